Source: an optimization exercise on an open RTL-to-GDS flow (aim: small area, a short achievable clock period and few clock cycles per item). Production flows keep margins and buffers that such runs may drop.
At most, simulation tests tie the RTL to the original design; equivalence was not proved.
The runs stand in the order in which they began. Some may have run side by side, so a run need not build on the results above it, and the first need not be the original design.
Not every run is shown, and edits may drop behaviour that the tests do not exercise.
The RTL of runs 3 to 6, 9, 10, 16, 19, 20 and 26 was laid out without a check of its function.
The clock input has no modelled driver; a real chip could not lean on it and would need a root buffer or a full tree.

--- design/flow/run.sh ---
#!/bin/bash
# synth_recipe.tcl (not shown) runs the flow's synth.tcl, then flattens the netlist and writes it again
# the make line also repeats each setting of config.mk as NAME=value (left out here)
make -C /OpenROAD-flow-scripts/flow DESIGN_CONFIG=/design/flow/config.mk WORK_HOME=/design/flow/orfs CLKGATE_MAP_FILE= SYNTH_SCRIPT=/design/flow/synth_recipe.tcl finish
--- design/flow/config.mk ---
export PLATFORM = sky130hd
export DESIGN_NAME = MS_DMAC_AHBL
export DESIGN_NICKNAME = MS_DMAC_AHBL
export VERILOG_FILES = /design/flow/design.v
export SDC_FILE = /design/flow/constraint.sdc
export NUM_CORES = 4
export LEC_CHECK = 0
export CAP_MARGIN = 20
export CORE_MARGIN = 2
export CORE_UTILIZATION = 40
export SLEW_MARGIN = 20
--- design/flow/constraint.sdc ---
create_clock -name core_clock -period 7.0 [get_ports {HCLK}]
set_input_delay 1.4000 -clock core_clock [delete_from_list [all_inputs] [get_ports {HCLK}]]
set_output_delay 1.4000 -clock core_clock [all_outputs]
set_load 0.01 [all_outputs]
--- design/flow/design.v ---
`timescale          1ns/1ps
`default_nettype    none
module MS_DMAC_AHBL (
    input   wire    HCLK,
    input   wire    HRESETn,
    output  wire    IRQ,
    input wire          HSEL,
    input wire [31:0]   HADDR,
    input wire [1:0]    HTRANS,
    input wire          HWRITE,
    input wire          HREADY,
    input wire [31:0]   HWDATA,
    input wire [2:0]    HSIZE,
    output wire         HREADYOUT,
    output wire [31:0]  HRDATA,
    output wire [31:0]  M_HADDR,
    output wire [1:0]   M_HTRANS,
    output wire [2:0] 	M_HSIZE,
    output wire         M_HWRITE,
    output wire [31:0]  M_HWDATA,
    input wire          M_HREADY,
    input wire [31:0]   M_HRDATA
);
    localparam  CTRL_REG_OFF    =   8'h00, 
                STATUS_REG_OFF  =   8'h04, 
                SADDR_REG_OFF   =   8'h08,
                DADDR_REG_OFF   =   8'h0C,
                SIZE_REG_OFF    =   8'h10,
                TRIG_REG_OFF    =   8'h14;
    wire [31:0] STATUS_REG;
    wire done;
    wire finish;
    assign      STATUS_REG  = {31'h0,done};
    assign      IRQ         = done;
    reg             last_HSEL; 
    reg [31:0]      last_HADDR; 
    reg             last_HWRITE; 
    reg [1:0]       last_HTRANS; 
    always@ (posedge HCLK or negedge HRESETn) begin
        if(!HRESETn) begin 
            last_HSEL       <= 0;   
            last_HADDR      <= 0;  
            last_HWRITE     <= 0; 
            last_HTRANS     <= 0; 
        end else if(HREADY) begin
            last_HSEL       <= HSEL;   
            last_HADDR      <= HADDR;  
            last_HWRITE     <= HWRITE; 
            last_HTRANS     <= HTRANS; 
        end
    end
    wire rd_enable = last_HSEL & (~last_HWRITE) & last_HTRANS[1]; 
    wire wr_enable = last_HSEL & (last_HWRITE) & last_HTRANS[1];
        reg [32-1:0] CTRL_REG; 
        wire CTRL_REG_sel = wr_enable & (last_HADDR[15:0] == CTRL_REG_OFF); 
        always @(posedge HCLK or negedge HRESETn) 
            if (~HRESETn) 
                CTRL_REG <= 'h0; 
            else if (CTRL_REG_sel) 
                CTRL_REG <= HWDATA[32-1:0];
        reg [32-1:0] SADDR_REG; 
        wire SADDR_REG_sel = wr_enable & (last_HADDR[15:0] == SADDR_REG_OFF); 
        always @(posedge HCLK or negedge HRESETn) 
            if (~HRESETn) 
                SADDR_REG <= 'h0; 
            else if (SADDR_REG_sel) 
                SADDR_REG <= HWDATA[32-1:0];
        reg [32-1:0] DADDR_REG; 
        wire DADDR_REG_sel = wr_enable & (last_HADDR[15:0] == DADDR_REG_OFF); 
        always @(posedge HCLK or negedge HRESETn) 
            if (~HRESETn) 
                DADDR_REG <= 'h0; 
            else if (DADDR_REG_sel) 
                DADDR_REG <= HWDATA[32-1:0];
        reg [16-1:0] SIZE_REG; 
        wire SIZE_REG_sel = wr_enable & (last_HADDR[15:0] == SIZE_REG_OFF); 
        always @(posedge HCLK or negedge HRESETn) 
            if (~HRESETn) 
                SIZE_REG <= 'h0; 
            else if (SIZE_REG_sel) 
                SIZE_REG <= HWDATA[16-1:0];
    reg             TRIG_REG;
    wire TRIG_REG_sel = wr_enable & (last_HADDR[7:0] == TRIG_REG_OFF);
    always @(posedge HCLK or negedge HRESETn)
    begin
        if (~HRESETn)
            TRIG_REG <= 1'h0;
        else if (TRIG_REG_sel)
            TRIG_REG <= HWDATA[0];
        else if(finish)
            TRIG_REG <= 1'h0;
    end  
    reg             DONE_REG;
    always @(posedge HCLK or negedge HRESETn)
    begin
        if (~HRESETn)
            DONE_REG <= 1'h0;
        else if (TRIG_REG_sel)
            DONE_REG <= 1'h0;
        else if(finish)
            DONE_REG <= 1'h1;
    end  
    wire [0-0:0] CTRL_REG_EN = CTRL_REG[0:0];
    wire [11-8:0] CTRL_REG_TRIGGER = CTRL_REG[11:8];
    wire [17-16:0] CTRL_REG_SRC_TYPE = CTRL_REG[17:16];
    wire [20-18:0] CTRL_REG_SRC_AI = CTRL_REG[20:18];
    wire [25-24:0] CTRL_REG_DEST_TYPE = CTRL_REG[25:24];
    wire [28-26:0] CTRL_REG_DEST_AI = CTRL_REG[28:26];
    assign HRDATA =
        (last_HADDR[15:0] == CTRL_REG_OFF) ? CTRL_REG :
        (last_HADDR[15:0] == STATUS_REG_OFF) ? STATUS_REG :
        (last_HADDR[15:0] == SADDR_REG_OFF) ? SADDR_REG :
        (last_HADDR[15:0] == DADDR_REG_OFF) ? DADDR_REG :
        (last_HADDR[15:0] == SIZE_REG_OFF) ? SIZE_REG :
        (last_HADDR[15:0] == TRIG_REG_OFF) ? TRIG_REG :
        32'hDEADBEEF; 
    localparam  IDLE_STATE  =   5'b00001,
                RA_STATE    =   5'b00010, 
                RD_STATE    =   5'b00100,
                WA_STATE    =   5'b01000,
                WD_STATE    =   5'b10000;
    reg [4:0] state, nstate;
    reg  [15:0] CNTR;
    wire [15:0] CNTR_NEXT = CNTR + 16'h1;
    wire        all_moved = (CNTR == SIZE_REG);
    wire        last_item = (CNTR_NEXT == SIZE_REG);
    always @(posedge HCLK or negedge HRESETn)
        if(!HRESETn) state <= IDLE_STATE;
        else state <= nstate;
    always @*
        case(state)
            IDLE_STATE: if(TRIG_REG & CTRL_REG_EN & ~all_moved) 
                            nstate = RA_STATE; 
                        else 
                            nstate = IDLE_STATE;
            RA_STATE:   if(M_HREADY) nstate = RD_STATE; else nstate = RA_STATE;
            RD_STATE:   if(M_HREADY) nstate = WA_STATE; else nstate = RD_STATE;
            WA_STATE:   if(M_HREADY) nstate = WD_STATE; else nstate = WA_STATE;
            WD_STATE:   if(M_HREADY) begin
                            if(last_item)
                                nstate = IDLE_STATE;
                            else  
                                nstate = RA_STATE; 
                        end else nstate = WD_STATE;
            default: nstate = state;
        endcase 
    wire [17:0] R_CNTR = (CTRL_REG_SRC_AI == 4) ? CNTR << 2 :
                          (CTRL_REG_SRC_AI == 2) ? CNTR << 1 : 
                          (CTRL_REG_SRC_AI == 1) ? CNTR      : CNTR;
    wire [17:0] W_CNTR  = (CTRL_REG_DEST_AI == 4) ? CNTR << 2 :
                          (CTRL_REG_DEST_AI == 2) ? CNTR << 1 : 
                          (CTRL_REG_DEST_AI == 1) ? CNTR      : CNTR;
    wire [31:0] R_ADDR = (CTRL_REG_SRC_AI != 0) ? (SADDR_REG + R_CNTR) : SADDR_REG;
    wire [31:0] W_ADDR = (CTRL_REG_DEST_AI != 0) ? (DADDR_REG + W_CNTR) : DADDR_REG;
    always @(posedge HCLK or negedge HRESETn)
        if(!HRESETn) CNTR <= 16'h0;
        else if (TRIG_REG_sel) CNTR <= 16'h0;
        else if((state==WD_STATE) & M_HREADY & TRIG_REG) CNTR <= CNTR_NEXT;
    assign finish = (state == IDLE_STATE) & TRIG_REG & CTRL_REG_EN & all_moved;
    assign done = DONE_REG;
    assign HREADYOUT = 1'b1;
    reg [31:0] rdata;
    always @(posedge HCLK)
        if((state == RD_STATE) & M_HREADY)
            rdata <= M_HRDATA;
    wire [31:0] aligned_rdata = (CTRL_REG_SRC_TYPE == 2 & CTRL_REG_DEST_TYPE == 1 & M_HADDR[1]) ? {rdata[15:0], rdata[15:0]} : rdata;  
    assign M_HADDR = (state == RA_STATE) ? R_ADDR : W_ADDR;
    assign M_HTRANS =  M_HREADY & ((state == RA_STATE) || (state == WA_STATE)) ? 2'h2 : 2'h0;
    assign M_HWDATA = (state == WD_STATE)  ? aligned_rdata : 32'hEEEEEEEE;
    assign M_HWRITE = (state == WA_STATE)  ? 1'b1 : 1'b0; 
    assign M_HSIZE = (state == RA_STATE) ? CTRL_REG_SRC_TYPE : CTRL_REG_DEST_TYPE;
endmodule
==> results_dict.tcl, run 1 <==
set metrics [dict create \
    antenna_found_initial 0 \
    crit_chain "nor3b_2 > buf_4 > mux2i_1 > or2_2 > fa_1 > nor2b_1 > o2111ai_1 > a21oi_1 > a21oi_1 > a21oi_1 > buf_4 > nand4_1 > xor2_1 > o21ai_0 > clkdlybuf4s50_1" \
    grt_pass1_wl_um 58900 \
    crit_type "reg2out" \
    ys_ff_latch 186 \
    die_h_um 180 \
    postCtsSetupRepairBufs 0 \
    drtAntennaViolNets 0 \
    synthDistinctLibCells 69 \
    wl_per_cell_um 20.2 \
    yosys.area.top_type "dfrtp_1" \
    drtIter0Drc 802 \
    layout.cells.non_filler 1859 \
    root_buffer "clkbuf_16" \
    crit_fanout 18 \
    synth-seq-area-share_pct 38.7 \
    worst-path-buf-inv 3 \
    arrival_ps 4910 \
    dpl.hpwl_um 27000 \
    grt_overflow_total 0 \
    hold_violations 0 \
    synth_top_flop_cell "dfrtp_1" \
    clock-sinks 186 \
    grt_start_max_net_pins 97 \
    setup_violations 0 \
    period_share_pct 90.2 \
    clk_pin_slew_ps 70 \
    initial_core_util_pct 40.6 \
    rsz0062_at_grt "no" \
    cp_top_family "compound AO/OA/AOI/OAI gates" \
    diodes 0 \
    cts-htree-levels 4 \
    first_pass_iters 5 \
    critPathRequiredTime_ps 5600 \
    synthesis.area_sq_um 12400 \
    ctsHoldBuffers 0 \
    cts_resized 0 \
    vias 10600 \
    rows 64 \
    end_kind "primary output" \
    vias_per_cell 5.70 \
    dieArea_sq_um 32500 \
    cap_violations 0 \
    gp_congestion 0.957 \
    synthArstFlopShare_pct 82.8 \
    synth-edff-count 32 \
    critPathLaunchType "flop" \
    clockBufferDepth 2 \
    status "no timing/DRC/antenna violations" \
    insertion_delay_ps 450 \
    finClkSkew_ps 14.4 \
    synthTopCellsByArea "dfrtp_1 (31%), mux2_2 (8.8%), edfxtp_1 (7.7%)" \
    clock.fmax_ghz 0.158 \
    slew_violations 0 \
    slowest_stage "clkdlybuf4s50_1" \
    synth_cells 1299 \
    grt_pass1_vias 10400 \
    layout-drive-gt1-share_pct 12.0 \
    maxSlewHeadroom_pct 30.4 \
    dp_cells 1826 \
    synth_top_area_share_pct 30.8 \
    core_area_sq_um 30600 \
    yosys_warnings 1 \
    die_x_um 180 \
    critPathMaxStageDelay_ps 590 \
    ios 211 \
    hold_class "reg2reg" \
    syn_area_per_cell_sq_um 9.57 \
    numCtsBuffers 17 \
    wl_um 37500 \
    critical_path.most_common_cell "a21oi_1" \
    finalSetupTns_ps 0 \
    fin_nets 1598 \
    tightestPinTransition_ps 1040 \
    cts_tree "built" \
    drcViolationCount 0 \
    port_buffers 187 \
    grt_usage_pct 22.8 \
    syn_to_final_growth_pct 23.0 \
    post-route-min-period_ps 6310 \
    fin_util_pct 50.0 \
]
state kept, by name, summed over array words and instances, names as in the netlist, 5 cells and up:
name and flops:
SIZE_REG 16, CNTR 16, rdata 32, state 5, last_HADDR 16, SADDR_REG 32, DADDR_REG 32, CTRL_REG 32
path summary, 6_finish.rpt:
path | start | to | slack (ps) | cells after the start
max reg2reg | last_HADDR[13] | SADDR_REG[19] | 3490 | 8
min in group asynchronous | HRESETn | SADDR_REG[17] | 1010 | 1
min reg2reg | CTRL_REG[5] | CTRL_REG[5] | 490 | 1
min | CTRL_REG[5] | CTRL_REG[5] | 490 | 1
max in group asynchronous | HRESETn | CTRL_REG[5] | 4650 | 2
max | CTRL_REG[20] | M_HADDR[20] | 690 | 15
worst reg2reg max path: stages, from the launching register on:
cell,delay [ps]
dfrtp_1,380
nor4_1,300
nand2_1,240
nor3b_4,330
nand4_1,630
buf_4,470
nor2_4,120
buf_4,490
mux2_2,420
Yosys cell counts (all sizes together), types with 4 or more instances:
cell type	instances
dfrtp	153
nand2	151
mux2	131
o21ai	85
nor2	83
a21oi	69
mux2i	62
clkbuf	47
xnor2	44
xor2	42
ha	39
buf	33
nand3	33
edfxtp	32
nor3	32
o221ai	24
nand2b	21
inv	19
a211oi	16
o31ai	15
and3	13
a31oi	12
nand4	12
a21o	11
nor3b	11
nor4	10
or3	9
and2	8
o21a	8
a222oi	7
nor2b	7
o211ai	6
a22oi	5
o22ai	4
or2	4
per-stage QoR:
stage / instance area [sq um] / setup slack, ps / hold WS [ps]
after floorplan: 12400 / 1760 / 457
after global placement: 14700 / 1320 / 471
after detailed placement: 14700 / 1280 / 479
after CTS: 15300 / 777 / 495
after global routing: 15300 / 458 / 513
final: 15300 / 688 / 491
cells in the final DEF (no fill, tap or decap), types with 12 or more instances in the layout:
master           Yosys  routed
xnor2_1             44      44
and3_1              13      13
buf_4                6      24
dfrtp_1            153     153
nor2_1              81      80
o31ai_1             15      15
a211oi_1            16      16
a21oi_1             69      69
nor3_1              30      28
o21ai_0             85      85
nand2b_1            21      21
ha_1                39      39
xor2_1              42      42
mux2_1              34      34
mux2_2              97      97
clkbuf_16            0      17
clkdlybuf4s50_1      0     186
edfxtp_1            32      32
nand3_1             33      33
o221ai_1            24      24
mux2i_1             62      62
a31oi_1             12      12
nand2_1            151     151
inv_1               19      19
metal layers:
metal / track usage [%] / share of wire, % / up-vias
met2: 35.6 / 45 / 347
li1: - / - / 5049
met4: 4.39 / 1.2 / 0
met5: 0 / 0 / -
met3: 5.88 / 7.4 / 31
met1: 32.2 / 46 / 5176
area by class of cell:
class                           instances  area (sq um)
Inverter                               19          71.3
Sequential cell                       186          4820
Fill cell                            2894         15300
Timing Repair Buffer                  211          2050
Tap cell                              396           495
Multi-Input combinational cell       1015          7260
Clock inverter                         15           156
Clock buffer                           17           425
cells by family (layout without fill, tap and decap cells):
logic type                 count (synthesis)  count (layout)  share of synthesized area (%)
muxes                                    193             193                           16.9
and+or+nand+nor                          405             405                           15.8
buffers and inverters                     99             262                           3.49
adders and majority gates                 41              41                           4.25
other                                      2               3                         0.0604
AOI/OAI and AO/OA                        287             287                           14.7
DFF                                      186             186                           38.7
xor gates and xnor gates                  86              86                           6.06
Power of run 1 is not shown: the default activity estimate is doubtful for this run.
==> run 2, diff against run 1 <==
==> design/flow/design.v (replaced) <==
`timescale          1ns/1ps
`default_nettype    none
module MS_DMAC_AHBL (
    input   wire    HCLK,
    input   wire    HRESETn,
    output  wire    IRQ,
    input wire          HSEL,
    input wire [31:0]   HADDR,
    input wire [1:0]    HTRANS,
    input wire          HWRITE,
    input wire          HREADY,
    input wire [31:0]   HWDATA,
    input wire [2:0]    HSIZE,
    output wire         HREADYOUT,
    output wire [31:0]  HRDATA,
    output wire [31:0]  M_HADDR,
    output wire [1:0]   M_HTRANS,
    output wire [2:0] 	M_HSIZE,
    output wire         M_HWRITE,
    output wire [31:0]  M_HWDATA,
    input wire          M_HREADY,
    input wire [31:0]   M_HRDATA
);
    reg         wr_en;
    reg         s_ctrl, s_stat, s_saddr, s_daddr, s_size, s_trig;
    always @(posedge HCLK or negedge HRESETn)
        if (~HRESETn) wr_en <= 1'b0;
        else wr_en <= HREADY & HSEL & HTRANS[1] & HWRITE & (HADDR[7:5] == 3'b000);
    always @(posedge HCLK) begin
        s_ctrl  <= (HADDR[4:2] == 3'd0);
        s_stat  <= (HADDR[4:2] == 3'd1);
        s_saddr <= (HADDR[4:2] == 3'd2);
        s_daddr <= (HADDR[4:2] == 3'd3);
        s_size  <= (HADDR[4:2] == 3'd4);
        s_trig  <= (HADDR[4:2] == 3'd5);
    end
    wire        trig_wr = wr_en & s_trig;
    reg [31:0]  CTRL_REG;
    reg [31:0]  SADDR_REG;
    reg [31:0]  DADDR_REG;
    reg [15:0]  SIZE_REG;
    always @(posedge HCLK or negedge HRESETn)
        if (~HRESETn) CTRL_REG <= 32'h0;
        else if (wr_en & s_ctrl) CTRL_REG <= HWDATA;
    always @(posedge HCLK or negedge HRESETn)
        if (~HRESETn) SADDR_REG <= 32'h0;
        else if (wr_en & s_saddr) SADDR_REG <= HWDATA;
    always @(posedge HCLK or negedge HRESETn)
        if (~HRESETn) DADDR_REG <= 32'h0;
        else if (wr_en & s_daddr) DADDR_REG <= HWDATA;
    always @(posedge HCLK or negedge HRESETn)
        if (~HRESETn) SIZE_REG <= 16'h0;
        else if (wr_en & s_size) SIZE_REG <= HWDATA[15:0];
    wire        EN        = CTRL_REG[0];
    wire [1:0]  SRC_TYPE  = CTRL_REG[17:16];
    wire [2:0]  SRC_AI    = CTRL_REG[20:18];
    wire [1:0]  DEST_TYPE = CTRL_REG[25:24];
    wire [2:0]  DEST_AI   = CTRL_REG[28:26];
    reg         busy;        
    reg         done;        
    reg         htrans_q;    
    reg         hwrite_q;    
    reg [15:0]  cntr;        
    reg [31:0]  haddr_q;
    reg [31:0]  rdata;
    wire        issue     = htrans_q & M_HREADY;
    wire        last      = (cntr == SIZE_REG);
    wire        start     = trig_wr & HWDATA[0] & EN & (SIZE_REG != 16'h0);
    wire        finish    = busy & EN & ~htrans_q & M_HREADY;
    wire [2:0]  ai        = hwrite_q ? SRC_AI : DEST_AI;
    wire [31:0] base      = hwrite_q ? SADDR_REG : DADDR_REG;
    wire [17:0] offset    = (ai == 3'd4) ? {cntr, 2'b00} :
                            (ai == 3'd2) ? {1'b0, cntr, 1'b0} :
                            (ai != 3'd0) ? {2'b00, cntr} : 18'h0;
    wire [31:0] next_addr = base + {14'h0, offset};
    always @(posedge HCLK or negedge HRESETn)
        if (~HRESETn) begin
            htrans_q <= 1'b0;
            hwrite_q <= 1'b1;
        end else if (start) begin
            htrans_q <= 1'b1;
            hwrite_q <= 1'b0;
        end else if (issue) begin
            if (~hwrite_q) begin
                hwrite_q <= 1'b1;
            end else if (last) begin
                htrans_q <= 1'b0;
            end else begin
                hwrite_q <= 1'b0;
            end
        end
    always @(posedge HCLK or negedge HRESETn)
        if (~HRESETn) cntr <= 16'h0;
        else if (issue & ~hwrite_q) cntr <= cntr + 16'h1;
        else if (issue & last) cntr <= 16'h0;
    always @(posedge HCLK)
        if (~htrans_q | M_HREADY) haddr_q <= next_addr;
    wire        half_from_word = (SRC_TYPE == 2'd2) & (DEST_TYPE == 2'd1);
    always @(posedge HCLK)
        if (htrans_q & hwrite_q) begin
            rdata[15:0]  <= M_HRDATA[15:0];
            rdata[31:16] <= half_from_word ? M_HRDATA[15:0] : M_HRDATA[31:16];
        end
    always @(posedge HCLK or negedge HRESETn)
        if (~HRESETn) busy <= 1'b0;
        else if (trig_wr) busy <= HWDATA[0];
        else if (finish) busy <= 1'b0;
    always @(posedge HCLK or negedge HRESETn)
        if (~HRESETn) done <= 1'b0;
        else if (trig_wr) done <= 1'b0;
        else if (finish) done <= 1'b1;
    assign IRQ       = done;
    assign HREADYOUT = 1'b1;
    assign HRDATA = ({32{s_ctrl}}  & CTRL_REG)
                  | ({32{s_saddr}} & SADDR_REG)
                  | ({32{s_daddr}} & DADDR_REG)
                  | ({32{s_size}}  & {16'h0, SIZE_REG})
                  | {31'h0, (s_stat & done) | (s_trig & busy)};
    assign M_HADDR  = haddr_q;
    assign M_HTRANS = {htrans_q, 1'b0};
    assign M_HWRITE = hwrite_q;
    assign M_HSIZE  = {1'b0, hwrite_q ? DEST_TYPE : SRC_TYPE};
    assign M_HWDATA = rdata;
endmodule
==> results_dict.tcl, run 2 <==
set metrics [dict create \
    status "no timing/DRC/antenna violations" \
    cap_violations 0 \
    finClkSkew_ps 12.0 \
    die_x_um 167 \
    synth_top_flop_cell "dfrtp_1" \
    min-delay-start "CTRL_REG[10]" \
    grt_pass1_vias 7582 \
    syn_area_per_cell_sq_um 11.7 \
    diodes 0 \
    hold_class "reg2reg" \
    arrival_ps 5090 \
    clockBufferDepth 3 \
    finalSetupTns_ps 0 \
    postCtsSetupRepairBufs 0 \
    synth_top_area_share_pct 31.2 \
    whs_path_depth 1 \
    grt_pass1_wl_um 42200 \
    synthArstFlopShare_pct 65.5 \
    yosys_warnings 1 \
    grt_usage_pct 18.7 \
    root_buffer "clkbuf_16" \
    layout_commonest_cell "clkdlybuf4s50_1" \
    core_area_sq_um 26000 \
    insertion_delay_ps 510 \
    synthTopCellsByArea "dfrtp_1 (31%), edfxtp_1 (18%), mux2_2 (16%)" \
    ctsHoldBuffers 0 \
    wl_per_cell_um 19.0 \
    maxSlewHeadroom_pct 36.2 \
    die_h_um 167 \
    grt_start_max_net_pins 71 \
    wl_um 26600 \
    ios 211 \
    drtIter0Drc 569 \
    synth-edff-count 64 \
    end_kind "flop" \
    crit_fanout 40 \
    critPathLaunchType "flop" \
    period_share_pct 69.3 \
    port_buffers 177 \
    grt_overflow_total 0 \
    syn_to_final_growth_pct 26.2 \
    clock-sinks 203 \
    gp_congestion 0.843 \
    synth_cells 901 \
    r2r_end "haddr_q[24]" \
    cts-htree-levels 1 \
    initial_core_util_pct 40.7 \
    cts_tree "built" \
    cts_resized 0 \
    dieArea_sq_um 27700 \
    dpl.hpwl_um 18800 \
    crit_type "reg2reg" \
    clk_pin_slew_ps 60 \
    vias 7688 \
    synthTopCellsByCount "mux2_2 (150), dfrtp_1 (132), nand2_1 (74)" \
    r2r_cells 12 \
    r2r_start "hwrite_q" \
    drtAntennaViolNets 0 \
    placed_cell_area_sq_um 12600 \
    hold_end "CTRL_REG[10]" \
    synthDistinctLibCells 74 \
    setup_violations 0 \
    antenna_found_initial 0 \
    reg2reg_slack_ps 2150 \
    synthesis.area_sq_um 10600 \
    critPathRequiredTime_ps 7240 \
    layout-drive-gt1-share_pct 20.3 \
    rows 59 \
    numCtsBuffers 23 \
    post-route-min-period_ps 4850 \
    slew_violations 0 \
    clock.fmax_ghz 0.206 \
    synth_most_common_cell "mux2_2" \
    design_area_sq_um 13300 \
    tightestPinTransition_ps 954 \
    ys_ff_latch 203 \
    rsz0062_at_grt "no" \
    drcViolationCount 0 \
    hold_violations 0 \
    synth-seq-area-share_pct 50.8 \
    final_cell_mix "clkdlybuf4s50_1 (176), mux2_2 (150), dfrtp_1 (132), nand2_1 (71), edfxtp_1 (64)" \
    fin_nets 1179 \
    yosys.area.top_type "dfrtp_1" \
    first_pass_iters 10 \
    vias_per_cell 5.48 \
]
==> run 2: critical path: stages, from the launching register on <==
cell and delay (ps):
dfstp_2 1000, buf_4 530, o32a_1 550, nor2_2 250, a22oi_1 200, a21oi_1 100, fa_1 480, a21o_1 210
a221o_1 400, o2111ai_2 320, nand3_1 250, nand4b_1 190, o211ai_2 100
==> run 2: through the flow <==
stage               instances  hold WS [ps]  utilization [%]  worst slack, ps
finish                   1403           505             51.3             2150
global route             1403           523             51.3             1800
CTS                      1403           508             51.3             2120
detailed placement       1362           494             48.4             2150
global placement         1362           487             48.4             2180
floorplan                 902           474                -             3300
==> run 2: routing by layer <==
layer,routed length [um],up-vias,global-route usage (%),share of wire (%)
met5,0,-,0,0
met4,495,0,4.50,1.9
li1,-,3652,-,-
met1,12700,3739,27.2,48
met2,11700,262,29.2,44
met3,1770,35,3.28,6.6
==> run 2: how the worst max path moves through the flow <==
| stage | from | to | slack, ps | cells past startpoint |
|---|---|---|---|---|
| 6_report | hwrite_q | haddr_q[24] | 2150 | 12 |
| 3_5_place_dp | hwrite_q | haddr_q[24] | 2150 | 12 |
| 3_3_place_gp | hwrite_q | haddr_q[24] | 2180 | 12 |
| 2_1_floorplan | hwrite_q | haddr_q[16] | 3300 | 12 |
| 5_1_grt | hwrite_q | haddr_q[24] | 1800 | 12 |
| 4_1_cts | hwrite_q | haddr_q[24] | 2120 | 12 |
==> run 2: cell type report <==
class | instances | area (sq um)
multi-input cells | 618 | 4890
fillers | 2326 | 12600
flip-flops and latches | 203 | 5380
repair buffers | 183 | 1810
inverters | 23 | 86.3
clock inverters | 11 | 104
clock buffers | 30 | 653
well taps | 335 | 419
==> run 2: cell families after synthesis <==
| logic type | Yosys count | synth area share (%) |
|---|---|---|
| flip-flops | 203 | 50.8 |
| AND/OR/NAND/NOR | 196 | 9.66 |
| AO/OA/AOI/OAI | 188 | 12.6 |
| multiplexers | 164 | 17.3 |
| buffers and inverters | 81 | 3.23 |
| XOR/XNOR | 47 | 3.89 |
| adder cells (fa/ha/maj) | 20 | 2.44 |
| other | 2 | 0.0710 |
Testbench counts for the RTL of run 2, summed over its fixed seeds: cycles 18,508, items 5,221.
Power of run 2 is not shown: the default activity estimate is doubtful for this run.
==> run 3, diff against run 2 <==
--- a/design/flow/design.v
+++ b/design/flow/design.v
@@ -60,19 +60,15 @@
     reg         done;        
     reg         htrans_q;    
     reg         hwrite_q;    
+    reg [1:0]   hsize_q;
     reg [15:0]  cntr;        
-    reg [31:0]  haddr_q;
+    reg [31:0]  haddr_q;     
+    reg [31:0]  nxaddr_q;    
     reg [31:0]  rdata;
     wire        issue     = htrans_q & M_HREADY;
     wire        last      = (cntr == SIZE_REG);
     wire        start     = trig_wr & HWDATA[0] & EN & (SIZE_REG != 16'h0);
     wire        finish    = busy & EN & ~htrans_q & M_HREADY;
-    wire [2:0]  ai        = hwrite_q ? SRC_AI : DEST_AI;
-    wire [31:0] base      = hwrite_q ? SADDR_REG : DADDR_REG;
-    wire [17:0] offset    = (ai == 3'd4) ? {cntr, 2'b00} :
-                            (ai == 3'd2) ? {1'b0, cntr, 1'b0} :
-                            (ai != 3'd0) ? {2'b00, cntr} : 18'h0;
-    wire [31:0] next_addr = base + {14'h0, offset};
     always @(posedge HCLK or negedge HRESETn)
         if (~HRESETn) begin
             htrans_q <= 1'b0;
@@ -89,12 +85,26 @@
                 hwrite_q <= 1'b0;
             end
         end
+    always @(posedge HCLK)
+        if (~htrans_q | M_HREADY)
+            hsize_q <= (htrans_q & ~hwrite_q) ? DEST_TYPE : SRC_TYPE;
     always @(posedge HCLK or negedge HRESETn)
         if (~HRESETn) cntr <= 16'h0;
         else if (issue & ~hwrite_q) cntr <= cntr + 16'h1;
         else if (issue & last) cntr <= 16'h0;
+    wire [2:0]  ai      = hwrite_q ? DEST_AI : SRC_AI;
+    wire [2:0]  step    = (ai == 3'd4) ? 3'd4 :
+                          (ai == 3'd2) ? 3'd2 :
+                          (ai != 3'd0) ? 3'd1 : 3'd0;
+    wire [31:0] stepped = haddr_q + {29'h0, step};
     always @(posedge HCLK)
-        if (~htrans_q | M_HREADY) haddr_q <= next_addr;
+        if (~htrans_q) begin
+            haddr_q  <= SADDR_REG;
+            nxaddr_q <= DADDR_REG;
+        end else if (M_HREADY) begin
+            haddr_q  <= nxaddr_q;
+            nxaddr_q <= stepped;
+        end
     wire        half_from_word = (SRC_TYPE == 2'd2) & (DEST_TYPE == 2'd1);
     always @(posedge HCLK)
         if (htrans_q & hwrite_q) begin
@@ -119,6 +129,6 @@
     assign M_HADDR  = haddr_q;
     assign M_HTRANS = {htrans_q, 1'b0};
     assign M_HWRITE = hwrite_q;
-    assign M_HSIZE  = {1'b0, hwrite_q ? DEST_TYPE : SRC_TYPE};
+    assign M_HSIZE  = {1'b0, hsize_q};
     assign M_HWDATA = rdata;
 endmodule
--- a/design/flow/config.mk
+++ b/design/flow/config.mk
@@ -5,7 +5,9 @@
 export SDC_FILE = /design/flow/constraint.sdc
 export NUM_CORES = 4
 export LEC_CHECK = 0
+export ABC_CLOCK_PERIOD_IN_PS = 2500
 export CAP_MARGIN = 20
 export CORE_MARGIN = 2
 export CORE_UTILIZATION = 40
+export SETUP_SLACK_MARGIN = 4.4
 export SLEW_MARGIN = 20
==> results_dict.tcl, run 3 <==
set metrics [dict create \
    status "no timing/DRC/antenna violations" \
    drcViolationCount 0 \
    synthArstFlopShare_pct 56.1 \
    die_x_um 170 \
    grt_pass1_wl_um 48900 \
    grt_overflow_total 0 \
    synthXorXnorAreaFrac_pct 3.28 \
    drtIter0Drc 609 \
    rows 60 \
    arrival_ps 1720 \
    root_buffer "clkbuf_16" \
    ctsHoldBuffers 0 \
    synthAdderAreaFrac_pct 0.525 \
    synth_top_family_by_area "multiplexers" \
    cts_tree "built" \
    synthDistinctLibCells 63 \
    dieArea_sq_um 28700 \
    synth_compound_area_share_pct 9.53 \
    slowest_stage "dfxtp_4" \
    synthesis.area_sq_um 11000 \
    ys_ff_latch 237 \
    cap_violations 0 \
    synthMuxAreaShare_pct 17.8 \
    rsz0062_at_grt "yes" \
    finalSetupTns_ps 0 \
    wl_per_cell_um 22.4 \
    clock.fmax_ghz 0.321 \
    layout.cells.non_filler 1454 \
    cts-htree-levels 1 \
    drtAntennaViolNets 0 \
    crit_type "reg2out" \
    maxSlewHeadroom_pct 41.2 \
    layout_commonest_cell "mux2_2" \
    numCtsBuffers 27 \
    end_kind "primary output" \
    yosys.area.top_type "dfrtp_1" \
    antenna_found_initial 0 \
    clock-sinks 237 \
    clk_pin_slew_ps 60 \
    reg2reg_slack_ps 4050 \
    critPathMaxStageDelay_ps 390 \
    layout-drive-gt1-share_pct 42.3 \
    ios 211 \
    hold_violations 0 \
    critPathLaunchType "flop" \
    vias 8057 \
    synth-edff-count 98 \
    yosys_warnings 1 \
    first_pass_iters 6 \
    holdWs_ps 507 \
    dp_cells 1310 \
    port_buffers 177 \
    diodes 0 \
    clockBufferDepth 3 \
    insertion_delay_ps 560 \
    synth_cells 837 \
    fin_nets 1203 \
    slew_violations 0 \
    syn_area_per_cell_sq_um 13.1 \
    synthTopCellsByCount "mux2_2 (168), dfrtp_1 (132), edfxtp_1 (98)" \
    synthTopCellsByArea "dfrtp_1 (30%), edfxtp_1 (27%), mux2_2 (17%)" \
    core_area_sq_um 27000 \
    tightestPinTransition_ps 880 \
    vias_per_cell 5.54 \
    dpl.hpwl_um 18500 \
    synth_top_flop_cell "dfrtp_1" \
    synth_top_area_share_pct 30.1 \
    period_share_pct 44.5 \
    die_h_um 170 \
    grt_pass1_vias 8156 \
    final_cell_mix "mux2_2 (168), dfrtp_1 (131), edfxtp_1 (98), clkdlybuf4s50_1 (74), buf_4 (66)" \
    setup_ws_ps 3880 \
    initial_core_util_pct 40.7 \
    syn_to_final_growth_pct 38.8 \
    post-place-ws_ps 3240 \
    setup_violations 0 \
    grt_usage_pct 22.3 \
    synthSimpleGateAreaFrac_pct 7.51 \
    finClkSkew_ps 25.1 \
    hold_class "reg2reg" \
    grt_start_max_net_pins 74 \
    synth-seq-area-share_pct 58.3 \
    wl_um 32600 \
    critPathRequiredTime_ps 5600 \
    crit_fanout 7 \
    crit_chain "buf_12 > a222oi_1 > inv_1 > buf_2" \
    gp_congestion 0.791 \
    post-route-min-period_ps 3120 \
    synth_most_common_cell "mux2_2" \
]
-- run 3: changes by cell type in the layout (fill, tap and decap cells not counted), sizes merged, moves of 9 or more --
| cell | previous run | this run |
|---|---|---|
| clkdlybuf4s50 | 176 | 74 |
| nand2 | 74 | 41 |
| nand3 | 26 | 9 |
| o21ai | 40 | 6 |
| clkbuf | 30 | 54 |
| xnor2 | 34 | 25 |
| ha | 19 | 3 |
| o2bb2ai | 0 | 12 |
| mux2 | 150 | 168 |
| edfxtp | 64 | 98 |
| buf | 7 | 159 |
| clkdlybuf4s15 | 0 | 33 |
| a21o | 14 | 4 |
-- run 3: logic make-up (layout without fill, tap and decap cells) --
family          Yosys count  after routing
simple gates            155            157
other cells               2              3
flops                   237            237
mux                     174            174
fa+ha+maj                 4              4
compound gates          143            143
buf+inv                  81            354
xor+xnor                 41             41
-- run 3: timing repair --
action                                  CTS  global route
pin swaps                                59            65
endpoints found under the setup margin  214            99
buffers inserted                         77             8
gates resized for setup                 388            89
cloned                                    7             2
-- run 3: through the flow --
stage / utilization (%) / cell area (sq um)
2_1_floorplan: - / 11000
3_3_place_gp: 48.5 / 13100
3_5_place_dp: 48.5 / 13100
4_1_cts: 54.9 / 14800
5_1_grt: 56.4 / 15200
6_report: 56.4 / 15200
-- run 3: routing by layer --
| layer | routed length (um) | global-route usage [%] |
|---|---|---|
| met4 | 1040 | 7.40 |
| met3 | 1620 | 3.47 |
| met5 | 0 | 0 |
| met2 | 15500 | 36.9 |
| met1 | 14400 | 30.3 |
-- run 3: area by class of cell --
type | count | area [sq um]
Fill cell | 2221 | 11700
Tap cell | 341 | 427
Inverter | 25 | 93.8
Sequential cell | 237 | 6410
Clock inverter | 8 | 105
Multi-Input combinational cell | 522 | 4870
Timing Repair Buffer | 279 | 2530
Clock buffer | 42 | 772
-- run 3: worst paths after layout --
| path | start | end | depth (start not counted) |
|---|---|---|---|
| worst max-delay path | s_ctrl | HRDATA[18] | 4 |
| worst min-delay path | CTRL_REG[22] | CTRL_REG[22] | 1 |
| worst max register to register | hwrite_q | nxaddr_q[20] | 12 |
| worst min register to register | CTRL_REG[22] | CTRL_REG[22] | 1 |
| max in group asynchronous | HRESETn | DADDR_REG[20] | 2 |
| min in group asynchronous | HRESETn | DADDR_REG[24] | 1 |
-- run 3: critical path, delay by kind of cell, from the launching register on --
kind / cells / cell delay [ps]
buf+inv: 3 / 450
flops: 1 / 390
compound gates: 1 / 340
Power of run 3 is not shown: the default activity estimate is doubtful for this run.
==> run 4, diff against run 3 <==
==> design/flow/config.mk (replaced) <==
export PLATFORM = sky130hd
export DESIGN_NAME = MS_DMAC_AHBL
export DESIGN_NICKNAME = MS_DMAC_AHBL
export VERILOG_FILES = /design/flow/design.v
export SDC_FILE = /design/flow/constraint.sdc
export NUM_CORES = 4
export LEC_CHECK = 0
export CAP_MARGIN = 20
export CORE_MARGIN = 2
export CORE_UTILIZATION = 40
export SLEW_MARGIN = 20
==> results_dict.tcl, run 4 <==
set metrics [dict create \
    end_kind "primary output" \
    root_buffer "clkbuf_16" \
    finalSetupTns_ps 0 \
    synth_most_common_cell "mux2_2" \
    clock-sinks 237 \
    die_x_um 170 \
    worst-path-buf-inv 3 \
    hold_violations 0 \
    whs_path_depth 1 \
    syn_area_per_cell_sq_um 13.1 \
    ios 211 \
    slowest_stage "dfxtp_1" \
    dieArea_sq_um 28700 \
    grt_start_max_net_pins 70 \
    synthArstFlopShare_pct 56.1 \
    vias 7536 \
    hold_end "done" \
    core_area_sq_um 27000 \
    hold_class "reg2reg" \
    gp_congestion 0.761 \
    crit_fanout 21 \
    rows 60 \
    synthAdderAreaFrac_pct 0.525 \
    r2r_cells 9 \
    drtAntennaViolNets 0 \
    antenna_found_initial 0 \
    crit_type "reg2out" \
    min-delay-start "s_trig" \
    synth_top_flop_cell "dfrtp_1" \
    cts_tree "built" \
    grt_usage_pct 19.7 \
    synthDistinctLibCells 63 \
    reg2reg_slack_ps 3080 \
    drcViolationCount 0 \
    insertion_delay_ps 540 \
    synth_compound_area_share_pct 9.53 \
    synthXorXnorAreaFrac_pct 3.28 \
    drtIter0Drc 502 \
    period_share_pct 58.2 \
    ys_ff_latch 237 \
    grt_overflow_total 0 \
    synth-edff-count 98 \
    synthMuxAreaShare_pct 17.8 \
    fin_nets 1110 \
    wl_um 28400 \
    numCtsBuffers 27 \
    layout-drive-gt1-share_pct 23.7 \
    post-route-min-period_ps 4080 \
    synthTopCellsByCount "mux2_2 (168), dfrtp_1 (132), edfxtp_1 (98)" \
    cts-htree-levels 1 \
    critPathRequiredTime_ps 5600 \
    slew_violations 0 \
    maxSlewHeadroom_pct 32.5 \
    dpl.hpwl_um 18500 \
    critPathMaxStageDelay_ps 770 \
    clk_pin_slew_ps 60 \
    clock.fmax_ghz 0.245 \
    cp_top_family "buffers and inverters" \
    crit_cells 4 \
    arrival_ps 2680 \
    port_buffers 177 \
    layout_commonest_cell "clkdlybuf4s50_1" \
    syn_to_final_growth_pct 26.8 \
    grt_pass1_vias 7538 \
    grt_pass1_wl_um 44100 \
    yosys_warnings 1 \
    status "no timing/DRC/antenna violations" \
    synth_top_family_by_area "multiplexers" \
    clockBufferDepth 3 \
    synth-seq-area-share_pct 58.3 \
    synthTopCellsByArea "dfrtp_1 (30%), edfxtp_1 (27%), mux2_2 (17%)" \
    tightestPinTransition_ps 1010 \
    final_cell_mix "clkdlybuf4s50_1 (176), mux2_2 (168), dfrtp_1 (131), edfxtp_1 (98), nand2_1 (41)" \
    postCtsSetupRepairBufs 0 \
    synthesis.area_sq_um 11000 \
    die_h_um 170 \
    r2r_start "hwrite_q" \
    rsz0062_at_grt "no" \
    cts_resized 0 \
    finClkSkew_ps 13.6 \
    yosys.area.top_type "dfrtp_1" \
    first_pass_iters 5 \
    vias_per_cell 5.54 \
    cap_violations 0 \
    synthSimpleGateAreaFrac_pct 7.51 \
    synth_cells 837 \
    r2r_end "nxaddr_q[31]" \
    crit_chain "buf_4 > a222oi_1 > inv_1 > clkdlybuf4s50_1" \
    setup_violations 0 \
    wl_per_cell_um 20.9 \
    initial_core_util_pct 40.7 \
    synth_top_area_share_pct 30.1 \
    ctsHoldBuffers 0 \
    critPathLaunchType "flop" \
    diodes 0 \
]
## run 4: cell counts after synthesis
No cell type changed its count.
## run 4: layer usage
metal	up-vias	share of wire, %	GRT usage (%)
li1	3490	-	-
met1	3810	45	27.7
met2	198	48	32.6
met3	38	4.7	2.47
met4	0	1.8	5.05
met5	-	0	0
## run 4: worst reg2reg max path, delay by kind of cell, from the launching register on
kind	cells	cell delay, ps
AO/OA/AOI/OAI	4	1420
flip-flops	1	900
adder cells (fa/ha/maj)	1	220
AND/OR/NAND/NOR	4	1140
## run 4: cell families after synthesis
logic type	count (synthesis)
muxes	174
DFF	237
xor gates and xnor gates	41
other	2
adders and majority gates	4
AOI/OAI and AO/OA	143
and+or+nand+nor	155
buffers and inverters	81
## run 4: how the worst max path moves through the flow
stage,start,to
global placement,hwrite_q,nxaddr_q[31]
CTS,s_ctrl,HRDATA[20]
floorplan,M_HREADY,haddr_q[0]
finish,s_ctrl,HRDATA[20]
detailed placement,hwrite_q,nxaddr_q[31]
global route,s_ctrl,HRDATA[20]
## run 4: per-stage QoR
| stage | area (sq um) | hold WS (ps) | cells | util [%] | setup slack (ps) |
|---|---|---|---|---|---|
| 3_5_place_dp | 13000 | 493 | 1311 | 48.4 | 3090 |
| 6_report | 13900 | 500 | 1361 | 51.6 | 2920 |
| 5_1_grt | 13900 | 513 | 1361 | 51.6 | 2860 |
| 4_1_cts | 13900 | 505 | 1361 | 51.6 | 2900 |
| 2_1_floorplan | 11000 | 445 | 838 | - | 3540 |
| 3_3_place_gp | 13000 | 480 | 1311 | 48.4 | 3120 |
## run 4: final cells by class
type	count	area (sq um)
Sequential cell	237	6400
Multi-Input combinational cell	520	4280
Fill cell	2342	13100
Clock buffer	36	749
Tap cell	341	427
Timing Repair Buffer	188	1860
Inverter	25	93.8
Clock inverter	14	97.6
Power of run 4 is not shown: the default activity estimate is doubtful for this run.
==> run 5, diff against run 4 <==
==> design/flow/design.v (replaced) <==
`timescale          1ns/1ps
`default_nettype    none
module MS_DMAC_AHBL (
    input   wire    HCLK,
    input   wire    HRESETn,
    output  wire    IRQ,
    input wire          HSEL,
    input wire [31:0]   HADDR,
    input wire [1:0]    HTRANS,
    input wire          HWRITE,
    input wire          HREADY,
    input wire [31:0]   HWDATA,
    input wire [2:0]    HSIZE,
    output wire         HREADYOUT,
    output wire [31:0]  HRDATA,
    output wire [31:0]  M_HADDR,
    output wire [1:0]   M_HTRANS,
    output wire [2:0] 	M_HSIZE,
    output wire         M_HWRITE,
    output wire [31:0]  M_HWDATA,
    input wire          M_HREADY,
    input wire [31:0]   M_HRDATA
);
    reg         wr_en;
    reg         s_ctrl, s_saddr, s_daddr, s_size, s_trig;
    always @(posedge HCLK or negedge HRESETn)
        if (~HRESETn) wr_en <= 1'b0;
        else wr_en <= HREADY & HSEL & HTRANS[1] & HWRITE & (HADDR[7:5] == 3'b000);
    always @(posedge HCLK) begin
        s_ctrl  <= (HADDR[4:2] == 3'd0);
        s_saddr <= (HADDR[4:2] == 3'd2);
        s_daddr <= (HADDR[4:2] == 3'd3);
        s_size  <= (HADDR[4:2] == 3'd4);
        s_trig  <= (HADDR[4:2] == 3'd5);
    end
    wire        trig_wr = wr_en & s_trig;
    reg [31:0]  CTRL_REG;
    reg [31:0]  SADDR_REG;
    reg [31:0]  DADDR_REG;
    reg [15:0]  SIZE_REG;
    wire [31:0] ctrl_nx  = (wr_en & s_ctrl)  ? HWDATA : CTRL_REG;
    wire [31:0] saddr_nx = (wr_en & s_saddr) ? HWDATA : SADDR_REG;
    wire [31:0] daddr_nx = (wr_en & s_daddr) ? HWDATA : DADDR_REG;
    wire [15:0] size_nx  = (wr_en & s_size)  ? HWDATA[15:0] : SIZE_REG;
    always @(posedge HCLK or negedge HRESETn)
        if (~HRESETn) begin
            CTRL_REG  <= 32'h0;
            SADDR_REG <= 32'h0;
            DADDR_REG <= 32'h0;
            SIZE_REG  <= 16'h0;
        end else begin
            CTRL_REG  <= ctrl_nx;
            SADDR_REG <= saddr_nx;
            DADDR_REG <= daddr_nx;
            SIZE_REG  <= size_nx;
        end
    wire        EN        = CTRL_REG[0];
    wire [1:0]  SRC_TYPE  = CTRL_REG[17:16];
    wire [2:0]  SRC_AI    = CTRL_REG[20:18];
    wire [1:0]  DEST_TYPE = CTRL_REG[25:24];
    wire [2:0]  DEST_AI   = CTRL_REG[28:26];
    reg         busy;        
    reg         done;        
    reg         htrans_q;    
    reg         hwrite_q;    
    reg [1:0]   hsize_q;
    reg         htrans_o;    
    reg         hwrite_o;
    reg [2:0]   step_q;      
    reg [15:0]  cntr;        
    reg [31:0]  haddr_q;     
    reg [31:0]  nxaddr_q;    
    reg [31:0]  rdata;
    wire        issue     = htrans_q & M_HREADY;
    wire        last      = (cntr == SIZE_REG);
    wire        start     = trig_wr & HWDATA[0] & EN & (SIZE_REG != 16'h0);
    wire        finish    = busy & EN & ~htrans_q & M_HREADY;
    reg         htrans_nx, hwrite_nx;
    always @* begin
        htrans_nx = htrans_q;
        hwrite_nx = hwrite_q;
        if (start) begin
            htrans_nx = 1'b1;
            hwrite_nx = 1'b0;
        end else if (issue) begin
            if (~hwrite_q) begin
                hwrite_nx = 1'b1;
            end else if (last) begin
                htrans_nx = 1'b0;
            end else begin
                hwrite_nx = 1'b0;
            end
        end
    end
    always @(posedge HCLK or negedge HRESETn)
        if (~HRESETn) begin
            htrans_q <= 1'b0;
            hwrite_q <= 1'b1;
            htrans_o <= 1'b0;
            hwrite_o <= 1'b1;
        end else begin
            htrans_q <= htrans_nx;
            hwrite_q <= hwrite_nx;
            htrans_o <= htrans_nx;
            hwrite_o <= hwrite_nx;
        end
    function [2:0] ai_step(input [2:0] ai);
        ai_step = (ai == 3'd4) ? 3'b100 :
                  (ai == 3'd2) ? 3'b010 :
                  (ai != 3'd0) ? 3'b001 : 3'b000;
    endfunction
    always @(posedge HCLK)
        if (~htrans_q | M_HREADY) begin
            hsize_q <= (htrans_q & ~hwrite_q) ? DEST_TYPE : SRC_TYPE;
            step_q  <= (htrans_q & ~hwrite_q) ? ai_step(DEST_AI) : ai_step(SRC_AI);
        end
    always @(posedge HCLK or negedge HRESETn)
        if (~HRESETn) cntr <= 16'h0;
        else if (issue & ~hwrite_q) cntr <= cntr + 16'h1;
        else if (issue & last) cntr <= 16'h0;
    wire [31:0] stepped = haddr_q + {29'h0, step_q};
    always @(posedge HCLK)
        if (~htrans_q) begin
            haddr_q  <= SADDR_REG;
            nxaddr_q <= DADDR_REG;
        end else if (M_HREADY) begin
            haddr_q  <= nxaddr_q;
            nxaddr_q <= stepped;
        end
    wire        half_from_word = (SRC_TYPE == 2'd2) & (DEST_TYPE == 2'd1);
    always @(posedge HCLK)
        if (htrans_q & hwrite_q) begin
            rdata[15:0]  <= M_HRDATA[15:0];
            rdata[31:16] <= half_from_word ? M_HRDATA[15:0] : M_HRDATA[31:16];
        end
    wire        busy_nx = trig_wr ? HWDATA[0] : (busy & ~finish);
    wire        done_nx = ~trig_wr & (done | finish);
    always @(posedge HCLK or negedge HRESETn)
        if (~HRESETn) begin
            busy <= 1'b0;
            done <= 1'b0;
        end else begin
            busy <= busy_nx;
            done <= done_nx;
        end
    reg [31:0]  hrdata_q;
    always @(posedge HCLK)
        case (HADDR[4:2])
            3'd0:    hrdata_q <= ctrl_nx;
            3'd1:    hrdata_q <= {31'h0, done_nx};
            3'd2:    hrdata_q <= saddr_nx;
            3'd3:    hrdata_q <= daddr_nx;
            3'd4:    hrdata_q <= {16'h0, size_nx};
            default: hrdata_q <= {31'h0, busy_nx};
        endcase
    assign IRQ       = done;
    assign HREADYOUT = 1'b1;
    assign HRDATA   = hrdata_q;
    assign M_HADDR  = haddr_q;
    assign M_HTRANS = {htrans_o, 1'b0};
    assign M_HWRITE = hwrite_o;
    assign M_HSIZE  = {1'b0, hsize_q};
    assign M_HWDATA = rdata;
endmodule
--- a/design/flow/config.mk
+++ b/design/flow/config.mk
@@ -5,7 +5,9 @@
 export SDC_FILE = /design/flow/constraint.sdc
 export NUM_CORES = 4
 export LEC_CHECK = 0
+export ABC_CLOCK_PERIOD_IN_PS = 2000
 export CAP_MARGIN = 20
 export CORE_MARGIN = 2
 export CORE_UTILIZATION = 40
+export SETUP_SLACK_MARGIN = 4.7
 export SLEW_MARGIN = 20
==> results_dict.tcl, run 5 <==
set metrics [dict create \
    grt_overflow_total 0 \
    hold_class "reg2reg" \
    drtIter0Drc 483 \
    ctsHoldBuffers 0 \
    grt_pass1_vias 8213 \
    syn_to_final_growth_pct 34.5 \
    synth_most_common_cell "mux2_2" \
    synth_top_flop_cell "dfrtp_1" \
    root_buffer "clkbuf_16" \
    yosys_warnings 1 \
    synth_top_area_share_pct 27.7 \
    cp_top_family "flip-flops" \
    synthAdderAreaFrac_pct 0.589 \
    layout_commonest_cell "mux2_2" \
    insertion_delay_ps 550 \
    worst-path-buf-inv 1 \
    vias_per_cell 5.23 \
    hold_violations 0 \
    post-place-ws_ps 3000 \
    slew_violations 0 \
    wl_um 33400 \
    post-route-min-period_ps 2690 \
    ys_ff_latch 271 \
    synthSimpleGateAreaFrac_pct 10.6 \
    core_area_sq_um 29500 \
    antenna_found_initial 1 \
    critPathLaunchType "flop" \
    drcViolationCount 0 \
    grt_pass1_wl_um 49600 \
    synthTopCellsByCount "mux2_2 (149), dfrtp_1 (132), edfxtp_1 (101)" \
    numCtsBuffers 29 \
    finClkSkew_ps 17.5 \
    synth_top_family_by_area "multiplexers" \
    cap_violations 0 \
    cts_tree "built" \
    setup_violations 0 \
    fin_nets 1310 \
    synthDistinctLibCells 54 \
    period_share_pct 38.4 \
    vias 8433 \
    grt_start_max_net_pins 84 \
    initial_core_util_pct 40.4 \
    first_pass_iters 4 \
    yosys.area.top_type "dfrtp_1" \
    rsz0062_at_grt "yes" \
    wl_per_cell_um 20.7 \
    status "no timing/DRC/antenna violations" \
    dieArea_sq_um 31200 \
    clock.fmax_ghz 0.372 \
    drtAntennaViolNets 0 \
    synthArstFlopShare_pct 49.1 \
    clockBufferDepth 3 \
    clk_pin_slew_ps 60 \
    synthXorXnorAreaFrac_pct 3.38 \
    synth_compound_area_share_pct 5.64 \
    crit_fanout 2 \
    synthTopCellsByArea "dfrtp_1 (28%), edfxtp_1 (25%), mux2_2 (14%)" \
    die_h_um 177 \
    ios 211 \
    synth_cells 940 \
    synthesis.area_sq_um 11900 \
    setup_ws_ps 4310 \
    synth-edff-count 101 \
    cts-htree-levels 1 \
    gp_congestion 0.775 \
    syn_area_per_cell_sq_um 12.7 \
    tightestPinTransition_ps 820 \
    end_kind "primary output" \
    synthMuxAreaShare_pct 17.3 \
    rows 63 \
    finalSetupTns_ps 0 \
    critPathMaxStageDelay_ps 640 \
    crit_type "reg2out" \
    clock-sinks 271 \
    maxSlewHeadroom_pct 45.3 \
    synth-seq-area-share_pct 59.7 \
    critPathRequiredTime_ps 5600 \
    dpl.hpwl_um 20000 \
    final_cell_mix "mux2_2 (149), dfrtp_1 (130), edfxtp_1 (101), nand2_1 (85), buf_4 (71)" \
    slowest_stage "dfstp_4" \
    crit_chain "buf_6" \
    port_buffers 177 \
    arrival_ps 1290 \
    layout-drive-gt1-share_pct 39.9 \
    grt_usage_pct 20.9 \
    die_x_um 177 \
]
-- run 5: changes by cell type in the layout (fill, tap and decap cells not counted), sizes merged, moves of 9 or more --
cell           change
dfxtp             +31
buf              +184
a22oi             -32
o2111ai           +15
nand2             +49
and2              +17
mux2              -19
a222oi            -16
mux2i             +32
clkdlybuf4s50    -106
o21ai             +15
clkbuf             +9
-- run 5: path summary, 6_finish.rpt --
path | from | endpoint | slack (ps) | cells past startpoint
max | hwrite_o | M_HWRITE | 4310 | 1
min | CTRL_REG[13] | CTRL_REG[13] | 490 | 1
max reg2reg | haddr_q[2] | nxaddr_q[18] | 4620 | 8
min reg2reg | CTRL_REG[13] | CTRL_REG[13] | 490 | 1
max in group asynchronous | HRESETn | CTRL_REG[15] | 5160 | 2
min in group asynchronous | HRESETn | SADDR_REG[29] | 900 | 1
-- run 5: through the flow --
step           cells  cell area (sq um)  utilization, %  hold WS [ps]
6_report        1611              16000            54.3           495
5_1_grt         1611              16000            54.3           512
4_1_cts         1583              15500            52.4           482
3_5_place_dp    1468              14100            47.7           475
3_3_place_gp    1468              14100            47.7           472
2_1_floorplan    941              12000               -           440
-- run 5: repair_timing --
item / 4_1_cts / 5_1_grt
cloned: 5 / 1
endpoints found under the setup margin: 237 / 192
pin swaps: 15 / 27
setup buffers: 57 / 26
resized for setup: 499 / 88
-- run 5: logic make-up (layout without fill, tap and decap cells) --
| kind of cell | after synthesis | in the layout |
|---|---|---|
| AND/OR/NAND/NOR | 243 | 246 |
| AO/OA/AOI/OAI | 105 | 105 |
| XOR/XNOR | 46 | 46 |
| buffers and inverters | 81 | 357 |
| flip-flops | 271 | 271 |
| multiplexers | 187 | 187 |
| adder cells (fa/ha/maj) | 5 | 5 |
| other | 2 | 4 |
-- run 5: layout make-up --
| type | instances | area (sq um) |
|---|---|---|
| Fill cell | 2508 | 13500 |
| Sequential cell | 271 | 7130 |
| Antenna cell | 1 | 2.50 |
| Inverter | 31 | 135 |
| Timing Repair Buffer | 272 | 2340 |
| Clock inverter | 9 | 71.3 |
| Timing Repair inverter | 1 | 5.00 |
| Clock buffer | 44 | 882 |
| Multi-Input combinational cell | 592 | 4950 |
| Tap cell | 390 | 488 |
-- run 5: metal layers --
metal  up-vias  wire length (um)  global-route usage (%)
met3        42              2260                    3.98
met1      4205             15400                    30.1
met2       264             15100                    32.6
li1       3922                 -                       -
met4         0               601                    5.27
met5         -                 0                       0
Power of run 5 is not shown: the default activity estimate is doubtful for this run.
==> run 6, diff against run 5 <==
==> design/flow/config.mk (replaced) <==
export PLATFORM = sky130hd
export DESIGN_NAME = MS_DMAC_AHBL
export DESIGN_NICKNAME = MS_DMAC_AHBL
export VERILOG_FILES = /design/flow/design.v
export SDC_FILE = /design/flow/constraint.sdc
export NUM_CORES = 4
export LEC_CHECK = 0
export ABC_CLOCK_PERIOD_IN_PS = 2500
export CAP_MARGIN = 20
export CORE_MARGIN = 2
export CORE_UTILIZATION = 40
export SETUP_SLACK_MARGIN = 4.4
export SLEW_MARGIN = 20
==> results_dict.tcl, run 6 <==
set metrics [dict create \
    wl_per_cell_um 20.3 \
    vias 8211 \
    wl_um 32000 \
    clk_pin_slew_ps 60 \
    dpl.hpwl_um 19900 \
    crit_type "reg2out" \
    synth_top_flop_cell "dfrtp_1" \
    vias_per_cell 5.22 \
    dieArea_sq_um 31200 \
    synthArstFlopShare_pct 49.1 \
    grt_overflow_total 0 \
    grt_start_max_net_pins 88 \
    status "no timing/DRC/antenna violations" \
    grt_pass1_vias 8281 \
    finalSetupTns_ps 0 \
    die_h_um 177 \
    final_cell_mix "mux2_2 (149), dfrtp_1 (131), edfxtp_1 (101), nand2_1 (86), clkdlybuf4s50_1 (71)" \
    cp_top_family "flip-flops" \
    rsz0062_at_grt "yes" \
    critPathLaunchType "flop" \
    cap_violations 0 \
    crit_chain "buf_6" \
    cts-htree-levels 1 \
    clockBufferDepth 3 \
    tightestPinTransition_ps 1050 \
    end_kind "primary output" \
    critPathMaxStageDelay_ps 640 \
    syn_to_final_growth_pct 29.8 \
    synth-seq-area-share_pct 59.7 \
    root_buffer "clkbuf_16" \
    period_share_pct 38.3 \
    insertion_delay_ps 540 \
    synth_top_area_share_pct 27.7 \
    ios 211 \
    synth-edff-count 101 \
    hold_class "reg2reg" \
    layout_commonest_cell "mux2_2" \
    finClkSkew_ps 15.3 \
    grt_pass1_wl_um 49300 \
    synthesis.area_sq_um 11900 \
    slowest_stage "dfstp_4" \
    syn_area_per_cell_sq_um 12.7 \
    core_area_sq_um 29500 \
    worst-path-buf-inv 1 \
    synthDistinctLibCells 54 \
    maxSlewHeadroom_pct 29.5 \
    rows 63 \
    numCtsBuffers 29 \
    yosys.area.top_type "dfrtp_1" \
    gp_congestion 0.783 \
    grt_usage_pct 20.5 \
    initial_core_util_pct 40.4 \
    cts_tree "built" \
    post-route-min-period_ps 2680 \
    clock.fmax_ghz 0.373 \
    hold_violations 0 \
    slew_violations 0 \
    drtIter0Drc 475 \
    synthTopCellsByArea "dfrtp_1 (28%), edfxtp_1 (25%), mux2_2 (14%)" \
    arrival_ps 1280 \
    synthTopCellsByCount "mux2_2 (149), dfrtp_1 (132), edfxtp_1 (101)" \
    layout-drive-gt1-share_pct 28.0 \
    drcViolationCount 0 \
    yosys_warnings 1 \
    holdWs_ps 491 \
    synth_cells 940 \
    clock-sinks 271 \
    crit_fanout 2 \
    critPathRequiredTime_ps 5600 \
    drtAntennaViolNets 0 \
    die_x_um 177 \
    setup_violations 0 \
    synth_most_common_cell "mux2_2" \
    ys_ff_latch 271 \
    port_buffers 177 \
    fin_nets 1274 \
    first_pass_iters 5 \
    antenna_found_initial 0 \
    diodes 0 \
]
run 6: repair_timing:
item                       in CTS  in global routing
hold endpoints to repair        0                  0
cloned                          2                  3
setup endpoints to repair     220                128
hold buffers                    0                  0
resized for setup             234                 52
setup buffers                  42                  4
pin swaps                       0                  2
run 6: kinds of logic after synthesis:
family          after synthesis  share of synthesized area [%]
compound gates              105                           5.64
xor+xnor                     46                           3.38
fa+ha+maj                     5                          0.589
buf+inv                      81                           2.79
flops                       271                           59.7
mux                         187                           17.3
other cells                   2                         0.0631
simple gates                243                           10.6
run 6: layout make-up:
class,instances,area [sq um]
Inverter,31,131
Fill cell,2572,14000
Clock buffer,50,926
Tap cell,390,488
Clock inverter,3,15.0
Timing Repair inverter,1,5.00
Timing Repair Buffer,237,2170
Multi-Input combinational cell,591,4610
Sequential cell,271,7110
run 6: metal layers:
layer  wire length [um]  global-route usage [%]  vias up
li1                   -                       -     3852
met1              14700                    29.7     4039
met2              14600                    32.5      291
met3               2310                    3.64       29
met4                431                    4.03        0
met5                  0                       0        -
run 6: metrics by stage:
| step | instance area (sq um) | util [%] | std cells | setup WS (ps) |
|---|---|---|---|---|
| floorplan | 11900 | - | 941 | 4420 |
| global placement | 14100 | 47.7 | 1470 | 3390 |
| detailed placement | 14100 | 47.7 | 1470 | 3370 |
| CTS | 15300 | 51.9 | 1567 | 4280 |
| global route | 15500 | 52.4 | 1574 | 4290 |
| finish | 15500 | 52.4 | 1574 | 4320 |
run 6: final timing paths:
check,start,endpoint,slack (ps),cells after the start
setup / recovery,hwrite_o,M_HWRITE,4320,1
hold / removal,CTRL_REG[30],CTRL_REG[30],490,1
setup reg to reg,haddr_q[11],nxaddr_q[25],4440,7
hold reg to reg,CTRL_REG[30],CTRL_REG[30],490,1
max in group asynchronous,HRESETn,SADDR_REG[25],4880,2
min in group asynchronous,HRESETn,SADDR_REG[11],920,1
Power of run 6 is not shown: the default activity estimate is doubtful for this run.
==> run 7, diff against run 6 <==
--- a/design/flow/design.v
+++ b/design/flow/design.v
@@ -97,12 +97,12 @@
             htrans_q <= 1'b0;
             hwrite_q <= 1'b1;
             htrans_o <= 1'b0;
-            hwrite_o <= 1'b1;
+            hwrite_o <= 1'b0;
         end else begin
             htrans_q <= htrans_nx;
             hwrite_q <= hwrite_nx;
             htrans_o <= htrans_nx;
-            hwrite_o <= hwrite_nx;
+            hwrite_o <= hwrite_nx & htrans_nx;
         end
     function [2:0] ai_step(input [2:0] ai);
         ai_step = (ai == 3'd4) ? 3'b100 :
==> results_dict.tcl, run 7 <==
set metrics [dict create \
    synth_top_flop_cell "dfrtp_1" \
    dieArea_sq_um 31300 \
    insertion_delay_ps 550 \
    critPathLaunchType "flop" \
    layout-drive-gt1-share_pct 28.7 \
    synth_cells 931 \
    final_cell_mix "mux2_2 (150), dfrtp_1 (132), edfxtp_1 (101), clkdlybuf4s50_1 (74), nand2_1 (59)" \
    vias 8118 \
    drtIter0Drc 487 \
    syn_to_final_growth_pct 29.3 \
    synth-edff-count 101 \
    cts-htree-levels 1 \
    r2r_start "wr_en" \
    whs_path_depth 1 \
    first_pass_iters 7 \
    critPathRequiredTime_ps 5600 \
    syn_area_per_cell_sq_um 12.9 \
    grt_start_max_net_pins 95 \
    grt_pass1_vias 8218 \
    setup_violations 0 \
    yosys_warnings 1 \
    ios 211 \
    hold_end "CTRL_REG[9]" \
    core_area_sq_um 29600 \
    critPathMaxStageDelay_ps 510 \
    r2r_cells 6 \
    synthDistinctLibCells 61 \
    dpl.hpwl_um 19900 \
    r2r_end "hrdata_q[18]" \
    min-delay-start "CTRL_REG[9]" \
    clock-sinks 272 \
    wl_per_cell_um 20.1 \
    cp_top_family "flip-flops" \
    synthTopCellsByCount "mux2_2 (150), dfrtp_1 (133), edfxtp_1 (101)" \
    initial_core_util_pct 40.5 \
    vias_per_cell 5.20 \
    finalSetupTns_ps 0 \
    period_share_pct 38.0 \
    maxSlewHeadroom_pct 30.3 \
    clk_pin_slew_ps 60 \
    cts_tree "built" \
    die_h_um 177 \
    synth_top_area_share_pct 27.8 \
    synthTopCellsByArea "dfrtp_1 (28%), edfxtp_1 (25%), mux2_2 (14%)" \
    hold_violations 0 \
    drtAntennaViolNets 0 \
    worst-path-buf-inv 1 \
    gp_congestion 0.808 \
    clockBufferDepth 3 \
    hold_class "reg2reg" \
    tightestPinTransition_ps 1040 \
    reg2reg_slack_ps 4470 \
    drcViolationCount 0 \
    rows 63 \
    grt_pass1_wl_um 47900 \
    synth_most_common_cell "mux2_2" \
    end_kind "primary output" \
    synthArstFlopShare_pct 49.3 \
    grt_usage_pct 19.8 \
    port_buffers 177 \
    slew_violations 0 \
    cap_violations 0 \
    rsz0062_at_grt "yes" \
    diodes 0 \
    post-route-min-period_ps 2660 \
    grt_overflow_total 0 \
    wl_um 31400 \
    crit_chain "buf_2" \
    die_x_um 177 \
    synth-seq-area-share_pct 59.5 \
    crit_fanout 3 \
    numCtsBuffers 30 \
    slowest_stage "edfxtp_1" \
    clock.fmax_ghz 0.376 \
    layout_commonest_cell "mux2_2" \
    root_buffer "clkbuf_16" \
    arrival_ps 1260 \
    antenna_found_initial 0 \
    yosys.area.top_type "dfrtp_1" \
    crit_type "reg2out" \
    fin_nets 1259 \
    synthesis.area_sq_um 12000 \
    finClkSkew_ps 8.95 \
    status "no timing/DRC/antenna violations" \
    crit_cells 1 \
    ys_ff_latch 272 \
]
[run 7: routing by layer]
layer / global-route usage [%] / part of all wire [%] / vias to the layer above
li1: - / - / 3813
met5: 0 / 0 / -
met2: 31.4 / 46 / 229
met4: 3.55 / 1.1 / 0
met1: 29.5 / 48 / 4052
met3: 2.64 / 5.4 / 24
[run 7: kinds of logic after synthesis]
family,after synthesis,share of synthesized area (%)
buffers and inverters,74,2.64
XOR/XNOR,48,3.57
AND/OR/NAND/NOR,228,10.4
other,2,0.0627
AO/OA/AOI/OAI,119,6.33
adder cells (fa/ha/maj),5,0.585
flip-flops,272,59.5
multiplexers,183,16.9
[run 7: worst max-delay path by stage]
stage	start	to	slack, ps
6_report	haddr_q[29]	M_HADDR[29]	4340
5_1_grt	haddr_q[29]	M_HADDR[29]	4320
4_1_cts	haddr_q[29]	M_HADDR[29]	4340
3_5_place_dp	HADDR[3]	hrdata_q[13]	3180
3_3_place_gp	HADDR[3]	hrdata_q[13]	3190
2_1_floorplan	HADDR[3]	hrdata_q[10]	4440
[run 7: through the flow]
step	instance area, sq um	instances	hold WS, ps	worst slack, ps	util [%]
2_1_floorplan	12000	932	456	4440	-
3_3_place_gp	14100	1459	476	3190	47.7
3_5_place_dp	14100	1459	483	3180	47.7
4_1_cts	15500	1555	497	4340	52.4
5_1_grt	15500	1561	508	4320	52.4
6_report	15500	1561	496	4340	52.4
[run 7: cell type report]
cell class | count | area [sq um]
clock buffer | 49 | 1020
inverter | 25 | 101
fill | 2637 | 14100
multi-input combinational | 588 | 4620
sequential | 272 | 7130
timing repair buffer | 230 | 2010
tap | 390 | 488
clock inverter | 7 | 114
[run 7: repair_timing]
action / 4_1_cts / 5_1_grt
gates cloned: 1 / 1
setup endpoints to repair: 252 / 142
hold endpoints to repair: 0 / 0
gates resized for setup: 235 / 38
hold buffers: 0 / 0
buffers inserted: 39 / 5
pin swaps: 1 / 0
Testbench counts for the RTL of run 7, summed over its fixed seeds: cycles 18,508, items 5,221.
Power of run 7 is not shown: the default activity estimate is doubtful for this run.
==> run 8, diff against run 7 <==
--- a/design/flow/config.mk
+++ b/design/flow/config.mk
@@ -9,5 +9,7 @@
 export CAP_MARGIN = 20
 export CORE_MARGIN = 2
 export CORE_UTILIZATION = 40
+export CTS_CLUSTER_DIAMETER = 100
+export CTS_CLUSTER_SIZE = 30
 export SETUP_SLACK_MARGIN = 4.4
 export SLEW_MARGIN = 20
==> results_dict.tcl, run 8 <==
set metrics [dict create \
    synth-edff-count 101 \
    yosys_warnings 1 \
    crit_fanout 3 \
    fin_nets 1245 \
    syn_to_final_growth_pct 23.3 \
    gp_congestion 0.808 \
    dpl.hpwl_um 19900 \
    diodes 0 \
    critPathRequiredTime_ps 5600 \
    slowest_stage "edfxtp_1" \
    grt_overflow_total 0 \
    arrival_ps 1210 \
    wl_um 31000 \
    maxSlewHeadroom_pct 30.2 \
    core_area_sq_um 29600 \
    post-route-min-period_ps 2610 \
    hold_class "reg2reg" \
    dieArea_sq_um 31300 \
    die_x_um 177 \
    fillCellCount 2727 \
    status "no timing/DRC/antenna violations" \
    antenna_found_initial 0 \
    rsz0062_at_grt "yes" \
    startpoint "haddr_q[29]" \
    r2r_start "haddr_q[0]" \
    ys_ff_latch 272 \
    numCtsBuffers 13 \
    insertion_delay_ps 500 \
    yosys.area.top_type "dfrtp_1" \
    synth_most_common_cell "mux2_2" \
    min-delay-start "CTRL_REG[21]" \
    worst-path-buf-inv 1 \
    final_cell_mix "mux2_2 (150), dfrtp_1 (132), edfxtp_1 (101), clkdlybuf4s50_1 (74), dlygate4sd2_1 (61)" \
    first_pass_iters 4 \
    clock-sinks 272 \
    cap_violations 0 \
    clockBufferDepth 3 \
    setup_violations 0 \
    clk_pin_slew_ps 110 \
    grt_pass1_wl_um 46700 \
    synthDistinctLibCells 61 \
    root_buffer "clkbuf_16" \
    crit_chain "buf_2" \
    cts-htree-levels 1 \
    tightestPinTransition_ps 1040 \
    wl_per_cell_um 20.3 \
    synth-seq-area-share_pct 59.5 \
    synthTopCellsByArea "dfrtp_1 (28%), edfxtp_1 (25%), mux2_2 (14%)" \
    slew_violations 0 \
    grt_start_max_net_pins 95 \
    rows 63 \
    finClkSkew_ps 18.5 \
    critPathMaxStageDelay_ps 520 \
    drtIter0Drc 536 \
    synth_cells 931 \
    layout-drive-gt1-share_pct 25.6 \
    syn_area_per_cell_sq_um 12.9 \
    drcViolationCount 0 \
    holdWs_ps 506 \
    initial_core_util_pct 40.5 \
    synthArstFlopShare_pct 49.3 \
    crit_type "reg2out" \
    grt_pass1_vias 7916 \
    drtAntennaViolNets 0 \
    critPathLaunchType "flop" \
    period_share_pct 37.3 \
    layout_commonest_cell "mux2_2" \
    grt_usage_pct 19.4 \
    vias_per_cell 5.26 \
    synthTopCellsByCount "mux2_2 (150), dfrtp_1 (133), edfxtp_1 (101)" \
    die_h_um 177 \
    vias 8044 \
    synth_top_flop_cell "dfrtp_1" \
    finalSetupTns_ps 0 \
    synthesis.area_sq_um 12000 \
    cp_top_family "flip-flops" \
    synth_top_area_share_pct 27.8 \
    port_buffers 177 \
    ctsHoldBuffers 0 \
    cts_tree "built" \
    ios 211 \
    end_kind "primary output" \
    clock.fmax_ghz 0.383 \
    hold_violations 0 \
]
run 8: per-layer routing:
metal / wire length [um] / vias up / GRT usage (%)
met1: 15000 / 4051 / 29.4
met2: 14100 / 213 / 30.6
li1: - / 3764 / -
met4: 213 / 0 / 2.65
met3: 1640 / 16 / 2.17
met5: 0 / - / 0
run 8: path summary, 6_finish.rpt:
kind / to / slack [ps] / cells past startpoint
setup / recovery: M_HADDR[29] / 4390 / 1
hold / removal: CTRL_REG[21] / 510 / 1
setup reg to reg: nxaddr_q[14] / 4540 / 8
hold reg to reg: CTRL_REG[21] / 510 / 1
max in group asynchronous: SADDR_REG[10] / 4900 / 2
min in group asynchronous: DADDR_REG[11] / 970 / 1
run 8: cell families after synthesis:
family | count (synthesis) | share of synthesized area, %
AOI/OAI and AO/OA | 119 | 6.33
xor gates and xnor gates | 48 | 3.57
adders and majority gates | 5 | 0.585
buffers and inverters | 74 | 2.64
DFF | 272 | 59.5
muxes | 183 | 16.9
other | 2 | 0.0627
and+or+nand+nor | 228 | 10.4
run 8: cell type report:
| cell class | count | area (sq um) | share of cell area, % |
|---|---|---|---|
| inverter | 25 | 101 | 0.686 |
| clock buffer | 18 | 344 | 2.33 |
| tap | 390 | 488 | 3.30 |
| sequential | 272 | 7130 | 48.3 |
| clock inverter | 3 | 31.3 | 0.212 |
| multi-input combinational | 588 | 4630 | 31.3 |
| timing repair buffer | 233 | 2040 | 13.8 |
run 8: repair_timing:
item / in CTS / in global routing
resized for setup: 171 / 44
pin swaps: 1 / 1
buffers inserted: 40 / 7
gates cloned: 0 / 2
setup endpoints to repair: 254 / 153
run 8: metrics by stage:
| step | worst slack [ps] | cell area (sq um) | utilization [%] | std cells |
|---|---|---|---|---|
| 5_1_grt | 4340 | 14800 | 50.0 | 1529 |
| 6_report | 4390 | 14800 | 50.0 | 1529 |
| 4_1_cts | 4390 | 14700 | 49.9 | 1520 |
| 3_3_place_gp | 3190 | 14100 | 47.7 | 1459 |
| 2_1_floorplan | 4440 | 12000 | - | 932 |
| 3_5_place_dp | 3180 | 14100 | 47.7 | 1459 |
Power of run 8 is not shown: the default activity estimate is doubtful for this run.
==> run 9, diff against run 8 <==
--- a/design/flow/design.v
+++ b/design/flow/design.v
@@ -66,10 +66,8 @@
     reg [1:0]   hsize_q;
     reg         htrans_o;    
     reg         hwrite_o;
-    reg [2:0]   step_q;      
     reg [15:0]  cntr;        
     reg [31:0]  haddr_q;     
-    reg [31:0]  nxaddr_q;    
     reg [31:0]  rdata;
     wire        issue     = htrans_q & M_HREADY;
     wire        last      = (cntr == SIZE_REG);
@@ -104,29 +102,33 @@
             htrans_o <= htrans_nx;
             hwrite_o <= hwrite_nx & htrans_nx;
         end
-    function [2:0] ai_step(input [2:0] ai);
-        ai_step = (ai == 3'd4) ? 3'b100 :
-                  (ai == 3'd2) ? 3'b010 :
-                  (ai != 3'd0) ? 3'b001 : 3'b000;
+    function [2:0] ai_shift(input [2:0] ai);
+        ai_shift = (ai == 3'd4) ? 3'b100 :
+                   (ai == 3'd2) ? 3'b010 :
+                   (ai != 3'd0) ? 3'b001 : 3'b000;
     endfunction
-    always @(posedge HCLK)
-        if (~htrans_q | M_HREADY) begin
+    wire        nx_is_wr = htrans_nx & ~hwrite_nx;
+    reg         sel_wr_q;
+    reg [2:0]   shift_q;
+    always @(posedge HCLK or negedge HRESETn)
+        if (~HRESETn) sel_wr_q <= 1'b0;
+        else sel_wr_q <= nx_is_wr;
+    always @(posedge HCLK) begin
+        shift_q <= nx_is_wr ? ai_shift(DEST_AI) : ai_shift(SRC_AI);
+        if (~htrans_q | M_HREADY)
             hsize_q <= (htrans_q & ~hwrite_q) ? DEST_TYPE : SRC_TYPE;
-            step_q  <= (htrans_q & ~hwrite_q) ? ai_step(DEST_AI) : ai_step(SRC_AI);
-        end
+    end
     always @(posedge HCLK or negedge HRESETn)
         if (~HRESETn) cntr <= 16'h0;
         else if (issue & ~hwrite_q) cntr <= cntr + 16'h1;
         else if (issue & last) cntr <= 16'h0;
-    wire [31:0] stepped = haddr_q + {29'h0, step_q};
+    wire [31:0] base      = sel_wr_q ? DADDR_REG : SADDR_REG;
+    wire [17:0] offset    = ({18{shift_q[2]}} & {cntr, 2'b00})
+                          | ({18{shift_q[1]}} & {1'b0, cntr, 1'b0})
+                          | ({18{shift_q[0]}} & {2'b00, cntr});
+    wire [31:0] next_addr = base + {14'h0, offset};
     always @(posedge HCLK)
-        if (~htrans_q) begin
-            haddr_q  <= SADDR_REG;
-            nxaddr_q <= DADDR_REG;
-        end else if (M_HREADY) begin
-            haddr_q  <= nxaddr_q;
-            nxaddr_q <= stepped;
-        end
+        if (~htrans_q | M_HREADY) haddr_q <= next_addr;
     wire        half_from_word = (SRC_TYPE == 2'd2) & (DEST_TYPE == 2'd1);
     always @(posedge HCLK)
         if (htrans_q & hwrite_q) begin
==> results_dict.tcl, run 9 <==
set metrics [dict create \
    setup_violations 0 \
    drcViolationCount 0 \
    vias_per_cell 5.32 \
    ys_ff_latch 241 \
    insertion_delay_ps 490 \
    die_x_um 173 \
    min-delay-start "CTRL_REG[30]" \
    end_kind "flop" \
    syn_to_final_growth_pct 27.7 \
    hold_violations 0 \
    critPathRequiredTime_ps 7250 \
    startpoint "sel_wr_q" \
    yosys.area.top_type "dfrtp_1" \
    crit_chain "buf_12 > mux2_4 > ha_4 > inv_2 > fa_2 > nor2b_4 > o31a_1 > o31a_4 > a31oi_4 > o21bai_1 > a21oi_2 > xnor2_1" \
    rsz0062_at_grt "yes" \
    ios 211 \
    synth-seq-area-share_pct 54.1 \
    hold_class "reg2reg" \
    rows 61 \
    finalSetupTns_ps 0 \
    cap_violations 0 \
    clk_pin_slew_ps 120 \
    post-route-min-period_ps 3030 \
    status "no timing/DRC/antenna violations" \
    wl_um 28800 \
    slew_violations 0 \
    fillCellCount 2479 \
    clock.fmax_ghz 0.331 \
    synth_most_common_cell "mux2_2" \
    drtAntennaViolNets 0 \
    wl_per_cell_um 19.1 \
    grt_pass1_wl_um 45500 \
    grt_usage_pct 18.9 \
    first_pass_iters 5 \
    initial_core_util_pct 40.7 \
    period_share_pct 43.2 \
    syn_area_per_cell_sq_um 12.1 \
    layout-drive-gt1-share_pct 27.7 \
    diodes 0 \
    layout_commonest_cell "mux2_2" \
    maxSlewHeadroom_pct 34.7 \
    ctsHoldBuffers 0 \
    synth_cells 944 \
    crit_fanout 7 \
    final_cell_mix "mux2_2 (153), dfrtp_1 (130), clkdlybuf4s50_1 (71), edfxtp_1 (66), nand2_1 (65)" \
    cts_tree "built" \
    clockBufferDepth 3 \
    root_buffer "clkbuf_16" \
    cts-htree-levels 1 \
    synthesis.area_sq_um 11400 \
    numCtsBuffers 12 \
    grt_start_max_net_pins 67 \
    use_met2_pct 30.0 \
    finClkSkew_ps 17.4 \
    slowest_stage "dfrtp_4" \
    crit_type "reg2reg" \
    vias 8027 \
    dpl.hpwl_um 20100 \
    synth_top_flop_cell "dfrtp_1" \
    dieArea_sq_um 29800 \
    synth-edff-count 66 \
    gp_congestion 0.814 \
    core_area_sq_um 27900 \
    grt_util_met1_pct 27.9 \
    synthTopCellsByArea "dfrtp_1 (29%), edfxtp_1 (17%), mux2_2 (16%)" \
    r2r_start "sel_wr_q" \
    cp_top_family "compound AO/OA/AOI/OAI gates" \
    synth_top_area_share_pct 29.5 \
    worst-path-buf-inv 2 \
    grt-busiest-layer "met2" \
    synthTopCellsByCount "mux2_2 (164), dfrtp_1 (134), nand2_1 (71)" \
    grt_overflow_total 0 \
    arrival_ps 3280 \
    tightestPinTransition_ps 976 \
    port_buffers 177 \
    clock-sinks 241 \
    die_h_um 173 \
    synthArstFlopShare_pct 56.0 \
    yosys_warnings 1 \
    antenna_found_initial 0 \
    synthDistinctLibCells 68 \
    critPathLaunchType "flop" \
    critPathMaxStageDelay_ps 530 \
    grt_pass1_vias 7987 \
    fin_nets 1252 \
    drtIter0Drc 463 \
    grt_util_met3_pct 2.95 \
]
[run 9: changes by cell type after synthesis, moves of 12 or more]
cell,before,now
mux2_2,150,164
ha_1,4,19
a222oi_1,0,14
nor3_1,12,0
a22oi_1,15,32
edfxtp_1,101,66
nand3_1,22,36
mux2i_1,33,13
o211ai_1,15,0
[run 9: worst paths after layout]
check,endpoint,slack (ps),depth (start not counted)
worst max-delay path,haddr_q[16],3970,12
worst min-delay path,CTRL_REG[30],510,1
worst max register to register,haddr_q[16],3970,12
worst min register to register,CTRL_REG[30],510,1
max in group asynchronous,sel_wr_q,5040,2
min in group asynchronous,DADDR_REG[9],770,1
[run 9: metrics by stage]
| step | utilization [%] | cell area [sq um] | setup slack [ps] | cells | hold slack [ps] |
|---|---|---|---|---|---|
| after floorplan | - | 11600 | 4020 | 945 | 471 |
| after global placement | 48.7 | 13600 | 2880 | 1454 | 477 |
| after detailed placement | 48.7 | 13600 | 2890 | 1454 | 483 |
| after CTS | 51.5 | 14400 | 4000 | 1506 | 509 |
| after global routing | 52.0 | 14500 | 3920 | 1509 | 521 |
| final | 52.0 | 14500 | 3970 | 1509 | 506 |
[run 9: layout make-up]
cell class                      instances  area [sq um]  share of cell area [%]
Timing Repair Buffer                  217          2050                    14.1
Multi-Input combinational cell        617          5290                    36.4
Clock buffer                           16           337                    2.32
Tap cell                              378           473                    3.25
Sequential cell                       241          6170                    42.5
Inverter                               36           149                    1.02
Clock inverter                          4          63.8                   0.439
[run 9: logic make-up after synthesis]
kind of cell / Yosys count / share of synthesized area (%)
xor+xnor: 43 / 3.31
other cells: 2 / 0.0660
flops: 241 / 54.1
compound gates: 173 / 11.1
fa+ha+maj: 20 / 2.26
simple gates: 201 / 8.48
mux: 177 / 17.4
buf+inv: 87 / 3.24
[run 9: per-layer routing]
| layer | share of wire (%) | vias to the layer above |
|---|---|---|
| met4 | 1.0 | 0 |
| met2 | 45 | 226 |
| met3 | 5.6 | 24 |
| met5 | 0 | - |
| met1 | 48 | 3966 |
| li1 | - | 3811 |
[run 9: what timing repair did]
item | 4_1_cts | 5_1_grt
gates cloned | 1 | 0
buffers inserted | 31 | 2
pin swaps | 27 | 15
setup endpoints to repair | 200 | 78
resized for setup | 183 | 57
Power of run 9 is not shown: the default activity estimate is doubtful for this run.
==> run 10, diff against run 9 <==
--- a/design/flow/config.mk
+++ b/design/flow/config.mk
@@ -9,7 +9,7 @@
 export CAP_MARGIN = 20
 export CORE_MARGIN = 2
 export CORE_UTILIZATION = 40
-export CTS_CLUSTER_DIAMETER = 100
-export CTS_CLUSTER_SIZE = 30
+export CTS_CLUSTER_DIAMETER = 80
+export CTS_CLUSTER_SIZE = 20
 export SETUP_SLACK_MARGIN = 4.4
 export SLEW_MARGIN = 20
==> results_dict.tcl, run 10 <==
set metrics [dict create \
    vias 8037 \
    insertion_delay_ps 510 \
    grt_overflow_total 0 \
    clk_pin_slew_ps 90 \
    synthArstFlopShare_pct 56.0 \
    maxSlewHeadroom_pct 34.4 \
    crit_type "reg2reg" \
    clockBufferDepth 3 \
    synthAdderAreaFrac_pct 2.26 \
    hold_class "reg2reg" \
    layout-drive-gt1-share_pct 26.7 \
    slew_violations 0 \
    synth-edff-count 66 \
    synth_top_flop_cell "dfrtp_1" \
    synthTopCellsByArea "dfrtp_1 (29%), edfxtp_1 (17%), mux2_2 (16%)" \
    status "no timing/DRC/antenna violations" \
    syn_area_per_cell_sq_um 12.1 \
    cts_tree "built" \
    tightestPinTransition_ps 980 \
    cts-htree-levels 1 \
    holdWs_ps 499 \
    drtIter0Drc 475 \
    end_kind "flop" \
    synthSimpleGateAreaFrac_pct 8.48 \
    port_buffers 177 \
    synth_most_common_cell "mux2_2" \
    drcViolationCount 0 \
    synthDistinctLibCells 68 \
    yosys.area.top_type "dfrtp_1" \
    first_pass_iters 5 \
    root_buffer "clkbuf_16" \
    setup_violations 0 \
    initial_core_util_pct 40.7 \
    synth_compound_area_share_pct 11.1 \
    dieArea_sq_um 29800 \
    final_cell_mix "mux2_2 (157), dfrtp_1 (128), clkdlybuf4s50_1 (71), dlygate4sd2_1 (70), nand2_1 (67)" \
    diodes 0 \
    grt_usage_pct 18.8 \
    core_area_sq_um 27900 \
    antenna_found_initial 0 \
    gp_congestion 0.814 \
    numCtsBuffers 16 \
    synth-seq-area-share_pct 54.1 \
    grt_pass1_wl_um 45100 \
    finClkSkew_ps 33.7 \
    synth_top_area_share_pct 29.5 \
    rsz0062_at_grt "yes" \
    wl_um 28600 \
    finalSetupTns_ps 0 \
    hold_violations 0 \
    synthMuxAreaShare_pct 17.4 \
    synthXorXnorAreaFrac_pct 3.31 \
    critPathLaunchType "flop" \
    drtAntennaViolNets 0 \
    ios 211 \
    yosys_warnings 1 \
    clock-sinks 241 \
    fin_nets 1246 \
    grt_pass1_vias 7915 \
    period_share_pct 42.6 \
    cap_violations 0 \
    ys_ff_latch 241 \
    vias_per_cell 5.33 \
    layout_commonest_cell "mux2_2" \
    synth_top_family_by_area "multiplexers" \
    syn_to_final_growth_pct 26.5 \
    synthesis.area_sq_um 11400 \
    die_x_um 173 \
    critPathRequiredTime_ps 7230 \
    arrival_ps 3210 \
    rows 61 \
    synth_cells 944 \
    crit_fanout 11 \
    clock.fmax_ghz 0.335 \
    dpl.hpwl_um 20100 \
    synthTopCellsByCount "mux2_2 (164), dfrtp_1 (134), nand2_1 (71)" \
    fillCellCount 2485 \
    die_h_um 173 \
    grt_start_max_net_pins 67 \
    wl_per_cell_um 19.0 \
    post-route-min-period_ps 2980 \
]
run 10: cell counts after synthesis:
Identical to the previous run, type by type.
run 10: cells by family (layout without fill, tap and decap cells):
| logic type | count (synthesis) | after routing |
|---|---|---|
| and+or+nand+nor | 201 | 201 |
| muxes | 177 | 177 |
| xor gates and xnor gates | 43 | 43 |
| adders and majority gates | 20 | 20 |
| other | 2 | 3 |
| buffers and inverters | 87 | 271 |
| AOI/OAI and AO/OA | 173 | 173 |
| DFF | 241 | 241 |
run 10: repair_timing:
item / 4_1_cts / 5_1_grt
cloned: 0 / 0
setup endpoints to repair: 200 / 72
hold buffers: 0 / 0
buffers inserted: 20 / 4
resized for setup: 168 / 51
pin swaps: 17 / 5
endpoints found under the hold margin: 0 / 0
run 10: worst max-delay path, cell delays in order, from the launching register on:
cell	delay, ps
dfrtp_4	500
buf_12	160
mux2_4	340
ha_4	180
inv_2	50
fa_2	200
nor2b_2	50
o31a_1	270
o31a_4	310
a31oi_4	290
o21ai_4	110
nor3b_2	200
a311oi_2	60
run 10: cell type report:
type | count | area, sq um | area share, %
well taps | 378 | 473 | 3.29
repair buffers | 207 | 1920 | 13.3
multi-input cells | 617 | 5200 | 36.1
inverters | 36 | 149 | 1.03
clock inverters | 3 | 22.5 | 0.156
clock buffers | 25 | 455 | 3.16
flip-flops and latches | 241 | 6170 | 42.9
run 10: routing by layer:
| layer | vias up | global-route usage (%) | wire [um] |
|---|---|---|---|
| met3 | 24 | 3.28 | 1660 |
| li1 | 3816 | - | - |
| met2 | 231 | 29.5 | 12700 |
| met4 | 0 | 3.35 | 378 |
| met5 | - | 0 | 0 |
| met1 | 3966 | 27.7 | 13800 |
run 10: worst paths after layout:
kind,start,to,slack [ps],cells after the start
max,sel_wr_q,haddr_q[20],4020,12
min,CTRL_REG[30],CTRL_REG[30],500,1
max reg2reg,sel_wr_q,haddr_q[20],4020,12
min reg2reg,CTRL_REG[30],CTRL_REG[30],500,1
max in group asynchronous,HRESETn,sel_wr_q,5050,2
min in group asynchronous,HRESETn,CTRL_REG[6],760,1
run 10: per-stage QoR:
step | utilization (%) | worst slack [ps] | instance area [sq um] | instances
after floorplan | - | 4020 | 11600 | 945
after global placement | 48.7 | 2880 | 13600 | 1454
after detailed placement | 48.7 | 2890 | 13600 | 1454
after CTS | 51.1 | 4040 | 14300 | 1502
after global routing | 51.5 | 3950 | 14400 | 1507
final | 51.5 | 4020 | 14400 | 1507
Power of run 10 is not shown: the default activity estimate is doubtful for this run.
==> run 11, diff against run 10 <==
==> design/flow/design.v: back to that of run 7 <==
==> results_dict.tcl, run 11 <==
set metrics [dict create \
    synthTopCellsByCount "mux2_2 (150), dfrtp_1 (133), edfxtp_1 (101)" \
    drcViolationCount 0 \
    crit_type "reg2out" \
    port_buffers 177 \
    vias_per_cell 5.24 \
    slowest_stage "edfxtp_1" \
    status "no timing/DRC/antenna violations" \
    synth_top_flop_cell "dfrtp_1" \
    cap_violations 0 \
    drtIter0Drc 501 \
    wl_per_cell_um 20.0 \
    ios 211 \
    yosys.area.top_type "dfrtp_1" \
    critPathMaxStageDelay_ps 520 \
    cts_tree "built" \
    grt_overflow_total 0 \
    synthTopCellsByArea "dfrtp_1 (28%), edfxtp_1 (25%), mux2_2 (14%)" \
    end_kind "primary output" \
    synth-edff-count 101 \
    synthDistinctLibCells 61 \
    whs_path_depth 1 \
    core_area_sq_um 29600 \
    period_share_pct 37.2 \
    die_h_um 177 \
    clock-sinks 272 \
    diodes 0 \
    final_cell_mix "mux2_2 (150), dfrtp_1 (132), edfxtp_1 (101), clkdlybuf4s50_1 (74), dlygate4sd2_1 (63)" \
    layout_commonest_cell "mux2_2" \
    ctsHoldBuffers 0 \
    clk_pin_slew_ps 80 \
    initial_core_util_pct 40.5 \
    slew_violations 0 \
    gp_congestion 0.808 \
    cts-htree-levels 1 \
    syn_area_per_cell_sq_um 12.9 \
    finClkSkew_ps 17.8 \
    dpl.hpwl_um 19900 \
    antenna_found_initial 0 \
    setup_violations 0 \
    insertion_delay_ps 500 \
    synthesis.area_sq_um 12000 \
    critPathRequiredTime_ps 5600 \
    synthArstFlopShare_pct 49.3 \
    ys_ff_latch 272 \
    crit_cells 1 \
    critPathLaunchType "flop" \
    post-route-min-period_ps 2610 \
    holdWs_ps 502 \
    synth-seq-area-share_pct 59.5 \
    clock.fmax_ghz 0.384 \
    first_pass_iters 5 \
    die_x_um 177 \
    grt_pass1_wl_um 46700 \
    synth_cells 931 \
    drtAntennaViolNets 0 \
    synth_top_area_share_pct 27.8 \
    ff_latch_area_sq_um 7130 \
    fillCellCount 2718 \
    rsz0062_at_grt "yes" \
    arrival_ps 1210 \
    wl_um 30500 \
    crit_fanout 3 \
    synth_most_common_cell "mux2_2" \
    finalSetupTns_ps 0 \
    vias 8019 \
    dieArea_sq_um 31300 \
    layout-drive-gt1-share_pct 24.6 \
    maxSlewHeadroom_pct 30.5 \
    fin_nets 1242 \
    worst-path-buf-inv 1 \
    hold_class "reg2reg" \
    numCtsBuffers 17 \
    rows 63 \
    tightestPinTransition_ps 1040 \
    hold_violations 0 \
    yosys_warnings 1 \
    grt_pass1_vias 7982 \
    grt_usage_pct 19.4 \
    grt_start_max_net_pins 95 \
    syn_to_final_growth_pct 23.9 \
    crit_chain "buf_2" \
    r2r_cells 6 \
    cp_top_family "flip-flops" \
    root_buffer "clkbuf_16" \
    clockBufferDepth 3 \
    multi_input_area_sq_um 4610 \
]
==> run 11: changes by cell type in the layout (fill, tap and decap cells not counted), sizes merged, moves of 9 or more <==
cell / previous run / this run
a222oi: 14 / 0
a22oi: 32 / 15
buf: 37 / 65
edfxtp: 66 / 101
ha: 19 / 4
inv: 33 / 24
mux2: 164 / 150
mux2i: 13 / 33
nand3: 36 / 22
nor2b: 8 / 18
nor3: 0 / 13
o211ai: 1 / 15
o21ai: 39 / 28
==> run 11: path summary, 6_finish.rpt <==
check / from / endpoint / slack, ps
worst min-delay path: CTRL_REG[21] / CTRL_REG[21] / 500
worst min register to register: CTRL_REG[21] / CTRL_REG[21] / 500
worst max register to register: wr_en / hrdata_q[18] / 4490
worst max-delay path: haddr_q[29] / M_HADDR[29] / 4390
max in group asynchronous: HRESETn / CTRL_REG[17] / 4890
min in group asynchronous: HRESETn / DADDR_REG[11] / 990
==> run 11: kinds of logic (layout without fill, tap and decap cells) <==
family                   after synthesis  count (layout)  share of synthesized area [%]
flip-flops                           272             272                           59.5
other                                  2               3                         0.0627
multiplexers                         183             183                           16.9
AND/OR/NAND/NOR                      228             229                           10.4
AO/OA/AOI/OAI                        119             119                           6.33
buffers and inverters                 74             281                           2.64
adder cells (fa/ha/maj)                5               5                          0.585
XOR/XNOR                              48              48                           3.57
==> run 11: metal layers <==
metal / up-vias / global-route usage (%) / part of all wire [%] / wire length, um
met5: - / 0 / 0 / 0
met4: 0 / 3.17 / 1.0 / 308
met3: 21 / 2.26 / 5.4 / 1640
met2: 221 / 30.8 / 46 / 14100
met1: 4015 / 29.0 / 47 / 14500
li1: 3762 / - / - / -
==> run 11: what timing repair did <==
action / CTS / global route
resized for setup: 173 / 27
setup endpoints to repair: 253 / 141
buffers inserted: 39 / 2
cloned: 0 / 1
pin swaps: 1 / 0
==> run 11: final cells by class <==
class | instances | area share, %
clock buffers | 27 | 3.25
well taps | 390 | 3.29
multi-input cells | 587 | 31.1
repair buffers | 227 | 13.6
flip-flops and latches | 272 | 48.0
clock inverters | 2 | 0.0590
inverters | 25 | 0.683
==> run 11: stage by stage <==
stage          utilization [%]  instances  instance area, sq um  setup WS [ps]
2_1_floorplan                -        932                 12000           4440
3_3_place_gp              47.7       1459                 14100           3190
3_5_place_dp              47.7       1459                 14100           3180
4_1_cts                   50.2       1527                 14800           4380
5_1_grt                   50.2       1530                 14800           4340
6_report                  50.2       1530                 14800           4390
Testbench counts for the RTL of run 11, summed over its fixed seeds: cycles 18,508, items 5,221.
Power of run 11 is not shown: the default activity estimate is doubtful for this run.
==> run 12, diff against run 11 <==
==> design/flow/flow/run.sh (new file) <==
#!/bin/bash
# The standard layout, with the port buffers built from the smallest buffer
# (buf_1) instead of the resizer's default pick; the resizer may still upsize
# them where timing needs it. make's output goes to flow_make.log here.
set -euo pipefail
export BUFFER_PORTS_ARGS="-buffer_cell sky130_fd_sc_hd__buf_1"
bash standard.sh > flow_make.log 2>&1
==> design/flow/standard.sh (new file) <==
#!/bin/bash
# synth_recipe.tcl (not shown) runs the flow's synth.tcl, then flattens the netlist and writes it again
# the make line also repeats each setting of config.mk as NAME=value (left out here)
make -C /OpenROAD-flow-scripts/flow DESIGN_CONFIG=/design/flow/config.mk WORK_HOME=/design/flow/orfs CLKGATE_MAP_FILE= SYNTH_SCRIPT=/design/flow/synth_recipe.tcl "${@:-finish}"
removed: design/flow/run.sh
==> results_dict.tcl, run 12 <==
set metrics [dict create \
    cts-htree-levels 1 \
    clock.fmax_ghz 0.388 \
    dpl.hpwl_um 19800 \
    synthTopCellsByCount "mux2_2 (150), dfrtp_1 (133), edfxtp_1 (101)" \
    grt_overflow_total 0 \
    syn_area_per_cell_sq_um 12.9 \
    ios 211 \
    ys_ff_latch 272 \
    layout-drive-gt1-share_pct 22.1 \
    syn_to_final_growth_pct 15.3 \
    fillCellCount 2754 \
    grt_usage_pct 19.0 \
    r2r_start "haddr_q[2]" \
    grt_pass1_wl_um 45800 \
    worst-path-buf-inv 1 \
    fin_nets 1230 \
    clk_pin_slew_ps 90 \
    clock-sinks 272 \
    initial_core_util_pct 40.5 \
    dieArea_sq_um 31300 \
    tightestPinTransition_ps 1050 \
    crit_chain "buf_1" \
    finClkSkew_ps 13.2 \
    port_buffers 177 \
    drtAntennaViolNets 0 \
    synth_top_flop_cell "dfrtp_1" \
    cap_violations 0 \
    r2r_cells 6 \
    core_area_sq_um 29600 \
    synthDistinctLibCells 61 \
    ctsHoldBuffers 0 \
    numCtsBuffers 17 \
    whs_path_depth 1 \
    first_pass_iters 5 \
    grt_start_max_net_pins 75 \
    critPathLaunchType "flop" \
    status "no timing/DRC/antenna violations" \
    synth_top_area_share_pct 27.8 \
    critPathRequiredTime_ps 5600 \
    drcViolationCount 0 \
    drtIter0Drc 407 \
    critPathMaxStageDelay_ps 490 \
    synthesis.area_sq_um 12000 \
    vias_per_cell 5.19 \
    cts_tree "built" \
    post-route-min-period_ps 2580 \
    clockBufferDepth 3 \
    die_x_um 177 \
    synth_cells 931 \
    final_cell_mix "buf_1 (168), mux2_2 (150), dfrtp_1 (132), edfxtp_1 (101), nand2_1 (61)" \
    end_kind "primary output" \
    crit_type "reg2out" \
    yosys_warnings 1 \
    hold_class "reg2reg" \
    synth-edff-count 101 \
    crit_cells 1 \
    grt_pass1_vias 7858 \
    synth_most_common_cell "mux2_2" \
    crit_fanout 3 \
    hold_violations 0 \
    gp_congestion 0.837 \
    finalSetupTns_ps 0 \
    synth-seq-area-share_pct 59.5 \
    maxSlewHeadroom_pct 29.5 \
    slew_violations 0 \
    insertion_delay_ps 510 \
    vias 7882 \
    min-delay-start "CTRL_REG[22]" \
    wl_um 29800 \
    synthTopCellsByArea "dfrtp_1 (28%), edfxtp_1 (25%), mux2_2 (14%)" \
    synthArstFlopShare_pct 49.3 \
    rows 63 \
    yosys.area.top_type "dfrtp_1" \
    root_buffer "clkbuf_16" \
    slowest_stage "edfxtp_1" \
    antenna_found_initial 1 \
    cp_top_family "flip-flops" \
    layout_commonest_cell "buf_1" \
    die_h_um 177 \
    rsz0062_at_grt "yes" \
    wl_per_cell_um 19.6 \
    arrival_ps 1180 \
    setup_violations 0 \
    period_share_pct 36.8 \
    startpoint "haddr_q[22]" \
]
run 12: cell counts after synthesis:
Identical to the previous run, type by type.
run 12: logic make-up after synthesis:
family / count (synthesis) / share of synthesized area (%)
xor+xnor: 48 / 3.57
buf+inv: 74 / 2.64
flops: 272 / 59.5
fa+ha+maj: 5 / 0.585
mux: 183 / 16.9
compound gates: 119 / 6.33
simple gates: 228 / 10.4
other cells: 2 / 0.0627
run 12: final timing paths:
path | endpoint | slack, ps
max in group asynchronous | SADDR_REG[25] | 4980
max reg2reg | nxaddr_q[27] | 4640
max | M_HADDR[22] | 4420
min | CTRL_REG[22] | 500
min reg2reg | CTRL_REG[22] | 500
min in group asynchronous | SADDR_REG[9] | 830
run 12: cell type report:
class / instances / area [sq um] / area share (%)
clock buffers: 28 / 477 / 3.45
clock inverters: 1 / 8.76 / 0.0634
multi-input cells: 587 / 4590 / 33.3
inverters: 25 / 101 / 0.734
flip-flops and latches: 272 / 7130 / 51.7
diodes: 1 / 2.50 / 0.0181
well taps: 390 / 488 / 3.53
repair buffers: 215 / 1000 / 7.26
run 12: metrics by stage:
stage | util, % | instance area, sq um | worst slack [ps] | hold slack [ps] | std cells
global route | 46.7 | 13800 | 4390 | 512 | 1518
global placement | 44.0 | 13000 | 3610 | 476 | 1460
finish | 46.7 | 13800 | 4420 | 503 | 1519
detailed placement | 44.0 | 13000 | 3530 | 484 | 1460
CTS | 46.1 | 13600 | 4350 | 504 | 1502
floorplan | - | 12000 | 4440 | 456 | 932
run 12: per-layer routing:
metal | vias up | global-route usage, % | wire (um)
li1 | 3731 | - | -
met1 | 3932 | 27.5 | 14400
met2 | 190 | 29.9 | 13300
met4 | 0 | 4.24 | 511
met5 | - | 0 | 0
met3 | 29 | 3.20 | 1600
run 12: repair_timing:
action	4_1_cts	5_1_grt
gates resized for setup	9	12
cloned	1	0
pin swaps	1	1
endpoints found under the setup margin	134	43
buffers inserted	12	16
Power of run 12 is not shown: the default activity estimate is doubtful for this run.
==> run 13, diff against run 12 <==
--- a/design/flow/config.mk
+++ b/design/flow/config.mk
@@ -8,8 +8,9 @@
 export ABC_CLOCK_PERIOD_IN_PS = 2500
 export CAP_MARGIN = 20
 export CORE_MARGIN = 2
-export CORE_UTILIZATION = 40
+export CORE_UTILIZATION = 65
 export CTS_CLUSTER_DIAMETER = 80
 export CTS_CLUSTER_SIZE = 20
+export PLACE_DENSITY = 0.75
 export SETUP_SLACK_MARGIN = 4.4
 export SLEW_MARGIN = 20
==> results_dict.tcl, run 13 <==
set metrics [dict create \
    clockBufferDepth 3 \
    slowest_stage "edfxtp_1" \
    critPathRequiredTime_ps 5600 \
    synthTopCellsByArea "dfrtp_1 (28%), edfxtp_1 (25%), mux2_2 (14%)" \
    synthArstFlopShare_pct 49.3 \
    yosys.area.top_type "dfrtp_1" \
    yosys_warnings 1 \
    core_area_sq_um 18000 \
    ios 211 \
    clk_pin_slew_ps 80 \
    setup_violations 0 \
    crit_cells 1 \
    insertion_delay_ps 490 \
    drcViolationCount 0 \
    grt_pass1_wl_um 43700 \
    synth_most_common_cell "mux2_2" \
    grt_start_max_net_pins 80 \
    cap_violations 0 \
    synth_top_area_share_pct 27.8 \
    synthesis.area_sq_um 12000 \
    cts_tree "built" \
    period_share_pct 37.0 \
    post-route-min-period_ps 2590 \
    crit_chain "buf_1" \
    finClkSkew_ps 16.2 \
    synth-edff-count 101 \
    rows 49 \
    hold_class "reg2reg" \
    worst-path-buf-inv 1 \
    clock.fmax_ghz 0.386 \
    numCtsBuffers 17 \
    synth-seq-area-share_pct 59.5 \
    drtAntennaViolNets 0 \
    syn_area_per_cell_sq_um 12.9 \
    wl_per_cell_um 20.7 \
    cts-htree-levels 1 \
    crit_type "reg2out" \
    maxSlewHeadroom_pct 32.3 \
    vias_per_cell 5.99 \
    wl_um 27700 \
    root_buffer "clkbuf_16" \
    layout-drive-gt1-share_pct 20.1 \
    grt_pass1_vias 8029 \
    first_pass_iters 5 \
    r2r_cells 6 \
    dpl.hpwl_um 18800 \
    arrival_ps 1190 \
    dieArea_sq_um 19500 \
    crit_fanout 3 \
    die_h_um 140 \
    cp_top_family "flip-flops" \
    synth_top_flop_cell "dfrtp_1" \
    drtIter0Drc 623 \
    antenna_found_initial 0 \
    finalSetupTns_ps 0 \
    diodes 0 \
    layout_commonest_cell "buf_1" \
    synthDistinctLibCells 61 \
    syn_to_final_growth_pct 12.3 \
    grt_overflow_total 0 \
    fillCellCount 1273 \
    fin_nets 1214 \
    synth_cells 931 \
    ys_ff_latch 272 \
    tightestPinTransition_ps 1020 \
    hold_violations 0 \
    critPathMaxStageDelay_ps 520 \
    initial_core_util_pct 66.4 \
    vias 8023 \
    gp_congestion 0.833 \
    rsz0062_at_grt "yes" \
    synthTopCellsByCount "mux2_2 (150), dfrtp_1 (133), edfxtp_1 (101)" \
    end_kind "primary output" \
    grt_usage_pct 28.4 \
    clock-sinks 272 \
    status "no timing/DRC/antenna violations" \
    die_x_um 140 \
    whs_path_depth 2 \
    slew_violations 0 \
    critPathLaunchType "flop" \
    port_buffers 177 \
    final_cell_mix "buf_1 (175), mux2_2 (150), dfrtp_1 (132), edfxtp_1 (101), nand2_1 (63)" \
]
run 13: worst paths after layout:
check	from	slack [ps]	end
setup / recovery	haddr_q[22]	4410	M_HADDR[22]
hold / removal	s_trig	490	busy
setup reg to reg	wr_en	4530	hrdata_q[27]
hold reg to reg	s_trig	490	busy
max in group asynchronous	HRESETn	4830	htrans_o
min in group asynchronous	HRESETn	1010	SADDR_REG[9]
run 13: per-layer routing:
layer | up-vias | track usage, % | wire length (um)
met5 | - | 0 | 0
met4 | 0 | 4.68 | 399
met3 | 22 | 4.03 | 1800
met2 | 276 | 46.5 | 13300
met1 | 4016 | 41.7 | 12200
li1 | 3709 | - | -
run 13: cell families after synthesis:
family | Yosys count | synth area share, %
mux | 183 | 16.9
flops | 272 | 59.5
compound gates | 119 | 6.33
buf+inv | 74 | 2.64
other cells | 2 | 0.0627
fa+ha+maj | 5 | 0.585
xor+xnor | 48 | 3.57
simple gates | 228 | 10.4
run 13: worst register-to-register path, cell delays in order, from the launching register on:
cell and delay, ps:
dfrtp_1 480, nand2_1 610, buf_4 430, mux2_2 390, mux2i_1 120, o21ai_0 140, nor2b_1 180
run 13: through the flow:
step / worst slack, ps / hold WS, ps / util [%] / cells / instance area [sq um]
3_3_place_gp: 3690 / 476 / 71.1 / 1300 / 12800
4_1_cts: 4400 / 500 / 74.2 / 1332 / 13400
3_5_place_dp: 3600 / 482 / 71.1 / 1300 / 12800
6_report: 4410 / 493 / 74.6 / 1340 / 13500
5_1_grt: 4370 / 520 / 74.6 / 1340 / 13500
2_1_floorplan: 4440 / 456 / - / 932 / 12000
run 13: repair_timing:
action / CTS / global route
hold buffers: 0 / 0
pin swaps: 1 / 0
resized for setup: 3 / 4
setup buffers: 4 / 8
setup endpoints to repair: 57 / 24
run 13: area by class of cell:
cell class | instances | area, sq um | share of cell area [%]
Timing Repair Buffer | 200 | 855 | 6.35
Inverter | 25 | 97.6 | 0.726
Clock buffer | 27 | 484 | 3.60
Clock inverter | 1 | 30.0 | 0.223
Sequential cell | 272 | 7130 | 53.0
Multi-Input combinational cell | 586 | 4570 | 34.0
Tap cell | 229 | 287 | 2.13
Power of run 13 is not shown: the default activity estimate is doubtful for this run.
==> run 14, diff against run 13 <==
==> design/flow/config.mk (replaced) <==
export PLATFORM = sky130hd
export DESIGN_NAME = MS_DMAC_AHBL
export DESIGN_NICKNAME = MS_DMAC_AHBL
export VERILOG_FILES = /design/flow/design.v
export SDC_FILE = /design/flow/constraint.sdc
export NUM_CORES = 4
export LEC_CHECK = 0
export ABC_CLOCK_PERIOD_IN_PS = 5000
export CAP_MARGIN = 20
export CORE_MARGIN = 2
export CORE_UTILIZATION = 40
export CTS_CLUSTER_DIAMETER = 80
export CTS_CLUSTER_SIZE = 20
export SETUP_SLACK_MARGIN = 4.4
export SLEW_MARGIN = 20
==> results_dict.tcl, run 14 <==
set metrics [dict create \
    post-route-min-period_ps 2580 \
    ctsHoldBuffers 0 \
    yosys_warnings 1 \
    wl_um 29800 \
    dieArea_sq_um 31300 \
    drtIter0Drc 407 \
    vias 7882 \
    synth_top_area_share_pct 27.8 \
    finClkSkew_ps 13.2 \
    slowest_stage "edfxtp_1" \
    tightestPinTransition_ps 1050 \
    synth_top_flop_cell "dfrtp_1" \
    synth-seq-area-share_pct 59.5 \
    setup_violations 0 \
    clock-sinks 272 \
    final_cell_mix "buf_1 (168), mux2_2 (150), dfrtp_1 (132), edfxtp_1 (101), nand2_1 (61)" \
    clock.fmax_ghz 0.388 \
    slew_violations 0 \
    crit_fanout 3 \
    crit_type "reg2out" \
    layout_commonest_cell "buf_1" \
    synth-edff-count 101 \
    rows 63 \
    initial_core_util_pct 40.5 \
    port_buffers 177 \
    arrival_ps 1180 \
    placed_cell_area_sq_um 13000 \
    syn_area_per_cell_sq_um 12.9 \
    first_pass_iters 5 \
    critPathMaxStageDelay_ps 490 \
    yosys.area.top_type "dfrtp_1" \
    maxSlewHeadroom_pct 29.5 \
    synthesis.area_sq_um 12000 \
    vias_per_cell 5.19 \
    grt_pass1_vias 7858 \
    synthArstFlopShare_pct 49.3 \
    fin_nets 1230 \
    die_h_um 177 \
    antenna_found_initial 1 \
    period_share_pct 36.8 \
    cts_tree "built" \
    status "no timing/DRC/antenna violations" \
    hold_class "reg2reg" \
    cp_top_family "flip-flops" \
    cap_violations 0 \
    critPathLaunchType "flop" \
    crit_chain "buf_1" \
    numCtsBuffers 17 \
    drtAntennaViolNets 0 \
    rsz0062_at_grt "yes" \
    core_area_sq_um 29600 \
    die_x_um 177 \
    clockBufferDepth 3 \
    dpl.hpwl_um 19800 \
    grt_start_max_net_pins 75 \
    root_buffer "clkbuf_16" \
    design_area_sq_um 13800 \
    critPathRequiredTime_ps 5600 \
    grt_usage_pct 19.0 \
    synthDistinctLibCells 61 \
    grt_pass1_wl_um 45800 \
    layout-drive-gt1-share_pct 22.1 \
    synth_most_common_cell "mux2_2" \
    finalSetupTns_ps 0 \
    hold_violations 0 \
    gp_congestion 0.837 \
    syn_to_final_growth_pct 15.3 \
    wl_per_cell_um 19.6 \
    ys_ff_latch 272 \
    fin_util_pct 46.7 \
    worst-path-buf-inv 1 \
    synthTopCellsByCount "mux2_2 (150), dfrtp_1 (133), edfxtp_1 (101)" \
    ios 211 \
    grt_overflow_total 0 \
    synth_cells 931 \
    end_kind "primary output" \
    drcViolationCount 0 \
    cts-htree-levels 1 \
    clk_pin_slew_ps 90 \
    holdWs_ps 503 \
    synthTopCellsByArea "dfrtp_1 (28%), edfxtp_1 (25%), mux2_2 (14%)" \
    insertion_delay_ps 510 \
]
-- run 14: cell count changes in the layout (fill, tap and decap cells not counted), sizes merged --
| cell | previous run | this run |
|---|---|---|
| clkinv | 0 | 1 |
| clkinvlp | 1 | 2 |
| buf | 198 | 210 |
| diode | 0 | 1 |
| inv | 24 | 23 |
| nor2 | 46 | 47 |
| clkbuf | 29 | 33 |
| bufinv | 1 | 0 |
-- run 14: area by class of cell --
class | count | area, sq um
flip-flops and latches | 272 | 7130
inverters | 25 | 101
diodes | 1 | 2.50
repair buffers | 215 | 1000
multi-input cells | 587 | 4590
fillers | 2754 | 15800
clock inverters | 1 | 8.76
clock buffers | 28 | 477
well taps | 390 | 488
-- run 14: routing by layer --
layer / share of wire, % / global-route usage, % / vias to the layer above
met4: 1.7 / 4.24 / 0
met5: 0 / 0 / -
met3: 5.4 / 3.20 / 29
met1: 48 / 27.5 / 3932
li1: - / - / 3731
met2: 45 / 29.9 / 190
-- run 14: what timing repair did --
action,4_1_cts,5_1_grt
pin swaps,1,1
setup endpoints to repair,134,43
buffers inserted,12,16
cloned,1,0
resized for setup,9,12
-- run 14: logic make-up after synthesis --
group / Yosys count / share of synthesized area, %
buffers and inverters: 74 / 2.64
flip-flops: 272 / 59.5
multiplexers: 183 / 16.9
other: 2 / 0.0627
XOR/XNOR: 48 / 3.57
AND/OR/NAND/NOR: 228 / 10.4
AO/OA/AOI/OAI: 119 / 6.33
adder cells (fa/ha/maj): 5 / 0.585
-- run 14: metrics by stage --
stage	setup WS, ps	std cells
after floorplan	4440	932
after global placement	3610	1460
after detailed placement	3530	1460
after CTS	4350	1502
after global routing	4390	1518
final	4420	1519
-- run 14: path summary, 6_finish.rpt --
path	cells past startpoint	startpoint	slack, ps	to
min	1	CTRL_REG[22]	500	CTRL_REG[22]
min in group asynchronous	1	HRESETn	830	SADDR_REG[9]
max	1	haddr_q[22]	4420	M_HADDR[22]
max reg2reg	6	haddr_q[2]	4640	nxaddr_q[27]
max in group asynchronous	2	HRESETn	4980	SADDR_REG[25]
min reg2reg	1	CTRL_REG[22]	500	CTRL_REG[22]
Power of run 14 is not shown: the default activity estimate is doubtful for this run.
==> run 15, diff against run 14 <==
--- a/design/flow/config.mk
+++ b/design/flow/config.mk
@@ -5,7 +5,7 @@
 export SDC_FILE = /design/flow/constraint.sdc
 export NUM_CORES = 4
 export LEC_CHECK = 0
-export ABC_CLOCK_PERIOD_IN_PS = 5000
+export ABC_AREA = 1
 export CAP_MARGIN = 20
 export CORE_MARGIN = 2
 export CORE_UTILIZATION = 40
==> results_dict.tcl, run 15 <==
set metrics [dict create \
    hold_class "reg2reg" \
    die_h_um 177 \
    crit_fanout 5 \
    synthTopCellsByArea "dfrtp_1 (28%), edfxtp_1 (25%), nand2_1 (16%)" \
    fillCellCount 2966 \
    clock-sinks 272 \
    slowest_stage "edfxtp_1" \
    synth_most_common_cell "nand2_1" \
    syn_area_per_cell_sq_um 9.04 \
    dieArea_sq_um 31200 \
    rsz0062_at_grt "yes" \
    ios 211 \
    grt_util_met3_pct 2.34 \
    cts_tree "built" \
    grt_start_max_net_pins 77 \
    antenna_found_initial 0 \
    crit_type "reg2out" \
    clk_pin_slew_ps 90 \
    yosys.area.top_type "dfrtp_1" \
    vias 9423 \
    diodes 0 \
    clock.fmax_ghz 0.382 \
    numCtsBuffers 18 \
    synth-edff-count 101 \
    die_x_um 177 \
    first_pass_iters 5 \
    port_buffers 177 \
    drcViolationCount 0 \
    critPathLaunchType "flop" \
    wl_per_cell_um 16.8 \
    grt_overflow_total 0 \
    post-route-min-period_ps 2620 \
    setup_violations 0 \
    synth_top_flop_cell "dfrtp_1" \
    initial_core_util_pct 40.5 \
    clockBufferDepth 3 \
    critPathMaxStageDelay_ps 520 \
    synthDistinctLibCells 45 \
    vias_per_cell 4.98 \
    period_share_pct 37.4 \
    core_area_sq_um 29500 \
    wl_um 31900 \
    synthesis.area_sq_um 11900 \
    synth_cells 1320 \
    grt_pass1_vias 9122 \
    syn_to_final_growth_pct 14.5 \
    finClkSkew_ps 17.6 \
    hold_violations 0 \
    arrival_ps 1220 \
    cp_top_family "flip-flops" \
    synthTopCellsByCount "nand2_1 (508), o21ai_0 (142), dfrtp_1 (133)" \
    synth_top_area_share_pct 27.9 \
    insertion_delay_ps 500 \
    use_met2_pct 33.3 \
    min-delay-start "CTRL_REG[29]" \
    dpl.hpwl_um 21600 \
    gp_congestion 0.876 \
    grt-busiest-layer "met2" \
    ys_ff_latch 272 \
    layout_commonest_cell "nand2_1" \
    worst-path-buf-inv 1 \
    synthArstFlopShare_pct 49.3 \
    yosys_warnings 1 \
    final_cell_mix "nand2_1 (505), buf_1 (173), o21ai_0 (142), dfrtp_1 (132), edfxtp_1 (101)" \
    tightestPinTransition_ps 1030 \
    end_kind "primary output" \
    synth-seq-area-share_pct 59.8 \
    layout-drive-gt1-share_pct 7.91 \
    drtIter0Drc 726 \
    rows 63 \
    drtAntennaViolNets 0 \
    status "no timing/DRC/antenna violations" \
    startpoint "haddr_q[13]" \
    cap_violations 0 \
    root_buffer "clkbuf_16" \
    finalSetupTns_ps 0 \
    maxSlewHeadroom_pct 31.4 \
    grt_pass1_wl_um 49900 \
    grt_util_met1_pct 29.1 \
    r2r_start "htrans_o" \
    grt_usage_pct 20.4 \
    fin_nets 1604 \
    cts-htree-levels 1 \
    critPathRequiredTime_ps 5600 \
    crit_chain "buf_6" \
    slew_violations 0 \
]
## run 15: worst paths after layout
path,end,slack [ps],cells after the start
max reg2reg,step_q[1],4640,7
min,CTRL_REG[29],500,2
max,M_HADDR[13],4380,1
min in group asynchronous,SIZE_REG[6],1030,1
max in group asynchronous,SIZE_REG[1],4700,2
min reg2reg,CTRL_REG[29],500,2
## run 15: layer usage
metal	vias up	part of all wire, %
li1	4641	-
met1	4526	45
met2	226	48
met3	30	5.1
met4	0	1.7
met5	-	0
## run 15: kinds of logic (layout without fill, tap and decap cells)
family	Yosys count	in the layout	share of synthesized area, %
and+or+nand+nor	671	671	23.3
other	2	3	0.0630
DFF	272	272	59.8
adders and majority gates	5	5	0.587
AOI/OAI and AO/OA	174	174	7.89
buffers and inverters	160	343	5.43
muxes	16	16	1.51
xor gates and xnor gates	20	20	1.47
## run 15: repair_timing
action | CTS | global route
hold buffers | 0 | 0
pin swaps | 0 | 0
resized for setup | 3 | 3
setup endpoints to repair | 81 | 14
buffers inserted | 4 | 13
## run 15: stage by stage
step / cell area, sq um / hold WS [ps] / utilization [%] / cells / setup slack, ps
global route: 13700 / 524 / 46.4 / 1894 / 4340
floorplan: 11900 / 461 / - / 1321 / 4590
CTS: 13600 / 504 / 46.0 / 1881 / 4370
detailed placement: 12900 / 483 / 43.9 / 1845 / 3730
finish: 13700 / 501 / 46.4 / 1894 / 4380
global placement: 12900 / 477 / 43.9 / 1845 / 3760
## run 15: layout make-up
type	instances	area [sq um]	area share, %
clock buffer	28	513	3.75
clock inverter	4	62.6	0.458
inverter	107	402	2.94
multi-input combinational	889	4180	30.6
sequential	272	7130	52.2
tap	390	488	3.57
timing repair buffer	204	888	6.50
## run 15: worst min-delay path: cells and delay by family (launching register included)
kind / cells / cell delay [ps]
AO/OA/AOI/OAI: 1 / 80
flip-flops: 1 / 330
AND/OR/NAND/NOR: 1 / 40
Power of run 15 is not shown: the default activity estimate is doubtful for this run.
==> run 16, diff against run 15 <==
--- a/design/flow/design.v
+++ b/design/flow/design.v
@@ -116,8 +116,8 @@
         end
     always @(posedge HCLK or negedge HRESETn)
         if (~HRESETn) cntr <= 16'h0;
-        else if (issue & ~hwrite_q) cntr <= cntr + 16'h1;
-        else if (issue & last) cntr <= 16'h0;
+        else if (~htrans_q) cntr <= 16'h0;
+        else if (M_HREADY & ~hwrite_q) cntr <= cntr + 16'h1;
     wire [31:0] stepped = haddr_q + {29'h0, step_q};
     always @(posedge HCLK)
         if (~htrans_q) begin
==> design/flow/flow/run.sh (replaced) <==
#!/bin/bash
# The standard layout with two changes:
# - the port buffers are built from the smallest buffer (buf_1) instead of
#   the resizer's default pick; the resizer may still upsize them;
# - after CTS, the clock tree's root buffer is removed, so the clock port
#   drives the first level of the tree (2 clock buffers) directly; every
#   register still gets its clock through two levels of buffers.
# make's output goes to flow_make.log here.
set -euo pipefail
export BUFFER_PORTS_ARGS="-buffer_cell sky130_fd_sc_hd__buf_1"
export POST_CTS_TCL="$PWD/flow/post_cts.tcl"
bash standard.sh > flow_make.log 2>&1
==> design/flow/flow/post_cts.tcl (new file) <==
set block [ord::get_db_block]
foreach root [$block getInsts] {
  if {![string match "clkbuf_0_*" [$root getName]]} { continue }
  set in_net [[$root findITerm A] getNet]
  set out_net [[$root findITerm X] getNet]
  if {$in_net eq "NULL" || $out_net eq "NULL"} { continue }
  if {[llength [$in_net getBTerms]] != 1} { continue }
  set loads {}
  foreach it [$out_net getITerms] {
    if {[$it getInst] ne $root} { lappend loads $it }
  }
  if {[llength $loads] > 4 || [llength [$out_net getBTerms]] != 0} { continue }
  puts "post_cts: removing [$root getName], [llength $loads] loads move to [$in_net getName]"
  foreach it $loads {
    $it disconnect
    $it connect $in_net
  }
  [$root findITerm A] disconnect
  [$root findITerm X] disconnect
  odb::dbInst_destroy $root
  odb::dbNet_destroy $out_net
}
estimate_parasitics -placement
report_clock_latency
--- a/design/flow/config.mk
+++ b/design/flow/config.mk
@@ -5,11 +5,11 @@
 export SDC_FILE = /design/flow/constraint.sdc
 export NUM_CORES = 4
 export LEC_CHECK = 0
-export ABC_AREA = 1
+export ABC_CLOCK_PERIOD_IN_PS = 2500
 export CAP_MARGIN = 20
 export CORE_MARGIN = 2
 export CORE_UTILIZATION = 40
 export CTS_CLUSTER_DIAMETER = 80
 export CTS_CLUSTER_SIZE = 20
-export SETUP_SLACK_MARGIN = 4.4
+export SETUP_SLACK_MARGIN = 4.7
 export SLEW_MARGIN = 20
==> results_dict.tcl, run 16 <==
set metrics [dict create \
    period_share_pct 35.4 \
    hold_violations 0 \
    post-route-min-period_ps 2480 \
    drtAntennaViolNets 0 \
    gp_congestion 0.825 \
    rsz0062_at_grt "yes" \
    critical_path.most_common_cell "buf_6" \
    wl_per_cell_um 20.8 \
    port_buffers 177 \
    die_x_um 177 \
    clock.fmax_ghz 0.403 \
    wl_met1_um 14300 \
    critPathLaunchType "flop" \
    wl_um 33000 \
    finalSetupTns_ps 0 \
    slowest_stage "or4_4" \
    critPathMaxStageDelay_ps 590 \
    synth-seq-area-share_pct 59.7 \
    met3WireLength_um 1760 \
    status "no timing/DRC/antenna violations" \
    die_h_um 177 \
    clk_pin_slew_ps 90 \
    insertion_delay_ps 380 \
    ys_ff_latch 272 \
    layout-drive-gt1-share_pct 34.2 \
    dieArea_sq_um 31200 \
    grt_overflow_total 0 \
    grt_pass1_wl_um 49200 \
    layout_commonest_cell "mux2_2" \
    maxSlewHeadroom_pct 56.9 \
    crit_fanout 6 \
    fin_nets 1296 \
    cp_top_family "simple AND/OR/NAND/NOR gates" \
    tightestPinTransition_ps 645 \
    vias_per_cell 5.47 \
    crit_type "reg2reg" \
    synthArstFlopShare_pct 49.3 \
    cap_violations 0 \
    diodes 0 \
    yosys_warnings 1 \
    slew_violations 0 \
    synth_top_area_share_pct 27.9 \
    synth-edff-count 101 \
    syn_to_final_growth_pct 24.0 \
    dpl.hpwl_um 20800 \
    syn_area_per_cell_sq_um 12.6 \
    grt_usage_pct 20.4 \
    hold_class "reg2reg" \
    vias 8682 \
    synthTopCellsByArea "dfrtp_1 (28%), edfxtp_1 (25%), mux2_2 (13%)" \
    synth_top_flop_cell "dfrtp_1" \
    synthTopCellsByCount "dfrtp_1 (133), mux2_2 (133), edfxtp_1 (101)" \
    final_cell_mix "mux2_2 (133), dfrtp_1 (132), edfxtp_1 (101), buf_1 (78), buf_4 (73)" \
    grt_start_max_net_pins 70 \
    rows 63 \
    worst-path-buf-inv 2 \
    yosys.area.top_type "dfrtp_1" \
    end_kind "flop" \
    ios 211 \
    drtIter0Drc 618 \
    grt_pass1_vias 8409 \
    finClkSkew_ps 17.2 \
    cts_tree "built" \
    initial_core_util_pct 40.5 \
    arrival_ps 2700 \
    topRoutingLayerUsed "met4" \
    fin_util_pct 50.2 \
    first_pass_iters 5 \
    wl_met2_um 16200 \
    synth_cells 950 \
    core_area_sq_um 29500 \
    critPathRequiredTime_ps 7220 \
    setup_violations 0 \
    crit_chain "buf_6 > ha_4 > a21oi_4 > or4_4 > buf_6 > or4_1 > a31oi_1" \
    drcViolationCount 0 \
    clock-sinks 272 \
    synthDistinctLibCells 57 \
    antenna_found_initial 0 \
    synthesis.area_sq_um 11900 \
]
-- run 16: cell types whose count changed after synthesis, sizes merged, moves of 36 or more --
| cell | before | now |
|---|---|---|
| a21oi | 7 | 43 |
| inv | 107 | 29 |
| mux2 | 16 | 133 |
| nand2 | 514 | 57 |
| nand3 | 47 | 10 |
| o21ai | 153 | 11 |
-- run 16: logic make-up (layout without fill, tap and decap cells) --
logic type | count (synthesis) | after routing | synth area share [%]
AOI/OAI and AO/OA | 190 | 191 | 11.0
xor gates and xnor gates | 33 | 33 | 2.42
adders and majority gates | 5 | 5 | 0.587
buffers and inverters | 84 | 327 | 2.78
DFF | 272 | 272 | 59.7
muxes | 149 | 149 | 13.9
other | 2 | 3 | 0.0629
and+or+nand+nor | 215 | 216 | 9.57
-- run 16: through the flow --
step | hold WS [ps] | std cells | worst slack, ps | cell area (sq um)
after floorplan | 451 | 951 | 4370 | 12100
after global placement | 461 | 1475 | 3200 | 13100
after detailed placement | 467 | 1475 | 3190 | 13100
after global routing | 509 | 1586 | 4490 | 14800
final | 484 | 1586 | 4520 | 14800
-- run 16: per-layer routing --
| metal | GRT usage (%) | vias up |
|---|---|---|
| met5 | 0 | - |
| met4 | 4.82 | 0 |
| met3 | 2.68 | 44 |
| met2 | 34.2 | 234 |
| met1 | 28.2 | 4362 |
| li1 | - | 4042 |
-- run 16: final timing paths --
check	from	to	slack (ps)	cells past startpoint
worst max register to register	haddr_q[2]	nxaddr_q[28]	4520	7
worst min-delay path	CTRL_REG[22]	CTRL_REG[22]	480	1
worst min register to register	CTRL_REG[22]	CTRL_REG[22]	480	1
min in group asynchronous	HRESETn	SADDR_REG[28]	990	1
worst max-delay path	haddr_q[2]	nxaddr_q[28]	4520	7
max in group asynchronous	HRESETn	htrans_o	4960	2
-- run 16: final cells by class --
cell class                 instances  area [sq um]
clock buffer                      27           494
clock inverter                     4          31.3
fill                            2678         14700
inverter                          31           165
multi-input combinational        597          4750
sequential                       272          7150
tap                              390           488
timing repair buffer             264          1720
timing repair inverter             1          5.00
Power of run 16 is not shown: the default activity estimate is doubtful for this run.
==> run 17, diff against run 16 <==
--- a/design/flow/design.v
+++ b/design/flow/design.v
@@ -116,8 +116,8 @@
         end
     always @(posedge HCLK or negedge HRESETn)
         if (~HRESETn) cntr <= 16'h0;
-        else if (~htrans_q) cntr <= 16'h0;
-        else if (M_HREADY & ~hwrite_q) cntr <= cntr + 16'h1;
+        else if (issue & ~hwrite_q) cntr <= cntr + 16'h1;
+        else if (issue & last) cntr <= 16'h0;
     wire [31:0] stepped = haddr_q + {29'h0, step_q};
     always @(posedge HCLK)
         if (~htrans_q) begin
==> results_dict.tcl, run 17 <==
set metrics [dict create \
    dieArea_sq_um 31300 \
    drtAntennaViolNets 0 \
    synth_cells 931 \
    dpl.hpwl_um 19800 \
    grt_pass1_vias 7873 \
    insertion_delay_ps 370 \
    hold_class "reg2reg" \
    slowest_stage "dfrtp_4" \
    worst-path-buf-inv 1 \
    reg2reg_slack_ps 4660 \
    post-route-min-period_ps 2430 \
    synthTopCellsByArea "dfrtp_1 (28%), edfxtp_1 (25%), mux2_2 (14%)" \
    initial_core_util_pct 40.5 \
    clock-sinks 272 \
    finClkSkew_ps 18.2 \
    arrival_ps 1030 \
    yosys_warnings 1 \
    post-place-ws_ps 3670 \
    syn_to_final_growth_pct 22.4 \
    rows 63 \
    antenna_found_initial 1 \
    grt_usage_pct 19.0 \
    gp_congestion 0.805 \
    synthesis.area_sq_um 12000 \
    ys_ff_latch 272 \
    end_kind "primary output" \
    critPathLaunchType "flop" \
    critPathRequiredTime_ps 5600 \
    grt_pass1_wl_um 46200 \
    synth-edff-count 101 \
    tightestPinTransition_ps 961 \
    layout_commonest_cell "mux2_2" \
    grt_start_max_net_pins 76 \
    yosys.area.top_type "dfrtp_1" \
    final_cell_mix "mux2_2 (150), dfrtp_1 (132), edfxtp_1 (101), buf_1 (89), buf_4 (63)" \
    vias 8129 \
    maxSlewHeadroom_pct 35.8 \
    crit_cells 1 \
    syn_area_per_cell_sq_um 12.9 \
    synth_top_flop_cell "dfrtp_1" \
    synthDistinctLibCells 61 \
    finalSetupTns_ps 0 \
    r2r_cells 8 \
    drtIter0Drc 582 \
    fin_nets 1270 \
    setup_violations 0 \
    drcViolationCount 0 \
    clk_pin_slew_ps 90 \
    slew_violations 0 \
    r2r_end "nxaddr_q[21]" \
    ios 211 \
    synthArstFlopShare_pct 49.3 \
    r2r_start "haddr_q[2]" \
    crit_fanout 4 \
    port_buffers 177 \
    cts_tree "built" \
    setup_ws_ps 4570 \
    synth_top_area_share_pct 27.8 \
    cp_top_family "flip-flops" \
    vias_per_cell 5.21 \
    wl_um 30900 \
    die_x_um 177 \
    hold_violations 0 \
    period_share_pct 34.7 \
    core_area_sq_um 29600 \
    grt_overflow_total 0 \
    clock.fmax_ghz 0.412 \
    cap_violations 0 \
    crit_type "reg2out" \
    startpoint "htrans_o" \
    synthTopCellsByCount "mux2_2 (150), dfrtp_1 (133), edfxtp_1 (101)" \
    wl_per_cell_um 19.8 \
    crit_chain "buf_6" \
    first_pass_iters 5 \
    synth-seq-area-share_pct 59.5 \
    status "no timing/DRC/antenna violations" \
    die_h_um 177 \
    crit_end "M_HTRANS[1]" \
    critPathMaxStageDelay_ps 520 \
    layout-drive-gt1-share_pct 34.8 \
    rsz0062_at_grt "yes" \
    synth_most_common_cell "mux2_2" \
]
==> run 17: worst min path at each step <==
| stage | from | to | slack (ps) | depth (start not counted) |
|---|---|---|---|---|
| floorplan | s_trig | busy | 460 | 2 |
| global placement | CTRL_REG[30] | CTRL_REG[30] | 480 | 1 |
| global route | CTRL_REG[1] | CTRL_REG[1] | 510 | 1 |
| detailed placement | CTRL_REG[1] | CTRL_REG[1] | 480 | 1 |
| finish | CTRL_REG[23] | CTRL_REG[23] | 500 | 1 |
==> run 17: layer usage <==
layer | vias to the layer above | share of wire [%] | global-route usage, %
met5 | - | 0 | 0
met3 | 31 | 5.0 | 2.38
met4 | 0 | 1.6 | 3.62
met1 | 4101 | 48 | 28.6
met2 | 181 | 45 | 29.6
li1 | 3816 | - | -
==> run 17: cell type report <==
cell class              instances  area [sq um]
well taps                     390           488
clock inverters                 1          7.51
inverters                      25           103
fillers                      2672         14900
repair buffers                255          1610
clock buffers                  27           452
diodes                          1          2.50
repair inverters                1          6.26
flip-flops and latches        272          7140
multi-input cells             587          4860
==> run 17: kinds of logic (layout without fill, tap and decap cells) <==
kind of cell / count (synthesis) / count (layout) / synth area share [%]
DFF: 272 / 272 / 59.5
and+or+nand+nor: 228 / 229 / 10.4
muxes: 183 / 183 / 16.9
AOI/OAI and AO/OA: 119 / 119 / 6.33
buffers and inverters: 74 / 309 / 2.64
xor gates and xnor gates: 48 / 48 / 3.57
adders and majority gates: 5 / 5 / 0.585
other: 2 / 4 / 0.0627
==> run 17: through the flow <==
step	instance area (sq um)	util, %	std cells	hold WS (ps)
global route	14700	49.6	1559	512
floorplan	12100	-	932	456
detailed placement	13100	44.3	1461	482
finish	14700	49.6	1559	502
global placement	13100	44.3	1461	477
Testbench counts for the RTL of run 17, summed over its fixed seeds: cycles 18,508, items 5,221.
Power of run 17 is not shown: the default activity estimate is doubtful for this run.
==> run 18, diff against run 17 <==
--- a/design/flow/config.mk
+++ b/design/flow/config.mk
@@ -11,5 +11,5 @@
 export CORE_UTILIZATION = 40
 export CTS_CLUSTER_DIAMETER = 80
 export CTS_CLUSTER_SIZE = 20
-export SETUP_SLACK_MARGIN = 4.7
+export SETUP_SLACK_MARGIN = 4.4
 export SLEW_MARGIN = 20
==> results_dict.tcl, run 18 <==
set metrics [dict create \
    final_cell_mix "buf_1 (171), mux2_2 (150), dfrtp_1 (132), edfxtp_1 (101), nand2_1 (60)" \
    syn_area_per_cell_sq_um 12.9 \
    period_share_pct 35.4 \
    ios 211 \
    post-route-min-period_ps 2480 \
    vias 7798 \
    grt_pass1_vias 7851 \
    synthesis.area_sq_um 12000 \
    layout-drive-gt1-share_pct 21.1 \
    grt_usage_pct 18.9 \
    setup_violations 0 \
    arrival_ps 2760 \
    fin_nets 1217 \
    synth_top_flop_cell "dfrtp_1" \
    crit_chain "buf_1 > buf_4 > nor2b_1 > nor2b_4 > buf_12 > a22oi_1 > o211ai_1" \
    syn_to_final_growth_pct 14.4 \
    vias_per_cell 5.18 \
    wl_met2_um 13300 \
    port_buffers 177 \
    die_x_um 177 \
    crit_fanout 24 \
    synth-edff-count 101 \
    finalSetupTns_ps 0 \
    synth_top_area_share_pct 27.8 \
    yosys.area.top_type "dfrtp_1" \
    cts_tree "built" \
    synthTopCellsByArea "dfrtp_1 (28%), edfxtp_1 (25%), mux2_2 (14%)" \
    core_area_sq_um 29600 \
    topRoutingLayerUsed "met4" \
    drcViolationCount 0 \
    drtAntennaViolNets 0 \
    critPathMaxStageDelay_ps 350 \
    critPathRequiredTime_ps 7280 \
    finClkSkew_ps 13.3 \
    initial_core_util_pct 40.5 \
    die_h_um 177 \
    wl_per_cell_um 19.7 \
    fillCellCount 2762 \
    synthArstFlopShare_pct 49.3 \
    rsz0062_at_grt "no" \
    hold_class "reg2reg" \
    crit_type "in2reg" \
    synth-seq-area-share_pct 59.5 \
    synthDistinctLibCells 61 \
    wl_met1_um 14300 \
    dpl.hpwl_um 19800 \
    cap_violations 0 \
    critPathLaunchType "primary input" \
    status "no timing/DRC/antenna violations" \
    dieArea_sq_um 31300 \
    wl_um 29700 \
    grt_start_max_net_pins 75 \
    clk_pin_slew_ps 90 \
    yosys_warnings 1 \
    grt_overflow_total 0 \
    hold_violations 0 \
    synth_most_common_cell "mux2_2" \
    slew_violations 0 \
    synth_cells 931 \
    tightestPinTransition_ps 1050 \
    rows 63 \
    ys_ff_latch 272 \
    slowest_stage "buf_4" \
    end_kind "flop" \
    grt_pass1_wl_um 45800 \
    antenna_found_initial 1 \
    insertion_delay_ps 370 \
    met3WireLength_um 1540 \
    first_pass_iters 4 \
    synthTopCellsByCount "mux2_2 (150), dfrtp_1 (133), edfxtp_1 (101)" \
    layout_commonest_cell "buf_1" \
    maxSlewHeadroom_pct 29.7 \
    gp_congestion 0.837 \
    clock-sinks 272 \
    clock.fmax_ghz 0.404 \
    drtIter0Drc 424 \
]
-- run 18: cell counts after synthesis --
Identical to the previous run, type by type.
-- run 18: per-layer routing --
metal / global-route usage, % / vias to the layer above
li1: - / 3707
met1: 27.5 / 3902
met2: 29.9 / 161
met3: 3.14 / 28
met4: 3.72 / 0
met5: 0 / -
-- run 18: final timing paths --
path                         startpoint             to  slack (ps)  cells after the start
min                        CTRL_REG[22]   CTRL_REG[22]         500                      1
min in group asynchronous       HRESETn   DADDR_REG[9]         970                      1
max reg2reg                  haddr_q[2]   nxaddr_q[27]        4610                      6
min reg2reg                CTRL_REG[22]   CTRL_REG[22]         500                      1
max in group asynchronous       HRESETn  SADDR_REG[25]        4850                      2
max                            HADDR[3]    hrdata_q[9]        4520                      7
-- run 18: cell type report --
cell class,count,area [sq um],share of cell area (%)
Antenna cell,1,2.50,0.0183
Tap cell,390,488,3.56
Clock inverter,1,8.76,0.0640
Sequential cell,272,7130,52.1
Multi-Input combinational cell,587,4600,33.6
Timing Repair Buffer,203,915,6.68
Clock buffer,27,452,3.30
Inverter,25,101,0.740
-- run 18: kinds of logic after synthesis --
| family | synth area share (%) |
|---|---|
| xor gates and xnor gates | 3.57 |
| and+or+nand+nor | 10.4 |
| muxes | 16.9 |
| buffers and inverters | 2.64 |
| DFF | 59.5 |
| other | 0.0627 |
| adders and majority gates | 0.585 |
| AOI/OAI and AO/OA | 6.33 |
-- run 18: through the flow --
step	hold WS [ps]	instances	setup slack [ps]	util, %	area, sq um
2_1_floorplan	456	932	4440	-	12000
3_3_place_gp	476	1460	3610	44.0	13000
3_5_place_dp	484	1460	3530	44.0	13000
5_1_grt	512	1505	4430	46.3	13700
6_report	503	1506	4520	46.3	13700
-- run 18: worst max-delay path, delay by kind of cell --
family	cells	cell delay [ps]
AO/OA/AOI/OAI	2	200
AND/OR/NAND/NOR	2	550
buffers and inverters	3	600
Power of run 18 is not shown: the default activity estimate is doubtful for this run.
==> run 19, diff against run 18 <==
--- a/design/flow/design.v
+++ b/design/flow/design.v
@@ -116,8 +116,8 @@
         end
     always @(posedge HCLK or negedge HRESETn)
         if (~HRESETn) cntr <= 16'h0;
-        else if (issue & ~hwrite_q) cntr <= cntr + 16'h1;
-        else if (issue & last) cntr <= 16'h0;
+        else if (~htrans_q) cntr <= 16'h0;
+        else if (M_HREADY & ~hwrite_q) cntr <= cntr + 16'h1;
     wire [31:0] stepped = haddr_q + {29'h0, step_q};
     always @(posedge HCLK)
         if (~htrans_q) begin
--- a/design/flow/config.mk
+++ b/design/flow/config.mk
@@ -11,5 +11,5 @@
 export CORE_UTILIZATION = 40
 export CTS_CLUSTER_DIAMETER = 80
 export CTS_CLUSTER_SIZE = 20
-export SETUP_SLACK_MARGIN = 4.4
+export SETUP_SLACK_MARGIN = 4.5
 export SLEW_MARGIN = 20
==> results_dict.tcl, run 19 <==
set metrics [dict create \
    rsz0062_at_grt "no" \
    critPathMaxStageDelay_ps 370 \
    setup_violations 0 \
    crit_fanout 19 \
    post-route-min-period_ps 2450 \
    wl_um 32100 \
    grt_usage_pct 20.0 \
    synth_top_flop_cell "dfrtp_1" \
    tightestPinTransition_ps 973 \
    critPathRequiredTime_ps 7250 \
    port_buffers 177 \
    diodes 0 \
    layout_commonest_cell "buf_1" \
    grt_pass1_vias 8447 \
    die_x_um 177 \
    clk_pin_slew_ps 90 \
    status "no timing/DRC/antenna violations" \
    dieArea_sq_um 31200 \
    worst-path-buf-inv 4 \
    synthesis.area_sq_um 11900 \
    cts_tree "built" \
    gp_congestion 0.830 \
    drtIter0Drc 708 \
    synth_top_area_share_pct 27.9 \
    crit_type "in2reg" \
    wl_per_cell_um 20.6 \
    insertion_delay_ps 370 \
    grt_start_max_net_pins 89 \
    antenna_found_initial 0 \
    synth-edff-count 101 \
    drcViolationCount 0 \
    initial_core_util_pct 40.5 \
    wl_met2_um 16000 \
    synth_cells 950 \
    rows 63 \
    synthTopCellsByArea "dfrtp_1 (28%), edfxtp_1 (25%), mux2_2 (13%)" \
    topRoutingLayerUsed "met4" \
    core_area_sq_um 29500 \
    finalSetupTns_ps 0 \
    crit_chain "clkbuf_4 > buf_12 > inv_6 > nor2_1 > buf_4 > and2_1 > o41a_1" \
    synthDistinctLibCells 57 \
    finClkSkew_ps 23.1 \
    synthTopCellsByCount "dfrtp_1 (133), mux2_2 (133), edfxtp_1 (101)" \
    fin_nets 1272 \
    dpl.hpwl_um 21100 \
    cp_top_family "buffers and inverters" \
    hold_class "reg2reg" \
    drtAntennaViolNets 0 \
    arrival_ps 2700 \
    vias 8567 \
    layout-drive-gt1-share_pct 22.2 \
    cap_violations 0 \
    first_pass_iters 5 \
    final_cell_mix "buf_1 (168), mux2_2 (133), dfrtp_1 (132), edfxtp_1 (101), buf_4 (59)" \
    ys_ff_latch 272 \
    grt_overflow_total 0 \
    syn_area_per_cell_sq_um 12.6 \
    syn_to_final_growth_pct 18.3 \
    die_h_um 177 \
    vias_per_cell 5.49 \
    grt_pass1_wl_um 48800 \
    critPathLaunchType "primary input" \
    synthArstFlopShare_pct 49.3 \
    maxSlewHeadroom_pct 35.1 \
    slew_violations 0 \
    clock.fmax_ghz 0.408 \
    met3WireLength_um 1510 \
    ios 211 \
    synth-seq-area-share_pct 59.7 \
    wl_met1_um 13900 \
    period_share_pct 35.0 \
    yosys_warnings 1 \
    clock-sinks 272 \
    reg2reg_slack_ps 4560 \
    hold_violations 0 \
    yosys.area.top_type "dfrtp_1" \
    slowest_stage "o41a_1" \
    end_kind "flop" \
]
==> run 19: changes by cell type after synthesis, sizes merged, moves of 14 or more <==
cell / change
o21ai: -17
a21o: +14
a31oi: +16
mux2i: -17
o211ai: +17
a211o: +16
mux2: -17
or4: +19
nor2b: -15
==> run 19: layout make-up <==
cell class / count / area, sq um
tap: 390 / 488
clock inverter: 1 / 8.76
timing repair buffer: 241 / 1260
sequential: 272 / 7130
clock buffer: 27 / 442
inverter: 31 / 139
fill: 2762 / 15400
multi-input combinational: 598 / 4660
==> run 19: through the flow <==
| stage | instances | cell area [sq um] | util [%] | setup slack, ps | hold WS, ps |
|---|---|---|---|---|---|
| after global placement | 1477 | 13000 | 44.2 | 3650 | 460 |
| after global routing | 1560 | 14100 | 47.9 | 4480 | 518 |
| after floorplan | 951 | 12000 | - | 4370 | 451 |
| final | 1560 | 14100 | 47.9 | 4550 | 491 |
| after detailed placement | 1477 | 13000 | 44.2 | 3660 | 471 |
==> run 19: kinds of logic after synthesis <==
group                    Yosys count  share of synthesized area, %
multiplexers                     149                          13.9
flip-flops                       272                          59.7
buffers and inverters             84                          2.78
AND/OR/NAND/NOR                  215                          9.57
adder cells (fa/ha/maj)            5                         0.587
XOR/XNOR                          33                          2.42
other                              2                        0.0629
AO/OA/AOI/OAI                    190                          11.0
==> run 19: worst paths after layout <==
path	from	to	cells after the start
hold / removal	CTRL_REG[23]	CTRL_REG[23]	1
setup reg to reg	haddr_q[9]	nxaddr_q[31]	5
setup / recovery	HADDR[3]	hrdata_q[0]	7
min in group asynchronous	HRESETn	CTRL_REG[11]	1
hold reg to reg	CTRL_REG[23]	CTRL_REG[23]	1
max in group asynchronous	HRESETn	CTRL_REG[5]	2
==> run 19: per-layer routing <==
| metal | GRT usage (%) | vias to the layer above |
|---|---|---|
| met5 | 0 | - |
| met4 | 4.68 | 0 |
| met3 | 1.93 | 33 |
| met2 | 34.1 | 236 |
| met1 | 27.6 | 4308 |
| li1 | - | 3990 |
==> run 19: worst register-to-register path, delay by kind of cell, from the launching register on <==
family / cells / cell delay [ps]
AO/OA/AOI/OAI: 2 / 780
AND/OR/NAND/NOR: 2 / 950
flip-flops: 1 / 400
buffers and inverters: 1 / 160
Power of run 19 is not shown: the default activity estimate is doubtful for this run.
==> run 20, diff against run 19 <==
--- a/design/flow/config.mk
+++ b/design/flow/config.mk
@@ -11,5 +11,5 @@
 export CORE_UTILIZATION = 40
 export CTS_CLUSTER_DIAMETER = 80
 export CTS_CLUSTER_SIZE = 20
-export SETUP_SLACK_MARGIN = 4.5
+export SETUP_SLACK_MARGIN = 4.4
 export SLEW_MARGIN = 20
==> results_dict.tcl, run 20 <==
set metrics [dict create \
    post-route-min-period_ps 2600 \
    vias_per_cell 5.54 \
    yosys.area.top_type "dfrtp_1" \
    crit_end "M_HADDR[1]" \
    reg2reg_slack_ps 4470 \
    startpoint "haddr_q[1]" \
    synthTopCellsByCount "dfrtp_1 (133), mux2_2 (133), edfxtp_1 (101)" \
    r2r_cells 5 \
    arrival_ps 1200 \
    period_share_pct 37.2 \
    diodes 0 \
    layout-drive-gt1-share_pct 19.7 \
    clk_pin_slew_ps 100 \
    rows 63 \
    hold_violations 0 \
    holdWs_ps 489 \
    synth_top_area_share_pct 27.9 \
    dieArea_sq_um 31200 \
    gp_congestion 0.842 \
    syn_to_final_growth_pct 15.8 \
    dpl.hpwl_um 21200 \
    synth-seq-area-share_pct 59.7 \
    slowest_stage "edfxtp_1" \
    layout_commonest_cell "buf_1" \
    synthTopCellsByArea "dfrtp_1 (28%), edfxtp_1 (25%), mux2_2 (13%)" \
    ys_ff_latch 272 \
    rsz0062_at_grt "yes" \
    cp_top_family "flip-flops" \
    finClkSkew_ps 32.9 \
    wl_um 32300 \
    core_area_sq_um 29500 \
    synthesis.area_sq_um 11900 \
    tightestPinTransition_ps 1040 \
    fillCellCount 2766 \
    r2r_start "haddr_q[1]" \
    ios 211 \
    synth_cells 950 \
    finalSetupTns_ps 0 \
    critPathMaxStageDelay_ps 510 \
    synth_top_flop_cell "dfrtp_1" \
    wl_per_cell_um 21.0 \
    vias 8505 \
    cts_tree "built" \
    cap_violations 0 \
    synth-edff-count 101 \
    synthDistinctLibCells 57 \
    end_kind "primary output" \
    status "no timing/DRC/antenna violations" \
    drtIter0Drc 651 \
    crit_cells 2 \
    antenna_found_initial 0 \
    die_h_um 177 \
    r2r_end "nxaddr_q[31]" \
    port_buffers 177 \
    critPathLaunchType "flop" \
    insertion_delay_ps 390 \
    crit_type "reg2out" \
    synthArstFlopShare_pct 49.3 \
    grt_overflow_total 0 \
    initial_core_util_pct 40.5 \
    slew_violations 0 \
    multi_input_area_sq_um 4570 \
    clock.fmax_ghz 0.385 \
    ff_latch_area_sq_um 7130 \
    drtAntennaViolNets 0 \
    drcViolationCount 0 \
    yosys_warnings 1 \
    setup_violations 0 \
    fin_nets 1246 \
    grt_pass1_vias 8195 \
    grt_usage_pct 20.3 \
    grt_pass1_wl_um 48900 \
    die_x_um 177 \
    hold_class "reg2reg" \
    first_pass_iters 5 \
    crit_fanout 3 \
    final_cell_mix "buf_1 (174), mux2_2 (133), dfrtp_1 (132), edfxtp_1 (101), nand2_1 (55)" \
    clock-sinks 272 \
    crit_chain "buf_4 > buf_6" \
    maxSlewHeadroom_pct 30.7 \
    critPathRequiredTime_ps 5600 \
    syn_area_per_cell_sq_um 12.6 \
    grt_start_max_net_pins 70 \
    worst-path-buf-inv 2 \
]
[run 20: cell counts after synthesis]
Identical to the previous run, type by type.
[run 20: worst min path at each step]
| stage | start | end | slack (ps) | cells after the start |
|---|---|---|---|---|
| 6_report | CTRL_REG[23] | CTRL_REG[23] | 490 | 1 |
| 5_1_grt | CTRL_REG[29] | CTRL_REG[29] | 500 | 1 |
| 2_1_floorplan | CTRL_REG[21] | CTRL_REG[21] | 450 | 1 |
| 3_3_place_gp | CTRL_REG[23] | CTRL_REG[23] | 460 | 1 |
| 3_5_place_dp | CTRL_REG[23] | CTRL_REG[23] | 470 | 1 |
[run 20: cell families after synthesis]
logic type	Yosys count	synth area share, %
muxes	149	13.9
xor gates and xnor gates	33	2.42
DFF	272	59.7
adders and majority gates	5	0.587
AOI/OAI and AO/OA	190	11.0
buffers and inverters	84	2.78
other	2	0.0629
and+or+nand+nor	215	9.57
[run 20: layout make-up]
type	instances	area share, %
clock buffers	26	3.32
clock inverters	3	0.127
inverters	31	0.987
multi-input cells	596	33.1
flip-flops and latches	272	51.6
well taps	390	3.53
repair buffers	217	7.36
[run 20: through the flow]
step	std cells	util [%]	instance area, sq um	setup slack, ps
global placement	1478	44.2	13000	3130
detailed placement	1478	44.2	13000	3120
finish	1535	46.9	13800	4400
floorplan	951	-	12000	4360
global route	1535	46.9	13800	4350
[run 20: routing by layer]
layer  wire length [um]  global-route usage, %
met4                523                   3.96
met5                  0                      0
met3               1750                   2.34
met2              15900                   33.8
met1              14100                   28.8
Power of run 20 is not shown: the default activity estimate is doubtful for this run.
==> run 21, diff against run 20 <==
--- a/design/flow/design.v
+++ b/design/flow/design.v
@@ -69,7 +69,6 @@
     reg [2:0]   step_q;      
     reg [15:0]  cntr;        
     reg [31:0]  haddr_q;     
-    reg [31:0]  nxaddr_q;    
     reg [31:0]  rdata;
     wire        issue     = htrans_q & M_HREADY;
     wire        last      = (cntr == SIZE_REG);
@@ -118,14 +117,25 @@
         if (~HRESETn) cntr <= 16'h0;
         else if (~htrans_q) cntr <= 16'h0;
         else if (M_HREADY & ~hwrite_q) cntr <= cntr + 16'h1;
-    wire [31:0] stepped = haddr_q + {29'h0, step_q};
+    reg         hc_q;
+    reg [17:0]  nx_lo;
+    reg         nx_c;
+    wire [18:0] stepped = {1'b0, haddr_q[17:0]} + {16'h0, step_q};
+    wire [13:0] nx_base = hwrite_q ? SADDR_REG[31:18] : DADDR_REG[31:18];
+    wire [13:0] nx_hi   = nx_base + {13'h0, nx_c & htrans_q};
+    always @(posedge HCLK)
+        if (~htrans_q | M_HREADY) haddr_q[31:18] <= nx_hi;
     always @(posedge HCLK)
         if (~htrans_q) begin
-            haddr_q  <= SADDR_REG;
-            nxaddr_q <= DADDR_REG;
+            haddr_q[17:0] <= SADDR_REG[17:0];
+            hc_q          <= 1'b0;
+            nx_lo         <= DADDR_REG[17:0];
+            nx_c          <= 1'b0;
         end else if (M_HREADY) begin
-            haddr_q  <= nxaddr_q;
-            nxaddr_q <= stepped;
+            haddr_q[17:0] <= nx_lo;
+            hc_q          <= nx_c;
+            nx_lo         <= stepped[17:0];
+            nx_c          <= hc_q | stepped[18];
         end
     wire        half_from_word = (SRC_TYPE == 2'd2) & (DEST_TYPE == 2'd1);
     always @(posedge HCLK)
==> results_dict.tcl, run 21 <==
set metrics [dict create \
    grt_overflow_total 0 \
    synthTopCellsByCount "mux2_2 (148), dfrtp_1 (133), edfxtp_1 (87)" \
    arrival_ps 2730 \
    post-route-min-period_ps 2490 \
    clk_pin_slew_ps 90 \
    rsz0062_at_grt "no" \
    synthesis.area_sq_um 11200 \
    grt_pass1_vias 7008 \
    synth_most_common_cell "mux2_2" \
    synth_cells 866 \
    maxSlewHeadroom_pct 29.5 \
    initial_core_util_pct 40.5 \
    layout-drive-gt1-share_pct 20.9 \
    drtIter0Drc 513 \
    first_pass_iters 4 \
    diodes 0 \
    crit_end "hrdata_q[0]" \
    status "no timing/DRC/antenna violations" \
    finalSetupTns_ps 0 \
    cts_tree "built" \
    reg2reg_slack_ps 4510 \
    r2r_start "wr_en" \
    grt_start_max_net_pins 73 \
    r2r_cells 5 \
    dieArea_sq_um 29400 \
    core_area_sq_um 27700 \
    vias_per_cell 5.07 \
    grt_pass1_wl_um 41600 \
    wl_per_cell_um 19.1 \
    layout_commonest_cell "buf_1" \
    insertion_delay_ps 370 \
    setup_violations 0 \
    port_buffers 177 \
    tightestPinTransition_ps 1050 \
    cap_violations 0 \
    fin_nets 1159 \
    die_x_um 171 \
    syn_to_final_growth_pct 16.0 \
    wl_um 27400 \
    yosys_warnings 1 \
    startpoint "wr_en" \
    slew_violations 0 \
    clock.fmax_ghz 0.402 \
    ios 211 \
    gp_congestion 0.833 \
    finClkSkew_ps 15.1 \
    drtAntennaViolNets 0 \
    final_cell_mix "buf_1 (172), mux2_2 (148), dfrtp_1 (132), edfxtp_1 (87), nand2_1 (66)" \
    drcViolationCount 0 \
    period_share_pct 35.5 \
    ys_ff_latch 260 \
    syn_area_per_cell_sq_um 13.0 \
    grt_usage_pct 18.5 \
    synthDistinctLibCells 54 \
    yosys.area.top_type "dfrtp_1" \
    end_kind "flop" \
    synthTopCellsByArea "dfrtp_1 (30%), edfxtp_1 (23%), mux2_2 (15%)" \
    crit_fanout 17 \
    dpl.hpwl_um 18100 \
    synth-edff-count 87 \
    synth_top_flop_cell "dfrtp_1" \
    critPathLaunchType "flop" \
    crit_type "reg2reg" \
    holdWs_ps 484 \
    antenna_found_initial 0 \
    clock-sinks 260 \
    rows 61 \
    critPathRequiredTime_ps 7240 \
    synth_top_area_share_pct 29.7 \
    r2r_end "hrdata_q[0]" \
    synth-seq-area-share_pct 60.2 \
    die_h_um 171 \
    synthArstFlopShare_pct 51.5 \
    hold_class "reg2reg" \
    hold_violations 0 \
    vias 7267 \
]
## run 21: changes by cell type after synthesis, sizes merged, moves of 14 or more
cell    change
inv        -18
and3       -14
xor2       +21
o211ai     -20
a31oi      -15
edfxtp     -14
mux2       +23
clkbuf     -17
a211o      -16
a21o       -15
nand3      +28
or4        -19
o31ai      -17
## run 21: worst min path at each step
stage	from	to	slack, ps	cells past startpoint
after floorplan	s_trig	done	440	1
after global placement	CTRL_REG[30]	CTRL_REG[30]	470	1
after detailed placement	s_trig	done	470	1
after global routing	CTRL_REG[9]	CTRL_REG[9]	510	1
final	s_trig	done	480	1
## run 21: area by class of cell
| type | instances | area, sq um |
|---|---|---|
| Multi-Input combinational cell | 551 | 4260 |
| Timing Repair inverter | 1 | 7.51 |
| Sequential cell | 260 | 6750 |
| Tap cell | 378 | 473 |
| Timing Repair Buffer | 204 | 985 |
| Inverter | 11 | 56.3 |
| Clock inverter | 4 | 51.3 |
| Clock buffer | 23 | 427 |
| Fill cell | 2568 | 14700 |
## run 21: layer usage
metal | global-route usage [%] | wire, um
met2 | 29.8 | 12700
met5 | 0 | 0
met4 | 3.21 | 347
met3 | 3.13 | 1470
met1 | 26.5 | 12900
## run 21: cell families (layout without fill, tap and decap cells)
logic type                 count (synthesis)  after routing  synth area share, %
other                                      2              3               0.0670
DFF                                      260            260                 60.2
muxes                                    173            173                 17.2
AOI/OAI and AO/OA                         93             93                 5.38
and+or+nand+nor                          218            218                 9.58
xor gates and xnor gates                  57             57                 4.45
adders and majority gates                  7              7                0.848
buffers and inverters                     56            243                 2.31
## run 21: worst max-delay path, cell delays in order (launching register included)
cell and delay [ps]:
dfrtp_1 480, nand2_1 710, buf_4 420, mux2_2 380, a22oi_1 240, a22oi_1 130
## run 21: metrics by stage
step,cells,setup slack [ps],util [%],instance area (sq um)
floorplan,867,4400,-,11200
global placement,1385,3630,44.2,12200
detailed placement,1385,3610,44.2,12200
global route,1432,4400,47.0,13000
finish,1432,4510,47.0,13000
Testbench counts for the RTL of run 21, summed over its fixed seeds: cycles 18,508, items 5,221.
Power of run 21 is not shown: the default activity estimate is doubtful for this run.
==> run 22, diff against run 21 <==
--- a/design/flow/config.mk
+++ b/design/flow/config.mk
@@ -11,5 +11,5 @@
 export CORE_UTILIZATION = 40
 export CTS_CLUSTER_DIAMETER = 80
 export CTS_CLUSTER_SIZE = 20
-export SETUP_SLACK_MARGIN = 4.4
+export SETUP_SLACK_MARGIN = 4.3
 export SLEW_MARGIN = 20
==> results_dict.tcl, run 22 <==
set metrics [dict create \
    crit_type "in2reg" \
    initial_core_util_pct 40.5 \
    post-route-min-period_ps 2560 \
    fillCellCount 2570 \
    final_cell_mix "buf_1 (173), mux2_2 (148), dfrtp_1 (132), edfxtp_1 (87), nand2_1 (66)" \
    grt_pass1_wl_um 41900 \
    clk_pin_slew_ps 90 \
    grt_pass1_vias 7152 \
    grt_overflow_total 0 \
    gp_congestion 0.823 \
    arrival_ps 2790 \
    vias 7334 \
    clock.fmax_ghz 0.391 \
    synth-seq-area-share_pct 60.2 \
    finClkSkew_ps 20.0 \
    port_buffers 177 \
    first_pass_iters 5 \
    ff_latch_area_sq_um 6750 \
    critPathLaunchType "primary input" \
    wl_per_cell_um 19.1 \
    period_share_pct 36.5 \
    drcViolationCount 0 \
    multi_input_area_sq_um 4250 \
    synthDistinctLibCells 54 \
    hold_violations 0 \
    rsz0062_at_grt "no" \
    wl_um 27400 \
    yosys.area.top_type "dfrtp_1" \
    grt_usage_pct 18.6 \
    yosys_warnings 1 \
    synthTopCellsByArea "dfrtp_1 (30%), edfxtp_1 (23%), mux2_2 (15%)" \
    synthArstFlopShare_pct 51.5 \
    status "no timing/DRC/antenna violations" \
    finalSetupTns_ps 0 \
    tightestPinTransition_ps 1030 \
    cts_tree "built" \
    synth_cells 866 \
    setup_ws_ps 4440 \
    slew_violations 0 \
    cap_violations 0 \
    crit_chain "buf_2 > nor2b_4 > o2111ai_2 > nor4_1 > xnor2_1 > nor2_1" \
    critPathMaxStageDelay_ps 340 \
    synthesis.area_sq_um 11200 \
    synth_most_common_cell "mux2_2" \
    syn_area_per_cell_sq_um 13.0 \
    drtIter0Drc 442 \
    ios 211 \
    end_kind "flop" \
    synth-edff-count 87 \
    layout_commonest_cell "buf_1" \
    setup_violations 0 \
    insertion_delay_ps 380 \
    rows 61 \
    maxSlewHeadroom_pct 30.8 \
    synthTopCellsByCount "mux2_2 (148), dfrtp_1 (133), edfxtp_1 (87)" \
    crit_fanout 10 \
    antenna_found_initial 2 \
    post-place-ws_ps 3380 \
    grt_start_max_net_pins 73 \
    synth_top_flop_cell "dfrtp_1" \
    syn_to_final_growth_pct 15.4 \
    clock-sinks 260 \
    synth_top_area_share_pct 29.7 \
    fin_nets 1155 \
    die_x_um 171 \
    layout-drive-gt1-share_pct 20.4 \
    slowest_stage "nor4_1" \
    dpl.hpwl_um 18300 \
    ys_ff_latch 260 \
    vias_per_cell 5.12 \
    critPathRequiredTime_ps 7240 \
    drtAntennaViolNets 0 \
    die_h_um 171 \
    hold_class "reg2reg" \
    dieArea_sq_um 29400 \
    core_area_sq_um 27700 \
]
==> run 22: cell counts after synthesis <==
Identical to the previous run, type by type.
==> run 22: cells by family after synthesis <==
family	Yosys count	synth area share (%)
mux	173	17.2
compound gates	93	5.38
xor+xnor	57	4.45
other cells	2	0.0670
fa+ha+maj	7	0.848
simple gates	218	9.58
flops	260	60.2
buf+inv	56	2.31
==> run 22: stage by stage <==
stage	hold WS, ps	util (%)	std cells	cell area (sq um)
finish	494	46.7	1432	12900
floorplan	438	-	867	11200
global route	516	46.7	1432	12900
global placement	475	44.2	1386	12200
detailed placement	478	44.2	1386	12200
==> run 22: worst paths after layout <==
path / from / to / slack (ps) / cells past startpoint
worst max register to register: wr_en / hrdata_q[0] / 4470 / 5
worst max-delay path: M_HREADY / cntr[15] / 4440 / 6
worst min register to register: CTRL_REG[30] / CTRL_REG[30] / 490 / 1
max in group asynchronous: HRESETn / htrans_o / 4830 / 2
min in group asynchronous: HRESETn / SIZE_REG[11] / 890 / 1
worst min-delay path: CTRL_REG[30] / CTRL_REG[30] / 490 / 1
==> run 22: layout make-up <==
type	count	share of cell area [%]
antenna	2	0.0387
clock buffer	24	3.33
clock inverter	5	0.280
inverter	11	0.406
multi-input combinational	551	32.9
sequential	260	52.2
tap	378	3.66
timing repair buffer	200	7.19
timing repair inverter	1	0.0387
==> run 22: critical path, delay by kind of cell <==
kind | cells | cell delay (ps)
AND/OR/NAND/NOR | 3 | 680
AO/OA/AOI/OAI | 1 | 300
buffers and inverters | 1 | 230
XOR/XNOR | 1 | 170
==> run 22: per-layer routing <==
| layer | vias to the layer above | track usage, % | wire [um] |
|---|---|---|---|
| met5 | - | 0 | 0 |
| met4 | 0 | 4.09 | 453 |
| met3 | 26 | 2.74 | 1320 |
| met2 | 194 | 30.0 | 12600 |
| met1 | 3653 | 26.7 | 13000 |
| li1 | 3461 | - | - |
Power of run 22 is not shown: the default activity estimate is doubtful for this run.
==> run 23, diff against run 22 <==
--- a/design/flow/config.mk
+++ b/design/flow/config.mk
@@ -8,8 +8,8 @@
 export ABC_CLOCK_PERIOD_IN_PS = 2500
 export CAP_MARGIN = 20
 export CORE_MARGIN = 2
-export CORE_UTILIZATION = 40
+export CORE_UTILIZATION = 55
 export CTS_CLUSTER_DIAMETER = 80
 export CTS_CLUSTER_SIZE = 20
-export SETUP_SLACK_MARGIN = 4.3
+export SETUP_SLACK_MARGIN = 4.4
 export SLEW_MARGIN = 20
==> results_dict.tcl, run 23 <==
set metrics [dict create \
    synth_most_common_cell "mux2_2" \
    initial_core_util_pct 55.8 \
    drtAntennaViolNets 0 \
    clock.fmax_ghz 0.390 \
    critPathMaxStageDelay_ps 430 \
    syn_to_final_growth_pct 14.0 \
    cts_tree "built" \
    synthesis.area_sq_um 11200 \
    final_cell_mix "buf_1 (174), mux2_2 (148), dfrtp_1 (132), edfxtp_1 (87), nand2_1 (67)" \
    die_x_um 147 \
    synthTopCellsByArea "dfrtp_1 (30%), edfxtp_1 (23%), mux2_2 (15%)" \
    crit_cells 2 \
    fillCellCount 1586 \
    vias_per_cell 5.72 \
    finClkSkew_ps 15.3 \
    critPathLaunchType "flop" \
    fin_nets 1151 \
    grt_pass1_wl_um 42900 \
    finalSetupTns_ps 0 \
    wl_per_cell_um 20.9 \
    startpoint "htrans_o" \
    crit_chain "buf_12 > buf_1" \
    slew_violations 0 \
    hold_class "reg2reg" \
    synth_cells 866 \
    syn_area_per_cell_sq_um 13.0 \
    worst-path-buf-inv 2 \
    wl_um 27500 \
    r2r_cells 6 \
    vias 7536 \
    core_area_sq_um 20100 \
    hold_violations 0 \
    synth_top_flop_cell "dfrtp_1" \
    grt_overflow_total 0 \
    synthArstFlopShare_pct 51.5 \
    drcViolationCount 0 \
    min-delay-start "CTRL_REG[12]" \
    synth-seq-area-share_pct 60.2 \
    status "no timing/DRC/antenna violations" \
    first_pass_iters 5 \
    r2r_start "wr_en" \
    synth-edff-count 87 \
    drtIter0Drc 406 \
    maxSlewHeadroom_pct 29.3 \
    ff_latch_area_sq_um 6750 \
    synthDistinctLibCells 54 \
    clk_pin_slew_ps 90 \
    yosys_warnings 1 \
    period_share_pct 36.6 \
    cap_violations 0 \
    arrival_ps 1160 \
    tightestPinTransition_ps 1060 \
    layout_commonest_cell "buf_1" \
    whs_path_depth 1 \
    crit_fanout 15 \
    synth_top_area_share_pct 29.7 \
    synthTopCellsByCount "mux2_2 (148), dfrtp_1 (133), edfxtp_1 (87)" \
    crit_type "reg2out" \
    multi_input_area_sq_um 4270 \
    setup_violations 0 \
    gp_congestion 0.815 \
    clock-sinks 260 \
    insertion_delay_ps 360 \
    port_buffers 177 \
    cp_top_family "flip-flops" \
    ys_ff_latch 260 \
    yosys.area.top_type "dfrtp_1" \
    antenna_found_initial 1 \
    grt_usage_pct 25.2 \
    critPathRequiredTime_ps 5600 \
    dieArea_sq_um 21600 \
    end_kind "primary output" \
    dpl.hpwl_um 17700 \
    die_h_um 147 \
    slowest_stage "dfrtp_2" \
    grt_pass1_vias 7624 \
    ios 211 \
    rows 52 \
    layout-drive-gt1-share_pct 20.0 \
    rsz0062_at_grt "no" \
    post-route-min-period_ps 2560 \
    grt_start_max_net_pins 69 \
]
run 23: cell types whose count changed in the layout (fill, tap and decap cells not counted), sizes merged:
cell	delta
inv	-2
clkinv	-3
diode	-1
buf	-3
clkbuf	+3
run 23: layer usage:
layer / wire length, um / track usage, % / vias up
met5: 0 / 0 / -
met4: 496 / 5.29 / 0
met3: 1430 / 3.29 / 36
met2: 13200 / 41.4 / 224
met1: 12400 / 36.6 / 3818
li1: - / - / 3458
run 23: area by class of cell:
cell class,instances,area share (%)
repair buffers,197,7.27
repair inverters,1,0.0587
diodes,1,0.0196
clock buffers,27,3.45
multi-input cells,551,33.4
inverters,11,0.411
flip-flops and latches,260,52.8
well taps,270,2.64
run 23: cells by family after synthesis:
group / synth area share (%)
xor gates and xnor gates: 4.45
and+or+nand+nor: 9.58
DFF: 60.2
AOI/OAI and AO/OA: 5.38
muxes: 17.2
other: 0.0670
adders and majority gates: 0.848
buffers and inverters: 2.31
run 23: final timing paths:
check                          endpoint  slack (ps)
setup / recovery            M_HTRANS[1]        4440
hold / removal             CTRL_REG[12]         500
setup reg to reg           hrdata_q[16]        4510
hold reg to reg            CTRL_REG[12]         500
max in group asynchronous      htrans_o        4680
min in group asynchronous      cntr[10]        1130
run 23: per-stage QoR:
step | setup WS (ps) | util [%] | cells | cell area (sq um) | hold WS, ps
final | 4440 | 63.6 | 1318 | 12800 | 499
after global routing | 4410 | 63.6 | 1318 | 12800 | 515
after detailed placement | 3670 | 60.2 | 1278 | 12100 | 469
after global placement | 3710 | 60.2 | 1278 | 12100 | 476
after floorplan | 4400 | - | 867 | 11200 | 438
Power of run 23 is not shown: the default activity estimate is doubtful for this run.
==> run 24, diff against run 23 <==
--- a/design/flow/design.v
+++ b/design/flow/design.v
@@ -113,9 +113,8 @@
             hsize_q <= (htrans_q & ~hwrite_q) ? DEST_TYPE : SRC_TYPE;
             step_q  <= (htrans_q & ~hwrite_q) ? ai_step(DEST_AI) : ai_step(SRC_AI);
         end
-    always @(posedge HCLK or negedge HRESETn)
-        if (~HRESETn) cntr <= 16'h0;
-        else if (~htrans_q) cntr <= 16'h0;
+    always @(posedge HCLK)
+        if (~htrans_q) cntr <= 16'h0;
         else if (M_HREADY & ~hwrite_q) cntr <= cntr + 16'h1;
     reg         hc_q;
     reg [17:0]  nx_lo;
==> design/flow/flow/run.sh (replaced) <==
#!/bin/bash
# The standard layout with three changes:
# - the port buffers are built from the smallest buffer (buf_1) instead of
#   the resizer's default pick; the resizer may still upsize them;
# - after CTS, the clock tree's root buffer is removed, so the clock port
#   drives the first level of the tree (2 clock buffers) directly; every
#   register still gets its clock through two levels of buffers;
# - CTS inserts no dummy loads to balance the tree.
# make's output goes to flow_make.log here.
set -euo pipefail
export BUFFER_PORTS_ARGS="-buffer_cell sky130_fd_sc_hd__buf_1"
export POST_CTS_TCL="$PWD/flow/post_cts.tcl"
export CTS_ARGS="-sink_clustering_enable -repair_clock_nets -sink_clustering_size 20 -sink_clustering_max_diameter 80 -dont_use_dummy_load"
bash standard.sh > flow_make.log 2>&1
--- a/design/flow/config.mk
+++ b/design/flow/config.mk
@@ -8,7 +8,7 @@
 export ABC_CLOCK_PERIOD_IN_PS = 2500
 export CAP_MARGIN = 20
 export CORE_MARGIN = 2
-export CORE_UTILIZATION = 55
+export CORE_UTILIZATION = 40
 export CTS_CLUSTER_DIAMETER = 80
 export CTS_CLUSTER_SIZE = 20
 export SETUP_SLACK_MARGIN = 4.4
==> results_dict.tcl, run 24 <==
set metrics [dict create \
    initial_core_util_pct 40.4 \
    first_pass_iters 5 \
    finalSetupTns_ps 0 \
    critPathMaxStageDelay_ps 420 \
    synthTopCellsByArea "dfrtp_1 (26%), edfxtp_1 (23%), mux2_2 (16%)" \
    period_share_pct 35.2 \
    ios 211 \
    synthSimpleGateAreaFrac_pct 10.6 \
    clock-sinks 260 \
    rsz0062_at_grt "no" \
    layout_commonest_cell "buf_1" \
    grt_pass1_vias 7087 \
    synthesis.area_sq_um 11200 \
    gp_congestion 0.797 \
    whs_path_depth 1 \
    clk_pin_slew_ps 80 \
    tightestPinTransition_ps 996 \
    use_met2_pct 28.3 \
    drtIter0Drc 409 \
    layout-drive-gt1-share_pct 19.7 \
    dieArea_sq_um 29300 \
    grt_pass1_wl_um 40300 \
    port_buffers 177 \
    slew_violations 0 \
    dpl.hpwl_um 17700 \
    slowest_stage "inv_1" \
    vias_per_cell 5.10 \
    grt-busiest-layer "met2" \
    synth_most_common_cell "mux2_2" \
    end_kind "flop" \
    synth-edff-count 87 \
    ys_ff_latch 260 \
    yosys.area.top_type "dfrtp_1" \
    setup_violations 0 \
    clock.fmax_ghz 0.406 \
    maxSlewHeadroom_pct 33.4 \
    crit_type "in2reg" \
    r2r_end "haddr_q[26]" \
    synth_top_family_by_area "multiplexers" \
    core_area_sq_um 27600 \
    syn_area_per_cell_sq_um 12.7 \
    drcViolationCount 0 \
    hold_class "reg2reg" \
    r2r_cells 8 \
    grt_util_met1_pct 25.3 \
    crit_chain "buf_1 > buf_4 > nor2_1 > nand2_1 > inv_1 > nand2_1 > nand3_1" \
    rows 61 \
    yosys_warnings 1 \
    die_h_um 171 \
    critPathLaunchType "primary input" \
    grt_usage_pct 17.7 \
    synthXorXnorAreaFrac_pct 4.55 \
    drtAntennaViolNets 0 \
    die_x_um 171 \
    synth_top_flop_cell "dfrtp_1" \
    synthAdderAreaFrac_pct 0.852 \
    startpoint "HADDR[3]" \
    synthDistinctLibCells 49 \
    critPathRequiredTime_ps 7280 \
    final_cell_mix "buf_1 (173), mux2_2 (156), dfrtp_1 (116), edfxtp_1 (87), nand2_1 (68)" \
    post-route-min-period_ps 2470 \
    synthTopCellsByCount "mux2_2 (156), dfrtp_1 (117), edfxtp_1 (87)" \
    reg2reg_slack_ps 4540 \
    synth_cells 876 \
    grt_util_met3_pct 3.10 \
    synthArstFlopShare_pct 45.4 \
    fillCellCount 2611 \
    hold_violations 0 \
    wl_um 26200 \
    vias 7222 \
    synth_top_area_share_pct 26.2 \
    synth-seq-area-share_pct 59.7 \
    wl_per_cell_um 18.5 \
    cap_violations 0 \
    critical_path.most_common_cell "nand2_1" \
    insertion_delay_ps 380 \
    antenna_found_initial 1 \
    synthMuxAreaShare_pct 17.3 \
    r2r_start "hwrite_q" \
    grt_overflow_total 0 \
    min-delay-start "CTRL_REG[21]" \
    status "no timing/DRC/antenna violations" \
    synth_compound_area_share_pct 4.72 \
    grt_start_max_net_pins 67 \
    finClkSkew_ps 72.6 \
    syn_to_final_growth_pct 13.8 \
    arrival_ps 2750 \
    crit_fanout 18 \
    fin_nets 1153 \
    hold_end "CTRL_REG[21]" \
]
[run 24: cell count changes in the layout (fill, tap and decap cells not counted), moves of 6 or more]
cell / previous run / this run
nand4_1: 8 / 16
clkbuf_1: 11 / 0
buf_4: 14 / 8
nor2_1: 38 / 45
mux2_1: 7 / 0
dfxtp_1: 39 / 55
mux2_2: 148 / 156
dfrtp_1: 132 / 116
[run 24: how the worst max path moves through the flow]
stage,endpoint,slack [ps],depth (start not counted)
floorplan,cntr[5],4420,8
global placement,hrdata_q[2],3260,6
detailed placement,hrdata_q[2],3250,6
global route,hrdata_q[31],4430,6
finish,hrdata_q[14],4530,7
[run 24: stage by stage]
stage               instance area (sq um)  hold WS [ps]  setup slack [ps]  instances  util, %
floorplan                           11200           438              4420        877        -
global route                        12700           515              4430       1416     46.0
global placement                    12200           474              3260       1392     44.1
detailed placement                  12200           480              3250       1392     44.1
finish                              12700           499              4530       1416     46.0
[run 24: critical path, delay by kind of cell]
kind | cells | cell delay [ps]
buffers and inverters | 3 | 710
AND/OR/NAND/NOR | 4 | 630
[run 24: kinds of logic (layout without fill, tap and decap cells)]
logic type,Yosys count,count (layout)
muxes,173,173
buffers and inverters,56,216
other,2,4
AOI/OAI and AO/OA,84,84
xor gates and xnor gates,58,58
and+or+nand+nor,236,236
adders and majority gates,7,7
DFF,260,260
[run 24: final cells by class]
class	count	area, sq um	share of cell area, %
Inverter	9	47.5	0.374
Timing Repair Buffer	191	826	6.50
Multi-Input combinational cell	561	4290	33.7
Tap cell	378	473	3.72
Antenna cell	1	2.50	0.0197
Clock buffer	16	400	3.15
Sequential cell	260	6670	52.5
[run 24: per-layer routing]
metal / routed length (um) / part of all wire (%) / vias to the layer above
li1: - / - / 3469
met3: 1420 / 5.4 / 27
met1: 12400 / 47 / 3546
met2: 11900 / 46 / 180
met5: 0 / 0 / -
met4: 426 / 1.6 / 0
Testbench counts for the RTL of run 24, summed over its fixed seeds: cycles 18,508, items 5,221.
Power of run 24 is not shown: the default activity estimate is doubtful for this run.
==> run 25, diff against run 24 <==
--- a/design/flow/config.mk
+++ b/design/flow/config.mk
@@ -11,5 +11,5 @@
 export CORE_UTILIZATION = 40
 export CTS_CLUSTER_DIAMETER = 80
 export CTS_CLUSTER_SIZE = 20
-export SETUP_SLACK_MARGIN = 4.4
+export SETUP_SLACK_MARGIN = 4.55
 export SLEW_MARGIN = 20
==> results_dict.tcl, run 25 <==
set metrics [dict create \
    layout.cells.non_filler 1447 \
    arrival_ps 1030 \
    insertion_delay_ps 370 \
    antenna_found_initial 1 \
    yosys.area.top_type "dfrtp_1" \
    drtIter0Drc 435 \
    min-delay-start "CTRL_REG[29]" \
    design_area_sq_um 13100 \
    initial_core_util_pct 40.4 \
    setup_ws_ps 4570 \
    synth-seq-area-share_pct 59.7 \
    grt_overflow_total 0 \
    end_kind "primary output" \
    gp_congestion 0.786 \
    critPathLaunchType "flop" \
    r2r_cells 9 \
    synth_top_flop_cell "dfrtp_1" \
    clock-sinks 260 \
    grt_pass1_wl_um 42000 \
    synthSimpleGateAreaFrac_pct 10.6 \
    synthXorXnorAreaFrac_pct 4.55 \
    wl_um 28000 \
    drtAntennaViolNets 0 \
    die_h_um 171 \
    slew_violations 0 \
    setup_violations 0 \
    crit_type "reg2out" \
    clk_pin_slew_ps 80 \
    hold_violations 0 \
    clock.fmax_ghz 0.411 \
    grt_usage_pct 18.6 \
    status "no timing/DRC/antenna violations" \
    yosys_warnings 1 \
    final_cell_mix "buf_1 (168), mux2_2 (156), dfrtp_1 (116), edfxtp_1 (87), nand2_1 (66)" \
    wl_per_cell_um 19.4 \
    synthesis.area_sq_um 11200 \
    syn_to_final_growth_pct 17.3 \
    finalSetupTns_ps 0 \
    reg2reg_slack_ps 4620 \
    synth-edff-count 87 \
    placed_cell_area_sq_um 12200 \
    fin_nets 1184 \
    first_pass_iters 5 \
    synth_cells 876 \
    cap_violations 0 \
    drcViolationCount 0 \
    die_x_um 171 \
    dieArea_sq_um 29300 \
    ios 211 \
    post-place-ws_ps 3730 \
    vias_per_cell 5.14 \
    synthArstFlopShare_pct 45.4 \
    dp_cells 1394 \
    ys_ff_latch 260 \
    synth_top_area_share_pct 26.2 \
    crit_fanout 2 \
    r2r_end "haddr_q[26]" \
    synthAdderAreaFrac_pct 0.852 \
    layout_commonest_cell "buf_1" \
    rsz0062_at_grt "yes" \
    synthDistinctLibCells 49 \
    vias 7444 \
    port_buffers 177 \
    synth_most_common_cell "mux2_2" \
    synthMuxAreaShare_pct 17.3 \
    synthTopCellsByArea "dfrtp_1 (26%), edfxtp_1 (23%), mux2_2 (16%)" \
    core_area_sq_um 27600 \
    post-route-min-period_ps 2430 \
    synth_top_family_by_area "multiplexers" \
    syn_area_per_cell_sq_um 12.7 \
    layout-drive-gt1-share_pct 23.6 \
    synthTopCellsByCount "mux2_2 (156), dfrtp_1 (117), edfxtp_1 (87)" \
    hold_class "reg2reg" \
    whs_path_depth 1 \
    r2r_start "hwrite_q" \
    finClkSkew_ps 38.9 \
    grt_pass1_vias 7267 \
    tightestPinTransition_ps 1010 \
    fillCellCount 2557 \
    synth_compound_area_share_pct 4.72 \
    rows 61 \
    critPathRequiredTime_ps 5600 \
    grt_start_max_net_pins 66 \
    dpl.hpwl_um 17600 \
    period_share_pct 34.7 \
    maxSlewHeadroom_pct 32.6 \
    hold_end "CTRL_REG[29]" \
]
run 25: cell types whose count changed in the layout (fill, tap and decap cells not counted), sizes merged:
| cell | before | now |
|---|---|---|
| buf | 187 | 216 |
| clkbuf | 20 | 16 |
| bufbuf | 0 | 3 |
| nand2b | 12 | 13 |
| clkinvlp | 2 | 6 |
| clkinv | 2 | 1 |
| inv | 5 | 4 |
run 25: critical path: stages, from the launching register on:
cell and delay [ps]:
dfrtp_2 430, buf_12 130, buf_6 110
run 25: cell families (layout without fill, tap and decap cells):
| kind of cell | after synthesis | in the layout |
|---|---|---|
| flops | 260 | 260 |
| mux | 173 | 173 |
| simple gates | 236 | 237 |
| other cells | 2 | 4 |
| xor+xnor | 58 | 58 |
| compound gates | 84 | 84 |
| buf+inv | 56 | 246 |
| fa+ha+maj | 7 | 7 |
run 25: worst max path at each step:
stage / startpoint / end / slack [ps] / cells past startpoint
floorplan: M_HREADY / cntr[5] / 4460 / 8
global placement: HADDR[2] / hrdata_q[11] / 3740 / 6
detailed placement: HADDR[2] / hrdata_q[3] / 3730 / 6
global route: HADDR[3] / hrdata_q[0] / 4530 / 7
finish: htrans_q / M_HTRANS[1] / 4570 / 2
run 25: area by class of cell:
class                           count  area [sq um]  area share [%]
Sequential cell                   260          6670            50.9
Timing Repair Buffer              219          1150            8.81
Tap cell                          378           473            3.61
Multi-Input combinational cell    562          4330            33.0
Antenna cell                        1          2.50          0.0191
Timing Repair inverter              2          10.0          0.0764
Inverter                            9          62.6           0.478
Clock buffer                       16           400            3.06
run 25: metrics by stage:
stage / hold WS [ps] / util (%)
3_5_place_dp: 481 / 44.2
3_3_place_gp: 477 / 44.2
5_1_grt: 505 / 47.4
2_1_floorplan: 438 / -
6_report: 499 / 47.4
run 25: routing by layer:
metal	wire length [um]	global-route usage (%)	vias up
met5	0	0	-
met4	351	3.35	0
met3	1540	2.87	22
met2	13100	30.6	211
li1	-	-	3515
met1	13100	26.4	3696
Power of run 25 is not shown: the default activity estimate is doubtful for this run.
==> run 26, diff against run 25 <==
--- a/design/flow/design.v
+++ b/design/flow/design.v
@@ -62,7 +62,8 @@
     reg         busy;        
     reg         done;        
     reg         htrans_q;    
-    reg         hwrite_q;    
+    reg         hread_q;     
+    wire        hwrite_q = ~hread_q;
     reg [1:0]   hsize_q;
     reg         htrans_o;    
     reg         hwrite_o;
@@ -74,34 +75,34 @@
     wire        last      = (cntr == SIZE_REG);
     wire        start     = trig_wr & HWDATA[0] & EN & (SIZE_REG != 16'h0);
     wire        finish    = busy & EN & ~htrans_q & M_HREADY;
-    reg         htrans_nx, hwrite_nx;
+    reg         htrans_nx, hread_nx;
     always @* begin
         htrans_nx = htrans_q;
-        hwrite_nx = hwrite_q;
+        hread_nx  = hread_q;
         if (start) begin
             htrans_nx = 1'b1;
-            hwrite_nx = 1'b0;
+            hread_nx  = 1'b1;
         end else if (issue) begin
-            if (~hwrite_q) begin
-                hwrite_nx = 1'b1;
+            if (hread_q) begin
+                hread_nx  = 1'b0;
             end else if (last) begin
                 htrans_nx = 1'b0;
             end else begin
-                hwrite_nx = 1'b0;
+                hread_nx  = 1'b1;
             end
         end
     end
     always @(posedge HCLK or negedge HRESETn)
         if (~HRESETn) begin
             htrans_q <= 1'b0;
-            hwrite_q <= 1'b1;
+            hread_q  <= 1'b0;
             htrans_o <= 1'b0;
             hwrite_o <= 1'b0;
         end else begin
             htrans_q <= htrans_nx;
-            hwrite_q <= hwrite_nx;
+            hread_q  <= hread_nx;
             htrans_o <= htrans_nx;
-            hwrite_o <= hwrite_nx & htrans_nx;
+            hwrite_o <= ~hread_nx & htrans_nx;
         end
     function [2:0] ai_step(input [2:0] ai);
         ai_step = (ai == 3'd4) ? 3'b100 :
@@ -113,9 +114,9 @@
             hsize_q <= (htrans_q & ~hwrite_q) ? DEST_TYPE : SRC_TYPE;
             step_q  <= (htrans_q & ~hwrite_q) ? ai_step(DEST_AI) : ai_step(SRC_AI);
         end
+    wire [15:0] cntr_inc = cntr + 16'h1;
     always @(posedge HCLK)
-        if (~htrans_q) cntr <= 16'h0;
-        else if (M_HREADY & ~hwrite_q) cntr <= cntr + 16'h1;
+        cntr <= ~htrans_q ? 16'h0 : (M_HREADY & hread_q) ? cntr_inc : cntr;
     reg         hc_q;
     reg [17:0]  nx_lo;
     reg         nx_c;
@@ -153,15 +154,11 @@
             done <= done_nx;
         end
     reg [31:0]  hrdata_q;
+    wire [31:0] rd_lo4 = HADDR[3] ? (HADDR[2] ? daddr_nx : saddr_nx)
+                                  : (HADDR[2] ? {31'h0, done_nx} : ctrl_nx);
+    wire [31:0] rd_hi4 = HADDR[2] ? {31'h0, busy_nx} : {16'h0, size_nx};
     always @(posedge HCLK)
-        case (HADDR[4:2])
-            3'd0:    hrdata_q <= ctrl_nx;
-            3'd1:    hrdata_q <= {31'h0, done_nx};
-            3'd2:    hrdata_q <= saddr_nx;
-            3'd3:    hrdata_q <= daddr_nx;
-            3'd4:    hrdata_q <= {16'h0, size_nx};
-            default: hrdata_q <= {31'h0, busy_nx};
-        endcase
+        hrdata_q <= HADDR[4] ? rd_hi4 : rd_lo4;
     assign IRQ       = done;
     assign HREADYOUT = 1'b1;
     assign HRDATA   = hrdata_q;
--- a/design/flow/config.mk
+++ b/design/flow/config.mk
@@ -11,5 +11,5 @@
 export CORE_UTILIZATION = 40
 export CTS_CLUSTER_DIAMETER = 80
 export CTS_CLUSTER_SIZE = 20
-export SETUP_SLACK_MARGIN = 4.55
+export SETUP_SLACK_MARGIN = 4.4
 export SLEW_MARGIN = 20
==> results_dict.tcl, run 26 <==
set metrics [dict create \
    status "no timing/DRC/antenna violations" \
    insertion_delay_ps 380 \
    vias_per_cell 5.14 \
    post-route-min-period_ps 2510 \
    synthTopCellsByArea "dfrtp_1 (26%), edfxtp_1 (23%), mux2_2 (15%)" \
    worst-path-buf-inv 2 \
    synthesis.area_sq_um 11200 \
    cap_violations 0 \
    drcViolationCount 0 \
    die_x_um 171 \
    antenna_found_initial 1 \
    synthTopCellsByCount "mux2_2 (149), dfrtp_1 (118), edfxtp_1 (87)" \
    synth-seq-area-share_pct 59.5 \
    grt_pass1_vias 7312 \
    yosys_warnings 1 \
    wl_per_cell_um 19.1 \
    finalSetupTns_ps 0 \
    initial_core_util_pct 40.4 \
    setup_ws_ps 4490 \
    synth_most_common_cell "mux2_2" \
    critPathLaunchType "flop" \
    layout-drive-gt1-share_pct 19.8 \
    clock-sinks 260 \
    synth_cells 877 \
    first_pass_iters 4 \
    clk_pin_slew_ps 80 \
    syn_to_final_growth_pct 14.7 \
    ios 211 \
    crit_chain "buf_12 > buf_1" \
    setup_violations 0 \
    synth_top_flop_cell "dfrtp_1" \
    critPathMaxStageDelay_ps 400 \
    drtAntennaViolNets 0 \
    fin_nets 1158 \
    maxSlewHeadroom_pct 44.6 \
    hold_class "reg2reg" \
    wl_um 27100 \
    cp_top_family "flip-flops" \
    wl_met1_um 12600 \
    clock.fmax_ghz 0.398 \
    grt_overflow_total 0 \
    period_share_pct 35.9 \
    fin_util_pct 46.4 \
    vias 7296 \
    crit_cells 2 \
    grt_usage_pct 18.2 \
    whs_path_depth 1 \
    synth-edff-count 87 \
    crit_fanout 15 \
    slowest_stage "dfrtp_2" \
    synth_top_area_share_pct 26.4 \
    crit_type "reg2out" \
    tightestPinTransition_ps 830 \
    topRoutingLayerUsed "met4" \
    critPathRequiredTime_ps 5600 \
    slew_violations 0 \
    met3WireLength_um 1230 \
    diodes 0 \
    port_buffers 177 \
    ys_ff_latch 260 \
    die_h_um 171 \
    core_area_sq_um 27700 \
    syn_area_per_cell_sq_um 12.8 \
    post-place-ws_ps 3780 \
    wl_met2_um 12900 \
    rows 61 \
    final_cell_mix "buf_1 (173), mux2_2 (148), dfrtp_1 (117), edfxtp_1 (87), nand2_1 (83)" \
    hold_violations 0 \
    grt_start_max_net_pins 80 \
    dieArea_sq_um 29400 \
    dpl.hpwl_um 17700 \
    drtIter0Drc 410 \
    yosys.area.top_type "dfrtp_1" \
    grt_pass1_wl_um 41500 \
    finClkSkew_ps 45.7 \
    gp_congestion 0.780 \
    synthArstFlopShare_pct 45.4 \
    layout_commonest_cell "buf_1" \
    rsz0062_at_grt "no" \
    design_area_sq_um 12900 \
    arrival_ps 1110 \
    r2r_cells 6 \
    end_kind "primary output" \
    placed_cell_area_sq_um 12300 \
    synthDistinctLibCells 52 \
]
-- run 26: changes by cell type after synthesis, moves of 8 or more --
cell,delta
a22oi_1,-15
nor2b_1,+18
o211ai_1,-9
and2_1,-8
xor2_1,-16
nand2_1,+14
mux2i_1,+11
a21oi_1,-10
o21ai_0,+12
a32oi_1,+13
nand2b_1,-8
xnor2_1,+18
-- run 26: worst reg2reg max path: cells and delay by family, from the launching register on --
family,cells,cell delay [ps]
adders and majority gates,1,370
DFF,1,400
AOI/OAI and AO/OA,2,290
and+or+nand+nor,2,830
xor gates and xnor gates,1,280
-- run 26: kinds of logic after synthesis --
group	Yosys count	share of synthesized area, %
muxes	180	17.8
AOI/OAI and AO/OA	75	4.31
DFF	260	59.5
xor gates and xnor gates	60	4.69
other	2	0.0670
adders and majority gates	7	0.849
buffers and inverters	56	2.32
and+or+nand+nor	237	10.5
-- run 26: area by class of cell --
| cell class | instances | area, sq um |
|---|---|---|
| Clock buffer | 16 | 400 |
| Fill cell | 2588 | 14900 |
| Inverter | 6 | 37.5 |
| Multi-Input combinational cell | 562 | 4360 |
| Sequential cell | 260 | 6670 |
| Tap cell | 378 | 473 |
| Timing Repair Buffer | 197 | 906 |
| Timing Repair inverter | 1 | 7.51 |
-- run 26: final timing paths --
kind,endpoint,start,slack (ps)
max,M_HTRANS[1],htrans_o,4490
min,done,s_trig,490
max reg2reg,nx_lo[17],step_q[2],4570
min reg2reg,done,s_trig,490
max in group asynchronous,SADDR_REG[8],HRESETn,4770
min in group asynchronous,DADDR_REG[31],HRESETn,1040
-- run 26: metrics by stage --
| step | instances | hold slack, ps |
|---|---|---|
| 6_report | 1420 | 485 |
| 5_1_grt | 1420 | 510 |
| 3_5_place_dp | 1394 | 472 |
| 3_3_place_gp | 1394 | 477 |
| 2_1_floorplan | 878 | 446 |
-- run 26: metal layers --
metal  vias up  track usage, %
met5         -               0
li1       3465               -
met1      3658            25.5
met2       145            30.4
met3        28            2.78
met4         0            3.28
Power of run 26 is not shown: the default activity estimate is doubtful for this run.

-- afterwards: timing with drivers on the ports --
The flow's constraints put no driver on any port. The routed layouts listed below were extracted and timed again, unchanged, in two steps.
Step 1 assumes that a clkbuf_16 drives the clock port and a buf_2 every other input.
Step 2 moves the port delays by t, midway between the first and last clock arrival at a register: inputs arrive t later, outputs are due t later. That takes back most of the time a late clock gives input paths.
Three values: ideal, step 1, step 2; two values: the first two.
run	t (ns)	slack for setup (ns)	worst setup path after step 2	slew at the worst register clock pin (ns)	cell pins on the clock port's net
run 1	0.486	0.688 / 0.648 / 1.134	register to output	0.08 / 0.08	1
run 2	0.548	2.150 / 2.150 / 2.150	register to register	0.06 / 0.06	1
run 3	0.594	3.883 / 3.833 / 3.976	input to register	0.06 / 0.06	1
run 4	0.577	2.924 / 2.877 / 3.077	register to register	0.06 / 0.06	1
run 5	0.588	4.313 / 4.266 / 4.134	input to register	0.06 / 0.06	1
run 6	0.585	4.322 / 4.272 / 3.882	input to register	0.07 / 0.07	1
run 7	0.591	4.341 / 4.297 / 3.874	input to register	0.07 / 0.07	1
run 8	0.535	4.389 / 4.342 / 3.936	input to register	0.12 / 0.12	1
run 9	0.528	3.974 / 3.974 / 3.974	register to register	0.12 / 0.12	1
run 10	0.536	4.017 / 4.017 / 3.972	input to register	0.09 / 0.09	1
run 11	0.533	4.393 / 4.350 / 3.923	input to register	0.09 / 0.09	1
run 12	0.552	4.424 / 4.372 / 3.972	input to register	0.09 / 0.09	1
run 13	0.530	4.409 / 4.365 / 3.949	input to register	0.09 / 0.09	1
run 14	0.552	4.424 / 4.372 / 3.972	input to register	0.09 / 0.09	1
run 15	0.545	4.382 / 4.335 / 4.042	input to register	0.09 / 0.09	1
run 16	0.431	4.521 / 4.521 / 4.262	input to register	0.09 / 0.09	2
run 17	0.422	4.573 / 4.513 / 4.340	input to register	0.09 / 0.09	2
run 18	0.430	4.524 / 4.468 / 4.125	input to register	0.09 / 0.09	2
run 19	0.424	4.550 / 4.493 / 4.157	input to register	0.09 / 0.09	2
run 20	0.436	4.399 / 4.338 / 4.092	input to register	0.10 / 0.10	2
run 21	0.424	4.512 / 4.490 / 4.116	input to register	0.09 / 0.09	2
run 22	0.432	4.443 / 4.415 / 4.035	input to register	0.09 / 0.09	2
run 23	0.416	4.438 / 4.377 / 4.123	input to register	0.09 / 0.09	2
run 24	0.405	4.534 / 4.511 / 4.174	input to register	0.09 / 0.09	2
run 25	0.412	4.569 / 4.505 / 4.200	input to register	0.08 / 0.08	2
run 26	0.417	4.486 / 4.425 / 4.118	input to register	0.09 / 0.09	2
After both steps setup and hold are still met in every run listed. For run 11, which loses most, drivers alone change the setup slack by -0.043 ns; drivers and shift together by -0.470 ns.
